Source: an optimization exercise on an open RTL-to-GDS flow (aim: small area, a short achievable clock period and few clock cycles). Production flows keep margins and buffers that such runs may drop. The RTL was checked by simulation tests, not by an equivalence proof against the original design. Order is by start time. A run may have started before the one above it ended, and the first run may already hold edits. The series may have gaps, and a smaller design here may also do less where the tests do not look. Power and IR drop assume default switching activity.

File: design/flow/config.mk
export PLATFORM = sky130hd
export DESIGN_NAME = fpmult_rtl
export DESIGN_NICKNAME = fpmult_rtl
export VERILOG_FILES = /design/flow/design.v
export SDC_FILE = /design/flow/constraint.sdc
export NUM_CORES = 4
export LEC_CHECK = 0
export CAP_MARGIN = 20
export CORE_MARGIN = 2
export CORE_UTILIZATION = 40
export PLACE_DENSITY = 0.6
export SLEW_MARGIN = 20
File: design/flow/constraint.sdc
create_clock -name core_clock -period 11.0 [get_ports {clk_in}]
set_input_delay 2.2000 -clock core_clock [delete_from_list [all_inputs] [get_ports {clk_in}]]
set_output_delay 2.2000 -clock core_clock [all_outputs]
set_load 0.01 [all_outputs]
File: design/flow/design.v
module fpmult_rtl #(parameter int P=53, parameter int Q=11)(
    input  logic rst_in_N,         
    input  logic clk_in,           
    input  logic [P+Q-1:0] x_in,      
    input  logic [P+Q-1:0] y_in,      
    input  logic [1:0] round_in,   
    input  logic start_in,         
    output logic [P+Q-1:0] p_out,   
    output logic [3:0] oor_out,  
    output logic done_out        
);
    logic[Q:0] exp_interm;
    exponent_adder #(.P(P), .Q(Q)) exp_adder (x_in[P+Q-2:0], y_in[P+Q-2:0], exp_interm);
    logic sign_out;
    sign_computer sign_comp (x_in[P+Q-1], y_in[P+Q-1], sign_out);
    logic[P-1:0] sig_a;
    logic[P-1:0] sig_b;
    input_handler  #(.P(P), .Q(Q)) sig_comp (x_in, y_in, sig_a, sig_b);
    logic[Q-1:0] exp_out;
    logic err;
    logic[P-2:0] sig_out;
    output_assembler #(.P(P), .Q(Q)) assemble_out(sign_out, exp_out, sig_out, p_out, oor_out);
    control_fsm #(.P(P), .Q(Q)) main_fsm (
        .clk(clk_in), .reset(~rst_in_N), .start(start_in), .exp_in(exp_interm), .sig_a(sig_a), .sig_b(sig_b),
        .a_no_sign(x_in[P+Q-2:0]), .b_no_sign(y_in[P+Q-2:0]), .sign(sign_out), .round_in(round_in),
        .exp_out(exp_out), .done(done_out), .err(err), .sig_out(sig_out)
    );
endmodule
module output_assembler #(parameter P, parameter Q) (
    input logic sign,
    input logic[Q-1:0] exp,
    input logic[P-2:0] sig,
    output logic[P+Q-1:0] p_out,
    output logic[3:0] oor_out
);
    assign p_out = {sign, exp, sig};
    assign oor_out[3] = ~(|exp | |sig );
    assign oor_out[2] = &exp & ~|sig;
    assign oor_out[1] = &exp & |sig;
    assign oor_out[0] = ~|exp & |sig;
endmodule
module input_handler #(parameter P, parameter Q)
(
    input logic[P+Q-1:0] x_in,
    input logic[P+Q-1:0] y_in,
    output logic[P-1:0] sig_a,
    output logic[P-1:0] sig_b
);
    localparam LEN = P+Q;
    localparam EXP_ED = LEN-2;
    localparam EXP_ST = P-1;
    assign sig_a = {|x_in[EXP_ED:EXP_ST] & ~&x_in[EXP_ED:EXP_ST], x_in[EXP_ST-1:0]};
    assign sig_b = {|y_in[EXP_ED:EXP_ST] & ~&y_in[EXP_ED:EXP_ST], y_in[EXP_ST-1:0]};
endmodule
module exponent_adder #(parameter P, parameter Q)
(
    input logic[P+Q-2:0] x_in,
    input logic[P+Q-2:0] y_in,
    output logic signed[Q:0] exp_out
);
    localparam LEN = P+Q;
    localparam EXP_ED = LEN-2;
    localparam EXP_ST = P-1;
    localparam BIAS = (1 << (Q-1)) - 1;
    logic[Q-1:0] x_tmp;
    logic[Q-1:0] y_tmp;
    assign x_tmp = x_in[EXP_ED:EXP_ST] == {Q{1'h0}} ? {{(Q-1){1'h0}}, 1'h1} : x_in[EXP_ED:EXP_ST];
    assign y_tmp = y_in[EXP_ED:EXP_ST] == {Q{1'h0}} ? {{(Q-1){1'h0}}, 1'h1} : y_in[EXP_ED:EXP_ST];
    assign exp_out = &x_tmp | &y_tmp ? 
                        {1'h0, {Q{1'h1}}} 
                        : ~|x_in | ~|y_in ? 
                            {(Q+1){1'h0}} 
                            : 
                            {1'b0, x_tmp} + {1'b0, y_tmp} - BIAS;
endmodule
module sign_computer(
    input logic x_sign,
    input logic y_sign,
    output logic sign_out
);
    assign sign_out = x_sign ^ y_sign;
endmodule
module nan_computer #(parameter P, parameter Q)(
    input logic[P+Q-2:0] x_in,
    input logic[P+Q-2:0] y_in,
    output logic is_nan
);
    localparam LEN = P+Q;
    localparam EXP_ED = LEN-2;
    localparam EXP_ST = P-1;
    localparam SIG_ED = EXP_ST-1;
    assign is_nan = (&x_in[EXP_ED:EXP_ST] & |x_in[SIG_ED:0]) | 
                    (&y_in[EXP_ED:EXP_ST] & |y_in[SIG_ED:0]) | 
                    (&x_in[EXP_ED:EXP_ST] & ~|x_in[SIG_ED:0] & ~|y_in) | 
                    (&y_in[EXP_ED:EXP_ST] & ~|y_in[SIG_ED:0] & ~|x_in);
endmodule
module negative_truncate_exp_in #(parameter P, parameter Q)(
    input logic[Q:0] exp_in,
    output logic[$clog2(P+1)-1:0] trunc_out,
    output logic[P:0] masked_bits
);
    logic[Q:0] neg_exp_in;
    assign neg_exp_in = ~exp_in + 1;
    assign trunc_out = neg_exp_in[$clog2(P+1)-1:0];
    assign masked_bits = (1 << (trunc_out)) - 1;
endmodule
module control_fsm #(parameter P, parameter Q)(
    input logic clk,
    input logic reset,
    input logic start,
    input logic signed[Q:0] exp_in,
    input logic[P-1:0] sig_a,
    input logic[P-1:0] sig_b,
    input logic[P+Q-2:0] a_no_sign,
    input logic[P+Q-2:0] b_no_sign,
    input logic sign,
    input logic[1:0] round_in,
    output logic[Q-1:0] exp_out,
    output logic done,
    output logic err,
    output logic[P-2:0] sig_out
);
    logic[3:0] cur_state;
    logic[3:0] next_state;
    logic mDone;
    logic mStart;
    logic mStart_next;
    logic[P-1:0] product_out;
    logic g_bit;
    logic r_bit;
    logic s_bit;
    logic signed [Q:0] exp_control_cur;
    logic signed [Q:0] exp_control_next;
    logic [$clog2(P)-1:0] exponent_shift;
    multiplier_fsm #(.P(P), .Q(Q)) fsm_multiplier_controlled (
        .clk(clk), .reset(reset), .start(mStart), .sig_a(sig_a), .sig_b(sig_b), .exp_in(exp_in),
        .product(product_out), .g(g_bit), .r(r_bit), .s(s_bit), .done(mDone), .exponent_shift(exponent_shift));
    logic is_nan;
    nan_computer #(.P(P), .Q(Q)) compute_nan(a_no_sign, b_no_sign, is_nan);
    logic[$clog2(P+1)-1:0] trunc_exp_in;
    logic[P:0] exp_in_bits_masked;
    negative_truncate_exp_in #(.P(P), .Q(Q)) trunc_neg_exp_in(exp_control_cur, trunc_exp_in, exp_in_bits_masked);
    logic signed[31:0] exp_extended;
    sign_extend_exponent #(.Q(Q)) extend_exp_signed (.exp_in(exp_in), .exp_extended(exp_extended));
    logic[P:0] control_product_cur;
    logic[P:0] control_product_next;
    logic g_control_cur;
    logic r_control_cur;
    logic s_control_cur;
    logic g_control_next;
    logic r_control_next;
    logic s_control_next;
    logic[P-2:0] sig_next;
    logic[Q-1:0] exp_next;
    always_ff @( posedge clk or posedge reset ) begin : main_ctrl_fsm
        if (reset) begin
            cur_state <= 4'b0000;
        end
        else begin
            if (cur_state == 4'b0111) begin
                done = 1'b1;
            end else begin
                done = 1'b0;
            end
            cur_state <= next_state;
            exp_control_cur <= exp_control_next;
            control_product_cur <= control_product_next;
            g_control_cur <= g_control_next;
            r_control_cur <= r_control_next;
            s_control_cur <= s_control_next;
            exp_out <= exp_next;
            sig_out <= sig_next;
        end
    end
    always_comb begin : main_ctrl_state_handler
        case (cur_state)
            4'b0000: begin
                if (start) begin
                    next_state = 4'b0001;
                    mStart = 1'b1;
                end
                else begin
                    mStart = 1'b0;
                    next_state = 4'b0000;
                end
                sig_next = sig_out;
                exp_next = exp_out;
                exp_control_next = exp_control_cur;
                control_product_next = control_product_cur;
                g_control_next = g_control_cur;
                r_control_next = r_control_cur;
                s_control_next = s_control_cur;
            end
            4'b0001: begin  
                if (mDone) begin
                    next_state = 4'b0010;
                    exp_control_next = exp_control_cur;
                    control_product_next = {1'b0, product_out};
                    g_control_next = g_bit;
                    r_control_next = r_bit;
                    s_control_next = s_bit;
                end
                else begin
                    next_state = 4'b0001;
                    exp_control_next = exp_control_cur;
                    control_product_next = control_product_cur;
                    g_control_next = g_control_cur;
                    r_control_next = r_control_cur;
                    s_control_next = s_control_cur;
                end
                mStart = 1'b0;
                sig_next = sig_out;
                exp_next = exp_out;
            end
            4'b0010: begin  
                if (control_product_cur[P-1]) begin
                    exp_control_next = exp_in + {{Q-1{1'b0}}, 1'b1};
                    s_control_next = r_control_cur | s_control_cur;
                    control_product_next = control_product_cur;
                    g_control_next = g_control_cur;
                    r_control_next = r_control_cur;
                end else begin
                    exp_control_next = exp_in - {{(Q+1-$clog2(P)){1'b0}}, exponent_shift};
                    control_product_next = {1'b0, control_product_cur[P-2:0], g_control_cur};
                    g_control_next = r_control_cur;
                    r_control_next = r_control_cur;
                    s_control_next = s_control_cur;
                end
                next_state = 4'b0011;
                mStart = 1'b0;
                sig_next = sig_out;
                exp_next = exp_out;
            end
            4'b0011: begin
                if (exp_control_cur < 1 && exp_control_cur > 1 - ((1 << (Q-1)) - 1) ) begin
                    if (exp_extended > -P) begin
                        r_control_next = 1'b0;
                        g_control_next = (trunc_exp_in <= P) ? control_product_cur[trunc_exp_in] : 1'b0;
                        exp_control_next = {Q+1{1'b0}};
                        control_product_next = control_product_cur >> (trunc_exp_in + 1);
                        if (exp_control_cur == 0) begin
                            s_control_next = r_control_cur | s_control_cur;
                        end else begin
                            s_control_next = r_control_cur | s_control_cur | (|(control_product_cur & exp_in_bits_masked));
                        end
                    end else begin  
                        s_control_next = g_control_cur | r_control_cur | s_control_cur | (|control_product_cur);
                        exp_control_next = {Q+1{1'b0}};
                        control_product_next = {P+1{1'b0}};
                        g_control_next = 1'b0;
                        r_control_next = 1'b0;
                    end
                end else begin
                    control_product_next = control_product_cur;
                    exp_control_next = exp_control_cur;
                    g_control_next = g_control_cur;
                    r_control_next = r_control_cur;
                    s_control_next = s_control_cur;
                end
                next_state = 4'b0100;
                mStart = 1'b0;
                sig_next = sig_out;
                exp_next = exp_out;
            end
            4'b0100: begin  
                    if(round_in == 2'b00) begin  
                        if (g_control_cur) begin  
                            if (s_control_cur) begin  
                                control_product_next = control_product_cur + {{P-1{1'b0}}, 1'b1};
                            end else if (control_product_cur[0]) begin  
                                control_product_next = control_product_cur + {{P-1{1'b0}}, 1'b1};
                            end else 
                                control_product_next = control_product_cur;
                        end else begin
                            control_product_next = control_product_cur;
                        end
                    end
                    else if (round_in == 2'b01) begin  
                        control_product_next = control_product_cur;
                    end
                    else if (round_in == 2'b10) begin
                        if ((g_control_cur | s_control_cur) & sign) begin  
                            control_product_next = control_product_cur + {{P-1{1'b0}}, 1'b1};
                        end else 
                            control_product_next = control_product_cur;
                    end
                    else begin
                        if ((g_control_cur | s_control_cur) & ~sign) begin  
                            control_product_next = control_product_cur + {{P-1{1'b0}}, 1'b1};
                        end else 
                            control_product_next = control_product_cur;
                    end
                exp_control_next = exp_control_cur;
                g_control_next = g_control_cur;
                r_control_next = r_control_cur;
                s_control_next = s_control_cur;
                next_state = 4'b0101;
                mStart = 1'b0;
                sig_next = sig_out;
                exp_next = exp_out;
            end
            4'b0101: begin  
                if (control_product_cur[P]) begin
                    exp_control_next = exp_in + {{Q-1{1'b0}}, 1'b1};
                    control_product_next = {1'b0, control_product_cur[P:1]};
                end else begin 
                    exp_control_next = exp_control_cur;
                    control_product_next = control_product_cur;
                end
                g_control_next = g_control_cur;
                r_control_next = r_control_cur;
                s_control_next = s_control_cur;
                next_state = 4'b0110;
                mStart = 1'b0;
                sig_next = sig_out;
                exp_next = exp_out;
            end
            4'b0110: begin  
                if (is_nan) begin  
                    sig_next = {{P-2{1'b0}}, 1'b1};  
                    exp_next = {Q{1'b1}};
                end
                else if (exp_control_cur < -(1 << (Q-1)) || exp_control_cur == {1'b0, {Q{1'b1}}}) begin
                    if (&a_no_sign[P+Q-2:P-1] | &b_no_sign[P+Q-2:P-1]) begin  
                        sig_next = {P-1{1'b0}};  
                        exp_next = {Q{1'b1}};
                    end else begin
                        if(round_in == 2'b00) begin  
                            sig_next = {P-1{1'b0}};  
                            exp_next = {Q{1'b1}};
                        end
                        else if (round_in == 2'b01) begin  
                            sig_next = {P-1{1'b1}};  
                            exp_next = {Q{1'b1}} - 1;
                        end
                        else if (round_in == 2'b10) begin  
                            if (sign) begin  
                                sig_next = {P-1{1'b0}};  
                                exp_next = {Q{1'b1}};
                            end else begin
                                sig_next = {P-1{1'b1}};  
                                exp_next = {Q{1'b1}} - 1;
                            end
                        end
                        else begin
                            if (sign) begin  
                                sig_next = {P-1{1'b1}};  
                                exp_next = {Q{1'b1}} - 1;
                            end else begin
                                sig_next = {P-1{1'b0}};  
                                exp_next = {Q{1'b1}};
                            end
                        end
                    end
                end
                else if ((exp_control_cur == 1 && !control_product_cur[P-1]) || exp_control_cur < 1) begin  
                    exp_next = {Q{1'b0}};
                    sig_next = control_product_cur[P-2:0];
                end
                else begin
                    exp_next = exp_control_cur[Q-1:0];
                    sig_next = control_product_cur[P-2:0];
                end
                exp_control_next = exp_control_cur;
                control_product_next = control_product_cur;
                g_control_next = g_control_cur;
                r_control_next = r_control_cur;
                s_control_next = s_control_cur;
                next_state = 4'b0111;
                mStart = 1'b0;
            end
            4'b0111: begin
                next_state = 4'b0000;
                mStart = 1'b0;
                sig_next = sig_out;
                exp_next = exp_out;
                exp_control_next = exp_control_cur;
                control_product_next = control_product_cur;
                g_control_next = g_control_cur;
                r_control_next = r_control_cur;
                s_control_next = s_control_cur;
            end
            default: begin
                next_state = 4'b0000;
                mStart = 1'b0;
                sig_next = sig_out;
                exp_next = exp_out;
                exp_control_next = exp_control_cur;
                control_product_next = control_product_cur;
                g_control_next = g_control_cur;
                r_control_next = r_control_cur;
                s_control_next = s_control_cur;
            end
        endcase
    end
endmodule
module multiplier_fsm #(parameter P, parameter Q)(
    input logic clk,
    input logic reset,
    input logic start,
    input logic[P-1:0] sig_a,
    input logic[P-1:0] sig_b,
    input logic signed[Q:0] exp_in,
    output logic[P-1:0] product,
    output logic g,
    output logic r,
    output logic s,
    output logic done,
    output logic[$clog2(P)-1:0] exponent_shift
);
    localparam PRODUCT_LEN=2*P;
    localparam REG_BITS=$clog2(P+1);
    localparam logic [REG_BITS-1:0] ST_LAST = P+1;
    localparam logic [REG_BITS-1:0] ST_DONE = P+2;
    logic [REG_BITS-1:0] cur_state;
    logic [REG_BITS-1:0] next_state;
    logic [PRODUCT_LEN-1:0] p_vector;
    logic [PRODUCT_LEN-1:0] product_next;
    logic [PRODUCT_LEN-1:0] p_vector_next;
    shift_add_clb #(P) shift_add_fsm (
        .product_cur(p_vector), .multiplicand(sig_b), .product_next(product_next));
    logic [31:0] leading_zeroes;
    leading_zero_counter #(PRODUCT_LEN) nlz (p_vector, leading_zeroes);
    logic[P-1:0] uPb_out;
    upper_P_bits #(P) uPb (leading_zeroes, p_vector, uPb_out);
    logic[31:0] lz_cap_out;
    leading_zero_cap #(.P(P), .Q(Q)) lz_cap (exp_in, leading_zeroes, lz_cap_out);
    logic [P-1:0] product_out_next;
    logic s_next;
    logic r_next;
    logic g_next;
    always_ff @( posedge clk or posedge reset) begin : mult_fsm
        if (reset) begin
            cur_state <= {REG_BITS{1'b0}};
        end else begin
            if (cur_state == ST_LAST) begin
                product <= product_out_next;
                s <= s_next;
                r <= r_next;
                g <= g_next;
                exponent_shift <= exponent_shift_next[$clog2(P)-1:0];
            end
            if (cur_state == ST_DONE) begin
                done = 1'b1;
            end else begin
                done = 1'b0;
            end
            cur_state <= next_state;
            p_vector <= p_vector_next;
        end
    end
    always_comb begin : multiplier_state_handler
        if (cur_state == 0) begin
            next_state = start ? {{(REG_BITS-1){1'b0}}, 1'b1} : {REG_BITS{1'b0}};
        end else if (cur_state <= ST_LAST) begin
            next_state = cur_state + 1;
        end else begin
            next_state = {REG_BITS{1'b0}};
        end
    end
    always_comb begin : shift_add_handler
        if (cur_state == {REG_BITS{1'b0}}) begin
            if (start) begin
                p_vector_next = {{P{1'b0}}, sig_a};  
            end else begin
                p_vector_next = p_vector;  
            end
        end else begin
            p_vector_next = product_next;  
        end
    end
    logic[31:0] exponent_shift_next;
    logic [PRODUCT_LEN-1:0] temp_store; 
    always_comb begin
        if (cur_state == ST_LAST) begin
            if (lz_cap_out > 1) begin
                exponent_shift_next = lz_cap_out - 1;
                if (P+1 < lz_cap_out) begin
                    product_out_next = uPb_out;
                end else begin
                    product_out_next = p_vector[PRODUCT_LEN-lz_cap_out -:P];
                end
                if (P-2<lz_cap_out) begin
                    s_next = 1'b0;
                end else begin
                    s_next = |(p_vector & ((1 << (P-1-lz_cap_out)) - 1));
                end
                if (P-1<lz_cap_out) begin
                    r_next = 1'b0;
                end else begin
                    r_next = p_vector[P-1-lz_cap_out];
                end
                if (P<lz_cap_out) begin
                    g_next = 1'b0;
                end else begin
                    g_next = p_vector[P-lz_cap_out];
                end
            end else begin
                product_out_next = p_vector[PRODUCT_LEN-1:P];
                s_next = |p_vector[P-3:0];
                r_next = p_vector[P-2];
                g_next = p_vector[P-1];
                exponent_shift_next = 32'b0;
            end
        end else begin
            product_out_next = product;
            s_next = s;
            r_next = r;
            g_next = g;
            exponent_shift_next = {{(32-$clog2(P)){1'b0}},exponent_shift};
        end
    end
endmodule
module shift_add_clb #(parameter P)(
    input logic[2*P-1:0] product_cur,
    input logic[P-1:0] multiplicand,
    output logic[2*P-1:0] product_next
);
    localparam PRODUCT_LEN=2*P;
    wire [PRODUCT_LEN:0] add_intermediary;
    wire [P:0] sum_upper;
    assign sum_upper = product_cur[PRODUCT_LEN-1:P] + (product_cur[0] ? {1'b0, multiplicand[P-1:0]} : {(P+1){1'b0}});
    assign add_intermediary = {sum_upper, product_cur[P-1:0]};
    assign product_next = add_intermediary[PRODUCT_LEN:1];  
endmodule
module sign_extend_exponent #(Q) (
    input logic[Q:0] exp_in,
    output logic signed[31:0] exp_extended
);
assign exp_extended = {{(32-(Q+1)){exp_in[Q]}}, exp_in};
endmodule
module leading_zero_counter #(
    parameter int PRODUCT_LEN = 16   
)(
    input  logic [PRODUCT_LEN-1:0] in_vector,  
    output logic [31:0] nlz   
);
    integer i;
    always_comb begin
        nlz = 0;
        for (i = 0; i < PRODUCT_LEN; i++) begin
            if (in_vector[i]) begin
                nlz = PRODUCT_LEN - 1 - i;
            end
        end
    end
endmodule
module upper_P_bits #(parameter int P) (
    input logic[31:0] lz,
    input logic[P*2-1:0] vec,
    output logic[P-1:0] out
);
    logic[P*2-1:0] mid;
    assign mid = vec << lz;
    assign out = mid[P*2-1 -: P];
endmodule
module leading_zero_cap #(parameter int P, parameter int Q) (
    input logic [Q:0] exp_in,
    input logic [31:0] lz,
    output logic [31:0] max_exp_shift
);
    assign max_exp_shift = lz > {{(32-(Q+1)){1'b0}}, exp_in} ? {{(32-(Q+1)){1'b0}}, exp_in} : lz;
endmodule
File: design/flow/run.sh
#!/bin/bash
# synth_recipe.tcl (not shown) runs the flow's synth.tcl, then flattens the netlist and writes it again
# the make line also repeats each setting of config.mk as NAME=value (left out here)
make -C /OpenROAD-flow-scripts/flow DESIGN_CONFIG=/design/flow/config.mk WORK_HOME=/design/flow/orfs CLKGATE_MAP_FILE= SYNTH_SCRIPT=/design/flow/synth_recipe.tcl finish
==> summary.md, run 1 <==
| Metric | Value |
|---|---|
| Share of the synthesized area in the top cell type | `0.209` |
| Worst skew pair latency | `660 ps` |
| Cell count of the worst reg-to-reg path | `36` |
| Die extent in y | `333 um` |
| Maximum VDD drop | `0.171 mV` |
| Fill count | `10.9k` |
| Most frequent CP cell | `ha_1` |
| Nets | `6292` |
| Synth Instances | `5931` |
| Gr usage total | `0.442` |
| Vias in the first global route | `48.0k` |
| Post-synth top area cell | `edfxtp_1` |
| Yosys cell types | `112` |
| RD Place Congestion | `1.07` |
| Num Clock Sinks | `311` |
| Synth Flop Type | `edfxtp_1` |
| Drt pass-1 iters | `7` |
| CP bufs+invs | `8` |
| Setup Skew | `41.9 ps` |
| DR vias/cell | `6.91` |
| Max_slew headroom | `0.205` |
| Pin count of the biggest net entering global routing | `129` |
| CP Max Fanout | `8` |
| Post-DP HPWL | `192 mm` |
| Switching Share | `0.577` |
| TritonCTS clock tree | `built` |
| Initial antenna violation count | `20` |
| Status | `timing/DRC/antenna clean` |
| # rows | `120` |
| CP Depth | `45` |
| Final WS setup | `626 ps` |
| Critical path's slowest cell | `a2111o_1` |
| Syn Std Cell Area | `43300 um2` |
| Maximum clock frequency | `0.0964 GHz` |
| Register bit total from synthesis | `311` |
| Combinational share of power | `0.769` |
| Initial core utilization | `0.404` |
| First-pass GRT wire length | `359 mm` |
| Syn-to-layout area delta | `16.2%` |
| H-tree levels | `2` |
| Share of total power in the clock network | `0.090` |
| Deepest clock path buffer count | `3` |
| Clock transition at the registers of the reported paths | `70 ps` |
| Startpoint types | `input pin` |
| Final setup viols | `0` |
| Grt ovf | `0` |
| Most common cell in the netlist | `nand2_1` |
| Critical Path End Type | `flop` |
| RSZ-0062 raised after global routing | `false` |
| # resized after CTS | `0` |
| Crit path kind | `input pin to flop` |
| Die area | `111000 um2` |
| I/O pins | `202` |
| Hold depth | `2` |
| CP arrival | `10770 ps` |
| Setup bufs post-CTS | `0` |
| Via count | `51.8k` |
| # DRC | `0` |
| Core area | `107000 um2` |
| Internal Power | `6.96 mW` |
| Yosys warnings | `3` |
| Number of flops mapped to enable cells by yosys | `302` |
| Max-cap violations | `0` |
| Leakage | `19.8 nW` |
| Place WS | `-14.1 ps` |
| Fin crit period | `10370 ps` |
| Worst path required time | `11400 ps` |
| Syn avg cell area | `7.31 um2` |
| Hold buffers post-CTS | `0` |
| CP max stage delay | `460 ps` |
| Final Hold Vio Count | `0` |
| Total CTS buffers | `41` |
| DR WL/cell | `34.0 um` |
| Share of layout cells above drive strength 1 | `0.129` |
| Period Utilization, post-route | `0.943` |
| Register area share after synthesis | `0.214` |
| Ranking of synthesized cells by instance count | `1007 x nand2_1, 613 x nor2_1, 470 x clkbuf_1` |
| Cell family with most CP delay | `simple AND/OR/NAND/NOR gates` |
| Overall Power | `16.5 mW` |
| Root cell of the clock tree | `clkbuf_16` |
| First-iteration detailed-routing DRC count | `8222` |
| Core Util, Final | `0.470` |
| Synth top area cells | `edfxtp_1 21%, nand2_1 8.7%, mux2i_1 8.7%, nor2_1 5.3%, a21oi_1 4.8%` |
| Routed Antenna Nets | `0` |
| PwrDens | `327 nW/um2` |
| Hold crit path type | `flop to flop` |
| Actual slew at the worst max-slew pin | `1180 ps` |
| Switching pwr | `9.50 mW` |
| Max Slew Vio Count | `0` |
| Synth async-reset ratio | `0.0289` |
| Sequential share of power | `0.141` |
| Final wirelength | `254 mm` |
| PortBufs | `201` |
| Die X | `333 um` |
sequential cells by signal, indices dropped and copies added (netlist names), 3 cells and up:
signal / flops
main_fsm.fsm_multiplier_controlled.product: 53
main_fsm.sig_out: 52
main_fsm.exp_out: 11
main_fsm.control_product_cur: 54
main_fsm.exp_control_cur: 12
main_fsm.fsm_multiplier_controlled.cur_state: 6
main_fsm.fsm_multiplier_controlled.exponent_shift: 6
main_fsm.cur_state: 3
main_fsm.fsm_multiplier_controlled.p_vector: 106
through the flow:
stage | hold slack, ps | instance area, um2 | cells | setup TNS (ps)
6_report | 536 | 50400 | 7490 | 0
5_1_grt | 549 | 50400 | 7482 | 0
4_1_cts | 540 | 50300 | 7480 | 0
3_5_place_dp | 517 | 48900 | 7404 | -14.1
3_3_place_gp | 516 | 48900 | 7404 | 0
2_1_floorplan | 495 | 43400 | 5931 | 0
per-layer routing:
layer,part of all wire,global-route usage
met1,0.38,0.557
met3,0.12,0.130
met4,0.083,0.303
met5,0.00035,0
met2,0.42,0.651
power by group through the flow:
stage | Sequential [mW] | Combinational, mW | Clock (mW)
finish | 2.33 | 12.7 | 1.48
global route | 2.32 | 13.1 | 1.54
CTS | 2.29 | 12.0 | 1.50
detailed placement | 2.31 | 12.0 | 0
global placement | 2.31 | 12.0 | 0
floorplan | 1.93 | 7.35 | 0
layout make-up:
| type | count | area [um2] | area share |
|---|---|---|---|
| Tap cell | 1403 | 1760 | 0.0348 |
| Inverter | 110 | 419 | 0.00832 |
| Timing Repair Buffer | 665 | 5690 | 0.113 |
| Clock buffer | 52 | 1110 | 0.0220 |
| Antenna cell | 8 | 20.0 | 0.000397 |
| Sequential cell | 311 | 9290 | 0.184 |
| Multi-Input combinational cell | 4917 | 31800 | 0.630 |
| Clock inverter | 24 | 342 | 0.00678 |
tightest hold or removal path, cell delays in order (launching register included):
cell and delay, ps:
edfxtp_1 340, nand2_1 50, nand2_1 50
cells in the final DEF (no fill, tap or decap), drive strengths merged, types with 40 or more instances in the layout:
master	n
nand3	196
edfxtp	302
mux4	90
and3	57
and2	79
o221ai	65
nor2b	40
o22ai	63
o21ai	386
a221oi	76
buf	463
a21oi	420
nand2	1007
clkdlybuf4s50	201
o21a	57
inv	108
o211ai	87
a211oi	91
clkbuf	53
a31oi	65
nor3	131
nand4	55
nor4	125
mux2i	375
nor2	616
xor2	66
ha	110
a21o	81
xnor2	101
cell families after synthesis:
kind of cell	synth area share
xor gates and xnor gates	0.0337
adders and majority gates	0.0331
buffers and inverters	0.0625
other	0.0000865
AOI/OAI and AO/OA	0.263
DFF	0.214
and+or+nand+nor	0.251
muxes	0.142
worst paths after layout:
check	endpoint	from	slack [ps]
worst max-delay path	main_fsm.fsm_multiplier_controlled.s	x_in[53]	630
worst min-delay path	main_fsm.fsm_multiplier_controlled.p_vector[12]	main_fsm.fsm_multiplier_controlled.p_vector[13]	540
max in group asynchronous	main_fsm.cur_state[0]	rst_in_N	8900
worst min register to register	main_fsm.fsm_multiplier_controlled.p_vector[12]	main_fsm.fsm_multiplier_controlled.p_vector[13]	540
min in group asynchronous	main_fsm.fsm_multiplier_controlled.cur_state[1]	rst_in_N	1900
worst max register to register	main_fsm.fsm_multiplier_controlled.s	flop	830
Testbench counts, summed over its fixed seeds: cycles 60,480.
## Run 2: large edit since run 1, in outline
design/flow/design.v: 563 -> 7741 lines; modules unchanged: 0
  fpmult_rtl: edited, 28 -> 240 lines
  fpm_booth_tree: new, 7501 lines, shown in part
  removed: output_assembler, input_handler, exponent_adder, sign_computer, nan_computer, negative_truncate_exp_in, control_fsm, multiplier_fsm, shift_add_clb, sign_extend_exponent, leading_zero_counter, upper_P_bits, leading_zero_cap
==> module fpmult_rtl as of run 2 <==
module fpmult_rtl #(parameter int P=53, parameter int Q=11)(
    input  logic rst_in_N,
    input  logic clk_in,
    input  logic [P+Q-1:0] x_in,
    input  logic [P+Q-1:0] y_in,
    input  logic [1:0] round_in,
    input  logic start_in,
    output logic [P+Q-1:0] p_out,
    output logic [3:0] oor_out,
    output logic done_out
);
    localparam logic [1:0] ST_IDLE = 2'd0, ST_LEFT = 2'd1, ST_RIGHT = 2'd2, ST_FINAL = 2'd3;
    logic [10:0] ex, ey;
    logic [51:0] fx, fy;
    logic        ex_z, ey_z, ex_o, ey_o, fx_nz, fy_nz, xn_z, yn_z;
    assign ex = x_in[62:52];
    assign ey = y_in[62:52];
    assign fx = x_in[51:0];
    assign fy = y_in[51:0];
    assign ex_z = ~|ex;
    assign ey_z = ~|ey;
    assign ex_o = &ex;
    assign ey_o = &ey;
    assign fx_nz = |fx;
    assign fy_nz = |fy;
    assign xn_z = ex_z & ~fx_nz;
    assign yn_z = ey_z & ~fy_nz;
    logic [52:0] sig_a, sig_b;
    assign sig_a = {~ex_z & ~ex_o, fx};
    assign sig_b = {~ey_z & ~ey_o, fy};
    logic [11:0] ein_c;
    always_comb begin
        if (ex_o | ey_o)
            ein_c = 12'h7ff;
        else if (xn_z | yn_z)
            ein_c = 12'h000;
        else
            ein_c = {1'b0, ex[10:1], ex[0] | ex_z} + {1'b0, ey[10:1], ey[0] | ey_z} - 12'd1023;
    end
    logic signed [11:0] ein_cs;
    assign ein_cs = ein_c;
    logic slow;
    assign slow = (ex_z & fx_nz) | (ey_z & fy_nz) | ((ein_cs <= 12'sd0) && (ein_cs >= -12'sd1022));
    logic [11:0] ein;
    logic [1:0]  rnd;
    logic        sgn, nan_r, spec_r;
    always_ff @(posedge clk_in) begin
        ein    <= ein_c;
        rnd    <= round_in;
        sgn    <= x_in[63] ^ y_in[63];
        nan_r  <= (ex_o & fx_nz) | (ey_o & fy_nz) | (ex_o & ~fx_nz & yn_z) | (ey_o & ~fy_nz & xn_z);
        spec_r <= ex_o | ey_o;
    end
    logic signed [11:0] ein_s;
    assign ein_s = ein;
    logic [105:0] tree_s, tree_c;
    fpm_booth_tree u_tree (.a(sig_a), .b(sig_b), .s(tree_s), .c(tree_c));
    logic [1:0]   st;
    logic [105:0] S, C;
    logic [6:0]   j;
    logic         denorm, sticky;
    logic [52:0] lo;
    logic        c53;
    assign {c53, lo} = {1'b0, S[52:0]} + {1'b0, C[52:0]};
    logic [52:0] ha_s, ha_c;
    assign ha_s = S[105:53] ^ C[105:53];
    assign ha_c = {S[104:53] & C[104:53], 1'b0};
    logic [52:0] gp_g [0:6];
    logic [52:0] gp_p [0:6];
    assign gp_g[0] = {ha_s[52:1] & ha_c[52:1], 1'b0};
    assign gp_p[0] = {ha_s[52:1] ^ ha_c[52:1], 1'b1};
    genvar lv, bi;
    generate
        for (lv = 0; lv < 6; lv++) begin : g_lv
            for (bi = 0; bi < 53; bi++) begin : g_bi
                if (bi >= (1 << lv)) begin : g_op
                    assign gp_g[lv+1][bi] = gp_g[lv][bi] | (gp_p[lv][bi] & gp_g[lv][bi - (1 << lv)]);
                    assign gp_p[lv+1][bi] = gp_p[lv][bi] & gp_p[lv][bi - (1 << lv)];
                end else begin : g_pass
                    assign gp_g[lv+1][bi] = gp_g[lv][bi];
                    assign gp_p[lv+1][bi] = gp_p[lv][bi];
                end
            end
        end
    endgenerate
    logic x0, g0, a0;
    assign x0 = ha_s[0];
    assign g0 = x0 & c53;       
    assign a0 = x0 | c53;       
    logic [52:0] U, U1;
    logic        U1_co;
    assign U[0]  = x0 ^ c53;
    assign U1[0] = ~(x0 ^ c53);
    generate
        for (bi = 1; bi < 53; bi++) begin : g_sum
            assign U[bi]  = (ha_s[bi] ^ ha_c[bi]) ^ (gp_g[6][bi-1] | (gp_p[6][bi-1] & g0));
            assign U1[bi] = (ha_s[bi] ^ ha_c[bi]) ^ (gp_g[6][bi-1] | (gp_p[6][bi-1] & a0));
        end
    endgenerate
    assign U1_co = &U;
    logic [105:0] PV;
    assign PV = {U, lo};
    logic q105;
    assign q105 = U[52];
    logic [50:0] zd;
    assign zd[0] = S[0] ^ C[0];
    assign zd[50:1] = (S[50:1] ^ C[50:1]) ^ (S[49:0] | C[49:0]);
    logic lo_nz;
    assign lo_nz = |zd;
    logic [11:0] e_pre;
    always_comb begin
        if (denorm)
            e_pre = 12'd0;
        else if (q105)
            e_pre = ein + 12'd1;
        else
            e_pre = ein - {5'd0, j};
    end
    logic signed [11:0] e_pre_s;
    assign e_pre_s = e_pre;
    logic pv_nz, shl, in_rng, zo;
    assign pv_nz  = |PV;
    assign shl    = ~PV[105] & pv_nz & ((j >= 7'd54) | (~PV[104] & ({5'd0, j} + 12'd1 < ein)));
    assign in_rng = (e_pre_s <= 12'sd0) && (e_pre_s >= -12'sd1021);
    assign zo     = ein_s <= -12'sd53;
    logic [5:0] trunc;
    assign trunc = 6'(-e_pre);
    logic [105:0] PVm;
    assign PVm = PV & ~({105'd0, q105 & ~zo} << 52);
    logic shl_sel, shr_first, shr_sel, hold_sel;
    assign shl_sel   = (st == ST_LEFT) & shl;
    assign shr_first = (st == ST_LEFT) & ~shl & in_rng;
    assign shr_sel   = shr_first | (st == ST_RIGHT);
    assign hold_sel  = (st == ST_LEFT) & ~shl & ~in_rng;
    logic [6:0] rcount;
    assign rcount = zo ? 7'd127 : {1'b0, trunc} + {6'd0, q105};
    always_ff @(posedge clk_in or negedge rst_in_N) begin
        if (!rst_in_N)
            st <= ST_IDLE;
        else begin
            case (st)
                ST_LEFT:  st <= shl ? ST_LEFT : (in_rng & (rcount != 7'd0)) ? ST_RIGHT : ST_FINAL;
                ST_RIGHT: st <= (j == 7'd1) ? ST_FINAL : ST_RIGHT;
                default:  st <= start_in ? (slow ? ST_LEFT : ST_FINAL) : ST_IDLE;
            endcase
        end
    end
    logic busy;
    assign busy = st[0] ^ st[1];
    always_ff @(posedge clk_in) begin
        if (!busy)
            S <= tree_s;
        else if (shl_sel)
            S <= {PV[104:0], 1'b0};
        else if (shr_sel)
            S <= {1'b0, PVm[105:1]};
        else
            S <= PV;
        C <= busy ? 106'd0 : tree_c;
        if (shl_sel)
            j <= j + 7'd1;
        else if (shr_first)
            j <= rcount;
        else if (st == ST_RIGHT)
            j <= j - 7'd1;
        else if (!hold_sel)
            j <= 7'd0;
        if (shr_first) begin
            denorm <= 1'b1;
            sticky <= PVm[0];
        end else if (st == ST_RIGHT) begin
            sticky <= sticky | PV[0];
        end else if (!shl_sel && !hold_sel) begin
            denorm <= 1'b0;
            sticky <= 1'b0;
        end
    end
    assign done_out = (st == ST_FINAL);
    logic g, s_b, lsb;
    assign g   = q105 ? lo[52] : lo[51];
    assign s_b = lo_nz | (q105 & lo[51]) | sticky;
    assign lsb = q105 ? U[0] : lo[52];
    logic inc;
    always_comb begin
        case (rnd)
            2'd0: inc = g & (s_b | lsb);
            2'd1: inc = 1'b0;
            2'd2: inc = (g | s_b) & sgn;
            default: inc = (g | s_b) & ~sgn;
        endcase
    end
    logic        cy, top;
    logic [51:0] sig;
    always_comb begin
        if (q105) begin
            cy  = inc & U1_co;
            top = 1'b1;
            sig = inc ? U1[51:0] : U[51:0];
        end else begin
            cy  = inc & lo[52] & U1[52];
            top = U[51] | (inc & lo[52] & U1[51]) ;
            sig = inc ? (lo[52] ? {U1[50:0], 1'b0} : {U[50:0], 1'b1}) : {U[50:0], lo[52]};
        end
        if (cy) begin
            sig = 52'd0;
            top = 1'b1;
        end
    end
    logic [11:0] e2;
    assign e2 = (cy | (q105 & ~denorm)) ? ein + 12'd1 : e_pre;
    logic signed [11:0] e2_s;
    assign e2_s = e2;
    logic [10:0] eo;
    logic [51:0] so;
    always_comb begin
        if (nan_r) begin
            eo = 11'h7ff;
            so = 52'd1;
        end else if ((e2_s < -12'sd1024) || (e2 == 12'h7ff)) begin
            if (spec_r | (rnd == 2'd0) | ((rnd == 2'd2) & sgn) | ((rnd == 2'd3) & ~sgn)) begin
                eo = 11'h7ff;
                so = 52'd0;
            end else begin
                eo = 11'h7fe;
                so = {52{1'b1}};
            end
        end else if (((e2 == 12'd1) & ~top) | (e2_s < 12'sd1)) begin
            eo = 11'd0;
            so = sig;
        end else begin
            eo = e2[10:0];
            so = sig;
        end
    end
    assign p_out = {sgn, eo, so};
    assign oor_out[3] = ~(|eo | |so);
    assign oor_out[2] = &eo & ~|so;
    assign oor_out[1] = &eo & |so;
    assign oor_out[0] = ~|eo & |so;
endmodule
==> module fpm_booth_tree as of run 2, first 98 of 7501 lines <==
module fpm_booth_tree (
    input  logic [52:0] a,
    input  logic [52:0] b,
    output logic [105:0] s,
    output logic [105:0] c
);
    logic neg0, one0, two0;
    logic pp0_0;
    logic pp0_1;
    logic pp0_2;
    logic pp0_3;
    logic pp0_4;
    logic pp0_5;
    logic pp0_6;
    logic pp0_7;
    logic pp0_8;
    logic pp0_9;
    logic pp0_10;
    logic pp0_11;
    logic pp0_12;
    logic pp0_13;
    logic pp0_14;
    logic pp0_15;
    logic pp0_16;
    logic pp0_17;
    logic pp0_18;
    logic pp0_19;
    logic pp0_20;
    logic pp0_21;
    logic pp0_22;
    logic pp0_23;
    logic pp0_24;
    logic pp0_25;
    logic pp0_26;
    logic pp0_27;
    logic pp0_28;
    logic pp0_29;
    logic pp0_30;
    logic pp0_31;
    logic pp0_32;
    logic pp0_33;
    logic pp0_34;
    logic pp0_35;
    logic pp0_36;
    logic pp0_37;
    logic pp0_38;
    logic pp0_39;
    logic pp0_40;
    logic pp0_41;
    logic pp0_42;
    logic pp0_43;
    logic pp0_44;
    logic pp0_45;
    logic pp0_46;
    logic pp0_47;
    logic pp0_48;
    logic pp0_49;
    logic pp0_50;
    logic pp0_51;
    logic pp0_52;
    logic pp0_53;
    logic sn0;
    logic neg1, one1, two1;
    logic pp1_0;
    logic pp1_1;
    logic pp1_2;
    logic pp1_3;
    logic pp1_4;
    logic pp1_5;
    logic pp1_6;
    logic pp1_7;
    logic pp1_8;
    logic pp1_9;
    logic pp1_10;
    logic pp1_11;
    logic pp1_12;
    logic pp1_13;
    logic pp1_14;
    logic pp1_15;
    logic pp1_16;
    logic pp1_17;
    logic pp1_18;
    logic pp1_19;
    logic pp1_20;
    logic pp1_21;
    logic pp1_22;
    logic pp1_23;
    logic pp1_24;
    logic pp1_25;
    logic pp1_26;
    logic pp1_27;
    logic pp1_28;
    logic pp1_29;
    logic pp1_30;
    logic pp1_31;
    logic pp1_32;
    logic pp1_33;
    logic pp1_34;
--- a/design/flow/config.mk
+++ b/design/flow/config.mk
@@ -6,7 +6,9 @@
 export NUM_CORES = 4
 export LEC_CHECK = 0
+export ABC_AREA = 1
 export CAP_MARGIN = 20
 export CORE_MARGIN = 2
 export CORE_UTILIZATION = 40
 export PLACE_DENSITY = 0.6
+export SETUP_SLACK_MARGIN = 3
 export SLEW_MARGIN = 20
==> run 2 against run 1 <==
  * Maximum frequency is 15% higher
  * Still clean on timing, DRC and antenna
  * Critical path depth increased by 1
  * Synthesized area rose by 95%
  * Highest routed layer unchanged
  * Cell count grew 85%
  * Largest cell class unchanged
  * Global-route usage down 5.3 points
  * Critical endpoint is now oor_out[0]
  * Worst setup slack gained 1300 ps
  * Synthesized cell count is 89% higher
  * First-iteration DRC count grew 36%
  * Flip-flop and latch count shrank 72
==> summary.md, run 2 <==
| Metric | Value |
|---|---|
| Status | `timing/DRC/antenna clean` |
| Register area share after synthesis | `0.0577` |
| Period Utilization, post-route | `0.822` |
| DR vias/cell | `6.21` |
| Number of flops mapped to enable cells by yosys | `8` |
| Largest regs | `S (106), C (105), ein (12)` |
| Hold crit path type | `flop to flop` |
| Core area | `210000 um2` |
| Drt pass-1 iters | `11` |
| TritonCTS clock tree | `built` |
| Gr usage total | `0.389` |
| RSZ-0062 raised after global routing | `true` |
| Fin crit period | `9040 ps` |
| Commonest non-fill, non-tap cell in the layout | `inv_1` |
| Initial core utilization | `0.403` |
| Final Hold Vio Count | `0` |
| Max-cap violations | `0` |
| # DRC | `0` |
| Clock transition at the registers of the reported paths | `80 ps` |
| Yosys warnings | `3` |
| Post-synth top area cell | `fa_1` |
| Largest Register | `S` |
| Share of layout cells above drive strength 1 | `0.109` |
| # rows | `168` |
| Synth async-reset ratio | `0.00837` |
| DR WL/cell | `31.1 um` |
| Via count | `86.3k` |
| Die extent in y | `464 um` |
| Max_slew headroom | `0.192` |
| Most common cell in the netlist | `inv_1` |
| Nets | `12.8k` |
| Final wirelength | `432 mm` |
| Largest register FFs | `106` |
| Syn avg cell area | `7.52 um2` |
| Most frequent cells in the layout | `1959 x inv_1, 1487 x xor2_1, 1466 x nand2_1` |
| Most frequent CP cell | `nand2_1` |
| Maximum clock frequency | `0.111 GHz` |
| Final setup viols | `0` |
| Max Slew Vio Count | `0` |
| I/O pins | `202` |
| Die area | `215000 um2` |
| CP arrival | `6840 ps` |
| Startpoint types | `flop` |
| CP max stage delay | `350 ps` |
| PortBufs | `201` |
| Yosys cell types | `67` |
| Syn-to-layout area delta | `10.9%` |
| Actual slew at the worst max-slew pin | `1210 ps` |
| Num Clock Sinks | `239` |
| Critical path's slowest cell | `nor4_4` |
| Initial antenna violation count | `18` |
| Register bit total from synthesis | `239` |
| First-iteration detailed-routing DRC count | `11.2k` |
| Worst skew pair latency | `620 ps` |
| Die X | `464 um` |
| Synth top area cells | `fa_1 31%, xor2_1 15%, o22ai_1 10%, inv_1 8.9%, nand2_1 6.8%` |
| RD Place Congestion | `1.06` |
| Total CTS buffers | `25` |
| Deepest clock path buffer count | `3` |
| Syn Std Cell Area | `84500 um2` |
| Pin count of the biggest net entering global routing | `170` |
| Critical Path End Type | `output port` |
| Share of the synthesized area in the top cell type | `0.310` |
| Hold buffers post-CTS | `0` |
| Root cell of the clock tree | `clkbuf_16` |
| Worst path required time | `8800 ps` |
| Setup Skew | `55.7 ps` |
| Synth Flop Type | `dfxtp_1` |
| H-tree levels | `1` |
| Vias in the first global route | `86.4k` |
| Post-DP HPWL | `311 mm` |
| Grt ovf | `0` |
| First-pass GRT wire length | `614 mm` |
| CP Max Fanout | `8` |
| Crit path kind | `flop to output port` |
| Setup TNS | `0 ps` |
| Ranking of synthesized cells by instance count | `2014 x inv_1, 1533 x nand2_1, 1488 x xor2_1` |
| Routed Antenna Nets | `0` |
| Synth Instances | `11.2k` |
==> run 2: changes by cell type after synthesis, moves of 229 or more <==
cell      delta
inv_1     +1913
xor2_1    +1422
o22ai_1   +1347
fa_1      +1305
nand2_1    +526
mux2i_1    -374
edfxtp_1   -294
nand3_1    +270
ha_1       +240
dfxtp_1    +229
==> run 2: cells by family (layout without fill, tap and decap cells) <==
| group | after synthesis | in the layout | synth area share |
|---|---|---|---|
| muxes | 1 | 1 | 0.000118 |
| buffers and inverters | 3038 | 2852 | 0.136 |
| DFF | 239 | 239 | 0.0577 |
| xor gates and xnor gates | 1525 | 1525 | 0.158 |
| and+or+nand+nor | 2689 | 2695 | 0.136 |
| adders and majority gates | 1658 | 1658 | 0.362 |
| AOI/OAI and AO/OA | 2087 | 2097 | 0.150 |
| other | 0 | 14 | 0 |
==> run 2: metrics by stage <==
| stage | hold WS, ps | cell area (um2) | cells | setup slack, ps | util |
|---|---|---|---|---|---|
| after floorplan | 533 | 84500 | 11200 | 3010 | - |
| after CTS | 669 | 92300 | 13800 | 1880 | 0.440 |
| final | 663 | 93700 | 13900 | 1960 | 0.447 |
| after global placement | 657 | 89000 | 13600 | 740 | 0.424 |
| after detailed placement | 650 | 89000 | 13600 | 727 | 0.424 |
| after global routing | 720 | 93700 | 13900 | 1660 | 0.447 |
==> run 2: worst max-delay path, delay by kind of cell, from the launching register on <==
kind | cells | cell delay (ps)
fa+ha+maj | 2 | 440
buf+inv | 7 | 860
compound gates | 2 | 290
flops | 1 | 340
simple gates | 35 | 4250
==> run 2: what timing repair did <==
| action | in CTS | in global routing |
|---|---|---|
| pin swaps | 102 | 63 |
| cloned | 13 | 10 |
| resized for setup | 474 | 379 |
| endpoints found under the setup margin | 229 | 224 |
| setup buffers | 119 | 62 |
==> run 2: layout make-up <==
type	count	area (um2)
Inverter	2155	8180
Sequential cell	239	4940
Multi-Input combinational cell	7976	70400
Fill cell	21300	116000
Clock inverter	13	181
Antenna cell	14	35.0
Clock buffer	32	703
Timing Repair Buffer	651	5760
Timing Repair inverter	1	8.76
Tap cell	2805	3510
==> run 2: final timing paths <==
path	slack, ps	cells after the start	to	from
worst min-delay path	660	2	sticky	sticky
worst max-delay path	1960	46	oor_out[0]	C[24]
min in group asynchronous	1760	1	st[1]	rst_in_N
worst min register to register	660	2	sticky	sticky
max in group asynchronous	9130	1	st[0]	rst_in_N
worst max register to register	3100	44	S[80]	C[12]
==> run 2: per-layer routing <==
layer	track usage	wire, um	vias up
met1	0.475	157000	41800
li1	-	-	35400
met2	0.559	174000	6959
met5	0.0292	902	-
met4	0.252	37500	35
met3	0.160	62100	2049
Testbench counts for the RTL of run 2, summed over its fixed seeds: cycles 960.
Power of run 2 is not shown: default switching activity piles up to over one toggle a cycle in this logic, so the estimate is an artifact.
==> run 3: too many edits to list; what changed since run 2 <==
design/flow/design.v: 7741 -> 6373 lines; modules unchanged: 0
  fpmult_rtl: edited, 240 -> 263 lines
  fpm_booth_tree: edited, 7501 -> 6099 lines, shown in part
  fpm_fa: new, 4 lines
  fpm_bsel: new, 3 lines
  fpm_ha: new, 4 lines
==> module fpmult_rtl, changes in run 3 <==
@@ -10,5 +10,5 @@
     output logic done_out
 );
-    localparam logic [1:0] ST_IDLE = 2'd0, ST_LEFT = 2'd1, ST_RIGHT = 2'd2, ST_FINAL = 2'd3;
+    localparam logic [2:0] ST_IDLE = 3'd0, ST_LEFT = 3'd1, ST_RIGHT = 3'd2, ST_FINAL = 3'd3, ST_SETTLE = 3'd4;
     logic [10:0] ex, ey;
     logic [51:0] fx, fy;
@@ -56,5 +56,5 @@
     logic [105:0] tree_s, tree_c;
     fpm_booth_tree u_tree (.a(sig_a), .b(sig_b), .s(tree_s), .c(tree_c));
-    logic [1:0]   st;
+    logic [2:0]   st;
     logic [105:0] S, C;
     logic [6:0]   j;
@@ -132,5 +132,6 @@
     assign shr_first = (st == ST_LEFT) & ~shl & in_rng;
     assign shr_sel   = shr_first | (st == ST_RIGHT);
-    assign hold_sel  = (st == ST_LEFT) & ~shl & ~in_rng;
+    assign hold_sel  = ((st == ST_LEFT) & ~shl & ~in_rng) | (st == ST_SETTLE);
+    logic sig_nz_r;
     logic [6:0] rcount;
     assign rcount = zo ? 7'd127 : {1'b0, trunc} + {6'd0, q105};
@@ -140,6 +141,7 @@
         else begin
             case (st)
-                ST_LEFT:  st <= shl ? ST_LEFT : (in_rng & (rcount != 7'd0)) ? ST_RIGHT : ST_FINAL;
-                ST_RIGHT: st <= (j == 7'd1) ? ST_FINAL : ST_RIGHT;
+                ST_LEFT:  st <= shl ? ST_LEFT : (in_rng & (rcount != 7'd0)) ? ST_RIGHT : ST_SETTLE;
+                ST_RIGHT: st <= (j == 7'd1) ? ST_SETTLE : ST_RIGHT;
+                ST_SETTLE: st <= ST_FINAL;
                 default:  st <= start_in ? (slow ? ST_LEFT : ST_FINAL) : ST_IDLE;
             endcase
@@ -147,5 +149,5 @@
     end
     logic busy;
-    assign busy = st[0] ^ st[1];
+    assign busy = (st == ST_LEFT) | (st == ST_RIGHT) | (st == ST_SETTLE);
     always_ff @(posedge clk_in) begin
         if (!busy)
@@ -175,4 +177,5 @@
             sticky <= 1'b0;
         end
+        sig_nz_r <= |sig;
     end
     assign done_out = (st == ST_FINAL);
@@ -207,8 +210,31 @@
         end
     end
-    logic [11:0] e2;
-    assign e2 = (cy | (q105 & ~denorm)) ? ein + 12'd1 : e_pre;
-    logic signed [11:0] e2_s;
-    assign e2_s = e2;
+    logic [11:0] e_hi, e_lo;
+    assign e_hi = ein + 12'd1;
+    assign e_lo = denorm ? 12'd0 : ein - {5'd0, j};
+    logic [11:0] e_hi_n, e_lo_n;
+    assign e_hi_n = ein_c + 12'd1;
+    assign e_lo_n = busy ? e_lo : ein_c;
+    logic signed [11:0] e_hi_ns, e_lo_ns;
+    assign e_hi_ns = e_hi_n;
+    assign e_lo_ns = e_lo_n;
+    logic ovf_hi, ovf_lo, sub_hi, sub_lo, one_lo;
+    logic [10:0] eo_hi, eo_lo;
+    always_ff @(posedge clk_in) begin
+        ovf_hi <= (e_hi_ns < -12'sd1024) || (e_hi_n == 12'h7ff);
+        ovf_lo <= (e_lo_ns < -12'sd1024) || (e_lo_n == 12'h7ff);
+        sub_hi <= e_hi_ns < 12'sd1;
+        sub_lo <= e_lo_ns < 12'sd1;
+        one_lo <= e_lo_n == 12'd1;
+        eo_hi  <= e_hi_n[10:0];
+        eo_lo  <= e_lo_n[10:0];
+    end
+    logic use_hi;
+    assign use_hi = cy | (q105 & ~denorm);
+    logic ovf, sub;
+    assign ovf = use_hi ? ovf_hi : ovf_lo;
+    assign sub = use_hi ? sub_hi : (sub_lo | (one_lo & ~top));
+    logic to_inf;
+    assign to_inf = spec_r | (rnd == 2'd0) | ((rnd == 2'd2) & sgn) | ((rnd == 2'd3) & ~sgn);
     logic [10:0] eo;
     logic [51:0] so;
@@ -217,24 +243,21 @@
             eo = 11'h7ff;
             so = 52'd1;
-        end else if ((e2_s < -12'sd1024) || (e2 == 12'h7ff)) begin
-            if (spec_r | (rnd == 2'd0) | ((rnd == 2'd2) & sgn) | ((rnd == 2'd3) & ~sgn)) begin
-                eo = 11'h7ff;
-                so = 52'd0;
-            end else begin
-                eo = 11'h7fe;
-                so = {52{1'b1}};
-            end
-        end else if (((e2 == 12'd1) & ~top) | (e2_s < 12'sd1)) begin
+        end else if (ovf) begin
+            eo = to_inf ? 11'h7ff : 11'h7fe;
+            so = to_inf ? 52'd0 : {52{1'b1}};
+        end else if (sub) begin
             eo = 11'd0;
             so = sig;
         end else begin
-            eo = e2[10:0];
+            eo = use_hi ? eo_hi : eo_lo;
             so = sig;
         end
     end
+    logic cls_sub;
+    assign cls_sub = ~nan_r & ~ovf & sub;
     assign p_out = {sgn, eo, so};
-    assign oor_out[3] = ~(|eo | |so);
-    assign oor_out[2] = &eo & ~|so;
-    assign oor_out[1] = &eo & |so;
-    assign oor_out[0] = ~|eo & |so;
+    assign oor_out[3] = cls_sub & ~sig_nz_r;
+    assign oor_out[2] = ~nan_r & ovf & to_inf;
+    assign oor_out[1] = nan_r;
+    assign oor_out[0] = cls_sub & sig_nz_r;
 endmodule
==> module fpm_booth_tree as of run 3, first 98 of 6099 lines <==
module fpm_booth_tree (
    input  logic [52:0] a,
    input  logic [52:0] b,
    output logic [105:0] s,
    output logic [105:0] c
);
    logic neg0, one0, two0;
    logic pp0_0;
    logic pp0_1;
    logic pp0_2;
    logic pp0_3;
    logic pp0_4;
    logic pp0_5;
    logic pp0_6;
    logic pp0_7;
    logic pp0_8;
    logic pp0_9;
    logic pp0_10;
    logic pp0_11;
    logic pp0_12;
    logic pp0_13;
    logic pp0_14;
    logic pp0_15;
    logic pp0_16;
    logic pp0_17;
    logic pp0_18;
    logic pp0_19;
    logic pp0_20;
    logic pp0_21;
    logic pp0_22;
    logic pp0_23;
    logic pp0_24;
    logic pp0_25;
    logic pp0_26;
    logic pp0_27;
    logic pp0_28;
    logic pp0_29;
    logic pp0_30;
    logic pp0_31;
    logic pp0_32;
    logic pp0_33;
    logic pp0_34;
    logic pp0_35;
    logic pp0_36;
    logic pp0_37;
    logic pp0_38;
    logic pp0_39;
    logic pp0_40;
    logic pp0_41;
    logic pp0_42;
    logic pp0_43;
    logic pp0_44;
    logic pp0_45;
    logic pp0_46;
    logic pp0_47;
    logic pp0_48;
    logic pp0_49;
    logic pp0_50;
    logic pp0_51;
    logic pp0_52;
    logic pp0_53;
    logic sn0;
    logic neg1, one1, two1;
    logic pp1_0;
    logic pp1_1;
    logic pp1_2;
    logic pp1_3;
    logic pp1_4;
    logic pp1_5;
    logic pp1_6;
    logic pp1_7;
    logic pp1_8;
    logic pp1_9;
    logic pp1_10;
    logic pp1_11;
    logic pp1_12;
    logic pp1_13;
    logic pp1_14;
    logic pp1_15;
    logic pp1_16;
    logic pp1_17;
    logic pp1_18;
    logic pp1_19;
    logic pp1_20;
    logic pp1_21;
    logic pp1_22;
    logic pp1_23;
    logic pp1_24;
    logic pp1_25;
    logic pp1_26;
    logic pp1_27;
    logic pp1_28;
    logic pp1_29;
    logic pp1_30;
    logic pp1_31;
    logic pp1_32;
    logic pp1_33;
    logic pp1_34;
==> module fpm_fa as of run 3 <==
module fpm_fa (input logic a, input logic b, input logic c, output logic s, output logic co);
    assign s = ~(~a ^ b ^ c);
    assign co = ~((~a & ~b) | (~a & ~c) | (~b & ~c));
endmodule
==> module fpm_bsel as of run 3 <==
module fpm_bsel (input logic one, input logic two, input logic neg, input logic b1, input logic b0, output logic pp);
    assign pp = ((one & b1) | (two & b0)) ^ neg;
endmodule
==> module fpm_ha as of run 3 <==
module fpm_ha (input logic a, input logic b, output logic s, output logic co);
    assign s = a ^ b;
    assign co = a & b;
endmodule
--- a/design/flow/config.mk
+++ b/design/flow/config.mk
@@ -6,5 +6,4 @@
 export NUM_CORES = 4
 export LEC_CHECK = 0
-export ABC_AREA = 1
 export CAP_MARGIN = 20
 export CORE_MARGIN = 2
@@ -13,2 +12,4 @@
 export SETUP_SLACK_MARGIN = 3
 export SLEW_MARGIN = 20
+export SYNTH_HIERARCHICAL = 1
+export SYNTH_MINIMUM_KEEP_SIZE = 0
==> run 3 against run 2 <==
  * Clock skew shrank 3.1 ps
  * Critical path type unchanged
  * Worst hold slack worse by 0.91 ps
  * Worst setup slack got worse by 100 ps
  * Critical path depth decreased by 16
==> summary.md, run 3 <==
| Metric | Value |
|---|---|
| Status | `timing/DRC/antenna clean` |
| PortBufs | `201` |
| Share of the synthesized area in the top cell type | `0.304` |
| Max-cap violations | `0` |
| Syn Std Cell Area | `87700 um2` |
| Commonest non-fill, non-tap cell in the layout | `xnor2_1` |
| Worst path required time | `8800 ps` |
| Deepest clock path buffer count | `3` |
| Nets | `10.4k` |
| Worst skew pair latency | `660 ps` |
| TritonCTS clock tree | `built` |
| H-tree levels | `1` |
| Reg2Reg Launch Point | `C[9]` |
| Syn avg cell area | `10.6 um2` |
| Setup TNS | `0 ps` |
| Critical path's slowest cell | `or4_4` |
| Fin crit period | `9140 ps` |
| Post-synth top area cell | `fa_1` |
| Ranking of synthesized cells by instance count | `1518 x xnor2_1, 1404 x a22oi_2, 1330 x fa_1` |
| Largest regs | `C (106), S (106), ein (12)` |
| Critical Path End Type | `output port` |
| Hold depth | `2` |
| Most frequent cells in the layout | `1511 x xnor2_1, 1406 x a22oi_2, 1330 x fa_1` |
| Core Util, Final | `0.448` |
| Gr usage total | `0.367` |
| CP Max Fanout | `6` |
| Yosys cell types | `100` |
| RD Place Congestion | `1.05` |
| Synth async-reset ratio | `0.0112` |
| Final WS setup | `1860 ps` |
| Actual slew at the worst max-slew pin | `1170 ps` |
| Share of layout cells above drive strength 1 | `0.276` |
| Reg2Reg Setup Slack | `3230 ps` |
| Critical path origin | `C[12]` |
| Final Hold Vio Count | `0` |
| Place WS | `565 ps` |
| CP arrival | `6940 ps` |
| Most frequent CP cell | `a21oi_2` |
| # rows | `171` |
| Number of flops mapped to enable cells by yosys | `8` |
| Register area | `5510 um2` |
| Register area share after synthesis | `0.0625` |
| Die extent in y | `472 um` |
| Most common cell in the netlist | `xnor2_1` |
| DR vias/cell | `6.85` |
| Hold crit path type | `flop to flop` |
| Clock transition at the registers of the reported paths | `80 ps` |
| CP bufs+invs | `5` |
| Die X | `472 um` |
| Num Clock Sinks | `269` |
| Synth Flop Type | `dfxtp_1` |
| Vias in the first global route | `81.8k` |
| Root cell of the clock tree | `clkbuf_16` |
| Cell family with most CP delay | `compound AO/OA/AOI/OAI gates` |
| Max_slew headroom | `0.222` |
| RSZ-0062 raised after global routing | `true` |
| I/O pins | `202` |
| DR WL/cell | `36.8 um` |
| Core area | `218000 um2` |
| Routed Antenna Nets | `0` |
| CP max stage delay | `540 ps` |
| Crit path kind | `flop to output port` |
| Fill count | `20.5k` |
| Maximum clock frequency | `0.109 GHz` |
| Startpoint types | `flop` |
| # DRC | `0` |
| Hold buffers post-CTS | `0` |
| Total CTS buffers | `29` |
| Syn-to-layout area delta | `11.1%` |
| Pin count of the biggest net entering global routing | `89` |
| Crit path capture | `p_out[46]` |
| Synth top area cells | `fa_1 30%, a22oi_2 20%, xnor2_1 15%, dfxtp_1 5.9%, ha_1 4.8%` |
| Initial core utilization | `0.403` |
| Cell count of the worst reg-to-reg path | `30` |
| Synth Instances | `8287` |
| Multi-input gate area | `81200 um2` |
| Max Slew Vio Count | `0` |
| Post-DP HPWL | `293 mm` |
| Yosys warnings | `9` |
| First-pass GRT wire length | `599 mm` |
| Reg-to-Reg End | `S[103]` |
| Register bit total from synthesis | `269` |
| Die area | `223000 um2` |
| Grt ovf | `0` |
| Initial antenna violation count | `25` |
| Setup Skew | `52.6 ps` |
| Drt pass-1 iters | `9` |
| CP Depth | `30` |
| Period Utilization, post-route | `0.831` |
| Final wirelength | `421 mm` |
| Final setup viols | `0` |
| First-iteration detailed-routing DRC count | `9416` |
| Via count | `78.4k` |
run 3: cell types whose count changed in the layout (fill, tap and decap cells not counted), sizes merged, moves of 64 or more:
cell,previous run,this run
xor2,1491,147
inv,2126,228
nand3,478,127
a22oi,24,1478
nand2,1564,332
xnor2,34,1518
nor4,29,93
nor2,456,261
o22ai,1410,7
mux2i,1,95
o21ai,182,280
conb,0,80
and2,5,129
run 3: cell type report:
| cell class | count | share of cell area |
|---|---|---|
| flip-flops and latches | 269 | 0.0566 |
| inverters | 227 | 0.00875 |
| multi-input cells | 7419 | 0.833 |
| clock buffers | 37 | 0.00862 |
| repair buffers | 620 | 0.0545 |
| well taps | 2854 | 0.0367 |
| clock inverters | 13 | 0.00143 |
| diodes | 8 | 0.000205 |
run 3: modules after synthesis (local to each module, per instance):
module / cells inside / copies in the design / flip-flops and latches / cell area (um2)
fpm_booth_tree: 408 / 1 / 0 / 3000
fpmult_rtl: 3669 / 1 / 269 / 27300
fpm_fa: 1 / 1325 / 0 / 20.0
fpm_ha: 1 / 77 / 0 / 12.5
fpm_bsel: 2 / 1404 / 0 / 21.3
run 3: worst min path at each step:
stage	from	to	slack, ps
final	st[1]	st[0]	660
after global routing	st[1]	st[0]	720
after CTS	st[1]	st[0]	660
after detailed placement	st[1]	st[0]	630
after global placement	st[1]	st[0]	620
after floorplan	st[1]	st[0]	570
run 3: timing repair:
item	in CTS	in global routing
cloned	10	2
buffers inserted	71	53
resized for setup	434	99
endpoints found under the setup margin	175	189
hold endpoints to repair	0	0
pin swaps	54	25
run 3: metal layers:
metal,vias to the layer above,part of all wire,GRT usage,wire (um)
met5,-,0.00039,0,165
met4,22,0.064,0.198,26800
met1,40100,0.38,0.468,162000
li1,30500,-,-,-
met2,6223,0.42,0.545,179000
met3,1593,0.13,0.123,53700
run 3: cells by family (layout without fill, tap and decap cells):
logic type                 Yosys count  after routing  share of synthesized area
AOI/OAI and AO/OA                 2511           2514                      0.283
adders and majority gates         1667           1667                      0.352
xor gates and xnor gates          1665           1665                      0.166
and+or+nand+nor                   1373           1373                     0.0807
buffers and inverters              681            897                     0.0411
DFF                                269            269                     0.0625
muxes                              119            120                     0.0142
other                                2             88                  0.0000857
run 3: per-stage QoR:
step	instances	hold WS (ps)	area, um2
5_1_grt	11400	718	97400
2_1_floorplan	8365	570	89100
3_5_place_dp	11300	633	94100
6_report	11400	662	97400
3_3_place_gp	11300	620	94000
4_1_cts	11400	659	96400
run 3: worst min-delay path, delay by kind of cell (launching register included):
family | cells | cell delay [ps]
flip-flops | 1 | 440
AO/OA/AOI/OAI | 1 | 130
AND/OR/NAND/NOR | 1 | 50
Testbench counts for the RTL of run 3, summed over its fixed seeds: cycles 960.
Power of run 3 is left out for the same reason.
==> inputs of run 4 (changes only) <==
--- a/design/flow/design.v
+++ b/design/flow/design.v
@@ -62,41 +62,11 @@
     logic [52:0] lo;
     logic        c53;
-    assign {c53, lo} = {1'b0, S[52:0]} + {1'b0, C[52:0]};
-    logic [52:0] ha_s, ha_c;
-    assign ha_s = S[105:53] ^ C[105:53];
-    assign ha_c = {S[104:53] & C[104:53], 1'b0};
-    logic [52:0] gp_g [0:6];
-    logic [52:0] gp_p [0:6];
-    assign gp_g[0] = {ha_s[52:1] & ha_c[52:1], 1'b0};
-    assign gp_p[0] = {ha_s[52:1] ^ ha_c[52:1], 1'b1};
-    genvar lv, bi;
-    generate
-        for (lv = 0; lv < 6; lv++) begin : g_lv
-            for (bi = 0; bi < 53; bi++) begin : g_bi
-                if (bi >= (1 << lv)) begin : g_op
-                    assign gp_g[lv+1][bi] = gp_g[lv][bi] | (gp_p[lv][bi] & gp_g[lv][bi - (1 << lv)]);
-                    assign gp_p[lv+1][bi] = gp_p[lv][bi] & gp_p[lv][bi - (1 << lv)];
-                end else begin : g_pass
-                    assign gp_g[lv+1][bi] = gp_g[lv][bi];
-                    assign gp_p[lv+1][bi] = gp_p[lv][bi];
-                end
-            end
-        end
-    endgenerate
-    logic x0, g0, a0;
-    assign x0 = ha_s[0];
-    assign g0 = x0 & c53;       
-    assign a0 = x0 | c53;       
+    fpm_add_lo u_add_lo (.a(S[52:0]), .b(C[52:0]), .s(lo), .co(c53));
     logic [52:0] U, U1;
-    logic        U1_co;
-    assign U[0]  = x0 ^ c53;
-    assign U1[0] = ~(x0 ^ c53);
-    generate
-        for (bi = 1; bi < 53; bi++) begin : g_sum
-            assign U[bi]  = (ha_s[bi] ^ ha_c[bi]) ^ (gp_g[6][bi-1] | (gp_p[6][bi-1] & g0));
-            assign U1[bi] = (ha_s[bi] ^ ha_c[bi]) ^ (gp_g[6][bi-1] | (gp_p[6][bi-1] & a0));
-        end
-    endgenerate
-    assign U1_co = &U;
+    logic        ones53, ones52;
+    fpm_add_hi u_add_hi (.a(S[105:53]), .b(C[105:53]), .ci(c53), .s(U), .s1(U1),
+                         .ones53(ones53), .ones52(ones52));
+    logic U1_co;
+    assign U1_co = ones53;
     logic [105:0] PV;
     assign PV = {U, lo};
@@ -201,5 +171,5 @@
             sig = inc ? U1[51:0] : U[51:0];
         end else begin
-            cy  = inc & lo[52] & U1[52];
+            cy  = inc & lo[52] & ones52;
             top = U[51] | (inc & lo[52] & U1[51]) ;
             sig = inc ? (lo[52] ? {U1[50:0], 1'b0} : {U[50:0], 1'b1}) : {U[50:0], lo[52]};
@@ -262,4 +232,82 @@
     assign oor_out[0] = cls_sub & sig_nz_r;
 endmodule
+module fpm_add_lo (
+    input  logic [52:0] a,
+    input  logic [52:0] b,
+    output logic [52:0] s,
+    output logic        co
+);
+    logic [52:0] g [0:6];
+    logic [52:0] p [0:6];
+    assign g[0] = a & b;
+    assign p[0] = a ^ b;
+    genvar lv, i;
+    generate
+        for (lv = 0; lv < 6; lv++) begin : g_lv
+            for (i = 0; i < 53; i++) begin : g_i
+                if (i >= (1 << lv)) begin : g_op
+                    assign g[lv+1][i] = g[lv][i] | (p[lv][i] & g[lv][i - (1 << lv)]);
+                    assign p[lv+1][i] = p[lv][i] & p[lv][i - (1 << lv)];
+                end else begin : g_pass
+                    assign g[lv+1][i] = g[lv][i];
+                    assign p[lv+1][i] = p[lv][i];
+                end
+            end
+        end
+    endgenerate
+    assign s[0] = p[0][0];
+    assign s[52:1] = p[0][52:1] ^ g[6][51:0];
+    assign co = g[6][52];
+endmodule
+module fpm_add_hi (
+    input  logic [52:0] a,
+    input  logic [52:0] b,
+    input  logic        ci,
+    output logic [52:0] s,
+    output logic [52:0] s1,
+    output logic        ones53,   
+    output logic        ones52    
+);
+    logic [52:0] hs, hc;
+    assign hs = a ^ b;
+    assign hc = {a[51:0] & b[51:0], 1'b0};
+    logic [52:0] z1, z2;
+    assign z1[0] = ~hs[0];
+    assign z2[0] = hs[0];
+    assign z1[52:1] = (hs[52:1] ^ hc[52:1]) ^ (hs[51:0] | hc[51:0]);
+    assign z2[1]    = (hs[1] ^ hc[1]) ^ 1'b1;
+    assign z2[52:2] = (hs[52:2] ^ hc[52:2]) ^ (hs[51:1] | hc[51:1]);
+    assign ones53 = ci ? ~|z2 : ~|z1;
+    assign ones52 = ci ? ~|z2[51:0] : ~|z1[51:0];
+    logic [52:0] g [0:6];
+    logic [52:0] p [0:6];
+    assign g[0] = {hs[52:1] & hc[52:1], 1'b0};
+    assign p[0] = {hs[52:1] ^ hc[52:1], 1'b1};
+    genvar lv, i;
+    generate
+        for (lv = 0; lv < 6; lv++) begin : g_lv
+            for (i = 0; i < 53; i++) begin : g_i
+                if (i >= (1 << lv)) begin : g_op
+                    assign g[lv+1][i] = g[lv][i] | (p[lv][i] & g[lv][i - (1 << lv)]);
+                    assign p[lv+1][i] = p[lv][i] & p[lv][i - (1 << lv)];
+                end else begin : g_pass
+                    assign g[lv+1][i] = g[lv][i];
+                    assign p[lv+1][i] = p[lv][i];
+                end
+            end
+        end
+    endgenerate
+    logic g0, a0;
+    assign g0 = hs[0] & ci;
+    assign a0 = hs[0] | ci;
+    assign s[0]  = hs[0] ^ ci;
+    assign s1[0] = ~(hs[0] ^ ci);
+    generate
+        for (i = 1; i < 53; i++) begin : g_sum
+            assign s[i]  = p[0][i] ^ (g[6][i-1] | (p[6][i-1] & g0));
+            assign s1[i] = p[0][i] ^ (g[6][i-1] | (p[6][i-1] & a0));
+        end
+    endgenerate
+endmodule
 module fpm_booth_tree (
     input  logic [52:0] a,
==> run 4 against run 3 <==
  * Utilization fell by 0.20 points
  * Register-to-register slack worse by 180 ps
  * Global-route usage is 1.0 points lower
  * Synthesized cell count is 1.6% lower
  * Design area is 0.23% higher
  * Critical endpoint is now p_out[55]
==> summary.md, run 4 <==
| Metric | Value |
|---|---|
| Setup TNS | `0 ps` |
| Syn avg cell area | `10.8 um2` |
| I/O pins | `202` |
| DR WL/cell | `36.2 um` |
| Final setup viols | `0` |
| # DRC | `0` |
| Critical path's slowest cell | `or4_4` |
| PortBufs | `201` |
| Deepest clock path buffer count | `3` |
| Critical Path End Type | `output port` |
| Worst skew pair latency | `640 ps` |
| Startpoint types | `flop` |
| Gr usage total | `0.357` |
| Num Clock Sinks | `269` |
| Synth Instances | `8153` |
| Drt pass-1 iters | `6` |
| First-iteration detailed-routing DRC count | `8668` |
| Via count | `76.5k` |
| Grt ovf | `0` |
| Die extent in y | `473 um` |
| Cell family with most CP delay | `simple AND/OR/NAND/NOR gates` |
| Pin count of the biggest net entering global routing | `81` |
| RSZ-0062 raised after global routing | `true` |
| Period Utilization, post-route | `0.820` |
| CP Max Fanout | `6` |
| Initial core utilization | `0.401` |
| # rows | `172` |
| Worst path required time | `8800 ps` |
| Max_slew headroom | `0.169` |
| Post-DP HPWL | `286 mm` |
| CP arrival | `6820 ps` |
| TritonCTS clock tree | `built` |
| Routed Antenna Nets | `0` |
| Fin cells | `11.3k` |
| Syn-to-layout area delta | `11.1%` |
| Final Hold Vio Count | `0` |
| Most frequent cells in the layout | `1597 x xnor2_1, 1404 x a22oi_2, 1330 x fa_1` |
| RD Place Congestion | `1.02` |
| Max Slew Vio Count | `0` |
| Status | `timing/DRC/antenna clean` |
| Final wirelength | `411 mm` |
| H-tree levels | `1` |
| Commonest non-fill, non-tap cell in the layout | `xnor2_1` |
| Largest regs | `C (106), S (106), ein (12)` |
| Die X | `473 um` |
| Maximum clock frequency | `0.111 GHz` |
| Core area | `219000 um2` |
| Setup Skew | `24.2 ps` |
| Die area | `223000 um2` |
| Vias in the first global route | `79.6k` |
| Syn Std Cell Area | `87900 um2` |
| Yosys warnings | `13` |
| Dpl cells | `11.2k` |
| Share of layout cells above drive strength 1 | `0.270` |
| Hold crit path type | `flop to flop` |
| Total CTS buffers | `29` |
| Core Util, Final | `0.446` |
| Actual slew at the worst max-slew pin | `1240 ps` |
| Fin crit period | `9020 ps` |
| Root cell of the clock tree | `clkbuf_16` |
| CP bufs+invs | `5` |
| Nets | `10.3k` |
| First-pass GRT wire length | `582 mm` |
| Fill count | `20.7k` |
| Crit path kind | `flop to output port` |
| CP max stage delay | `650 ps` |
| Initial antenna violation count | `18` |
| DR vias/cell | `6.76` |
| Max-cap violations | `0` |
| Clock transition at the registers of the reported paths | `70 ps` |
## run 4: path summary, 6_finish.rpt
kind                            slack [ps]  depth (start not counted)   endpoint     start
worst max-delay path                  1980                         32  p_out[55]      C[5]
min in group asynchronous             1780                          1      st[0]  rst_in_N
worst min-delay path                   580                          1      st[0]     st[1]
max in group asynchronous             9030                          1      st[2]  rst_in_N
worst max register to register        3050                         30     S[104]      C[5]
worst min register to register         580                          1      st[0]     st[1]
## run 4: final cells by class
class / instances / area [um2] / area share
diodes: 7 / 17.5 / 0.000179
clock buffers: 34 / 817 / 0.00837
clock inverters: 19 / 297 / 0.00304
inverters: 323 / 1220 / 0.0125
multi-input cells: 7227 / 81100 / 0.831
flip-flops and latches: 269 / 5500 / 0.0563
well taps: 2871 / 3590 / 0.0368
repair buffers: 577 / 5080 / 0.0520
repair inverters: 1 / 8.76 / 0.0000897
## run 4: stage by stage
stage	cell area, um2	hold slack [ps]	setup WS [ps]
3_3_place_gp	94800	550	871
2_1_floorplan	89900	502	2780
5_1_grt	97600	617	1800
6_report	97600	581	1980
4_1_cts	96700	564	1720
3_5_place_dp	94800	562	749
## run 4: routing by layer
metal	part of all wire	global-route usage	up-vias
met4	0.060	0.180	12
met1	0.39	0.454	39400
met5	0.00018	0	-
li1	-	-	29900
met3	0.12	0.107	1466
met2	0.44	0.548	5739
## run 4: what timing repair did
action                     4_1_cts  5_1_grt
setup buffers                   45       49
pin swaps                       33       41
gates cloned                    14        1
gates resized for setup        374       81
hold buffers                     0        0
setup endpoints to repair      190      197
Testbench counts for the RTL of run 4, summed over its fixed seeds: cycles 960.
Power of run 4 is left out for the same reason.
==> inputs of run 5 (changes only) <==
--- a/design/flow/config.mk
+++ b/design/flow/config.mk
@@ -6,4 +6,5 @@
 export NUM_CORES = 4
 export LEC_CHECK = 0
+export ABC_AREA = 1
 export CAP_MARGIN = 20
 export CORE_MARGIN = 2
@@ -12,4 +13,2 @@
 export SETUP_SLACK_MARGIN = 3
 export SLEW_MARGIN = 20
-export SYNTH_HIERARCHICAL = 1
-export SYNTH_MINIMUM_KEEP_SIZE = 0
==> run 5 against run 4 <==
  * Design area fell by 3.6%
  * Maximum frequency is 12% higher
  * Largest cell class unchanged
  * Clock-buffer cell count grew 7
  * Cell count grew 27%
  * Worst setup slack gained 940 ps
  * Critical path type is now input pin to flop
  * Wire length is 11% higher
  * Synthesized cell count increased by 45%
  * Flip-flop and latch count fell by 1
  * Critical endpoint is now C[58]
  * Global-route usage rose by 4.1 points
  * Register-to-register slack improved by 770 ps
  * Sequential share of layout area increased by 0.17 points
  * Die area down 0.33%
==> summary.md, run 5 <==
| Metric | Value |
|---|---|
| RSZ-0062 raised after global routing | `true` |
| Commonest non-fill, non-tap cell in the layout | `inv_1` |
| Final setup viols | `0` |
| Share of layout cells above drive strength 1 | `0.0645` |
| Fin cells | `14.3k` |
| Most frequent cells in the layout | `1966 x inv_1, 1942 x nand2_1, 1491 x xor2_1` |
| Critical path origin | `x_in[29]` |
| Yosys cell types | `62` |
| Gr usage total | `0.398` |
| Num Clock Sinks | `268` |
| Core area | `217000 um2` |
| Largest Register | `S` |
| Final wirelength | `458 mm` |
| Syn-to-layout area delta | `7.48%` |
| CP Max Fanout | `52` |
| Ranking of synthesized cells by instance count | `1976 x inv_1, 1960 x nand2_1, 1491 x xor2_1` |
| Reg-to-Reg End | `S[36]` |
| Reg2Reg Launch Point | `C[13]` |
| Deepest clock path buffer count | `3` |
| Setup TNS | `0 ps` |
| Post-synth top area cell | `fa_1` |
| CP arrival | `8560 ps` |
| Root cell of the clock tree | `clkbuf_16` |
| DR vias/cell | `6.21` |
| Die extent in y | `472 um` |
| Synth Instances | `11.8k` |
| Design Area, Final | `94100 um2` |
| Placed cell areas | `91900 um2` |
| Vias in the first global route | `88.6k` |
| Total CTS buffers | `35` |
| Synth async-reset ratio | `0.0112` |
| Worst path required time | `11480 ps` |
| Final Hold Vio Count | `0` |
| Cell count of the worst reg-to-reg path | `36` |
| Die area | `223000 um2` |
| Number of flops mapped to enable cells by yosys | `8` |
| Most common cell in the netlist | `inv_1` |
| Routed Antenna Nets | `0` |
| Post-DP HPWL | `331 mm` |
| Initial antenna violation count | `21` |
| Critical Path End Type | `flop` |
| Hold worst-path end | `denorm` |
| First-iteration detailed-routing DRC count | `12.6k` |
| Fill count | `22.3k` |
| Startpoint types | `input pin` |
| Maximum clock frequency | `0.124 GHz` |
| Largest regs | `S (106), C (105), ein (12)` |
| # rows | `171` |
| Clock transition at the registers of the reported paths | `70 ps` |
| TritonCTS clock tree | `built` |
| Max Slew Vio Count | `0` |
| Worst skew pair latency | `620 ps` |
| Setup Skew | `56.0 ps` |
| First-pass GRT wire length | `642 mm` |
| Crit path kind | `input pin to flop` |
| Grt ovf | `0` |
| Share of the synthesized area in the top cell type | `0.299` |
| Fin crit period | `8080 ps` |
| Register bit total from synthesis | `268` |
| PortBufs | `201` |
| # DRC | `0` |
| Dpl cells | `14.2k` |
| Initial core utilization | `0.403` |
| RD Place Congestion | `1.03` |
| Die X | `472 um` |
| Max_slew headroom | `0.154` |
| H-tree levels | `2` |
| Hold buffers post-CTS | `0` |
| Hold depth | `2` |
| DR WL/cell | `31.9 um` |
| Max-cap violations | `0` |
| I/O pins | `202` |
| Status | `timing/DRC/antenna clean` |
| Nets | `13.3k` |
| Register area share after synthesis | `0.0623` |
| Drt pass-1 iters | `10` |
| Period Utilization, post-route | `0.734` |
| Actual slew at the worst max-slew pin | `1260 ps` |
| Syn Std Cell Area | `87600 um2` |
| Syn avg cell area | `7.43 um2` |
| Largest register FFs | `106` |
| Via count | `89.1k` |
| Hold crit path type | `flop to flop` |
| Synth Flop Type | `dfxtp_1` |
| Hold_sp | `denorm` |
| Synth top area cells | `fa_1 30%, xor2_1 15%, o22ai_1 10%, inv_1 8.5%, nand2_1 8.4%` |
| Pin count of the biggest net entering global routing | `128` |
| Yosys warnings | `7` |
| Reg2Reg Setup Slack | `3820 ps` |
## run 5: worst max-delay path, stage by stage
cell and delay [ps]:
buf_2 70, buf_4 600, or2_2 270, inv_1 90, a21oi_4 120, buf_4 890, o22ai_1 170, xor2_1 220
fa_1 600, inv_1 60, fa_1 460, fa_1 520, fa_1 440, fa_1 480, fa_1 470, fa_1 590
inv_1 90, nor2_1 160
## run 5: cell type report
type / count / area (um2) / area share
Multi-Input combinational cell: 8548 / 71700 / 0.761
Inverter: 2106 / 7990 / 0.0849
Sequential cell: 268 / 5460 / 0.0580
Timing Repair Buffer: 483 / 4210 / 0.0447
Tap cell: 2854 / 3570 / 0.0379
Clock buffer: 41 / 971 / 0.0103
Clock inverter: 21 / 239 / 0.00254
Antenna cell: 13 / 32.5 / 0.000346
Timing Repair inverter: 1 / 8.76 / 0.0000930
## run 5: repair_timing
action,CTS,global route
buffers inserted,9,22
setup endpoints to repair,145,137
pin swaps,11,16
cloned,4,3
gates resized for setup,123,139
## run 5: logic make-up after synthesis
group | after synthesis | share of synthesized area
AOI/OAI and AO/OA | 1996 | 0.137
xor gates and xnor gates | 1559 | 0.156
adders and majority gates | 1709 | 0.356
buffers and inverters | 2981 | 0.130
DFF | 268 | 0.0623
muxes | 10 | 0.00114
and+or+nand+nor | 3269 | 0.157
## run 5: metrics by stage
| step | utilization | setup slack (ps) | hold slack [ps] |
|---|---|---|---|
| after floorplan | - | 3860 | 510 |
| after global placement | 0.422 | 1580 | 684 |
| after detailed placement | 0.423 | 1430 | 668 |
| after CTS | 0.429 | 2980 | 690 |
| after global routing | 0.433 | 2940 | 729 |
| final | 0.433 | 2920 | 700 |
## run 5: per-layer routing
metal	up-vias	wire, um	GRT usage
met5	-	511	0.00800
met4	20	35600	0.236
met3	1982	65800	0.155
met2	7320	182000	0.561
met1	43200	174000	0.510
li1	36600	-	-
## run 5: worst max-delay path by stage
stage                      end  slack (ps)  depth (start not counted)
finish                   C[58]        2920                         18
global route             C[58]        2940                         20
CTS                  p_out[58]        2980                         42
detailed placement  oor_out[3]        1430                         39
global placement    oor_out[3]        1580                         39
floorplan                S[55]        3860                         18
Power of run 5 is left out for the same reason.
==> inputs of run 6 (changes only) <==
--- a/design/flow/design.v
+++ b/design/flow/design.v
@@ -150,34 +150,22 @@
     end
     assign done_out = (st == ST_FINAL);
-    logic g, s_b, lsb;
-    assign g   = q105 ? lo[52] : lo[51];
-    assign s_b = lo_nz | (q105 & lo[51]) | sticky;
-    assign lsb = q105 ? U[0] : lo[52];
-    logic inc;
-    always_comb begin
-        case (rnd)
-            2'd0: inc = g & (s_b | lsb);
-            2'd1: inc = 1'b0;
-            2'd2: inc = (g | s_b) & sgn;
-            default: inc = (g | s_b) & ~sgn;
-        endcase
-    end
-    logic        cy, top;
-    logic [51:0] sig;
-    always_comb begin
-        if (q105) begin
-            cy  = inc & U1_co;
-            top = 1'b1;
-            sig = inc ? U1[51:0] : U[51:0];
-        end else begin
-            cy  = inc & lo[52] & ones52;
-            top = U[51] | (inc & lo[52] & U1[51]) ;
-            sig = inc ? (lo[52] ? {U1[50:0], 1'b0} : {U[50:0], 1'b1}) : {U[50:0], lo[52]};
-        end
-        if (cy) begin
-            sig = 52'd0;
-            top = 1'b1;
-        end
-    end
+    logic ne_m, up_m;
+    assign ne_m = rnd == 2'd0;
+    assign up_m = ((rnd == 2'd2) & sgn) | ((rnd == 2'd3) & ~sgn);
+    logic st0, st1;
+    assign st0 = lo_nz | sticky;
+    assign st1 = lo_nz | lo[51] | sticky;
+    logic inc0, inc1;
+    assign inc0 = (ne_m & lo[51] & (st0 | lo[52])) | (up_m & (lo[51] | st0));
+    assign inc1 = (ne_m & lo[52] & (st1 | U[0])) | (up_m & (lo[52] | st1));
+    logic cy0, cy1;
+    assign cy0 = inc0 & lo[52] & ones52;
+    assign cy1 = inc1 & U1_co;
+    logic [51:0] sig0, sig1, sig;
+    assign sig0 = cy0 ? 52'd0 : inc0 ? (lo[52] ? {U1[50:0], 1'b0} : {U[50:0], 1'b1}) : {U[50:0], lo[52]};
+    assign sig1 = cy1 ? 52'd0 : inc1 ? U1[51:0] : U[51:0];
+    assign sig  = q105 ? sig1 : sig0;
+    logic top0;
+    assign top0 = cy0 | U[51] | (inc0 & lo[52] & U1[51]);
     logic [11:0] e_hi, e_lo;
     assign e_hi = ein + 12'd1;
@@ -201,27 +189,17 @@
     end
     logic use_hi;
-    assign use_hi = cy | (q105 & ~denorm);
-    logic ovf, sub;
-    assign ovf = use_hi ? ovf_hi : ovf_lo;
-    assign sub = use_hi ? sub_hi : (sub_lo | (one_lo & ~top));
+    assign use_hi = q105 ? (~denorm | cy1) : cy0;
     logic to_inf;
     assign to_inf = spec_r | (rnd == 2'd0) | ((rnd == 2'd2) & sgn) | ((rnd == 2'd3) & ~sgn);
-    logic [10:0] eo;
+    logic ovf, sub;
+    assign ovf = use_hi ? ovf_hi : ovf_lo;
+    assign sub = use_hi ? sub_hi : (sub_lo | (one_lo & ~top0));
+    logic [10:0] eo_a, eo_b, eo;
+    assign eo_a = nan_r ? 11'h7ff : ovf_hi ? (to_inf ? 11'h7ff : 11'h7fe) : sub_hi ? 11'd0 : eo_hi;
+    assign eo_b = nan_r ? 11'h7ff : ovf_lo ? (to_inf ? 11'h7ff : 11'h7fe) :
+                  (sub_lo | (one_lo & ~top0)) ? 11'd0 : eo_lo;
+    assign eo = use_hi ? eo_a : eo_b;
     logic [51:0] so;
-    always_comb begin
-        if (nan_r) begin
-            eo = 11'h7ff;
-            so = 52'd1;
-        end else if (ovf) begin
-            eo = to_inf ? 11'h7ff : 11'h7fe;
-            so = to_inf ? 52'd0 : {52{1'b1}};
-        end else if (sub) begin
-            eo = 11'd0;
-            so = sig;
-        end else begin
-            eo = use_hi ? eo_hi : eo_lo;
-            so = sig;
-        end
-    end
+    assign so = nan_r ? 52'd1 : ovf ? {52{~to_inf}} : sig;
     logic cls_sub;
     assign cls_sub = ~nan_r & ~ovf & sub;
@@ -6410,6 +6388,5 @@
 endmodule
 module fpm_fa (input logic a, input logic b, input logic c, output logic s, output logic co);
-    assign s = ~(~a ^ b ^ c);
-    assign co = ~((~a & ~b) | (~a & ~c) | (~b & ~c));
+    assign {co, s} = {1'b0, a} + {1'b0, b} + {1'b0, c};
 endmodule
 module fpm_bsel (input logic one, input logic two, input logic neg, input logic b1, input logic b0, output logic pp);
==> run 6 against run 5 <==
  * Non-clock buffer count up 74
  * Via count decreased by 1.3%
  * Maximum frequency increased by 0.53%
  * Worst setup slack better by 43 ps
  * Cell count fell by 3.4%
  * Critical path depth down 3
  * Critical endpoint is now S[47]
==> summary.md, run 6 <==
| Metric | Value |
|---|---|
| Number of flops mapped to enable cells by yosys | `8` |
| Synth Flop Type | `dfxtp_1` |
| Busiest grt layer | `met2` |
| Max Slew Vio Count | `0` |
| Post-DP HPWL | `325 mm` |
| Largest register FFs | `106` |
| Synth top area cells | `fa_1 31%, xor2_1 16%, o22ai_1 10%, nand2_1 8.5%, dfxtp_1 6.0%` |
| Routed Antenna Nets | `0` |
| Largest regs | `S (106), C (105), ein (12)` |
| Vias in the first global route | `86.2k` |
| Post-synth top area cell | `fa_1` |
| Register bit total from synthesis | `268` |
| DR vias/cell | `6.35` |
| Met1 Use GR | `0.505` |
| Largest Register | `S` |
| H-tree levels | `2` |
| CP Max Fanout | `17` |
| CP arrival | `8680 ps` |
| Yosys cell types | `55` |
| Period Utilization, post-route | `0.730` |
| RD Place Congestion | `1.07` |
| PortBufs | `201` |
| Initial core utilization | `0.403` |
| Fin cells | `13.8k` |
| Nets | `12.8k` |
| Max-cap violations | `0` |
| Drt pass-1 iters | `14` |
| Hold_sp | `denorm` |
| DR WL/cell | `32.6 um` |
| Core area | `212000 um2` |
| # rows | `169` |
| Syn Std Cell Area | `85500 um2` |
| Final setup viols | `0` |
| # DRC | `0` |
| Yosys warnings | `7` |
| Die extent in y | `466 um` |
| Die area | `218000 um2` |
| Grt ovf | `0` |
| Synth Instances | `11.2k` |
| Via count | `87.9k` |
| RSZ-0062 raised after global routing | `false` |
| Num Clock Sinks | `268` |
| Hold crit path type | `flop to flop` |
| Ranking of synthesized cells by instance count | `1944 x nand2_1, 1518 x xor2_1, 1411 x o22ai_1` |
| Share of layout cells above drive strength 1 | `0.0812` |
| Actual slew at the worst max-slew pin | `1320 ps` |
| Dpl cells | `13.7k` |
| Worst skew pair latency | `710 ps` |
| Commonest non-fill, non-tap cell in the layout | `nand2_1` |
| Share of the synthesized area in the top cell type | `0.306` |
| Clock transition at the registers of the reported paths | `70 ps` |
| Final wirelength | `451 mm` |
| Fill count | `21.4k` |
| Most common cell in the netlist | `nand2_1` |
| Register area share after synthesis | `0.0638` |
| Initial antenna violation count | `25` |
| First-iteration detailed-routing DRC count | `13.0k` |
| Synth async-reset ratio | `0.0112` |
| Setup TNS | `0 ps` |
| First-pass GRT wire length | `633 mm` |
| Maximum clock frequency | `0.124 GHz` |
| Die X | `466 um` |
| Worst path required time | `11640 ps` |
| Reg2Reg Launch Point | `C[41]` |
| Critical path origin | `x_in[5]` |
| Startpoint types | `input pin` |
| Most frequent cells in the layout | `1919 x nand2_1, 1515 x xor2_1, 1411 x o22ai_1` |
| Max_slew headroom | `0.121` |
| Met3 Use GR | `0.183` |
| Syn-to-layout area delta | `9.29%` |
| Syn avg cell area | `7.61 um2` |
| I/O pins | `202` |
| Gr usage total | `0.402` |
| Status | `timing/DRC/antenna clean` |
| Total CTS buffers | `40` |
| Deepest clock path buffer count | `3` |
| Routing usage on met2 | `0.558` |
| Final Hold Vio Count | `0` |
| Critical Path End Type | `flop` |
| Setup Skew | `67.4 ps` |
| Core Util, Final | `0.440` |
| TritonCTS clock tree | `built` |
| Fin crit period | `8030 ps` |
| Pin count of the biggest net entering global routing | `82` |
| Crit path kind | `input pin to flop` |
| Root cell of the clock tree | `clkbuf_16` |
## run 6: cell families (layout without fill, tap and decap cells)
logic type / after synthesis / count (layout) / share of synthesized area
adders and majority gates: 1709 / 1709 / 0.365
xor gates and xnor gates: 1573 / 1573 / 0.161
buffers and inverters: 2316 / 2081 / 0.104
and+or+nand+nor: 3457 / 3462 / 0.171
AOI/OAI and AO/OA: 1910 / 1916 / 0.135
other: 0 / 18 / 0
DFF: 268 / 268 / 0.0638
## run 6: area by class of cell
class	instances	area [um2]	share of cell area
clock inverter	25	314	0.00336
sequential	268	5490	0.0587
antenna	18	45.0	0.000482
inverter	1449	5560	0.0594
multi-input combinational	8660	72200	0.773
timing repair inverter	2	17.5	0.000187
clock buffer	48	1070	0.0115
tap	2821	3530	0.0378
timing repair buffer	557	5230	0.0559
## run 6: worst paths after layout
| check | to | slack, ps | depth (start not counted) |
|---|---|---|---|
| max | S[47] | 2970 | 15 |
| min | denorm | 460 | 2 |
| max reg2reg | S[71] | 3460 | 34 |
| min reg2reg | denorm | 460 | 2 |
| max in group asynchronous | st[2] | 9040 | 1 |
| min in group asynchronous | st[0] | 1750 | 1 |
## run 6: critical path: stages
cell	delay, ps
clkdlybuf4s18_2	620
nor2_1	260
a21oi_4	760
buf_4	410
o22ai_1	130
xor2_1	210
fa_1	450
fa_1	520
fa_1	510
fa_1	540
fa_1	470
fa_1	620
fa_1	550
or2_2	340
nand2_1	70
## run 6: metrics by stage
stage / cell area [um2] / setup WS [ps] / hold slack, ps
after global placement: 90100 / 1620 / 434
after global routing: 93500 / 2950 / 473
after floorplan: 85500 / 3610 / 418
after CTS: 92300 / 3000 / 452
final: 93500 / 2970 / 461
after detailed placement: 90100 / 1530 / 440
## run 6: what timing repair did
item | 4_1_cts | 5_1_grt
hold buffers | 0 | 0
pin swaps | 12 | 12
buffers inserted | 35 | 31
gates cloned | 10 | 10
setup endpoints to repair | 221 | 158
hold endpoints to repair | 0 | 0
resized for setup | 113 | 188
## run 6: metal layers
layer	vias to the layer above	routed length (um)
li1	35700	-
met1	42500	167000
met2	7499	177000
met3	2089	70100
met4	24	36400
met5	-	764
Testbench counts for the RTL of run 6, summed over its fixed seeds: cycles 960.
Power of run 6 is left out for the same reason.
==> inputs of run 7 (changes only) <==
==> design/flow/flow/run.sh (new file) <==
#!/bin/bash
# The standard layout (standard.sh, unchanged synthesis and steps), with
# one difference: the buffers that placement puts on every input and output
# port are sky130_fd_sc_hd__buf_4 instead of the cell the resizer picks by
# itself (a delay cell, clkdlybuf4s50_1).
set -euo pipefail
export BUFFER_PORTS_ARGS="-buffer_cell sky130_fd_sc_hd__buf_4"
bash standard.sh > standard_flow.log 2>&1
==> design/flow/standard.sh (new file) <==
#!/bin/bash
# synth_recipe.tcl (not shown) runs the flow's synth.tcl, then flattens the netlist and writes it again
# the make line also repeats each setting of config.mk as NAME=value (left out here)
make -C /OpenROAD-flow-scripts/flow DESIGN_CONFIG=/design/flow/config.mk WORK_HOME=/design/flow/orfs CLKGATE_MAP_FILE= SYNTH_SCRIPT=/design/flow/synth_recipe.tcl "${@:-finish}"
removed: design/flow/run.sh
==> run 7 against run 6 <==
  * Design area is 2.2% lower
  * Via count decreased by 0.85%
  * Utilization fell by 0.98 points
  * Flip-flop and latch count stayed put
  * Non-clock buffer count is 110 lower
  * Clock-buffer cell count rose by 1
  * Global-route usage increased by 0.17 points
  * Synthesized cell count is the same
  * Die area stayed put
  * Worst hold slack got worse by 12 ps
  * Synthesized area unchanged
  * Critical path type unchanged
==> summary.md, run 7 <==
| Metric | Value |
|---|---|
| Status | `timing/DRC/antenna clean` |
| Yosys warnings | `7` |
| Post-DP HPWL | `327 mm` |
| Die extent in y | `466 um` |
| Syn avg cell area | `7.61 um2` |
| Hold buffers post-CTS | `0` |
| Register area share after synthesis | `0.0638` |
| Die X | `466 um` |
| Synth Flop Type | `dfxtp_1` |
| Maximum clock frequency | `0.124 GHz` |
| Deepest clock path buffer count | `3` |
| Most frequent cells in the layout | `1932 x nand2_1, 1517 x xor2_1, 1411 x o22ai_1` |
| Post-synth top area cell | `fa_1` |
| Actual slew at the worst max-slew pin | `1400 ps` |
| Reg2Reg Setup Slack | `3360 ps` |
| Syn Std Cell Area | `85500 um2` |
| Syn-to-layout area delta | `6.86%` |
| Synth async-reset ratio | `0.0112` |
| Yosys cell types | `55` |
| Max_slew headroom | `0.0635` |
| Largest regs | `S (106), C (105), ein (12)` |
| Final wirelength | `451 mm` |
| Core area | `212000 um2` |
| Initial antenna violation count | `24` |
| Vias in the first global route | `86.1k` |
| RSZ-0062 raised after global routing | `true` |
| Fin crit period | `8080 ps` |
| Root cell of the clock tree | `clkbuf_16` |
| DR vias/cell | `6.35` |
| Share of layout cells above drive strength 1 | `0.0826` |
| Grt ovf | `0` |
| Worst path required time | `11620 ps` |
| # DRC | `0` |
| Setup Skew | `48.1 ps` |
| Setup TNS | `0 ps` |
| Final Hold Vio Count | `0` |
| Commonest non-fill, non-tap cell in the layout | `nand2_1` |
| # rows | `169` |
| Crit path kind | `input pin to flop` |
| First-pass GRT wire length | `634 mm` |
| Largest Register | `S` |
| Max Slew Vio Count | `0` |
| Drt pass-1 iters | `10` |
| CP arrival | `8700 ps` |
| Gr usage total | `0.404` |
| Clock transition at the registers of the reported paths | `60 ps` |
| Share of the synthesized area in the top cell type | `0.306` |
| Die area | `218000 um2` |
| H-tree levels | `2` |
| Final setup viols | `0` |
| Period Utilization, post-route | `0.734` |
| Number of flops mapped to enable cells by yosys | `8` |
| PortBufs | `201` |
| RD Place Congestion | `1.08` |
| TritonCTS clock tree | `built` |
| Startpoint types | `input pin` |
| Routed Antenna Nets | `0` |
| Register bit total from synthesis | `268` |
| Nets | `12.7k` |
| Via count | `87.2k` |
| Worst skew pair latency | `700 ps` |
| Initial core utilization | `0.403` |
| Most common cell in the netlist | `nand2_1` |
| Pin count of the biggest net entering global routing | `83` |
| Num Clock Sinks | `268` |
| I/O pins | `202` |
| CP Max Fanout | `22` |
| Largest register FFs | `106` |
| Synth top area cells | `fa_1 31%, xor2_1 16%, o22ai_1 10%, nand2_1 8.5%, dfxtp_1 6.0%` |
| DR WL/cell | `32.8 um` |
| Ranking of synthesized cells by instance count | `1944 x nand2_1, 1518 x xor2_1, 1411 x o22ai_1` |
| Total CTS buffers | `40` |
| Synth Instances | `11.2k` |
| First-iteration detailed-routing DRC count | `12.8k` |
| Critical Path End Type | `flop` |
| Hold crit path type | `flop to flop` |
| Max-cap violations | `0` |
## run 7: cell counts after synthesis
Identical to the previous run, type by type.
## run 7: final timing paths
| kind | from | end | depth (start not counted) |
|---|---|---|---|
| min in group asynchronous | rst_in_N | st[2] | 1 |
| setup / recovery | x_in[45] | S[59] | 15 |
| max in group asynchronous | rst_in_N | st[0] | 1 |
| hold reg to reg | denorm | denorm | 2 |
| setup reg to reg | C[20] | S[68] | 31 |
| hold / removal | denorm | denorm | 2 |
## run 7: worst max-delay path, cell delays in order
cell and delay, ps:
buf_4 420, or2_2 200, inv_1 220, a21oi_4 1110
buf_4 420, o22ai_1 120, xor2_1 210, fa_1 790
fa_1 590, fa_1 550, fa_1 570, fa_1 470
fa_1 430, or2_2 300, nand2_1 60
## run 7: cells by family after synthesis
| logic type | Yosys count | synth area share |
|---|---|---|
| xor+xnor | 1573 | 0.161 |
| buf+inv | 2316 | 0.104 |
| compound gates | 1910 | 0.135 |
| simple gates | 3457 | 0.171 |
| fa+ha+maj | 1709 | 0.365 |
| flops | 268 | 0.0638 |
## run 7: area by class of cell
class / count / area [um2]
sequential: 268 / 5480
timing repair buffer: 447 / 3510
antenna: 20 / 50.0
fill: 21600 / 121000
clock buffer: 49 / 1130
multi-input combinational: 8652 / 71800
clock inverter: 25 / 368
inverter: 1449 / 5500
tap: 2821 / 3530
## run 7: routing by layer
layer,routed length (um),track usage,vias up
li1,-,-,35500
met1,168000,0.506,42200
met2,178000,0.565,7291
met3,68300,0.180,2187
met4,36200,0.241,22
met5,609,0.0217,-
## run 7: per-stage QoR
step,cell area (um2),utilization,hold WS [ps],std cells,setup WS [ps]
3_3_place_gp,89300,0.421,436,13600,2040
3_5_place_dp,89300,0.421,442,13600,1960
4_1_cts,91000,0.429,453,13700,3000
2_1_floorplan,85500,-,418,11200,3610
6_report,91400,0.431,449,13700,2920
5_1_grt,91400,0.430,484,13700,2930
## run 7: timing repair
action / in CTS / in global routing
cloned: 3 / 0
setup buffers: 2 / 8
pin swaps: 5 / 4
endpoints found under the setup margin: 66 / 111
gates resized for setup: 42 / 66
Power of run 7 is left out for the same reason.
==> inputs of run 8 (changes only) <==
--- a/design/flow/design.v
+++ b/design/flow/design.v
@@ -224,7 +224,7 @@
         for (lv = 0; lv < 6; lv++) begin : g_lv
             for (i = 0; i < 53; i++) begin : g_i
-                if (i >= (1 << lv)) begin : g_op
-                    assign g[lv+1][i] = g[lv][i] | (p[lv][i] & g[lv][i - (1 << lv)]);
-                    assign p[lv+1][i] = p[lv][i] & p[lv][i - (1 << lv)];
+                if ((i >> lv) & 1) begin : g_op
+                    assign g[lv+1][i] = g[lv][i] | (p[lv][i] & g[lv][((i >> lv) << lv) - 1]);
+                    assign p[lv+1][i] = p[lv][i] & p[lv][((i >> lv) << lv) - 1];
                 end else begin : g_pass
                     assign g[lv+1][i] = g[lv][i];
@@ -266,7 +266,7 @@
         for (lv = 0; lv < 6; lv++) begin : g_lv
             for (i = 0; i < 53; i++) begin : g_i
-                if (i >= (1 << lv)) begin : g_op
-                    assign g[lv+1][i] = g[lv][i] | (p[lv][i] & g[lv][i - (1 << lv)]);
-                    assign p[lv+1][i] = p[lv][i] & p[lv][i - (1 << lv)];
+                if ((i >> lv) & 1) begin : g_op
+                    assign g[lv+1][i] = g[lv][i] | (p[lv][i] & g[lv][((i >> lv) << lv) - 1]);
+                    assign p[lv+1][i] = p[lv][i] & p[lv][((i >> lv) << lv) - 1];
                 end else begin : g_pass
                     assign g[lv+1][i] = g[lv][i];
--- a/design/flow/config.mk
+++ b/design/flow/config.mk
@@ -11,4 +11,4 @@
 export CORE_UTILIZATION = 40
 export PLACE_DENSITY = 0.6
-export SETUP_SLACK_MARGIN = 3
+export SETUP_SLACK_MARGIN = 4
 export SLEW_MARGIN = 20
==> run 8 against run 7 <==
  * Worst hold slack better by 120 ps
  * Worst setup slack better by 950 ps
  * Utilization is 2.9 points higher
  * Wire length is 6.7% lower
  * Clock-buffer cell count is 9 lower
  * Cell count is 7.1% lower
  * Via count is 4.4% lower
==> summary.md, run 8 <==
| Metric | Value |
|---|---|
| Root cell of the clock tree | `clkbuf_16` |
| Maximum clock frequency | `0.140 GHz` |
| Via count | `83.3k` |
| Share of layout cells above drive strength 1 | `0.155` |
| Post-synth top area cell | `fa_1` |
| RSZ-0062 raised after global routing | `true` |
| Synth Flop Type | `dfxtp_1` |
| Max Slew Vio Count | `0` |
| Largest register FFs | `106` |
| Num Clock Sinks | `268` |
| Synth Instances | `10.2k` |
| Final Hold Vio Count | `0` |
| Syn-to-layout area delta | `14.1%` |
| Worst skew pair latency | `640 ps` |
| First-iteration detailed-routing DRC count | `13.8k` |
| # DRC | `0` |
| Share of the synthesized area in the top cell type | `0.323` |
| Critical Path End Type | `flop` |
| Vias in the first global route | `80.8k` |
| Actual slew at the worst max-slew pin | `1310 ps` |
| Commonest non-fill, non-tap cell in the layout | `xor2_1` |
| DR WL/cell | `33.0 um` |
| H-tree levels | `2` |
| Deepest clock path buffer count | `3` |
| Yosys cell types | `63` |
| Max-cap violations | `0` |
| Largest regs | `S (106), C (105), ein (12)` |
| Most frequent CP cell | `fa_1` |
| Crit-path cells | `buf_6 -> inv_4 -> nand4_1 -> nor4_2 -> and3_4 -> inv_4 -> nand2_8 -> clkinv_16 -> buf_6 -> buf_4 -> a22oi_2 -> ha_1 -> fa_1 -> fa_1 -> fa_1 -> fa_2 -> fa_1 -> fa_1 -> or2_2 -> nand2_1` |
| Largest Register | `S` |
| Post-DP HPWL | `283 mm` |
| TritonCTS clock tree | `built` |
| Hold crit path type | `flop to flop` |
| Die X | `455 um` |
| Synth async-reset ratio | `0.0112` |
| Clock transition at the registers of the reported paths | `70 ps` |
| Fin cells | `12.8k` |
| Die extent in y | `455 um` |
| Pin count of the biggest net entering global routing | `138` |
| Final wirelength | `421 mm` |
| Critical path's slowest cell | `fa_1` |
| Most common cell in the netlist | `xor2_1` |
| CP max stage delay | `570 ps` |
| Die area | `207000 um2` |
| Total CTS buffers | `35` |
| Syn Std Cell Area | `81300 um2` |
| Syn avg cell area | `8.00 um2` |
| Initial core utilization | `0.402` |
| I/O pins | `202` |
| Max_slew headroom | `0.126` |
| First-pass GRT wire length | `585 mm` |
| Fin crit period | `7130 ps` |
| PortBufs | `201` |
| Most frequent cells in the layout | `1446 x xor2_1, 1338 x o22ai_1, 1296 x nand2_1` |
| Hold buffers post-CTS | `0` |
| Number of flops mapped to enable cells by yosys | `8` |
| Register area share after synthesis | `0.0671` |
| CP Max Fanout | `7` |
| Synth top area cells | `fa_1 32%, xor2_1 16%, o22ai_1 10%, dfxtp_1 6.3%, nand2_1 6.3%` |
| Setup TNS | `0 ps` |
| DR vias/cell | `6.53` |
| Initial antenna violation count | `21` |
| Ranking of synthesized cells by instance count | `1465 x xor2_1, 1361 x o22ai_1, 1358 x nand2_1` |
| Nets | `11.9k` |
| Fill count | `19.5k` |
| Dpl cells | `12.4k` |
| Place WS | `2310 ps` |
| Routed Antenna Nets | `0` |
| Status | `timing/DRC/antenna clean` |
| Gr usage total | `0.391` |
| Period Utilization, post-route | `0.648` |
| RD Place Congestion | `1.08` |
| Core area | `202000 um2` |
| Placed cell areas | `84900 um2` |
| Drt pass-1 iters | `20` |
| Grt ovf | `0` |
| Crit path kind | `input pin to flop` |
| Final setup viols | `0` |
| Design Area, Final | `92800 um2` |
| Setup Skew | `60.9 ps` |
| Final WS setup | `3870 ps` |
| Register bit total from synthesis | `268` |
| Yosys warnings | `7` |
| Worst path required time | `11560 ps` |
| CP arrival | `7690 ps` |
| # rows | `165` |
| Startpoint types | `input pin` |
[run 8: cell count changes in the layout (fill, tap and decap cells not counted), moves of 73 or more]
cell     change
fa_2        +88
fa_1        -83
nor2_1     -106
nand2_1    -636
o22ai_1     -73
inv_1      -392
[run 8: timing repair]
action,4_1_cts,5_1_grt
setup buffers,121,117
gates resized for setup,448,538
endpoints found under the setup margin,240,197
pin swaps,57,148
gates cloned,26,11
[run 8: kinds of logic after synthesis]
group,share of synthesized area
flip-flops,0.0671
AO/OA/AOI/OAI,0.148
adder cells (fa/ha/maj),0.384
buffers and inverters,0.0923
XOR/XNOR,0.165
AND/OR/NAND/NOR,0.144
[run 8: cell type report]
class                           count  area (um2)  share of cell area
Clock buffer                       40         946              0.0102
Clock inverter                     24         340             0.00367
Inverter                         1081        4470              0.0482
Timing Repair Buffer              678        6850              0.0738
Multi-Input combinational cell   7958       71200               0.767
Timing Repair inverter             11        96.3             0.00104
Tap cell                         2672        3340              0.0360
Sequential cell                   268        5560              0.0599
Antenna cell                       22        55.1            0.000593
[run 8: layer usage]
metal  up-vias  part of all wire  track usage
met3      2315              0.17        0.205
met1     40200              0.35        0.470
met2      7629              0.38        0.527
met5         -            0.0032       0.0227
met4        36             0.099        0.279
li1      33100                 -            -
[run 8: worst max-delay path, delay by kind of cell]
family                     cells  cell delay, ps
buffers and inverters          6             680
AOI/OAI and AO/OA              1             460
and+or+nand+nor                6            1110
adders and majority gates      7            3210
[run 8: final timing paths]
path / cells after the start / from / endpoint / slack [ps]
worst min-delay path: 2 / denorm / denorm / 570
worst max-delay path: 20 / y_in[56] / S[63] / 3870
max in group asynchronous: 1 / rst_in_N / st[2] / 9500
min in group asynchronous: 1 / rst_in_N / st[0] / 1380
worst max register to register: 32 / S[37] / S[50] / 4310
worst min register to register: 2 / denorm / denorm / 570
[run 8: metrics by stage]
stage | util | hold slack [ps]
final | 0.459 | 567
after global routing | 0.459 | 592
after CTS | 0.443 | 563
after detailed placement | 0.420 | 544
after global placement | 0.420 | 539
after floorplan | - | 439
Testbench counts for the RTL of run 8, summed over its fixed seeds: cycles 960.
Power of run 8 is left out for the same reason.
==> inputs of run 9 (changes only) <==
--- a/design/flow/config.mk
+++ b/design/flow/config.mk
@@ -9,6 +9,6 @@
 export CAP_MARGIN = 20
 export CORE_MARGIN = 2
-export CORE_UTILIZATION = 40
-export PLACE_DENSITY = 0.6
+export CORE_UTILIZATION = 55
+export PLACE_DENSITY = 0.7
 export SETUP_SLACK_MARGIN = 4
 export SLEW_MARGIN = 20
==> run 9 against run 8 <==
  * Cell count down 5.7%
  * Synthesized area stayed put
  * First-iteration DRC count grew 6.0%
  * Largest cell class unchanged
  * Register-to-register slack got worse by 100 ps
  * Via count rose by 1.8%
  * Still clean on timing, DRC and antenna
  * Synthesized cell count is the same
  * Clock-buffer cell count fell by 3
  * Critical path depth fell by 1
  * Clock skew is 20 ps higher
  * Flip-flop and latch count unchanged
==> summary.md, run 9 <==
| Metric | Value |
|---|---|
| Largest regs | `S (106), C (105), ein (12)` |
| PortBufs | `201` |
| Reg2Reg Setup Slack | `4210 ps` |
| Ranking of synthesized cells by instance count | `1465 x xor2_1, 1361 x o22ai_1, 1358 x nand2_1` |
| Core area | `147000 um2` |
| Met1 Use GR | `0.607` |
| H-tree levels | `2` |
| RSZ-0062 raised after global routing | `true` |
| RD Place Congestion | `1.09` |
| Syn avg cell area | `8.00 um2` |
| I/O pins | `202` |
| CP Max Fanout | `15` |
| Gr usage total | `0.504` |
| Status | `timing/DRC/antenna clean` |
| Met3 Use GR | `0.295` |
| Crit path kind | `input pin to flop` |
| Via count | `84.8k` |
| Fill count | `12.7k` |
| DR vias/cell | `7.06` |
| Max Slew Vio Count | `0` |
| Deepest clock path buffer count | `3` |
| Commonest non-fill, non-tap cell in the layout | `xor2_1` |
| Synth Flop Type | `dfxtp_1` |
| Multi-input gate area | `71000 um2` |
| DR WL/cell | `33.2 um` |
| Yosys cell types | `63` |
| Setup TNS | `0 ps` |
| Drt pass-1 iters | `17` |
| Grt ovf | `0` |
| Syn Std Cell Area | `81300 um2` |
| Total CTS buffers | `34` |
| Hold depth | `2` |
| Most common cell in the netlist | `xor2_1` |
| Pin count of the biggest net entering global routing | `89` |
| Hold crit path type | `flop to flop` |
| Yosys warnings | `7` |
| Cell count of the worst reg-to-reg path | `35` |
| Post-synth top area cell | `fa_1` |
| Register area | `5490 um2` |
| Die X | `389 um` |
| Worst skew pair latency | `650 ps` |
| Synth Instances | `10.2k` |
| Hold buffers post-CTS | `0` |
| CP arrival | `7680 ps` |
| Register bit total from synthesis | `268` |
| Max-cap violations | `0` |
| Clock transition at the registers of the reported paths | `70 ps` |
| Worst path required time | `11530 ps` |
| Routed Antenna Nets | `0` |
| Startpoint types | `input pin` |
| Design Area, Final | `91600 um2` |
| Synth top area cells | `fa_1 32%, xor2_1 16%, o22ai_1 10%, dfxtp_1 6.3%, nand2_1 6.3%` |
| Critical Path End Type | `flop` |
| Maximum clock frequency | `0.140 GHz` |
| Initial core utilization | `0.552` |
| Share of layout cells above drive strength 1 | `0.149` |
| Register area share after synthesis | `0.0671` |
| Actual slew at the worst max-slew pin | `1430 ps` |
| Synth async-reset ratio | `0.0112` |
| Setup Skew | `81.0 ps` |
| TritonCTS clock tree | `built` |
| Final wirelength | `399 mm` |
| Nets | `11.9k` |
| Root cell of the clock tree | `clkbuf_16` |
| Final setup viols | `0` |
| Busiest grt layer | `met2` |
| Fin crit period | `7140 ps` |
| Initial antenna violation count | `32` |
| Share of the synthesized area in the top cell type | `0.323` |
| Largest register FFs | `106` |
| Die extent in y | `389 um` |
| First-pass GRT wire length | `558 mm` |
| Max_slew headroom | `0.0466` |
| Most frequent cells in the layout | `1443 x xor2_1, 1343 x o22ai_1, 1312 x nand2_1` |
| Largest Register | `S` |
| Placed cell areas | `83900 um2` |
| Routing usage on met2 | `0.678` |
| First-iteration detailed-routing DRC count | `14.6k` |
| Number of flops mapped to enable cells by yosys | `8` |
| Post-DP HPWL | `265 mm` |
| Num Clock Sinks | `268` |
| Die area | `151000 um2` |
| Final Hold Vio Count | `0` |
| Period Utilization, post-route | `0.649` |
| Vias in the first global route | `81.9k` |
| Syn-to-layout area delta | `12.6%` |
| # DRC | `0` |
| # rows | `141` |
[run 9: what timing repair did]
action	in CTS	in global routing
gates resized for setup	456	447
gates cloned	23	19
endpoints found under the setup margin	247	220
endpoints found under the hold margin	0	0
pin swaps	58	159
setup buffers	109	134
[run 9: final cells by class]
cell class,instances,share of cell area
Multi-Input combinational cell,7961,0.775
Timing Repair Buffer,677,0.0756
Inverter,1081,0.0486
Sequential cell,268,0.0600
Antenna cell,31,0.000847
Clock buffer,37,0.00986
Tap cell,1930,0.0264
Clock inverter,25,0.00295
Timing Repair inverter,11,0.00105
[run 9: worst max-delay path: stages]
cell	delay, ps
buf_12	150
or2_2	330
clkinvlp_4	130
buf_12	110
a21oi_4	70
buf_6	170
buf_12	170
o22ai_2	350
xor2_1	190
fa_1	810
fa_1	540
fa_1	580
fa_1	190
inv_1	60
fa_1	550
inv_1	70
fa_1	500
or2_2	380
nand2_1	80
[run 9: per-stage QoR]
| stage | utilization | setup WS, ps | std cells | hold slack, ps |
|---|---|---|---|---|
| final | 0.622 | 3860 | 12000 | 544 |
| after global routing | 0.621 | 3860 | 12000 | 588 |
| after CTS | 0.599 | 3990 | 11800 | 560 |
| after detailed placement | 0.570 | 2010 | 11600 | 538 |
| after global placement | 0.570 | 2030 | 11600 | 546 |
| after floorplan | - | 3970 | 10200 | 439 |
[run 9: final timing paths]
check | start | endpoint
max reg2reg | C[42] | S[51]
min | denorm | denorm
min reg2reg | denorm | denorm
min in group asynchronous | rst_in_N | st[0]
max in group asynchronous | rst_in_N | st[2]
max | x_in[17] | S[72]
[run 9: cell families (layout without fill, tap and decap cells)]
logic type | count (synthesis) | count (layout) | share of synthesized area
flip-flops | 268 | 268 | 0.0671
AND/OR/NAND/NOR | 2723 | 2728 | 0.144
other | 0 | 31 | 0
buffers and inverters | 1952 | 1831 | 0.0923
AO/OA/AOI/OAI | 1985 | 1992 | 0.148
XOR/XNOR | 1529 | 1529 | 0.165
adder cells (fa/ha/maj) | 1712 | 1712 | 0.384
[run 9: routing by layer]
layer,share of wire,up-vias
met5,0.0042,-
met4,0.091,60
met3,0.19,2671
met2,0.38,8488
met1,0.34,40500
li1,-,33100
Power of run 9 is left out for the same reason.
## Run 10: large edit since run 9, in outline
design/flow/design.v: 6398 -> 6398 lines; modules unchanged: 6
  fpm_booth_tree: edited, 6099 -> 6099 lines, shown in part
==> module fpm_booth_tree, changes in run 10, first 22 of 1462 lines <==
@@ -4555,110 +4555,110 @@
     fpm_fa u_fs141 (.a(pp18_15), .b(pp19_13), .c(pp20_11), .s(fs141), .co(fc142));
     fpm_ha u_hs143 (.a(pp21_9), .b(pp22_7), .s(hs143), .co(hc144));
-    fpm_fa u_fs145 (.a(pp0_52), .b(pp1_50), .c(pp2_48), .s(fs145), .co(fc146));
-    fpm_fa u_fs147 (.a(pp3_46), .b(pp4_44), .c(pp5_42), .s(fs147), .co(fc148));
-    fpm_fa u_fs149 (.a(pp6_40), .b(pp7_38), .c(pp8_36), .s(fs149), .co(fc150));
-    fpm_fa u_fs151 (.a(pp9_34), .b(pp10_32), .c(pp11_30), .s(fs151), .co(fc152));
-    fpm_fa u_fs153 (.a(pp12_28), .b(pp13_26), .c(pp14_24), .s(fs153), .co(fc154));
-    fpm_fa u_fs155 (.a(pp15_22), .b(pp16_20), .c(pp17_18), .s(fs155), .co(fc156));
-    fpm_fa u_fs157 (.a(pp18_16), .b(pp19_14), .c(pp20_12), .s(fs157), .co(fc158));
-    fpm_fa u_fs159 (.a(pp21_10), .b(pp22_8), .c(pp23_6), .s(fs159), .co(fc160));
-    fpm_fa u_fs161 (.a(pp0_53), .b(pp1_51), .c(pp2_49), .s(fs161), .co(fc162));
-    fpm_fa u_fs163 (.a(pp3_47), .b(pp4_45), .c(pp5_43), .s(fs163), .co(fc164));
-    fpm_fa u_fs165 (.a(pp6_41), .b(pp7_39), .c(pp8_37), .s(fs165), .co(fc166));
-    fpm_fa u_fs167 (.a(pp9_35), .b(pp10_33), .c(pp11_31), .s(fs167), .co(fc168));
-    fpm_fa u_fs169 (.a(pp12_29), .b(pp13_27), .c(pp14_25), .s(fs169), .co(fc170));
-    fpm_fa u_fs171 (.a(pp15_23), .b(pp16_21), .c(pp17_19), .s(fs171), .co(fc172));
-    fpm_fa u_fs173 (.a(pp18_17), .b(pp19_15), .c(pp20_13), .s(fs173), .co(fc174));
-    fpm_fa u_fs175 (.a(pp21_11), .b(pp22_9), .c(pp23_7), .s(fs175), .co(fc176));
-    fpm_fa u_fs177 (.a(1'b1), .b(sn0), .c(pp1_52), .s(fs177), .co(fc178));
-    fpm_fa u_fs179 (.a(pp2_50), .b(pp3_48), .c(pp4_46), .s(fs179), .co(fc180));
-    fpm_fa u_fs181 (.a(pp5_44), .b(pp6_42), .c(pp7_40), .s(fs181), .co(fc182));
==> run 10 against run 9 <==
  * Largest cell class unchanged
  * Critical endpoint is now S[65]
  * Clock-buffer cell count grew 11
  * Maximum frequency rose by 0.42%
  * Still clean
  * Die area about the same
==> summary.md, run 10 <==
| Metric | Value |
|---|---|
| H-tree levels | `2` |
| Syn Std Cell Area | `81300 um2` |
| Die extent in y | `389 um` |
| Period Utilization, post-route | `0.647` |
| Vias in the first global route | `83.3k` |
| Pin count of the biggest net entering global routing | `84` |
| Max-cap violations | `0` |
| CP Max Fanout | `22` |
| Synth async-reset ratio | `0.0112` |
| RD Place Congestion | `1.08` |
| Yosys warnings | `7` |
| Synth Instances | `10.1k` |
| DR vias/cell | `7.13` |
| Via count | `85.2k` |
| Ranking of synthesized cells by instance count | `1499 x xor2_1, 1415 x o22ai_1, 1313 x fa_1` |
| Setup TNS | `0 ps` |
| Crit path kind | `input pin to flop` |
| Deepest clock path buffer count | `3` |
| Largest register FFs | `106` |
| Critical path's slowest cell | `fa_1` |
| Register area | `5550 um2` |
| # DRC | `0` |
| Critical Path End Type | `flop` |
| Share of the synthesized area in the top cell type | `0.323` |
| Most frequent cells in the layout | `1481 x xor2_1, 1406 x o22ai_1, 1294 x fa_1` |
| Max_slew headroom | `0.137` |
| Routed Antenna Nets | `0` |
| Total CTS buffers | `39` |
| Actual slew at the worst max-slew pin | `1280 ps` |
| Die X | `389 um` |
| Most common cell in the netlist | `xor2_1` |
| TritonCTS clock tree | `built` |
| Initial antenna violation count | `21` |
| First-iteration detailed-routing DRC count | `15.7k` |
| Reg2Reg Launch Point | `C[26]` |
| Maximum clock frequency | `0.141 GHz` |
| Syn avg cell area | `8.01 um2` |
| Worst skew pair latency | `660 ps` |
| Largest Register | `S` |
| Setup Skew | `64.3 ps` |
| CP max stage delay | `540 ps` |
| I/O pins | `202` |
| Nets | `11.8k` |
| Hold depth | `2` |
| Number of flops mapped to enable cells by yosys | `8` |
| Register area share after synthesis | `0.0671` |
| Synth top area cells | `fa_1 32%, xor2_1 16%, o22ai_1 11%, dfxtp_1 6.3%, ha_1 6.1%` |
| Max Slew Vio Count | `0` |
| Register bit total from synthesis | `268` |
| Crit-path cells | `buf_12 -> nand2_2 -> inv_1 -> nor2_4 -> clkinv_4 -> buf_12 -> buf_16 -> o22ai_1 -> xor2_1 -> fa_2 -> fa_2 -> fa_1 -> fa_1 -> fa_2 -> fa_1 -> fa_1 -> or2_2 -> nand2_1` |
| Hold crit path type | `flop to flop` |
| Reg2Reg Setup Slack | `4260 ps` |
| # rows | `141` |
| Clock transition at the registers of the reported paths | `70 ps` |
| Crit path capture | `S[65]` |
| Initial core utilization | `0.552` |
| Status | `timing/DRC/antenna clean` |
| RSZ-0062 raised after global routing | `true` |
| Fin crit period | `7110 ps` |
| Most frequent CP cell | `fa_1` |
| Post-DP HPWL | `259 mm` |
| PortBufs | `201` |
| Synth Flop Type | `dfxtp_1` |
| Final setup viols | `0` |
| Grt ovf | `0` |
| Yosys cell types | `63` |
| Critical path origin | `x_in[31]` |
| First-pass GRT wire length | `564 mm` |
| DR WL/cell | `33.9 um` |
| Core area | `147000 um2` |
| Multi-input gate area | `71800 um2` |
| Startpoint types | `input pin` |
| Drt pass-1 iters | `33` |
| Worst path required time | `11590 ps` |
| Share of layout cells above drive strength 1 | `0.149` |
| Die area | `151000 um2` |
| Fill count | `12.6k` |
| Final Hold Vio Count | `0` |
| Cell count of the worst reg-to-reg path | `35` |
| Final wirelength | `405 mm` |
| Commonest non-fill, non-tap cell in the layout | `xor2_1` |
| CP arrival | `7700 ps` |
| Gr usage total | `0.510` |
| Largest regs | `S (106), C (105), ein (12)` |
| Num Clock Sinks | `268` |
| Post-synth top area cell | `fa_1` |
| Syn-to-layout area delta | `12.9%` |
| Root cell of the clock tree | `clkbuf_16` |
| Reg-to-Reg End | `S[72]` |
## run 10: cell count changes after synthesis, moves of 13 or more
cell and change:
nor2_1 +48, o211ai_1 -29, o21ai_0 -37, buf_1 +54, nand2_1 -63, xor2_1 +34
inv_1 -13, clkbuf_1 -67, inv_2 +17, nor3_1 +20, o22ai_1 +54
## run 10: layer usage
metal	vias up	track usage	share of wire
li1	33000	-	-
met2	8664	0.681	0.38
met1	40500	0.602	0.33
met3	2991	0.310	0.19
met4	64	0.331	0.097
met5	-	0.0960	0.0055
## run 10: cells by family after synthesis
family | after synthesis | synth area share
AO/OA/AOI/OAI | 1958 | 0.146
XOR/XNOR | 1561 | 0.168
adder cells (fa/ha/maj) | 1712 | 0.385
buffers and inverters | 1936 | 0.0913
flip-flops | 268 | 0.0671
AND/OR/NAND/NOR | 2711 | 0.143
## run 10: final cells by class
cell class              instances  share of cell area
clock buffers                  48              0.0117
clock inverters                24             0.00303
repair inverters               18             0.00147
inverters                    1074              0.0482
flip-flops and latches        268              0.0604
diodes                          9            0.000245
well taps                    1930              0.0263
multi-input cells            7956               0.782
repair buffers                617              0.0663
## run 10: metrics by stage
step           hold WS [ps]  utilization  worst slack [ps]  instance area (um2)  instances
2_1_floorplan           563            -              3940                81800      10100
3_3_place_gp            602        0.569              2030                83800      11600
3_5_place_dp            608        0.569              1940                83800      11600
4_1_cts                 624        0.601              3970                88500      11800
5_1_grt                 683        0.623              3850                91800      11900
6_report                618        0.623              3890                91800      11900
## run 10: worst min-delay path by stage
stage,slack [ps],end,start
3_5_place_dp,610,sticky,sticky
2_1_floorplan,560,sticky,sticky
3_3_place_gp,600,sticky,sticky
6_report,620,sticky,sticky
5_1_grt,680,sticky,sticky
4_1_cts,620,sticky,sticky
## run 10: timing repair
item,CTS,global route
pin swaps,68,89
hold buffers,0,0
cloned,30,16
hold endpoints to repair,0,0
endpoints found under the setup margin,251,175
buffers inserted,112,93
resized for setup,533,494
## run 10: critical path, delay by kind of cell
family | cells | cell delay [ps]
buffers and inverters | 5 | 860
adders and majority gates | 7 | 3320
and+or+nand+nor | 4 | 790
AOI/OAI and AO/OA | 1 | 220
xor gates and xnor gates | 1 | 230
Testbench counts for the RTL of run 10, summed over its fixed seeds: cycles 960.
Power of run 10 is left out for the same reason.
==> inputs of run 11 (changes only) <==
==> design/flow/design.v: back to that of run 8 <==
--- a/design/flow/config.mk
+++ b/design/flow/config.mk
@@ -9,6 +9,7 @@
 export CAP_MARGIN = 20
 export CORE_MARGIN = 2
-export CORE_UTILIZATION = 55
-export PLACE_DENSITY = 0.7
+export CORE_UTILIZATION = 40
+export PLACE_DENSITY = 0.6
 export SETUP_SLACK_MARGIN = 4
 export SLEW_MARGIN = 20
+export TNS_END_PERCENT = 20
==> run 11 against run 10 <==
  * Design area is 0.81% higher
  * Via count is 3.6% lower
  * Critical path depth is 6 lower
  * Highest routed layer unchanged
==> summary.md, run 11 <==
| Metric | Value |
|---|---|
| Status | `timing/DRC/antenna clean` |
| Pin count of the biggest net entering global routing | `94` |
| Nets | `11.8k` |
| Multi-input gate area | `71200 um2` |
| DR WL/cell | `33.0 um` |
| Reg-to-Reg End | `S[50]` |
| Synth top area cells | `fa_1 32%, xor2_1 16%, o22ai_1 10%, dfxtp_1 6.3%, nand2_1 6.3%` |
| Cell family with most CP delay | `adder cells` |
| Num Clock Sinks | `268` |
| Routed Antenna Nets | `0` |
| Syn avg cell area | `8.00 um2` |
| Period Utilization, post-route | `0.651` |
| CP Depth | `12` |
| Worst path required time | `11480 ps` |
| Setup Skew | `86.9 ps` |
| Post-DP HPWL | `286 mm` |
| Die extent in y | `455 um` |
| Share of layout cells above drive strength 1 | `0.154` |
| # DRC | `0` |
| Register bit total from synthesis | `268` |
| Syn Std Cell Area | `81300 um2` |
| Hold depth | `2` |
| Hold worst-path end | `denorm` |
| Vias in the first global route | `80.3k` |
| Die X | `455 um` |
| Crit-path cells | `buf_8 -> inv_2 -> buf_4 -> xor2_1 -> fa_1 -> inv_1 -> fa_1 -> fa_1 -> fa_1 -> fa_1 -> fa_2 -> nor2_1` |
| Synth async-reset ratio | `0.0112` |
| H-tree levels | `2` |
| Setup TNS | `0 ps` |
| CP bufs+invs | `4` |
| Number of flops mapped to enable cells by yosys | `8` |
| Final setup viols | `0` |
| Largest regs | `S (106), C (105), ein (12)` |
| Core area | `202000 um2` |
| First-pass GRT wire length | `585 mm` |
| Cell count of the worst reg-to-reg path | `36` |
| # rows | `165` |
| RSZ-0062 raised after global routing | `true` |
| Ranking of synthesized cells by instance count | `1465 x xor2_1, 1361 x o22ai_1, 1358 x nand2_1` |
| First-iteration detailed-routing DRC count | `12.7k` |
| Fill count | `19.6k` |
| Final wirelength | `419 mm` |
| Synth Instances | `10.2k` |
| Critical path's slowest cell | `xor2_1` |
| Startpoint types | `input pin` |
| Grt ovf | `0` |
| Commonest non-fill, non-tap cell in the layout | `xor2_1` |
| Yosys warnings | `7` |
| Clock transition at the registers of the reported paths | `70 ps` |
| Max Slew Vio Count | `0` |
| Initial antenna violation count | `26` |
| Largest Register | `S` |
| Reg2Reg Launch Point | `C[14]` |
| Post-synth top area cell | `fa_1` |
| Die area | `207000 um2` |
| Final WS setup | `3840 ps` |
| Root cell of the clock tree | `clkbuf_16` |
| Drt pass-1 iters | `13` |
| Reg2Reg Setup Slack | `4560 ps` |
| Largest register FFs | `106` |
| CP Max Fanout | `18` |
| Initial core utilization | `0.402` |
| Deepest clock path buffer count | `3` |
| Gr usage total | `0.391` |
| RD Place Congestion | `1.11` |
| CP max stage delay | `870 ps` |
| Register area share after synthesis | `0.0671` |
| Max-cap violations | `0` |
| CP arrival | `7640 ps` |
| TritonCTS clock tree | `built` |
| I/O pins | `202` |
| Core Util, Final | `0.458` |
| Actual slew at the worst max-slew pin | `1210 ps` |
| Yosys cell types | `63` |
| PortBufs | `201` |
| Maximum clock frequency | `0.140 GHz` |
| Max_slew headroom | `0.195` |
| Via count | `82.1k` |
| Most common cell in the netlist | `xor2_1` |
| Critical Path End Type | `flop` |
| Share of the synthesized area in the top cell type | `0.323` |
| Worst skew pair latency | `680 ps` |
| Place WS | `1850 ps` |
| Hold_sp | `denorm` |
| DR vias/cell | `6.46` |
| Most frequent cells in the layout | `1447 x xor2_1, 1342 x o22ai_1, 1294 x nand2_1` |
| Hold crit path type | `flop to flop` |
| Most frequent CP cell | `fa_1` |
| Fin crit period | `7160 ps` |
| Synth Flop Type | `dfxtp_1` |
| Fin Hold WS | `571 ps` |
| Total CTS buffers | `38` |
| Final Hold Vio Count | `0` |
| Crit path kind | `input pin to flop` |
| Register area | `5580 um2` |
| Syn-to-layout area delta | `13.7%` |
[run 11: changes by cell type after synthesis, sizes merged, moves of 35 or more]
cell | previous run | this run
clkbuf | 686 | 755
buf | 176 | 116
nand2 | 1312 | 1387
nor2 | 628 | 579
o21ai | 181 | 223
o22ai | 1415 | 1361
xor2 | 1501 | 1466
[run 11: tightest hold or removal path, cell delays in order, from the launching register on]
cell,delay [ps]
dfxtp_1,390
nand2_1,100
nand2_1,40
[run 11: timing repair]
item / in CTS / in global routing
gates resized for setup: 412 / 611
setup buffers: 105 / 108
cloned: 20 / 15
endpoints found under the setup margin: 237 / 172
pin swaps: 58 / 150
hold buffers: 0 / 0
[run 11: cells by family (layout without fill, tap and decap cells)]
group | Yosys count | count (layout) | share of synthesized area
buffers and inverters | 1952 | 1807 | 0.0923
and+or+nand+nor | 2723 | 2726 | 0.144
adders and majority gates | 1712 | 1712 | 0.384
other | 0 | 8 | 0
DFF | 268 | 268 | 0.0671
xor gates and xnor gates | 1529 | 1529 | 0.165
AOI/OAI and AO/OA | 1985 | 1988 | 0.148
[run 11: layout make-up]
type                            instances  area share
Multi-Input combinational cell       7955       0.770
Inverter                             1081      0.0476
Sequential cell                       268      0.0604
Tap cell                             2672      0.0361
Timing Repair inverter                 13     0.00101
Clock buffer                           49      0.0116
Timing Repair Buffer                  644      0.0698
Antenna cell                            8    0.000216
Clock inverter                         20     0.00323
[run 11: how the worst max path moves through the flow]
stage	from	endpoint	slack (ps)
floorplan	x_in[33]	S[59]	3960
global placement	C[3]	p_out[13]	2070
detailed placement	C[3]	p_out[13]	1850
CTS	x_in[9]	S[48]	3870
global route	x_in[1]	S[52]	3850
finish	x_in[39]	C[40]	3840
[run 11: routing by layer]
metal | wire, um | vias to the layer above | GRT usage | part of all wire
li1 | - | 33000 | - | -
met1 | 149000 | 40000 | 0.479 | 0.35
met2 | 164000 | 7072 | 0.539 | 0.39
met3 | 68500 | 2005 | 0.187 | 0.16
met4 | 37800 | 44 | 0.263 | 0.090
met5 | 678 | - | 0.00597 | 0.0016
[run 11: metrics by stage]
step	area (um2)	std cells
final	92500	12700
after global routing	92500	12700
after CTS	89100	12600
after detailed placement	84900	12400
after global placement	84800	12400
after floorplan	81900	10200
Testbench counts for the RTL of run 11, summed over its fixed seeds: cycles 960.
Power of run 11 is left out for the same reason.
==> inputs of run 12 (changes only) <==
--- a/design/flow/config.mk
+++ b/design/flow/config.mk
@@ -9,7 +9,6 @@
 export CAP_MARGIN = 20
 export CORE_MARGIN = 2
-export CORE_UTILIZATION = 40
-export PLACE_DENSITY = 0.6
-export SETUP_SLACK_MARGIN = 4
+export CORE_UTILIZATION = 55
+export PLACE_DENSITY = 0.7
+export SETUP_SLACK_MARGIN = 4.2
 export SLEW_MARGIN = 20
-export TNS_END_PERCENT = 20
==> run 12 against run 11 <==
  * Still clean
  * First-iteration DRC count increased by 29%
  * Wire length increased by 1.2%
  * Non-clock buffer count increased by 52
  * Critical path depth increased by 2
  * Global-route usage increased by 15 points
  * Synthesized cell count unchanged
  * Cell count decreased by 5.2%
==> summary.md, run 12 <==
| Metric | Value |
|---|---|
| Fin crit period | `6980 ps` |
| Via count | `86.4k` |
| Share of the synthesized area in the top cell type | `0.323` |
| Adder-Cell Fraction of Synth Area | `0.384` |
| Yosys warnings | `7` |
| Total CTS buffers | `38` |
| Number of flops mapped to enable cells by yosys | `8` |
| Synth Instances | `10.2k` |
| Synth top area cells | `fa_1 32%, xor2_1 16%, o22ai_1 10%, dfxtp_1 6.3%, nand2_1 6.3%` |
| Synth Flop Type | `dfxtp_1` |
| Deepest clock path buffer count | `3` |
| Max Slew Vio Count | `0` |
| Design Area, Final | `93700 um2` |
| RD Place Congestion | `1.10` |
| CP Max Fanout | `53` |
| Routing usage on met2 | `0.705` |
| Syn avg cell area | `8.00 um2` |
| Met1 Use GR | `0.632` |
| Busiest grt layer | `met2` |
| Cell count of the worst reg-to-reg path | `29` |
| Syn Std Cell Area | `81300 um2` |
| Placed cell areas | `84500 um2` |
| Syn-to-layout area delta | `15.2%` |
| Hold depth | `2` |
| Final wirelength | `424 mm` |
| Period Utilization, post-route | `0.635` |
| # DRC | `0` |
| Final setup viols | `0` |
| Status | `timing/DRC/antenna clean` |
| H-tree levels | `2` |
| Ranking of synthesized cells by instance count | `1465 x xor2_1, 1361 x o22ai_1, 1358 x nand2_1` |
| Critical Path End Type | `flop` |
| Most common cell in the netlist | `xor2_1` |
| Yosys cell types | `63` |
| Initial core utilization | `0.552` |
| Max_slew headroom | `0.162` |
| Startpoint types | `input pin` |
| Post-DP HPWL | `272 mm` |
| Reg2Reg Launch Point | `S[50]` |
| Max-cap violations | `0` |
| Maximum clock frequency | `0.143 GHz` |
| Largest Register | `S` |
| # rows | `141` |
| Largest family of logic cells by synthesized area | `adder cells` |
| Post-synthesis simple-gate area fraction | `0.144` |
| DR vias/cell | `7.17` |
| Gr usage total | `0.538` |
| Largest register FFs | `106` |
| Compound-gate portion of the synthesized area | `0.148` |
| Register area share after synthesis | `0.0671` |
| Core Util, Final | `0.636` |
| Num Clock Sinks | `268` |
| Final Hold Vio Count | `0` |
| Met3 Use GR | `0.334` |
| Worst path required time | `11620 ps` |
| Share of layout cells above drive strength 1 | `0.184` |
| RSZ-0062 raised after global routing | `true` |
| Hold worst-path end | `denorm` |
| Post-Synth XOR/XNOR Area | `0.165` |
| Hold_sp | `denorm` |
| Post-synth top area cell | `fa_1` |
| TritonCTS clock tree | `built` |
| Post-synthesis mux area share | `0` |
| PortBufs | `201` |
| Pin count of the biggest net entering global routing | `96` |
| Vias in the first global route | `82.9k` |
| Die area | `151000 um2` |
| Grt ovf | `0` |
| Die extent in y | `389 um` |
| Actual slew at the worst max-slew pin | `1250 ps` |
| Commonest non-fill, non-tap cell in the layout | `xor2_1` |
| Routed Antenna Nets | `0` |
| Reg2Reg Setup Slack | `4230 ps` |
| Clock transition at the registers of the reported paths | `60 ps` |
| Root cell of the clock tree | `clkbuf_16` |
| Setup Skew | `84.2 ps` |
| Hold crit path type | `flop to flop` |
| First-iteration detailed-routing DRC count | `16.3k` |
| Worst skew pair latency | `700 ps` |
| I/O pins | `202` |
| Reg-to-Reg End | `S[34]` |
| DR WL/cell | `35.2 um` |
| Nets | `11.9k` |
| CP arrival | `7610 ps` |
| Die X | `389 um` |
| Crit path kind | `input pin to flop` |
| Register bit total from synthesis | `268` |
| Initial antenna violation count | `28` |
| Most frequent cells in the layout | `1427 x xor2_1, 1315 x o22ai_1, 1258 x nand2_1` |
| Setup TNS | `0 ps` |
| Largest regs | `S (106), C (105), ein (12)` |
| Fill count | `12.5k` |
| Synth async-reset ratio | `0.0112` |
| Core area | `147000 um2` |
| Drt pass-1 iters | `20` |
| First-pass GRT wire length | `586 mm` |
[run 12: changes by cell type in the layout (fill, tap and decap cells not counted), sizes merged]
| cell | delta |
|---|---|
| clkinv | +14 |
| nand4 | +1 |
| clkbuf | +4 |
| clkinvlp | -2 |
| buf | +45 |
| diode | +16 |
| a21oi | +2 |
| nand2 | +3 |
| inv | -13 |
| nand3 | +2 |
| bufbuf | +5 |
| nor2 | -1 |
[run 12: how the worst max path moves through the flow]
stage / startpoint / to / slack [ps] / cells past startpoint
floorplan: x_in[35] / S[57] / 4110 / 13
global placement: x_in[37] / S[54] / 2400 / 18
detailed placement: C[3] / p_out[40] / 2220 / 30
CTS: S[45] / p_out[40] / 4170 / 29
global route: C[41] / p_out[41] / 4060 / 32
finish: y_in[41] / S[52] / 4020 / 14
[run 12: logic make-up (layout without fill, tap and decap cells)]
| family | after synthesis | after routing |
|---|---|---|
| simple gates | 2723 | 2731 |
| compound gates | 1985 | 1990 |
| buf+inv | 1952 | 1860 |
| fa+ha+maj | 1712 | 1712 |
| xor+xnor | 1529 | 1529 |
| flops | 268 | 268 |
| other cells | 0 | 24 |
[run 12: final cells by class]
cell class | count | area [um2] | share of cell area
Timing Repair inverter | 14 | 105 | 0.00112
Antenna cell | 24 | 60.1 | 0.000641
Multi-Input combinational cell | 7962 | 72300 | 0.771
Clock buffer | 51 | 1080 | 0.0115
Tap cell | 1930 | 2410 | 0.0258
Inverter | 1081 | 4490 | 0.0480
Timing Repair Buffer | 696 | 7380 | 0.0787
Clock inverter | 18 | 275 | 0.00294
Sequential cell | 268 | 5610 | 0.0599
[run 12: per-layer routing]
metal  share of wire  wire, um
met2            0.37    156000
met1            0.33    141000
met4            0.10     42600
met5          0.0088      3720
met3            0.19     81200
[run 12: critical path, cell delays in order]
cell,delay [ps]
buf_4,130
clkinv_2,40
buf_6,500
o22ai_2,230
xor2_2,520
fa_2,590
fa_2,620
fa_2,460
fa_2,440
fa_2,400
fa_1,470
fa_1,430
or2_2,300
nand2_1,60
[run 12: metrics by stage]
stage | setup slack, ps | instances | hold slack, ps
6_report | 4020 | 12000 | 597
5_1_grt | 4060 | 12000 | 647
4_1_cts | 4170 | 11900 | 595
3_5_place_dp | 2220 | 11600 | 556
3_3_place_gp | 2400 | 11600 | 542
2_1_floorplan | 4110 | 10200 | 439
[run 12: timing repair]
action | in CTS | in global routing
hold buffers | 0 | 0
pin swaps | 109 | 145
buffers inserted | 154 | 101
gates resized for setup | 649 | 559
cloned | 34 | 18
hold endpoints to repair | 0 | 0
setup endpoints to repair | 250 | 190
Power of run 12 is left out for the same reason.
==> inputs of run 13 (changes only) <==
--- a/design/flow/config.mk
+++ b/design/flow/config.mk
@@ -7,8 +7,8 @@
 export LEC_CHECK = 0
 export ABC_AREA = 1
-export CAP_MARGIN = 20
+export CAP_MARGIN = 10
 export CORE_MARGIN = 2
 export CORE_UTILIZATION = 55
 export PLACE_DENSITY = 0.7
-export SETUP_SLACK_MARGIN = 4.2
-export SLEW_MARGIN = 20
+export SETUP_SLACK_MARGIN = 4
+export SLEW_MARGIN = 10
==> run 13 against run 12 <==
  * Via count shrank 2.1%
  * Critical path depth stayed put
  * Worst hold slack got worse by 54 ps
  * Critical path type unchanged
  * Wire length decreased by 6.1%
  * Now fails the layout checks on capacitance limit, slew limit
  * Sequential share of layout area is essentially flat
  * Register-to-register slack about the same
  * Worst setup slack worse by 170 ps
  * Maximum frequency decreased by 2.4%
  * Synthesized cell count unchanged
==> summary.md, run 13 <==
| Metric | Value |
|---|---|
| Commonest non-fill, non-tap cell in the layout | `xor2_1` |
| Final setup viols | `0` |
| PortBufs | `201` |
| First-iteration detailed-routing DRC count | `14.6k` |
| Share of the synthesized area in the top cell type | `0.323` |
| # rows | `141` |
| Startpoint types | `input pin` |
| SO Faults | `capacitance limit, slew limit` |
| Max Slew Vio Count | `13` |
| DR vias/cell | `7.04` |
| Initial antenna violation count | `31` |
| Vias in the first global route | `81.9k` |
| Worst skew pair latency | `660 ps` |
| Drt pass-1 iters | `17` |
| Setup Skew | `83.9 ps` |
| Routed Antenna Nets | `0` |
| Die extent in y | `389 um` |
| Design Area, Final | `91500 um2` |
| Max-cap violations | `1` |
| Post-DP HPWL | `265 mm` |
| Reg2Reg Setup Slack | `4240 ps` |
| Initial core utilization | `0.552` |
| I/O pins | `202` |
| Hold buffers post-CTS | `0` |
| DR WL/cell | `33.2 um` |
| Yosys warnings | `7` |
| Syn avg cell area | `8.00 um2` |
| CP Max Fanout | `16` |
| Register bit total from synthesis | `268` |
| Maximum clock frequency | `0.140 GHz` |
| Syn-to-layout area delta | `12.5%` |
| Period Utilization, post-route | `0.650` |
| Register area share after synthesis | `0.0671` |
| Synth top area cells | `fa_1 32%, xor2_1 16%, o22ai_1 10%, dfxtp_1 6.3%, nand2_1 6.3%` |
| Status | `finished with violations` |
| Total CTS buffers | `34` |
| Die area | `151000 um2` |
| Synth Instances | `10.2k` |
| Die X | `389 um` |
| Synth async-reset ratio | `0.0112` |
| Deepest clock path buffer count | `3` |
| Gr usage total | `0.504` |
| Core area | `147000 um2` |
| H-tree levels | `2` |
| Final Hold Vio Count | `0` |
| Number of flops mapped to enable cells by yosys | `8` |
| RSZ-0062 raised after global routing | `true` |
| Yosys cell types | `63` |
| Crit path capture | `S[45]` |
| Nets | `11.9k` |
| Placed cell areas | `83900 um2` |
| Syn Std Cell Area | `81300 um2` |
| Most frequent cells in the layout | `1443 x xor2_1, 1343 x o22ai_1, 1312 x nand2_1` |
| First-pass GRT wire length | `558 mm` |
| Setup TNS | `0 ps` |
| Ranking of synthesized cells by instance count | `1465 x xor2_1, 1361 x o22ai_1, 1358 x nand2_1` |
| Max_slew headroom | `-0.0148` |
| TritonCTS clock tree | `built` |
| Hold crit path type | `flop to flop` |
| Pin count of the biggest net entering global routing | `89` |
| Post-synth top area cell | `fa_1` |
| Most common cell in the netlist | `xor2_1` |
| Largest Register | `S` |
| Reg-to-Reg End | `S[53]` |
| Clock transition at the registers of the reported paths | `70 ps` |
| Grt ovf | `0` |
| Worst path required time | `11530 ps` |
| Cell count of the worst reg-to-reg path | `35` |
| Crit path kind | `input pin to flop` |
| Fin crit period | `7150 ps` |
| Reg2Reg Launch Point | `C[42]` |
| RD Place Congestion | `1.09` |
| CP arrival | `7680 ps` |
| Root cell of the clock tree | `clkbuf_16` |
| Actual slew at the worst max-slew pin | `1520 ps` |
| Final wirelength | `399 mm` |
| Num Clock Sinks | `268` |
| Critical Path End Type | `flop` |
| Via count | `84.6k` |
| Largest regs | `S (106), C (105), ein (12)` |
| Share of layout cells above drive strength 1 | `0.149` |
| Synth Flop Type | `dfxtp_1` |
| # DRC | `0` |
| Critical path origin | `y_in[0]` |
| Largest register FFs | `106` |
## run 13: changes by cell type in the layout (fill, tap and decap cells not counted), moves of 29 or more
cell     before   now
fa_1       1146  1209
fa_2        167   104
nand2_1    1258  1312
dfxtp_1     184   233
nand2_2      97    50
o21ai_2      42    13
## run 13: per-layer routing
layer  global-route usage  vias to the layer above  wire, um
met2                0.678                     8477    150000
met5               0.0514                        -      1650
met4                0.309                       54     36600
li1                     -                    33100         -
met3                0.295                     2650     74700
met1                0.607                    40300    136000
## run 13: cells by family after synthesis
logic type / count (synthesis) / share of synthesized area
AND/OR/NAND/NOR: 2723 / 0.144
flip-flops: 268 / 0.0671
XOR/XNOR: 1529 / 0.165
AO/OA/AOI/OAI: 1985 / 0.148
buffers and inverters: 1952 / 0.0923
adder cells (fa/ha/maj): 1712 / 0.384
## run 13: through the flow
stage	instances	utilization	worst slack [ps]	hold slack [ps]
floorplan	10200	-	3970	439
global placement	11600	0.570	2030	546
detailed placement	11600	0.570	2010	538
CTS	11800	0.599	3990	560
global route	12000	0.621	3860	588
finish	12000	0.621	3850	542
## run 13: how the worst min path moves through the flow
stage / from / endpoint / slack [ps] / cells past startpoint
after global routing: denorm / denorm / 590 / 2
after floorplan: denorm / denorm / 440 / 2
final: denorm / denorm / 540 / 2
after detailed placement: denorm / denorm / 540 / 2
after CTS: denorm / denorm / 560 / 2
after global placement: denorm / denorm / 550 / 2
## run 13: layout make-up
class	instances	area, um2
clock buffers	37	903
multi-input cells	7961	71000
flip-flops and latches	268	5490
inverters	1081	4450
well taps	1930	2410
repair buffers	673	6880
clock inverters	25	270
diodes	26	65.1
fillers	12700	55800
repair inverters	11	96.3
## run 13: what timing repair did
item	in CTS	in global routing
resized for setup	456	444
pin swaps	58	158
setup buffers	109	132
gates cloned	23	19
hold endpoints to repair	0	0
setup endpoints to repair	247	221
## run 13: worst max-delay path, stage by stage
cell and delay (ps):
buf_4 430, buf_4 520, inv_2 390, o22ai_1 490, xor2_1 160, fa_1 500
inv_1 50, fa_1 490, fa_1 530, fa_1 460, fa_1 480, fa_1 500
or2_4 310, nand2_1 80
Power of run 13 is left out for the same reason.

==> static timing again, ports no longer ideal <==
How much do the figures lean on ideal ports? The routed layouts below were timed once more, with nothing changed but the port constraints. Step 1 sets driving cells, clkbuf_16 on the clock port and buf_2 on the other inputs (assumed; they add their load-dependent delay and slew). Step 2, shift: input delay + t, output delay - t, t = (earliest + latest rising clock arrival at the registers) / 2. This alone moves slack from input paths to output paths. Slacks: no drivers / after step 1 / after step 2; pairs: no drivers / after step 1.
run	t, ns	setup WS [ns]	hold slack, ns	clock arrival spread, ns	pins driven straight from the clock port
run 1	0.719	0.626 / 0.683 / -0.036	0.536 / 0.536 / 0.536	0.042 / 0.042	1
run 2	0.668	1.960 / 1.885 / 2.225	0.663 / 0.663 / 0.663	0.056 / 0.057	1
run 3	0.704	1.860 / 1.793 / 2.262	0.662 / 0.662 / 0.662	0.052 / 0.052	1
run 4	0.704	1.980 / 1.906 / 2.301	0.581 / 0.581 / 0.581	0.024 / 0.024	1
run 5	0.682	2.923 / 2.987 / 2.305	0.700 / 0.700 / 0.700	0.057 / 0.056	1
run 6	0.740	2.966 / 2.977 / 2.237	0.461 / 0.461 / 0.461	0.068 / 0.068	1
run 7	0.749	2.921 / 2.832 / 2.083	0.449 / 0.449 / 0.449	0.048 / 0.048	1
run 8	0.691	3.868 / 3.838 / 3.147	0.567 / 0.567 / 0.567	0.061 / 0.060	1
run 9	0.685	3.856 / 3.886 / 3.201	0.544 / 0.544 / 0.544	0.083 / 0.083	1
run 10	0.701	3.886 / 3.843 / 3.189	0.618 / 0.618 / 0.618	0.065 / 0.065	1
run 11	0.713	3.842 / 3.852 / 3.139	0.571 / 0.571 / 0.571	0.087 / 0.087	1
run 12	0.735	4.017 / 4.011 / 3.336	0.597 / 0.597 / 0.597	0.084 / 0.084	1
run 13	0.692	3.846 / 3.879 / 3.187	0.542 / 0.542 / 0.542	0.086 / 0.086	1
With both steps, setup timing fails in run 1, where it was met with ideal ports. For run 7, which loses most, drivers alone change the setup slack by -0.089 ns; drivers and shift together by -0.838 ns.
